What follows belongs to an exercise in optimizing a design on an open flow for small area; a production flow would make more cautious choices. At most, simulation tests tie the RTL to the original design; equivalence was not proved. Runs are listed by start time; runs that overlapped did not see each other's results, and the first one shown may already differ from the original design. Not every run is shown, and edits may drop behaviour that the tests do not exercise. For runs 3 and 4, only the layout was checked, not whether the RTL still works. Power and IR drop assume default switching activity.

==> flow/design.v <==
module tamagotchi_top (
    input        clk,
    input        reset,        
    input        btn_salud,    
    input        btn_ali,      
    input        btn_reset,    
    input        btn_test,     
    input        ult,          
    input        gyro,         
    output       rs,
    output       rw,
    output       enable,
    output [7:0] data,
    output [6:0] seg_display,
    output       clk_out,
    output       an,
    output       tstled
);
    reg [4:0] div;
    always @(posedge clk) begin
        if (!reset) div <= 5'd0;
        else        div <= div + 5'd1;
    end
    assign clk_out = div[4];
    assign enable  = div[2];
    wire fsm_tick = (div == 5'b01111);
    wire lcd_tick = (div[2:0] == 3'b011);
    wire [3:0] display_out;
    wire [1:0] display_out2;
    tamagotchi_fsm U_tamagotchi (
        .clk(clk),
        .reset(reset),
        .tick(fsm_tick),
        .btn_salud(btn_salud),
        .btn_ali(btn_ali),
        .ult(ult),
        .gyro(gyro),
        .btn_reset(btn_reset),
        .btn_test(btn_test),
        .display_out(display_out),
        .display_out2(display_out2),
        .seg_display(seg_display),
        .an(an),
        .tstled(tstled)
    );
    bucleEspera U_bucleEspera (
        .clk(clk),
        .reset(reset),
        .tick(lcd_tick),
        .select_figures(display_out),
        .sleep(display_out2),
        .rs(rs),
        .rw(rw),
        .data(data)
    );
endmodule
module tamagotchi_fsm (
    input wire btn_salud,
    input wire btn_ali,
    input wire ult,
    input wire gyro,
    input wire btn_reset,
    input wire btn_test,
    input wire clk,
    input wire reset,    
    input wire tick,     
    output wire [3:0] display_out,
    output reg  [1:0] display_out2,
    output wire [6:0] seg_display,
    output wire an,
    output wire tstled
    );
    reg [3:0] nivel_salud, nivel_energia, nivel_hambre, nivel_diversion;
    reg [4:0] timer_salud, timer_energia, timer_hambre, timer_diversion;
    reg [7:0] timer_diversion2, timer_energia2;
    reg energia_tst, diversion_tst;    
    reg test_mode, dead_mode;
    reg d3, d1, d0;                    
    reg [3:0] seg_lvl;                 
    wire d2 = (seg_lvl >= 4'd5);
    assign display_out = {d3, d2, d1, d0};
    assign an = 1'b0;
    assign tstled = ~test_mode;
    reg [3:0] n_s, n_e, n_h, n_d;
    reg [4:0] n_ts, n_te, n_th, n_td;
    reg [7:0] n_td2, n_te2;
    reg n_et, n_dt, n_test, n_dead;
    reg [3:0] n_disp;
    reg [1:0] n_do2;
    reg [3:0] n_seg;
    always @(*) begin
        n_s = nivel_salud; n_e = nivel_energia; n_h = nivel_hambre; n_d = nivel_diversion;
        n_ts = timer_salud; n_te = timer_energia; n_th = timer_hambre; n_td = timer_diversion;
        n_td2 = timer_diversion2; n_te2 = timer_energia2;
        n_et = energia_tst; n_dt = diversion_tst;
        n_test = test_mode; n_dead = dead_mode;
        n_disp = display_out;
        n_do2 = display_out2;
        if (!btn_reset) begin
            n_s = 4'd8; n_e = 4'd8; n_h = 4'd8; n_d = 4'd8;
            n_disp = 4'b1000;
            n_do2 = 2'b00;
            n_test = 1'b0;
            n_dead = 1'b0;
            n_et = 1'b0; n_dt = 1'b0;
            n_td = 0; n_te = 0; n_th = 0; n_ts = 0;
        end
        if (!btn_test) begin
            n_test = 1'b1;
            n_d = 4'd1; n_e = 4'd1; n_s = 4'd1; n_h = 4'd1;
            n_dead = 1'b0;
            n_do2 = 2'b00;
        end
        if (nivel_diversion == 4'd1 && nivel_energia == 4'd1 &&
            nivel_salud == 4'd1 && nivel_hambre == 4'd1 && !test_mode)
            n_dead = 1'b1;
        if (test_mode) begin
            if (!btn_salud && nivel_salud != 4'd1) begin
                n_disp = 4'b0000;
                if (display_out == 4'b0100) n_s = 4'd1;
            end
            if (!btn_salud && nivel_salud == 4'd1) begin
                n_disp = 4'b0000;
                if (display_out == 4'b0000) n_s = 4'd10;
            end
            if (!btn_ali && nivel_hambre != 4'd1) begin
                n_disp = 4'b0010;
                if (display_out == 4'b0110) n_h = 4'd1;
            end
            if (!btn_ali && nivel_hambre == 4'd1) begin
                n_disp = 4'b0110;
                if (display_out == 4'b0010) n_h = 4'd10;
            end
            if (ult && !diversion_tst) begin
                n_disp = 4'b0011;
                if (display_out == 4'b0011 && timer_diversion2 > 2) begin
                    n_d = 4'd10; n_td2 = 0; n_dt = 1'b1;
                end else n_td2 = timer_diversion2 + 1;
            end
            if (ult && diversion_tst) begin
                n_disp = 4'b0111;
                if (display_out == 4'b0111 && timer_diversion2 > 2) begin
                    n_d = 4'd1; n_td2 = 0; n_dt = 1'b0;
                end else n_td2 = timer_diversion2 + 1;
            end
            if (!gyro && !energia_tst) begin
                n_disp = 4'b0001;
                if (display_out == 4'b0001 && timer_energia2 > 2) begin
                    n_e = 4'd10; n_te2 = 0; n_et = 1'b1;
                end else n_te2 = timer_energia2 + 1;
            end
            if (!gyro && energia_tst) begin
                n_disp = 4'b0101;
                if (display_out == 4'b0101 && timer_energia2 > 2) begin
                    n_e = 4'd1; n_te2 = 0; n_et = 1'b0;
                end else n_te2 = timer_energia2 + 1;
            end
        end
        if (!dead_mode && !test_mode) begin
            if (!btn_salud && nivel_salud < 4'd5) begin
                n_disp = 4'b0000;
                if (display_out == 4'b0000) n_s = nivel_salud + 1;
            end
            if (!btn_salud && nivel_salud > 4'd4) begin
                n_disp = 4'b0100;
                if (nivel_salud < 4'd10 && display_out == 4'b0100) n_s = nivel_salud + 1;
            end
            if (!btn_ali && nivel_hambre < 4'd5) begin
                n_disp = 4'b0010;
                if (display_out == 4'b0010) n_h = nivel_hambre + 1;
            end
            if (!btn_ali && nivel_hambre > 4'd4) begin
                n_disp = 4'b0110;
                if (nivel_hambre < 4'd10 && display_out == 4'b0110) n_h = nivel_hambre + 1;
            end
            if (ult && nivel_diversion < 4'd5) begin
                n_disp = 4'b0011;
                if (display_out == 4'b0011 && timer_diversion2 == 6) begin
                    n_d = nivel_diversion + 1; n_td2 = 0;
                end else n_td2 = timer_diversion2 + 1;
            end
            if (ult && nivel_diversion > 4'd4) begin
                n_disp = 4'b0111;
                if (nivel_diversion < 4'd10 && display_out == 4'b0111 && timer_diversion2 == 6) begin
                    n_d = nivel_diversion + 1; n_td2 = 0;
                end else n_td2 = timer_diversion2 + 1;
            end
            if (!gyro && nivel_energia < 4'd5) begin
                n_disp = 4'b0101;
                n_do2 = 2'b01;
                if (display_out2 == 2'b01 && timer_energia2 == 12) begin
                    n_e = nivel_energia + 1; n_te2 = 0;
                end else n_te2 = timer_energia2 + 1;
            end
            if (!gyro && nivel_energia > 4'd4) begin
                n_disp = 4'b0101;
                n_do2 = 2'b01;
                if (nivel_energia < 4'd10 && display_out2 == 2'b01 && timer_energia2 == 12) begin
                    n_e = nivel_energia + 1; n_te2 = 0;
                end else n_te2 = timer_energia2 + 1;
            end
        end
        if (!test_mode) begin
            if (timer_salud == 24 && nivel_salud > 4'd1) begin
                n_s = nivel_salud - 1; n_ts = 0;
            end else n_ts = timer_salud + 1;
            if (nivel_salud == 4'd1) n_ts = 0;
            if (gyro) begin
                if (!dead_mode) begin
                    n_do2 = 2'b00;
                    if (timer_energia == 24 && nivel_energia > 4'd1) begin
                        n_e = nivel_energia - 1; n_te = 0;
                    end else n_te = timer_energia + 1;
                    if (nivel_energia == 4'd1) n_te = 0;
                end
                if (dead_mode) n_do2 = 2'b11;
            end
            if (timer_hambre == 24 && nivel_hambre > 4'd1) begin
                n_h = nivel_hambre - 1; n_th = 0;
            end else n_th = timer_hambre + 1;
            if (nivel_hambre == 4'd1) n_th = 0;
            if (timer_diversion == 24 && nivel_diversion > 4'd1) begin
                n_d = nivel_diversion - 1; n_td = 0;
            end else n_td = timer_diversion + 1;
            if (nivel_diversion == 4'd1) n_td = 0;
        end
        case (display_out[1:0])
            2'b00: n_seg = nivel_salud;
            2'b01: n_seg = nivel_energia;
            2'b10: n_seg = nivel_hambre;
            default: n_seg = nivel_diversion;
        endcase
    end
    always @(posedge clk) begin
        if (!reset) begin
            nivel_salud <= 4'd3;
            nivel_energia <= 4'd4;
            nivel_hambre <= 4'd5;
            nivel_diversion <= 4'd6;
            timer_salud <= 0;
            timer_energia <= 0;
            timer_hambre <= 0;
            timer_diversion <= 0;
            timer_diversion2 <= 0;
            timer_energia2 <= 0;
            d3 <= 1'b1; d1 <= 1'b0; d0 <= 1'b0;
            display_out2 <= 2'b00;
            dead_mode <= 1'b0;
            test_mode <= 1'b0;
            seg_lvl <= 4'd0;
            energia_tst <= 1'b0;
            diversion_tst <= 1'b0;
        end else if (tick) begin
            nivel_salud <= n_s;
            nivel_energia <= n_e;
            nivel_hambre <= n_h;
            nivel_diversion <= n_d;
            timer_salud <= n_ts;
            timer_energia <= n_te;
            timer_hambre <= n_th;
            timer_diversion <= n_td;
            timer_diversion2 <= n_td2;
            timer_energia2 <= n_te2;
            d3 <= n_disp[3]; d1 <= n_disp[1]; d0 <= n_disp[0];
            display_out2 <= n_do2;
            dead_mode <= n_dead;
            test_mode <= n_test;
            seg_lvl <= n_seg;
            energia_tst <= n_et;
            diversion_tst <= n_dt;
        end
    end
    function [6:0] get_seg_display;
        input [3:0] level;
        case (level)
            4'd1:  get_seg_display = 7'b1111001;
            4'd2:  get_seg_display = 7'b0100100;
            4'd3:  get_seg_display = 7'b0110000;
            4'd4:  get_seg_display = 7'b0011001;
            4'd5:  get_seg_display = 7'b0010010;
            4'd6:  get_seg_display = 7'b0000010;
            4'd7:  get_seg_display = 7'b1111000;
            4'd8:  get_seg_display = 7'b0000000;
            4'd9:  get_seg_display = 7'b0010000;
            4'd10: get_seg_display = 7'b0001000;
            default: get_seg_display = 7'b1111111;
        endcase
    endfunction
    assign seg_display = get_seg_display(seg_lvl);
endmodule
module bucleEspera (
    input clk,
    input reset,                  
    input tick,                   
    input [3:0] select_figures,
    input [1:0] sleep,
    output reg rs,
    output rw,
    output reg [7:0] data
);
localparam M_INIT   = 3'd0;   
localparam M_CC0    = 3'd1;   
localparam M_SV     = 3'd2;   
localparam M_CREATE = 3'd3;   
localparam M_CC1    = 3'd4;   
localparam M_SCW    = 3'd5;   
localparam M_WAIT   = 3'd6;   
localparam C_ZERO = 3'd0, C_FELIZ = 3'd1, C_TRISTE = 3'd2, C_NEUTRO = 3'd3,
           C_DORMIDO = 3'd4, C_MUERTO = 3'd5;
localparam L_ZERO = 3'd0, L_SALUD = 3'd1, L_ENERGIA = 3'd2, L_COMIDA = 3'd3,
           L_DIVERSION = 3'd4, L_ZZZ = 3'd5, L_MUERTE = 3'd6;
reg [2:0] mode;
reg [5:0] n;
reg t;
reg change;
reg [2:0] sel1, sel2;
reg [4:0] gatoFeliz [0:63];
reg [4:0] gatoTriste [0:63];
reg [4:0] gatoNeutro [0:63];
reg [4:0] energia [0:63];
reg [4:0] diversion [0:63];
reg [4:0] alimentacion [0:63];
reg [4:0] salud [0:63];
reg [4:0] gatoDormido [0:63];
reg [4:0] zzz [0:63];
reg [4:0] gatoMuerto [0:63];
reg [4:0] muerte [0:63];
initial begin
	$readmemb("GatoFelizF.mem", gatoFeliz);
	$readmemb("GatoTristeF.mem", gatoTriste);
	$readmemb("GatoNeutroF.mem", gatoNeutro);
	$readmemb("ComidaF.mem", alimentacion);
	$readmemb("EnergiaF.mem", energia);
	$readmemb("SaludF.mem", salud);
	$readmemb("DiversionF.mem", diversion);
	$readmemb("GatoDormido.mem", gatoDormido);
	$readmemb("ZZZ.mem", zzz);
	$readmemb("GatoMuerto.mem", gatoMuerto);
	$readmemb("Muerte.mem", muerte);
end
reg [4:0] row1, row2;
always @(*) begin
    case (sel1)
        C_FELIZ:   row1 = gatoFeliz[n];
        C_TRISTE:  row1 = gatoTriste[n];
        C_NEUTRO:  row1 = gatoNeutro[n];
        C_DORMIDO: row1 = gatoDormido[n];
        C_MUERTO:  row1 = gatoMuerto[n];
        default:   row1 = 5'd0;
    endcase
    case (sel2)
        L_SALUD:     row2 = salud[n];
        L_ENERGIA:   row2 = energia[n];
        L_COMIDA:    row2 = alimentacion[n];
        L_DIVERSION: row2 = diversion[n];
        L_ZZZ:       row2 = zzz[n];
        L_MUERTE:    row2 = muerte[n];
        default:     row2 = 5'd0;
    endcase
end
assign rw = 1'b0;
always @(*) begin
    rs = 1'b0;
    data = 8'h00;
    case (mode)
        M_INIT: case (n[1:0])
            2'd1: data = 8'h38;
            2'd2: data = 8'h0C;
            2'd3: data = 8'h01;
            default: data = 8'h00;
        endcase
        M_CC0, M_SV: data = 8'h01;
        M_CREATE: if (!t) data = {2'b01, n[5:3], 3'b000};
                  else begin rs = 1'b1; data = {3'b000, change ? row2 : row1}; end
        M_CC1: data = 8'h0C;
        M_SCW: if (!t) data = {1'b1, n[2], 3'b000, change, n[1:0]};
               else begin rs = 1'b1; data = {5'b00000, n[2:0]}; end
        M_WAIT: if (!t) rs = 1'b1;
                else data = 8'hC4;
        default: ;
    endcase
end
always @(posedge clk) begin
    if (!reset) begin
        mode <= M_INIT;
        n <= 6'd0;
        t <= 1'b0;
        change <= 1'b0;
        sel1 <= C_ZERO;
        sel2 <= L_ZERO;
    end else if (tick) begin
        case (mode)
            M_INIT: begin
                if (n[1:0] == 2'd3) begin
                    mode <= M_CC0; n <= 6'd0;
                end else n <= n + 6'd1;
            end
            M_CC0: begin
                mode <= M_SV;
                if (sleep == 2'b01) begin
                    sel1 <= C_DORMIDO; sel2 <= L_ZZZ;
                end else if (sleep == 2'b11) begin
                    sel1 <= C_MUERTO; sel2 <= L_MUERTE;
                end else begin
                    case (select_figures[3:2])
                        2'b01: sel1 <= C_FELIZ;
                        2'b00: sel1 <= C_TRISTE;
                        2'b10: sel1 <= C_NEUTRO;
                        default: ;
                    endcase
                    if (select_figures[3:2] == 2'b10) sel2 <= L_ZERO;
                    else case (select_figures[1:0])
                        2'b00: sel2 <= L_SALUD;
                        2'b01: sel2 <= L_ENERGIA;
                        2'b10: sel2 <= L_COMIDA;
                        default: sel2 <= L_DIVERSION;
                    endcase
                end
            end
            M_SV: begin
                mode <= M_CREATE; n <= 6'd0; t <= 1'b0;
            end
            M_CREATE: begin
                if (!t) t <= 1'b1;
                else if (n == 6'd62) begin
                    mode <= M_CC1; n <= 6'd0; t <= 1'b0;
                end else begin
                    n <= n + 6'd1;
                    if (n[2:0] == 3'd7) t <= 1'b0;
                end
            end
            M_CC1: begin
                mode <= M_SCW; n <= 6'd0; t <= 1'b0;
            end
            M_SCW: begin
                if (!t) t <= 1'b1;
                else begin
                    t <= 1'b0;
                    if (n[2:0] == 3'd7) begin
                        mode <= M_WAIT; n <= 6'd0; change <= ~change;
                    end else n <= n + 6'd1;
                end
            end
            M_WAIT: begin
                if (!t) begin
                    if (n == 6'd25) begin
                        mode <= M_CC0; n <= 6'd0;
                    end else t <= 1'b1;
                end else begin
                    t <= 1'b0; n <= n + 6'd1;
                end
            end
            default: mode <= M_INIT;
        endcase
    end
end
endmodule
==> flow/ComidaF.mem <==
00000
00000
00000
00000
00000
00000
00000
00000
00000
00000
00000
00000
00000
00000
00000
00000
00000
00000
00011
00100
01000
01000
10000
10000
00000
00000
11100
00010
00010
00001
00001
00001
00000
00000
00000
00000
00000
00000
00000
00000
00001
00001
01111
10000
10000
01001
01001
00110
00000
00000
00000
11111
10000
00000
00000
00000
00001
00010
01100
10000
00000
00000
00000
00000
==> flow/DiversionF.mem <==
00000
00000
00000
00000
00000
00000
00000
00000
00100
00100
00101
01001
10001
11111
10000
10000
00000
11101
00010
00010
00000
10001
00001
00000
00000
10000
01000
01000
00100
10100
10010
00100
00000
00000
00000
00000
00000
00000
00000
00000
10000
01000
00111
00000
00000
00000
00000
00000
00000
00011
11100
00000
00000
00000
00000
00000
10000
00000
00000
00000
00000
00000
00000
00000
==> flow/EnergiaF.mem <==
00000
00000
00000
00000
00000
00000
00000
00000
00000
00000
00000
00001
00010
00010
00010
00010
00000
01110
10001
11111
00000
00011
00110
01100
00000
00000
00000
10000
01000
01000
01000
01000
00000
00000
00000
00000
00000
00000
00000
00000
00010
00010
00010
00010
00010
00010
00001
00000
11111
00110
01100
11000
00000
00000
11111
00000
01000
01000
01000
01000
01000
01000
10000
00000
==> flow/GatoDormido.mem <==
00011
00100
00100
00100
00100
00100
00100
00100
00000
10000
01000
00100
00100
00011
00000
01110
00000
00001
00010
00100
00100
11000
00000
01110
11000
00100
00100
00100
00100
00100
00100
00100
01000
10000
01000
10000
01100
00010
00001
00000
01110
00000
00000
00000
00000
00000
00000
11111
01110
00000
00000
01110
01010
01110
00000
11111
00010
00001
00010
00001
00110
01000
10000
00000
==> flow/GatoFelizF.mem <==
00011
00100
00100
00100
00100
00100
00100
00100
00000
10000
01000
00100
00100
00011
00000
01100
00000
00001
00010
00100
00100
11000
00000
00110
11000
00100
00100
00100
00100
00100
00100
00100
01000
10000
01000
10000
01100
00010
00001
00000
01100
01100
00000
00000
01001
00110
00000
11111
00110
00110
00000
00000
10010
01100
00000
11111
00010
00001
00010
00001
00110
01000
10000
00000
==> flow/GatoMuerto.mem <==
00011
00100
00100
00100
00100
00100
00100
00100
00000
10000
01000
00100
00100
00011
00000
00000
00000
00001
00010
00100
00100
11000
00000
00000
11000
00100
00100
00100
00100
00100
00100
00100
01000
10000
01000
10000
01100
00010
00001
00000
01010
00100
01010
00000
00000
00000
00000
11111
01010
00100
01010
00000
11110
01100
00000
11111
00010
00001
00010
00001
00110
01000
10000
00000
==> flow/GatoNeutroF.mem <==
00011
00100
00100
00100
00100
00100
00100
00100
00000
10000
01000
00100
00100
00011
00000
01100
00000
00001
00010
00100
00100
11000
00000
00110
11000
00100
00100
00100
00100
00100
00100
00100
01000
10000
01000
10000
01100
00010
00001
00000
01100
01100
00000
00000
00111
00000
00000
11111
00110
00110
00000
00000
11100
00000
00000
11111
00010
00001
00010
00001
00110
01000
10000
00000
==> flow/GatoTristeF.mem <==
00011
00100
00100
00100
00100
00100
00100
00100
00000
10000
01000
00100
00100
00011
00000
01100
00000
00001
00010
00100
00100
11000
00000
00110
11000
00100
00100
00100
00100
00100
00100
00100
01000
10000
01000
10000
01100
00010
00001
00000
01100
01100
00000
00011
00100
00100
00000
11111
00110
00110
00000
11000
00100
00100
00000
11111
00010
00001
00010
00001
00110
01000
10000
00000
==> flow/Muerte.mem <==
00000
00000
00000
00000
00000
00000
00000
00000
00000
00000
00000
00001
00010
00010
00010
00010
00000
01110
10001
00100
01110
00100
00100
00000
00000
00000
00000
10000
01000
01000
01000
01000
00000
00000
00000
00000
00000
00000
00000
00000
00010
00010
00010
00010
00010
00010
00010
11111
00000
01010
01110
01110
00000
00000
00000
11111
01000
01000
01000
01000
01000
01000
01000
11111
==> flow/SaludF.mem <==
00000
00000
00000
00000
00000
00000
00000
00000
00000
00111
01000
10000
10000
10000
10000
10000
00000
10001
01010
00100
00000
00000
00000
00000
00000
11100
00010
01001
00101
00001
00001
00001
00000
00000
00000
00000
00000
00000
00000
00000
01000
00100
00010
00001
00000
00000
00000
00000
00000
00000
00000
00000
10001
01010
00100
00000
00010
00100
01000
10000
00000
00000
00000
00000
==> flow/ZZZ.mem <==
00000
00000
00000
00000
00000
00000
00000
00000
00000
00000
11110
00010
00100
01000
10000
11110
00000
00000
00000
00000
00000
00000
00000
00000
00000
00000
11110
00010
00100
01000
10000
11110
11100
00100
01000
10000
11100
00000
00000
00000
00000
00000
00000
00000
00000
00000
00000
00000
11100
00100
01000
10000
11100
00000
00000
00000
00000
00000
00000
00000
00000
00000
00000
00000
==> flow/run.sh <==
#!/bin/bash
# synth_recipe.tcl (not shown) runs the flow's synth.tcl, then flattens the netlist and writes it again
# the make line also repeats each setting of config.mk as NAME=value (left out here)
make -C /OpenROAD-flow-scripts/flow DESIGN_CONFIG=/design/flow/config.mk WORK_HOME=/design/flow/orfs CLKGATE_MAP_FILE= SYNTH_SCRIPT=/design/flow/synth_recipe.tcl finish
==> flow/config.mk <==
export PLATFORM = sky130hd
export DESIGN_NAME = tamagotchi_top
export DESIGN_NICKNAME = tamagotchi_top
export VERILOG_FILES = /design/flow/design.v
export SDC_FILE = /design/flow/constraint.sdc
export NUM_CORES = 4
export LEC_CHECK = 0
export CAP_MARGIN = 20
export CORE_MARGIN = 2
export CORE_UTILIZATION = 40
export SLEW_MARGIN = 20
==> flow/constraint.sdc <==
create_clock -name core_clock -period 10.0 [get_ports {clk}]
set_input_delay 2.0000 -clock core_clock [delete_from_list [all_inputs] [get_ports {clk}]]
set_output_delay 2.0000 -clock core_clock [all_outputs]
set_load 0.01 [all_outputs]
==> qor.tcl, run 1 <==
set qor(total_leakage_power_nw) 3.994
set qor(postSynth.topFlopCell) {dfxtp_1}
set qor(synthesis.instances) 1394
set qor(nFillCells) 2552
set qor(syn_avg_cell_area_um2) 7.362
set qor(switching_share) 0.2577
set qor(wl_um) 35920
set qor(post_synth_instance_area_mm2) 0.01026
set qor(run_status) {finished clean}
set qor(most-common-layout-cells) {nor2_1 (150), dfxtp_1 (144), a21oi_1 (142), nand2_1 (121), o21ai_0 (113)}
set qor(worstSkewPairLatency_ns) 0.44
set qor(detail-route-antenna-nets) 0
set qor(post-cts-setup-buffer-count) 0
set qor(grt_overall_usage) 0.2680
set qor(route.vias.total) 10690
set qor(setup_slack_ns) 4.498
set qor(flow.area_growth_from_synthesis_pct) 9.071
set qor(p_clk_frac) 0.487
set qor(timing.clock.skew_ns) 0.01771
set qor(fmaxAchievable_mhz) 181.8
set qor(synth-seq-cells) 144
set qor(cell_internal_pwr_mw) 0.9332
set qor(grt_setup_unrepaired) {false}
set qor(min_period_over_period) 0.5502
set qor(vert_die_dim_um) 164.2
set qor(holdCritPathClass) {flop to flop}
set qor(cts_buffer_depth) 2
set qor(placement.setup.worst_slack_ns) 4.329
set qor(initial_util) 0.4075
set qor(timing.critical_path.from_type) {flop}
set qor(grt_pass1_wl_um) 57180
set qor(vias_in_the_first_global_route) 10160
set qor(finalWorstPathRequiredPeriod_ns) 5.502
set qor(htreeDepth) 4
set qor(yosysSeqAreaShare) 0.2809
set qor(die_area_mm2) 0.02695
set qor(clk_pin_slew_worst_paths_ns) 0.07
set qor(area.sequential_mm2) 0.002883
set qor(clock_sinks) 144
set qor(synth-edff-count) 0
set qor(power.ir.vdd_worst_mv) 0.07199
set qor(layout-drive-gt1-share) 0.06209
set qor(tightest_slew_margin_relative_to_the_limit) 0.2215
set qor(dieWidth_um) 164.2
set qor(maxCapViolCount) 0
set qor(timing.critical_path.fanout_max) 16
set qor(pwr-share-comb) 0.050
set qor(switchingPower_mw) 0.3239
set qor(power.share.sequential) 0.463
set qor(antenna_found_initial) 0
set qor(post_drt_via_cell_ratio) 6.289
set qor(synth.top_cell.area_share) 0.2809
set qor(drtPass1Iterations) 7
set qor(fraction_of_synthesis_flops_using_an_asynchronous_set_or_reset_pin) 0
set qor(yosysUniqueCellTypes) 92
set qor(post_cts_resized) 0
set qor(row_count) 58
set qor(most_common_cell_after_layout_fill_and_taps_aside) {nor2_1}
set qor(multi_input_comb_area_mm2) 0.006754
set qor(coreArea_mm2) 0.02518
set qor(critical_path_required_ns) 8.00
set qor(tightestPinTransition_ns) 1.167
set qor(io_pins) 29
set qor(drt_iter0_drc) 1286
set qor(nNetsFinal) 1417
set qor(drt_drc_violations_left) 0
set qor(clock_tree_from_tritoncts) {built}
set qor(final-setup-viol-count) 0
set qor(detailed_place_hpwl_um) 25000
set qor(tns_ns) 0
set qor(number_of_hold_slack_violations_in_the_final_timing_report) 0
set qor(cts_made_buffers) 17
set qor(synth-warning-count) 3
set qor(place_congestion) 0.9910
set qor(wire_per_inst_um) 21.14
set qor(largest_net_degree_at_the_start_of_global_routing) 69
set qor(antenna_cells) 0
set qor(holdBufCountCts) 0
set qor(p_per_area_mw_per_mm2) 112.3
set qor(globalRouteOverflowTotal) 0
set qor(yosys-top-cells-area) {dfxtp_1 (28%), a21oi_1 (6.9%), ha_1 (6.5%)}
set qor(cp-end-kind) {output port}
set qor(port-buffer-count) 26
set qor(critPathKind) {flop to output port}
set qor(cell_type_contributing_the_most_total_cell_area_after_synthesis) {dfxtp_1}
set qor(final_max_slew_viol_count) 0
set qor(ctsRootBufferMaster) {clkbuf_16}
set qor(timing.critical_path.arrival_ns) 3.50
-- through the flow --
stage / power, mW / util / cell area [µm²] / hold WS (ns) / instances
6_report: 1.257 / 0.4445 / 11190 / 0.4462 / 1699
5_1_grt: 1.296 / 0.4445 / 11190 / 0.4815 / 1699
4_1_cts: 1.265 / 0.4445 / 11190 / 0.4439 / 1699
3_5_place_dp: 0.6560 / 0.4223 / 10640 / 0.4282 / 1667
3_3_place_gp: 0.6564 / 0.4221 / 10630 / 0.4155 / 1667
2_1_floorplan: 0.6344 / - / 10270 / 0.4021 / 1395
-- routing by layer --
metal | part of all wire | track usage | wire, µm
met1 | 0.44 | 0.3529 | 15720
met2 | 0.46 | 0.4350 | 16660
met3 | 0.064 | 0.04217 | 2281
met4 | 0.035 | 0.1128 | 1256
met5 | 0 | 0 | 0
-- synthesized netlist by cell type (11+ instances only) --
library cell and n:
ha_1 53, a221oi_1 16, o21ai_0 113, o21ai_1 14, o31ai_1 12, and2_1 16, buf_2 16, inv_1 58
o22ai_1 13, and3_1 17, nand3_1 47, nor2_1 150, a21oi_1 142, nand2_1 121, dfxtp_1 144, nor3_1 38
or3_1 16, nand2b_1 11, nor2b_1 23, a211oi_1 23, a31oi_1 25, o211ai_1 25, mux2i_1 17, clkbuf_1 67
-- logic make-up after synthesis --
logic type	synth area share
XOR/XNOR	0.01024
AO/OA/AOI/OAI	0.3194
buffers and inverters	0.06206
multiplexers	0.02865
other	0.0003654
AND/OR/NAND/NOR	0.2337
flip-flops	0.2809
adder cells (fa/ha/maj)	0.06462
-- power groups by stage --
stage / Clock (mW) / Combinational, mW / Sequential, mW
after floorplan: 0 / 0.0414 / 0.593
after global placement: 0 / 0.0617 / 0.595
after detailed placement: 0 / 0.0614 / 0.595
after CTS: 0.622 / 0.0617 / 0.581
after global routing: 0.647 / 0.0679 / 0.582
final: 0.612 / 0.0634 / 0.582
-- critical path: stages (launching register included) --
cell,delay [ns]
dfxtp_1,0.80
nor2b_1,0.35
a221oi_1,0.12
a211oi_1,0.47
a21oi_1,0.14
nand2_1,0.14
o21ai_0,0.10
o31ai_1,0.30
clkdlybuf4s50_1,0.62
-- final timing paths --
check | start | end | slack, ns | cells after the start
setup / recovery | U_bucleEspera.sel2[2]$_SDFFE_PN0P_ | data[3] | 4.50 | 8
hold / removal | div[0]$_SDFF_PN0_ | div[0]$_SDFF_PN0_ | 0.45 | 1
setup reg to reg | div[0]$_SDFF_PN0_ | flop | 4.92 | 16
hold reg to reg | div[0]$_SDFF_PN0_ | div[0]$_SDFF_PN0_ | 0.45 | 1
-- final cells by class --
class                   count  area share
flip-flops and latches    144      0.2575
repair buffers             38     0.03085
clock buffers              20     0.04080
multi-input cells        1091      0.6034
inverters                  64     0.02146
well taps                 330     0.03689
clock inverters            12    0.009054
==> run 2, diff against run 1 <==
==> flow/design.v (replaced) <==
module tamagotchi_top (
    input        clk,
    input        reset,        
    input        btn_salud,    
    input        btn_ali,      
    input        btn_reset,    
    input        btn_test,     
    input        ult,          
    input        gyro,         
    output       rs,
    output       rw,
    output       enable,
    output [7:0] data,
    output [6:0] seg_display,
    output       clk_out,
    output       an,
    output       tstled
);
    reg [4:0] div;
    always @(posedge clk) begin
        if (!reset) div <= 5'd0;
        else        div <= div + 5'd1;
    end
    assign clk_out = div[4];
    assign enable  = div[2];
    wire fsm_tick = (div == 5'b01111);
    wire lcd_tick = (div[2:0] == 3'b011);
    wire [3:0] display_out;
    wire [1:0] display_out2;
    tamagotchi_fsm U_tamagotchi (
        .clk(clk),
        .reset(reset),
        .tick(fsm_tick),
        .btn_salud(btn_salud),
        .btn_ali(btn_ali),
        .ult(ult),
        .gyro(gyro),
        .btn_reset(btn_reset),
        .btn_test(btn_test),
        .display_out(display_out),
        .display_out2(display_out2),
        .seg_display(seg_display),
        .an(an),
        .tstled(tstled)
    );
    bucleEspera U_bucleEspera (
        .clk(clk),
        .reset(reset),
        .tick(lcd_tick),
        .select_figures(display_out),
        .sleep(display_out2),
        .rs(rs),
        .rw(rw),
        .data(data)
    );
endmodule
module tamagotchi_fsm (
    input wire btn_salud,
    input wire btn_ali,
    input wire ult,
    input wire gyro,
    input wire btn_reset,
    input wire btn_test,
    input wire clk,
    input wire reset,    
    input wire tick,     
    output wire [3:0] display_out,
    output reg  [1:0] display_out2,
    output wire [6:0] seg_display,
    output wire an,
    output wire tstled
    );
    reg [3:0] nivel_salud, nivel_energia, nivel_hambre, nivel_diversion;
    reg [4:0] timer_salud, timer_energia, timer_hambre, timer_diversion;
    reg [7:0] timer_diversion2, timer_energia2;
    reg energia_tst, diversion_tst;    
    reg test_mode, dead_mode;
    reg d3, d1, d0;                    
    reg [3:0] seg_lvl;                 
    wire d2 = (seg_lvl >= 4'd5);
    assign display_out = {d3, d2, d1, d0};
    assign an = 1'b0;
    assign tstled = ~test_mode;
    wire R = ~btn_reset;
    wire T = ~btn_test;
    wire S = ~btn_salud;
    wire A = ~btn_ali;
    wire U = ult;
    wire G = ~gyro;             
    wire tm = test_mode;
    wire dm = dead_mode;
    wire nrm = ~dm & ~tm;       
    wire s1 = (nivel_salud == 4'd1);
    wire e1 = (nivel_energia == 4'd1);
    wire h1 = (nivel_hambre == 4'd1);
    wire v1 = (nivel_diversion == 4'd1);
    wire disp0000 = (display_out == 4'b0000);
    wire disp0100 = (display_out == 4'b0100);
    wire disp0010 = (display_out == 4'b0010);
    wire disp0110 = (display_out == 4'b0110);
    wire disp0011 = (display_out == 4'b0011);
    wire disp0111 = (display_out == 4'b0111);
    wire disp0001 = (display_out == 4'b0001);
    wire disp0101 = (display_out == 4'b0101);
    wire tv_ok = (timer_diversion2 > 8'd2);
    wire te_ok = (timer_energia2 > 8'd2);
    wire tv_fire = tm & U & (diversion_tst ? disp0111 : disp0011) & tv_ok;   
    wire te_fire = tm & G & (energia_tst ? disp0101 : disp0001) & te_ok;    
    wire s_inc = nrm & S & (nivel_salud < 4'd5 ? disp0000 : (nivel_salud != 4'd10 & disp0100));
    wire h_inc = nrm & A & (nivel_hambre < 4'd5 ? disp0010 : (nivel_hambre != 4'd10 & disp0110));
    wire v_inc = nrm & U & (timer_diversion2 == 8'd6) &
                 (nivel_diversion < 4'd5 ? disp0011 : (nivel_diversion != 4'd10 & disp0111));
    wire e_inc = nrm & G & (display_out2 == 2'b01) & (timer_energia2 == 8'd12) & (nivel_energia != 4'd10);
    wire s_dec = ~tm & (timer_salud == 5'd24) & ~s1;
    wire h_dec = ~tm & (timer_hambre == 5'd24) & ~h1;
    wire v_dec = ~tm & (timer_diversion == 5'd24) & ~v1;
    wire e_run = ~tm & ~G & ~dm;        
    wire e_dec = e_run & (timer_energia == 5'd24) & ~e1;
    wire act = tm | ~dm;                 
    always @(posedge clk) begin
        if (!reset) begin
            nivel_salud <= 4'd3;
            nivel_energia <= 4'd4;
            nivel_hambre <= 4'd5;
            nivel_diversion <= 4'd6;
            timer_salud <= 0;
            timer_energia <= 0;
            timer_hambre <= 0;
            timer_diversion <= 0;
            timer_diversion2 <= 0;
            timer_energia2 <= 0;
            d3 <= 1'b1; d1 <= 1'b0; d0 <= 1'b0;
            display_out2 <= 2'b00;
            dead_mode <= 1'b0;
            test_mode <= 1'b0;
            seg_lvl <= 4'd0;
            energia_tst <= 1'b0;
            diversion_tst <= 1'b0;
        end else if (tick) begin
            if (tm & S & ~s1 & disp0100)      nivel_salud <= 4'd1;
            else if (tm & S & s1 & disp0000)  nivel_salud <= 4'd10;
            else if (s_dec)                   nivel_salud <= nivel_salud - 4'd1;
            else if (s_inc)                   nivel_salud <= nivel_salud + 4'd1;
            else if (T)                       nivel_salud <= 4'd1;
            else if (R)                       nivel_salud <= 4'd8;
            if (tm & A & ~h1 & disp0110)      nivel_hambre <= 4'd1;
            else if (tm & A & h1 & disp0010)  nivel_hambre <= 4'd10;
            else if (h_dec)                   nivel_hambre <= nivel_hambre - 4'd1;
            else if (h_inc)                   nivel_hambre <= nivel_hambre + 4'd1;
            else if (T)                       nivel_hambre <= 4'd1;
            else if (R)                       nivel_hambre <= 4'd8;
            if (tv_fire)                      nivel_diversion <= diversion_tst ? 4'd1 : 4'd10;
            else if (v_dec)                   nivel_diversion <= nivel_diversion - 4'd1;
            else if (v_inc)                   nivel_diversion <= nivel_diversion + 4'd1;
            else if (T)                       nivel_diversion <= 4'd1;
            else if (R)                       nivel_diversion <= 4'd8;
            if (te_fire)                      nivel_energia <= energia_tst ? 4'd1 : 4'd10;
            else if (e_dec)                   nivel_energia <= nivel_energia - 4'd1;
            else if (e_inc)                   nivel_energia <= nivel_energia + 4'd1;
            else if (T)                       nivel_energia <= 4'd1;
            else if (R)                       nivel_energia <= 4'd8;
            if (~tm)                          timer_salud <= (timer_salud == 5'd24 | s1) ? 5'd0 : timer_salud + 5'd1;
            else if (R)                       timer_salud <= 5'd0;
            if (~tm)                          timer_hambre <= (timer_hambre == 5'd24 | h1) ? 5'd0 : timer_hambre + 5'd1;
            else if (R)                       timer_hambre <= 5'd0;
            if (~tm)                          timer_diversion <= (timer_diversion == 5'd24 | v1) ? 5'd0 : timer_diversion + 5'd1;
            else if (R)                       timer_diversion <= 5'd0;
            if (e_run)                        timer_energia <= (timer_energia == 5'd24 | e1) ? 5'd0 : timer_energia + 5'd1;
            else if (R)                       timer_energia <= 5'd0;
            if (tv_fire | v_inc)              timer_diversion2 <= 8'd0;
            else if (U & act)                 timer_diversion2 <= timer_diversion2 + 8'd1;
            if (te_fire | e_inc)              timer_energia2 <= 8'd0;
            else if (G & act)                 timer_energia2 <= timer_energia2 + 8'd1;
            if (tv_fire)                      diversion_tst <= ~diversion_tst;
            else if (R)                       diversion_tst <= 1'b0;
            if (te_fire)                      energia_tst <= ~energia_tst;
            else if (R)                       energia_tst <= 1'b0;
            if (act & G)                      {d3, d1, d0} <= 3'b001;
            else if (act & U)                 {d3, d1, d0} <= 3'b011;
            else if (act & A)                 {d3, d1, d0} <= 3'b010;
            else if (act & S)                 {d3, d1, d0} <= 3'b000;
            else if (R)                       {d3, d1, d0} <= 3'b100;
            if (~tm & ~G)                     display_out2 <= dm ? 2'b11 : 2'b00;
            else if (nrm & G)                 display_out2 <= 2'b01;
            else if (R | T)                   display_out2 <= 2'b00;
            if (T)                            test_mode <= 1'b1;
            else if (R)                       test_mode <= 1'b0;
            if (s1 & e1 & h1 & v1 & ~tm)      dead_mode <= 1'b1;
            else if (R | T)                   dead_mode <= 1'b0;
            case (display_out[1:0])
                2'b00: seg_lvl <= nivel_salud;
                2'b01: seg_lvl <= nivel_energia;
                2'b10: seg_lvl <= nivel_hambre;
                default: seg_lvl <= nivel_diversion;
            endcase
        end
    end
    localparam [111:0] SEG_TABLE = 112'b1111111111111111111111111111111111100010000010000000000011110000000010001001000110010110000010010011110011111111;
    assign seg_display = SEG_TABLE[seg_lvl * 7 +: 7];
endmodule
module bucleEspera (
    input clk,
    input reset,                  
    input tick,                   
    input [3:0] select_figures,
    input [1:0] sleep,
    output reg rs,
    output rw,
    output reg [7:0] data
);
localparam M_INIT   = 3'd0;   
localparam M_CC0    = 3'd1;   
localparam M_SV     = 3'd2;   
localparam M_CREATE = 3'd3;   
localparam M_CC1    = 3'd4;   
localparam M_SCW    = 3'd5;   
localparam M_WAIT   = 3'd6;   
localparam C_ZERO = 3'd0, C_FELIZ = 3'd1, C_TRISTE = 3'd2, C_NEUTRO = 3'd3,
           C_DORMIDO = 3'd4, C_MUERTO = 3'd5;
localparam L_ZERO = 3'd0, L_SALUD = 3'd1, L_ENERGIA = 3'd2, L_COMIDA = 3'd3,
           L_DIVERSION = 3'd4, L_ZZZ = 3'd5, L_MUERTE = 3'd6;
reg [2:0] mode;
reg [5:0] n;
reg t;
reg change;
reg [2:0] sel1, sel2;
localparam [511:0] ROM_CAT0 = 512'h000000000000000000000000000000000a808040000220010a808040000220010a809040000220010a808840000220010a809040000220010000000000000000;
localparam [511:0] ROM_CAT1 = 512'h00000000000000000000000000000000159585200004200115b981200084a001158390200084200115838820008420011593a020008420010000000000000000;
localparam [511:0] ROM_CAT2 = 512'h0000000000000000000000000000000010b28210fe1818fe10a98110fe9898fe10939310fe9898fe10b3b310fe9898fe10a3a310fe9898fe0000000000000000;
localparam [511:0] ROM_CAT3 = 512'h0000000000000000000000000000000020b585150120040020b9811501a084002090831501208400208883150120840020a09315012084000000000000000000;
localparam [511:0] ROM_CAT4 = 512'h000000000000000000000000000000004090800a012002004080800a012002004090800a012002004088800a012002004090800a012002000000000000000000;
localparam [511:0] ROM_LVL0 = 512'h0000000000000000808080000004080000000000000000000002040000623c0001086700e004000000414000002c080000100800f80202000000000000000000;
localparam [511:0] ROM_LVL1 = 512'h0000000000000000808eff000012f000000000008c008c0000020400400c2000020884001804000000433f00006af00001200400040402000000000000000000;
localparam [511:0] ROM_LVL2 = 512'h0000000000000000808c8000007a0000001300139400940000040400b002270004088400040800000047000000ca000002400200120802000000000000000000;
localparam [511:0] ROM_LVL3 = 512'h0000000000000000ff8e8000f012000000150015a400a400000402000c02280004086400043000003f4d0000f08a0000042001000a0404000000000000000000;
localparam [511:0] ROM_LVL4 = 512'h0000000000000000808080000804000000190019c400c400010401006222f0000818180004c0000040490000080c0000081000000202f8000000000000000000;
wire [4:0] row1 = {ROM_CAT4[{sel1, n}], ROM_CAT3[{sel1, n}], ROM_CAT2[{sel1, n}],
                   ROM_CAT1[{sel1, n}], ROM_CAT0[{sel1, n}]};
wire [4:0] row2 = {ROM_LVL4[{sel2, n}], ROM_LVL3[{sel2, n}], ROM_LVL2[{sel2, n}],
                   ROM_LVL1[{sel2, n}], ROM_LVL0[{sel2, n}]};
assign rw = 1'b0;
always @(*) begin
    rs = 1'b0;
    data = 8'h00;
    case (mode)
        M_INIT: case (n[1:0])
            2'd1: data = 8'h38;
            2'd2: data = 8'h0C;
            2'd3: data = 8'h01;
            default: data = 8'h00;
        endcase
        M_CC0, M_SV: data = 8'h01;
        M_CREATE: if (!t) data = {2'b01, n[5:3], 3'b000};
                  else begin rs = 1'b1; data = {3'b000, change ? row2 : row1}; end
        M_CC1: data = 8'h0C;
        M_SCW: if (!t) data = {1'b1, n[2], 3'b000, change, n[1:0]};
               else begin rs = 1'b1; data = {5'b00000, n[2:0]}; end
        M_WAIT: if (!t) rs = 1'b1;
                else data = 8'hC4;
        default: ;
    endcase
end
always @(posedge clk) begin
    if (!reset) begin
        mode <= M_INIT;
        n <= 6'd0;
        t <= 1'b0;
        change <= 1'b0;
        sel1 <= C_ZERO;
        sel2 <= L_ZERO;
    end else if (tick) begin
        case (mode)
            M_INIT: begin
                if (n[1:0] == 2'd3) begin
                    mode <= M_CC0; n <= 6'd0;
                end else n <= n + 6'd1;
            end
            M_CC0: begin
                mode <= M_SV;
                if (sleep == 2'b01) begin
                    sel1 <= C_DORMIDO; sel2 <= L_ZZZ;
                end else if (sleep == 2'b11) begin
                    sel1 <= C_MUERTO; sel2 <= L_MUERTE;
                end else begin
                    case (select_figures[3:2])
                        2'b01: sel1 <= C_FELIZ;
                        2'b00: sel1 <= C_TRISTE;
                        2'b10: sel1 <= C_NEUTRO;
                        default: ;
                    endcase
                    if (select_figures[3:2] == 2'b10) sel2 <= L_ZERO;
                    else case (select_figures[1:0])
                        2'b00: sel2 <= L_SALUD;
                        2'b01: sel2 <= L_ENERGIA;
                        2'b10: sel2 <= L_COMIDA;
                        default: sel2 <= L_DIVERSION;
                    endcase
                end
            end
            M_SV: begin
                mode <= M_CREATE; n <= 6'd0; t <= 1'b0;
            end
            M_CREATE: begin
                if (!t) t <= 1'b1;
                else if (n == 6'd62) begin
                    mode <= M_CC1; n <= 6'd0; t <= 1'b0;
                end else begin
                    n <= n + 6'd1;
                    if (n[2:0] == 3'd7) t <= 1'b0;
                end
            end
            M_CC1: begin
                mode <= M_SCW; n <= 6'd0; t <= 1'b0;
            end
            M_SCW: begin
                if (!t) t <= 1'b1;
                else begin
                    t <= 1'b0;
                    if (n[2:0] == 3'd7) begin
                        mode <= M_WAIT; n <= 6'd0; change <= ~change;
                    end else n <= n + 6'd1;
                end
            end
            M_WAIT: begin
                if (!t) begin
                    if (n == 6'd25) begin
                        mode <= M_CC0; n <= 6'd0;
                    end else t <= 1'b1;
                end else begin
                    t <= 1'b0; n <= n + 6'd1;
                end
            end
            default: mode <= M_INIT;
        endcase
    end
end
endmodule
removed: flow/ComidaF.mem
removed: flow/DiversionF.mem
removed: flow/EnergiaF.mem
removed: flow/GatoDormido.mem
removed: flow/GatoFelizF.mem
removed: flow/GatoMuerto.mem
removed: flow/GatoNeutroF.mem
removed: flow/GatoTristeF.mem
removed: flow/Muerte.mem
removed: flow/SaludF.mem
removed: flow/ZZZ.mem
==> run 2 against run 1 <==
Effect of this change: die area down 20%; cell count down 17%; flip-flop and latch count shrank 57; worst setup slack worse by 0.90 ns; clock power decreased by 46%; synthesized area shrank 20%; sequential power is about 40% lower; clock skew decreased by 0.0042 ns; largest cell class unchanged; total power fell by 42%; first-iteration DRC count shrank 21%; sequential share of layout area down 5.9 points; combinational power shrank 11%.
==> qor.tcl, run 2 <==
set qor(run_status) {finished clean}
set qor(synth_top_cells_by_count) {nor2_1 (147), o21ai_0 (108), nand2_1 (104)}
set qor(globalRouteOverflowTotal) 0 ;# unchanged
set qor(syn_avg_cell_area_um2) 6.956 ;# -5.5%
set qor(vert_die_dim_um) 147.1 ;# -10%
set qor(timing.critical_path.fanout_max) 20 ;# +4
set qor(p_per_area_mw_per_mm2) 83.49 ;# -26%
set qor(drtPass1Iterations) 6 ;# -1
set qor(clk_pin_slew_worst_paths_ns) 0.07 ;# about the same
set qor(final_max_slew_viol_count) 0 ;# unchanged
set qor(crit_path_top_delay_cell) {nor2b_1}
set qor(number_of_hold_slack_violations_in_the_final_timing_report) 0 ;# unchanged
set qor(grt_pass1_wl_um) 42420 ;# -26%
set qor(drt_drc_violations_left) 0 ;# unchanged
set qor(holdCritPathClass) {flop to flop}
set qor(postSynth.topFlopCell) {dfxtp_1}
set qor(cp-end-kind) {output port}
set qor(largest_net_degree_at_the_start_of_global_routing) 67 ;# -2.9%
set qor(final-setup-viol-count) 0 ;# unchanged
set qor(timing.critical_path.cells) {inv_1 -> ha_1 -> nor2b_1 -> a22oi_1 -> a2111oi_0 -> a311oi_1 -> a2111oi_0 -> a31o_2 -> clkdlybuf4s50_1}
set qor(fmaxAchievable_mhz) 156.1 ;# -14%
set qor(yosysUniqueCellTypes) 79 ;# -14%
set qor(post_synth_instance_area_mm2) 0.008194 ;# -20%
set qor(port-buffer-count) 26 ;# unchanged
set qor(synth-edff-count) 0 ;# unchanged
set qor(kind_of_cell_adding_the_most_delay_to_the_critical_path) {compound AO/OA/AOI/OAI gates}
set qor(antenna_cells) 0 ;# unchanged
set qor(nNetsFinal) 1202 ;# -15%
set qor(most-common-layout-cells) {nor2_1 (147), o21ai_0 (107), nand2_1 (104), a21oi_1 (97), dfxtp_1 (85)}
set qor(top_regs) {U_tamagotchi.timer_diversion2: 8 flops, U_tamagotchi.timer_energia2: 8 flops, U_bucleEspera.n: 6 flops}
set qor(cell_type_contributing_the_most_total_cell_area_after_synthesis) {dfxtp_1}
set qor(most_common_cell_after_layout_fill_and_taps_aside) {nor2_1}
set qor(layout-drive-gt1-share) 0.03944 ;# -0.02265
set qor(nFillCells) 2081 ;# -18%
set qor(cp_num_buf_inv) 2 ;# +1
set qor(synth-seq-cells) 87 ;# -40%
set qor(clock_sinks) 87 ;# -40%
set qor(yosys-top-cells-area) {dfxtp_1 (21%), ha_1 (8.9%), nor2_1 (6.7%)}
set qor(yosysSeqAreaShare) 0.2126 ;# -0.06836
set qor(pwr-share-comb) 0.077 ;# +0.027
set qor(cts_buffer_depth) 2 ;# unchanged
set qor(min_from) {div[0]$_SDFF_PN0_}
set qor(post_cts_resized) 0 ;# unchanged
set qor(ctsRootBufferMaster) {clkbuf_16}
set qor(post-layout-total-power_mw) 0.7340 ;# -42%
set qor(dominant_cell_type_by_count_on_the_critical_path) {a2111oi_0}
set qor(grt_util_met2) 0.3773 ;# -0.05762
set qor(io_pins) 29 ;# unchanged
set qor(flow.area_growth_from_synthesis_pct) 7.299
set qor(synth-warning-count) 3 ;# unchanged
set qor(timing.clock.skew_ns) 0.01348 ;# -0.004227 ns
set qor(row_count) 52 ;# -10%
set qor(dieWidth_um) 147.1 ;# -10%
set qor(p_clk_frac) 0.446 ;# -0.041
set qor(drt_iter0_drc) 1010 ;# -21%
set qor(timing.critical_path.from_type) {flop}
set qor(critical_path_required_ns) 8.00 ;# about the same
set qor(timing.critical_path.arrival_ns) 4.41 ;# +0.91 ns
set qor(wl_um) 26850 ;# -25%
set qor(synth.top_cell.area_share) 0.2126 ;# -0.06836
set qor(cell_internal_pwr_mw) 0.5381 ;# -42%
set qor(grt_setup_unrepaired) {false}
set qor(tns_ns) 0 ;# unchanged
set qor(post-cts-setup-buffer-count) 0 ;# unchanged
set qor(detail-route-antenna-nets) 0 ;# unchanged
set qor(min_period_over_period) 0.6406 ;# +0.09040
set qor(fraction_of_synthesis_flops_using_an_asynchronous_set_or_reset_pin) 0 ;# unchanged
set qor(detailed_place_hpwl_um) 18790 ;# -25%
set qor(power.ir.vdd_worst_mv) 0.06876 ;# -4.5%
set qor(tightestPinTransition_ns) 1.003 ;# -0.1632 ns
set qor(cp-startpoint) {U_bucleEspera.n[0]$_SDFFE_PN0P_}
set qor(route.vias.total) 8732 ;# -18%
set qor(place_congestion) 0.9943 ;# +0.33%
set qor(switching_share) 0.2670 ;# +0.009295
set qor(worstSkewPairLatency_ns) 0.36 ;# -0.08 ns
set qor(vias_in_the_first_global_route) 7984 ;# -21%
set qor(clock_tree_from_tritoncts) {built}
set qor(initial_util) 0.4063 ;# -0.001267
set qor(maxCapViolCount) 0 ;# unchanged
set qor(antenna_found_initial) 0 ;# unchanged
set qor(holdBufCountCts) 0 ;# unchanged
set qor(layer_carrying_the_most_global_route_usage) {met2}
set qor(met3_usage) 0.04006 ;# -0.002110
set qor(synth_most_common_cell) {nor2_1}
set qor(synthesis.instances) 1178 ;# -15%
set qor(grt_overall_usage) 0.2409 ;# -0.02717
set qor(slowest_delay_ns) 0.74 ;# -0.06 ns
set qor(cts_made_buffers) 9 ;# -8
set qor(power.share.sequential) 0.477 ;# +0.014
set qor(worstReg2RegStart) {U_bucleEspera.n[0]$_SDFFE_PN0P_}
set qor(wire_per_inst_um) 19.03 ;# -10%
set qor(coreArea_mm2) 0.02017 ;# -20%
set qor(post_drt_via_cell_ratio) 6.189 ;# -1.6%
set qor(global_route.usage.met1) 0.3153 ;# -0.03759
set qor(htreeDepth) 3 ;# -1
set qor(tightest_slew_margin_relative_to_the_limit) 0.3266 ;# +0.1051
set qor(finalWorstPathRequiredPeriod_ns) 6.406 ;# +0.9040 ns
set qor(critPathKind) {flop to output port}
set qor(switchingPower_mw) 0.1960 ;# -40%
set qor(total_leakage_power_nw) 3.037 ;# -24%
set qor(die_area_mm2) 0.02165 ;# -20%
==> run 2: cell count changes in the layout (fill, tap and decap cells not counted), moves of 9 or more <==
| cell | previous run | this run |
|---|---|---|
| o211ai_1 | 25 | 12 |
| xor2_1 | 3 | 16 |
| nand3_1 | 47 | 32 |
| a21oi_1 | 142 | 97 |
| dfxtp_1 | 144 | 85 |
| a221oi_1 | 16 | 6 |
| nand2_1 | 121 | 104 |
| o21ai_1 | 14 | 5 |
| nand2b_1 | 11 | 24 |
==> run 2: logic make-up (layout without fill, tap and decap cells) <==
group | count (synthesis) | after routing | synth area share
other | 1 | 2 | 0.0004576
multiplexers | 17 | 17 | 0.02107
flip-flops | 87 | 87 | 0.2126
AO/OA/AOI/OAI | 380 | 380 | 0.2994
adder cells (fa/ha/maj) | 58 | 58 | 0.08856
AND/OR/NAND/NOR | 455 | 455 | 0.2718
XOR/XNOR | 33 | 33 | 0.03527
buffers and inverters | 147 | 109 | 0.07085
==> run 2: cell type report <==
| cell class | instances | area [µm²] | share of cell area |
|---|---|---|---|
| Multi-Input combinational cell | 945 | 5876 | 0.6683 |
| Sequential cell | 87 | 1744 | 0.1984 |
| Timing Repair Buffer | 37 | 342.8 | 0.03899 |
| Tap cell | 270 | 337.8 | 0.03842 |
| Clock buffer | 10 | 229.0 | 0.02604 |
| Inverter | 56 | 210.2 | 0.02391 |
| Clock inverter | 6 | 52.55 | 0.005977 |
==> run 2: worst register-to-register path: stages, from the launching register on <==
cell and delay [ns]:
dfxtp_1 0.80, ha_1 0.58, nand2b_1 0.28, nor3_1 0.40, o21bai_1 0.11, a31oi_1 0.61, inv_1 0.15, o21ai_0 0.38
nor2_1 0.11
==> run 2: per-stage QoR <==
step	utilization	std cells	hold slack [ns]	area (µm²)	setup slack (ns)
finish	0.4359	1411	0.4509	8792	3.594
global route	0.4359	1411	0.4834	8792	3.193
CTS	0.4359	1411	0.4548	8792	3.660
detailed placement	0.4220	1395	0.4385	8511	4.063
global placement	0.4220	1395	0.4312	8511	4.161
floorplan	-	1179	0.4175	8198	5.488
==> run 2: power by group through the flow <==
stage,sequential (mW),combinational [mW],clock (mW)
after global routing,0.351,0.0602,0.351
after CTS,0.350,0.0545,0.338
after detailed placement,0.358,0.0545,0
after floorplan,0.357,0.0366,0
after global placement,0.358,0.0548,0
final,0.350,0.0562,0.328
==> run 2: final timing paths <==
kind / cells after the start / slack [ns] / end
worst max-delay path: 9 / 3.59 / data[1]
worst min register to register: 1 / 0.45 / div[0]$_SDFF_PN0_
worst min-delay path: 1 / 0.45 / div[0]$_SDFF_PN0_
worst max register to register: 8 / 6.46 / U_bucleEspera.n[3]$_SDFFE_PN0P_
==> run 2: metal layers <==
layer  share of wire  wire length (µm)  vias to the layer above
met3           0.079              2110                      107
met1            0.43             11590                     4013
met4           0.052              1395                        0
li1                -                 -                     4166
met5               0                 0                        -
met2            0.44             11750                      446
==> run 3, diff against run 2 <==
--- a/flow/design.v
+++ b/flow/design.v
@@ -73,6 +73,16 @@
     reg [3:0] nivel_salud, nivel_energia, nivel_hambre, nivel_diversion;
     reg [4:0] timer_salud, timer_energia, timer_hambre, timer_diversion;
     reg [7:0] timer_diversion2, timer_energia2;
+    function [4:0] step5;
+        input [4:0] t;
+        step5 = {t[3:0], ~(t[4] ^ t[2])};
+    endfunction
+    function [7:0] step8;
+        input [7:0] t;
+        step8 = {t[6:0], ~(t[7] ^ t[5] ^ t[4] ^ t[3]) ^ (t[6:0] == 7'h7f)};
+    endfunction
+    localparam [4:0] T24 = 5'b10100;
+    localparam [7:0] T6 = 8'h3D, T12 = 8'h43;
     reg energia_tst, diversion_tst;    
     reg test_mode, dead_mode;
     reg d3, d1, d0;                    
@@ -102,20 +112,20 @@
     wire disp0111 = (display_out == 4'b0111);
     wire disp0001 = (display_out == 4'b0001);
     wire disp0101 = (display_out == 4'b0101);
-    wire tv_ok = (timer_diversion2 > 8'd2);
-    wire te_ok = (timer_energia2 > 8'd2);
+    wire tv_ok = ~(timer_diversion2[7:2] == 6'd0 && timer_diversion2[1:0] != 2'b10);    
+    wire te_ok = ~(timer_energia2[7:2] == 6'd0 && timer_energia2[1:0] != 2'b10);
     wire tv_fire = tm & U & (diversion_tst ? disp0111 : disp0011) & tv_ok;   
     wire te_fire = tm & G & (energia_tst ? disp0101 : disp0001) & te_ok;    
     wire s_inc = nrm & S & (nivel_salud < 4'd5 ? disp0000 : (nivel_salud != 4'd10 & disp0100));
     wire h_inc = nrm & A & (nivel_hambre < 4'd5 ? disp0010 : (nivel_hambre != 4'd10 & disp0110));
-    wire v_inc = nrm & U & (timer_diversion2 == 8'd6) &
+    wire v_inc = nrm & U & (timer_diversion2 == T6) &
                  (nivel_diversion < 4'd5 ? disp0011 : (nivel_diversion != 4'd10 & disp0111));
-    wire e_inc = nrm & G & (display_out2 == 2'b01) & (timer_energia2 == 8'd12) & (nivel_energia != 4'd10);
-    wire s_dec = ~tm & (timer_salud == 5'd24) & ~s1;
-    wire h_dec = ~tm & (timer_hambre == 5'd24) & ~h1;
-    wire v_dec = ~tm & (timer_diversion == 5'd24) & ~v1;
+    wire e_inc = nrm & G & (display_out2 == 2'b01) & (timer_energia2 == T12) & (nivel_energia != 4'd10);
+    wire s_dec = ~tm & (timer_salud == T24) & ~s1;
+    wire h_dec = ~tm & (timer_hambre == T24) & ~h1;
+    wire v_dec = ~tm & (timer_diversion == T24) & ~v1;
     wire e_run = ~tm & ~G & ~dm;        
-    wire e_dec = e_run & (timer_energia == 5'd24) & ~e1;
+    wire e_dec = e_run & (timer_energia == T24) & ~e1;
     wire act = tm | ~dm;                 
     always @(posedge clk) begin
         if (!reset) begin
@@ -159,18 +169,18 @@
             else if (e_inc)                   nivel_energia <= nivel_energia + 4'd1;
             else if (T)                       nivel_energia <= 4'd1;
             else if (R)                       nivel_energia <= 4'd8;
-            if (~tm)                          timer_salud <= (timer_salud == 5'd24 | s1) ? 5'd0 : timer_salud + 5'd1;
+            if (~tm)                          timer_salud <= (timer_salud == T24 | s1) ? 5'd0 : step5(timer_salud);
             else if (R)                       timer_salud <= 5'd0;
-            if (~tm)                          timer_hambre <= (timer_hambre == 5'd24 | h1) ? 5'd0 : timer_hambre + 5'd1;
+            if (~tm)                          timer_hambre <= (timer_hambre == T24 | h1) ? 5'd0 : step5(timer_hambre);
             else if (R)                       timer_hambre <= 5'd0;
-            if (~tm)                          timer_diversion <= (timer_diversion == 5'd24 | v1) ? 5'd0 : timer_diversion + 5'd1;
+            if (~tm)                          timer_diversion <= (timer_diversion == T24 | v1) ? 5'd0 : step5(timer_diversion);
             else if (R)                       timer_diversion <= 5'd0;
-            if (e_run)                        timer_energia <= (timer_energia == 5'd24 | e1) ? 5'd0 : timer_energia + 5'd1;
+            if (e_run)                        timer_energia <= (timer_energia == T24 | e1) ? 5'd0 : step5(timer_energia);
             else if (R)                       timer_energia <= 5'd0;
             if (tv_fire | v_inc)              timer_diversion2 <= 8'd0;
-            else if (U & act)                 timer_diversion2 <= timer_diversion2 + 8'd1;
+            else if (U & act)                 timer_diversion2 <= step8(timer_diversion2);
             if (te_fire | e_inc)              timer_energia2 <= 8'd0;
-            else if (G & act)                 timer_energia2 <= timer_energia2 + 8'd1;
+            else if (G & act)                 timer_energia2 <= step8(timer_energia2);
             if (tv_fire)                      diversion_tst <= ~diversion_tst;
             else if (R)                       diversion_tst <= 1'b0;
             if (te_fire)                      energia_tst <= ~energia_tst;
@@ -215,29 +225,17 @@
 localparam M_CC1    = 3'd4;   
 localparam M_SCW    = 3'd5;   
 localparam M_WAIT   = 3'd6;   
-localparam C_ZERO = 3'd0, C_FELIZ = 3'd1, C_TRISTE = 3'd2, C_NEUTRO = 3'd3,
+localparam C_ZERO = 3'd2, C_FELIZ = 3'd3, C_TRISTE = 3'd1, C_NEUTRO = 3'd0,
            C_DORMIDO = 3'd4, C_MUERTO = 3'd5;
-localparam L_ZERO = 3'd0, L_SALUD = 3'd1, L_ENERGIA = 3'd2, L_COMIDA = 3'd3,
-           L_DIVERSION = 3'd4, L_ZZZ = 3'd5, L_MUERTE = 3'd6;
+localparam L_ZERO = 3'd0, L_SALUD = 3'd6, L_ENERGIA = 3'd2, L_COMIDA = 3'd5,
+           L_DIVERSION = 3'd4, L_ZZZ = 3'd3, L_MUERTE = 3'd7;
 reg [2:0] mode;
 reg [5:0] n;
 reg t;
 reg change;
 reg [2:0] sel1, sel2;
-localparam [511:0] ROM_CAT0 = 512'h000000000000000000000000000000000a808040000220010a808040000220010a809040000220010a808840000220010a809040000220010000000000000000;
-localparam [511:0] ROM_CAT1 = 512'h00000000000000000000000000000000159585200004200115b981200084a001158390200084200115838820008420011593a020008420010000000000000000;
-localparam [511:0] ROM_CAT2 = 512'h0000000000000000000000000000000010b28210fe1818fe10a98110fe9898fe10939310fe9898fe10b3b310fe9898fe10a3a310fe9898fe0000000000000000;
-localparam [511:0] ROM_CAT3 = 512'h0000000000000000000000000000000020b585150120040020b9811501a084002090831501208400208883150120840020a09315012084000000000000000000;
-localparam [511:0] ROM_CAT4 = 512'h000000000000000000000000000000004090800a012002004080800a012002004090800a012002004088800a012002004090800a012002000000000000000000;
-localparam [511:0] ROM_LVL0 = 512'h0000000000000000808080000004080000000000000000000002040000623c0001086700e004000000414000002c080000100800f80202000000000000000000;
-localparam [511:0] ROM_LVL1 = 512'h0000000000000000808eff000012f000000000008c008c0000020400400c2000020884001804000000433f00006af00001200400040402000000000000000000;
-localparam [511:0] ROM_LVL2 = 512'h0000000000000000808c8000007a0000001300139400940000040400b002270004088400040800000047000000ca000002400200120802000000000000000000;
-localparam [511:0] ROM_LVL3 = 512'h0000000000000000ff8e8000f012000000150015a400a400000402000c02280004086400043000003f4d0000f08a0000042001000a0404000000000000000000;
-localparam [511:0] ROM_LVL4 = 512'h0000000000000000808080000804000000190019c400c400010401006222f0000818180004c0000040490000080c0000081000000202f8000000000000000000;
-wire [4:0] row1 = {ROM_CAT4[{sel1, n}], ROM_CAT3[{sel1, n}], ROM_CAT2[{sel1, n}],
-                   ROM_CAT1[{sel1, n}], ROM_CAT0[{sel1, n}]};
-wire [4:0] row2 = {ROM_LVL4[{sel2, n}], ROM_LVL3[{sel2, n}], ROM_LVL2[{sel2, n}],
-                   ROM_LVL1[{sel2, n}], ROM_LVL0[{sel2, n}]};
+wire [4:0] row;
+glyph_rom U_rom (.s1(sel1), .s2(sel2), .n(n), .ch(change), .q(row));
 assign rw = 1'b0;
 always @(*) begin
     rs = 1'b0;
@@ -251,7 +249,7 @@
         endcase
         M_CC0, M_SV: data = 8'h01;
         M_CREATE: if (!t) data = {2'b01, n[5:3], 3'b000};
-                  else begin rs = 1'b1; data = {3'b000, change ? row2 : row1}; end
+                  else begin rs = 1'b1; data = {3'b000, row}; end
         M_CC1: data = 8'h0C;
         M_SCW: if (!t) data = {1'b1, n[2], 3'b000, change, n[1:0]};
                else begin rs = 1'b1; data = {5'b00000, n[2:0]}; end
@@ -335,3 +333,830 @@
     end
 end
 endmodule
+module glyph_rom(s1, s2, n, ch, q);
+  input [2:0] s1;
+  wire [2:0] s1;
+  input [2:0] s2;
+  wire [2:0] s2;
+  input [5:0] n;
+  wire [5:0] n;
+  input ch;
+  wire ch;
+  output [4:0] q;
+  wire [4:0] q;
+  wire _000_;
+  wire _001_;
+  wire _002_;
+  wire _003_;
+  wire _004_;
+  wire _005_;
+  wire _006_;
+  wire _007_;
+  wire _008_;
+  wire _009_;
+  wire _010_;
+  wire _011_;
+  wire _012_;
+  wire _013_;
+  wire _014_;
+  wire _015_;
+  wire _016_;
+  wire _017_;
+  wire _018_;
+  wire _019_;
+  wire _020_;
+  wire _021_;
+  wire _022_;
+  wire _023_;
+  wire _024_;
+  wire _025_;
+  wire _026_;
+  wire _027_;
+  wire _028_;
+  wire _029_;
+  wire _030_;
+  wire _031_;
+  wire _032_;
+  wire _033_;
+  wire _034_;
+  wire _035_;
+  wire _036_;
+  wire _037_;
+  wire _038_;
+  wire _039_;
+  wire _040_;
+  wire _041_;
+  wire _042_;
+  wire _043_;
+  wire _044_;
+  wire _045_;
+  wire _046_;
+  wire _047_;
+  wire _048_;
+  wire _049_;
+  wire _050_;
+  wire _051_;
+  wire _052_;
+  wire _053_;
+  wire _054_;
+  wire _055_;
+  wire _056_;
+  wire _057_;
+  wire _058_;
+  wire _059_;
+  wire _060_;
+  wire _061_;
+  wire _062_;
+  wire _063_;
+  wire _064_;
+  wire _065_;
+  wire _066_;
+  wire _067_;
+  wire _068_;
+  wire _069_;
+  wire _070_;
+  wire _071_;
+  wire _072_;
+  wire _073_;
+  wire _074_;
+  wire _075_;
+  wire _076_;
+  wire _077_;
+  wire _078_;
+  wire _079_;
+  wire _080_;
+  wire _081_;
+  wire _082_;
+  wire _083_;
+  wire _084_;
+  wire _085_;
+  wire _086_;
+  wire _087_;
+  wire _088_;
+  wire _089_;
+  wire _090_;
+  wire _091_;
+  wire _092_;
+  wire _093_;
+  wire _094_;
+  wire _095_;
+  wire _096_;
+  wire _097_;
+  wire _098_;
+  wire _099_;
+  wire _100_;
+  wire _101_;
+  wire _102_;
+  wire _103_;
+  wire _104_;
+  wire _105_;
+  wire _106_;
+  wire _107_;
+  wire _108_;
+  wire _109_;
+  wire _110_;
+  wire _111_;
+  wire _112_;
+  wire _113_;
+  wire _114_;
+  wire _115_;
+  wire _116_;
+  wire _117_;
+  wire _118_;
+  wire _119_;
+  wire _120_;
+  wire _121_;
+  wire _122_;
+  wire _123_;
+  wire _124_;
+  wire _125_;
+  wire _126_;
+  wire _127_;
+  wire _128_;
+  wire _129_;
+  wire _130_;
+  wire _131_;
+  wire _132_;
+  wire _133_;
+  wire _134_;
+  wire _135_;
+  wire _136_;
+  wire _137_;
+  wire _138_;
+  wire _139_;
+  wire _140_;
+  wire _141_;
+  wire _142_;
+  wire _143_;
+  wire _144_;
+  wire _145_;
+  wire _146_;
+  wire _147_;
+  wire _148_;
+  wire _149_;
+  wire _150_;
+  wire _151_;
+  wire _152_;
+  wire _153_;
+  wire _154_;
+  wire _155_;
+  wire _156_;
+  wire _157_;
+  wire _158_;
+  wire _159_;
+  wire _160_;
+  wire _161_;
+  wire _162_;
+  wire _163_;
+  wire _164_;
+  wire _165_;
+  wire _166_;
+  wire _167_;
+  wire _168_;
+  wire _169_;
+  wire _170_;
+  wire _171_;
+  wire _172_;
+  wire _173_;
+  wire _174_;
+  wire _175_;
+  wire _176_;
+  wire _177_;
+  wire _178_;
+  wire _179_;
+  wire _180_;
+  wire _181_;
+  wire _182_;
+  wire _183_;
+  wire _184_;
+  wire _185_;
+  wire _186_;
+  wire _187_;
+  wire _188_;
+  wire _189_;
+  wire _190_;
+  wire _191_;
+  wire _192_;
+  wire _193_;
+  wire _194_;
+  wire _195_;
+  wire _196_;
+  wire _197_;
+  wire _198_;
+  wire _199_;
+  wire _200_;
+  wire _201_;
+  wire _202_;
+  wire _203_;
+  wire _204_;
+  wire _205_;
+  wire _206_;
+  wire _207_;
+  wire _208_;
+  wire _209_;
+  wire _210_;
+  wire _211_;
+  wire _212_;
+  wire _213_;
+  wire _214_;
+  wire _215_;
+  wire _216_;
+  wire _217_;
+  wire _218_;
+  wire _219_;
+  wire _220_;
+  wire _221_;
+  wire _222_;
+  wire _223_;
+  wire _224_;
+  wire _225_;
+  wire _226_;
+  wire _227_;
+  wire _228_;
+  wire _229_;
+  wire _230_;
+  wire _231_;
+  wire _232_;
+  wire _233_;
+  wire _234_;
+  wire _235_;
+  wire _236_;
+  wire _237_;
+  wire _238_;
+  wire _239_;
+  wire _240_;
+  wire _241_;
+  wire _242_;
+  wire _243_;
+  wire _244_;
+  wire _245_;
+  wire _246_;
+  wire _247_;
+  wire _248_;
+  wire _249_;
+  wire _250_;
+  wire _251_;
+  wire _252_;
+  wire _253_;
+  wire _254_;
+  wire _255_;
+  wire _256_;
+  wire _257_;
+  wire _258_;
+  wire _259_;
+  wire _260_;
+  wire _261_;
+  wire _262_;
+  wire _263_;
+  wire _264_;
+  wire _265_;
+  wire _266_;
+  wire _267_;
+  wire _268_;
+  wire _269_;
+  wire _270_;
+  wire _271_;
+  wire _272_;
+  wire _273_;
+  wire _274_;
+  wire _275_;
+  wire _276_;
+  wire _277_;
+  wire _278_;
+  wire _279_;
+  wire _280_;
+  wire _281_;
+  wire _282_;
+  wire _283_;
+  wire _284_;
+  wire _285_;
+  wire _286_;
+  wire _287_;
+  wire _288_;
+  wire _289_;
+  wire _290_;
+  wire _291_;
+  wire _292_;
+  wire _293_;
+  wire _294_;
+  wire _295_;
+  wire _296_;
+  wire _297_;
+  wire _298_;
+  wire _299_;
+  wire _300_;
+  wire _301_;
+  wire _302_;
+  wire _303_;
+  wire _304_;
+  wire _305_;
+  wire _306_;
+  wire _307_;
+  wire _308_;
+  wire _309_;
+  wire _310_;
+  wire _311_;
+  wire _312_;
+  wire _313_;
+  wire _314_;
+  wire _315_;
+  wire _316_;
+  wire _317_;
+  wire _318_;
+  wire _319_;
+  wire _320_;
+  wire _321_;
+  wire _322_;
+  wire _323_;
+  wire _324_;
+  wire _325_;
+  wire _326_;
+  wire _327_;
+  wire _328_;
+  wire _329_;
+  wire _330_;
+  wire _331_;
+  wire _332_;
+  wire _333_;
+  wire _334_;
+  wire _335_;
+  wire _336_;
+  wire _337_;
+  wire _338_;
+  wire _339_;
+  wire _340_;
+  wire _341_;
+  wire _342_;
+  wire _343_;
+  wire _344_;
+  wire _345_;
+  wire _346_;
+  wire _347_;
+  wire _348_;
+  wire _349_;
+  wire _350_;
+  wire _351_;
+  wire _352_;
+  wire _353_;
+  wire _354_;
+  wire _355_;
+  wire _356_;
+  wire _357_;
+  wire _358_;
+  wire _359_;
+  wire _360_;
+  wire _361_;
+  wire _362_;
+  wire _363_;
+  wire _364_;
+  wire _365_;
+  wire _366_;
+  wire _367_;
+  wire _368_;
+  wire _369_;
+  wire _370_;
+  wire _371_;
+  wire _372_;
+  wire _373_;
+  wire _374_;
+  wire _375_;
+  wire _376_;
+  wire _377_;
+  wire _378_;
+  wire _379_;
+  wire _380_;
+  wire _381_;
+  wire _382_;
+  wire _383_;
+  wire _384_;
+  wire _385_;
+  wire _386_;
+  wire _387_;
+  wire _388_;
+  wire _389_;
+  wire _390_;
+  wire _391_;
+  wire _392_;
+  wire _393_;
+  wire _394_;
+  wire _395_;
+  wire _396_;
+  wire _397_;
+  wire _398_;
+  wire _399_;
+  wire _400_;
+  wire _401_;
+  wire _402_;
+  wire _403_;
+  wire _404_;
+  assign _090_ = 4'h8 >> { n[0], n[1] };
+  assign _100_ = 4'h8 >> { _090_, n[2] };
+  assign _111_ = 4'h1 >> n[4:3];
+  assign _122_ = 4'h8 >> n[4:3];
+  assign _133_ = 4'h1 >> { _122_, _111_ };
+  assign _144_ = 4'h8 >> { _133_, n[5] };
+  assign _155_ = 4'h8 >> { _144_, _100_ };
+  assign _166_ = 4'h2 >> { _155_, s2[0] };
+  assign _176_ = 4'h4 >> n[4:3];
+  assign _187_ = 4'h8 >> { n[5], n[2] };
+  assign _198_ = 4'h4 >> { n[0], n[1] };
+  assign _209_ = 4'h8 >> { _198_, n[5] };
+  assign _220_ = 4'h1 >> { n[0], n[1] };
+  assign _231_ = 4'h8 >> { _220_, n[2] };
+  assign _241_ = 4'h1 >> { _231_, _209_ };
+  assign _252_ = 4'h1 >> { _241_, _187_ };
+  assign _263_ = 4'h4 >> { n[5], n[2] };
+  assign _274_ = 4'h8 >> { _263_, n[1] };
+  assign _285_ = 4'h1 >> { n[5], n[2] };
+  assign _296_ = 4'h8 >> { _285_, _198_ };
+  assign _306_ = 4'h1 >> { _296_, _274_ };
+  assign _317_ = 4'h4 >> { _306_, _252_ };
+  assign _328_ = 4'h2 >> { _317_, _176_ };
+  assign _339_ = 4'h2 >> { _328_, _166_ };
+  assign _348_ = 4'h2 >> n[4:3];
+  assign _349_ = 4'h4 >> { _348_, _285_ };
+  assign _350_ = 4'h2 >> { _349_, _339_ };
+  assign _351_ = 4'h4 >> { n[5], n[0] };
+  assign _352_ = 4'h1 >> { _351_, n[4] };
+  assign _353_ = 4'h4 >> { n[4], n[0] };
+  assign _354_ = 4'h2 >> { _353_, n[1] };
+  assign _355_ = 4'h4 >> { _354_, _352_ };
+  assign _356_ = 4'h2 >> { _355_, s2[0] };
+  assign _357_ = 4'h1 >> { _356_, _350_ };
+  assign _358_ = 4'h2 >> n[3:2];
+  assign _359_ = 4'h8 >> { _358_, _355_ };
+  assign _360_ = 4'h2 >> { _359_, _357_ };
+  assign _361_ = 4'h4 >> n[3:2];
+  assign _362_ = 4'h2 >> { n[0], n[1] };
+  assign _363_ = 4'h8 >> { _362_, _361_ };
+  assign _364_ = 4'h8 >> { _363_, n[4] };
+  assign _365_ = 4'h2 >> { n[1], n[2] };
+  assign _366_ = 4'h2 >> { _187_, _176_ };
+  assign _367_ = 4'h8 >> { _348_, _209_ };
+  assign _368_ = 4'h1 >> { _367_, _366_ };
+  assign _369_ = 4'h2 >> { _368_, _365_ };
+  assign _370_ = 4'h1 >> { _369_, _364_ };
+  assign _371_ = 4'h4 >> { _370_, _360_ };
+  assign _372_ = 4'h4 >> { _366_, _090_ };
+  assign _373_ = 4'h4 >> { _372_, _306_ };
+  assign _374_ = 4'h2 >> { n[5], n[2] };
+  assign _375_ = 4'h8 >> { _374_, _348_ };
+  assign _376_ = 4'h8 >> { _375_, _198_ };
+  assign _377_ = 4'h1 >> { _376_, s2[0] };
+  assign _378_ = 4'h4 >> { _377_, _373_ };
+  assign _379_ = 4'h1 >> { n[4], n[0] };
+  assign _380_ = 4'h2 >> { n[5], n[1] };
+  assign _381_ = 4'h8 >> { _380_, _361_ };
+  assign _382_ = 4'h4 >> { _381_, _379_ };
+  assign _383_ = 4'h4 >> { _361_, n[1] };
+  assign _384_ = 4'h4 >> n[5:4];
+  assign _385_ = 4'h8 >> { _384_, n[0] };
+  assign _386_ = 4'h8 >> { _385_, _383_ };
+  assign _387_ = 4'h1 >> { _386_, _382_ };
+  assign _388_ = 4'h8 >> { _387_, _378_ };
+  assign _389_ = 4'h8 >> { ch, s2[2] };
+  assign _390_ = 4'h4 >> { _389_, s2[1] };
+  assign _391_ = 4'h4 >> { _390_, _388_ };
+  assign _392_ = 4'h4 >> { _391_, _371_ };
+  assign _393_ = 4'h2 >> s2[2:1];
+  assign _394_ = 4'h8 >> { _393_, ch };
+  assign _395_ = 4'h2 >> { _365_, n[4] };
+  assign _396_ = 4'h1 >> { _395_, s2[0] };
+  assign _397_ = 4'h2 >> { _396_, _394_ };
+  assign _398_ = 4'h1 >> { _374_, _351_ };
+  assign _399_ = 4'h1 >> { _398_, n[3] };
+  assign _400_ = 4'h4 >> { _399_, s2[0] };
+  assign _401_ = 4'h1 >> { n[5], n[3] };
+  assign _402_ = 4'h8 >> { n[5], n[3] };
+  assign _403_ = 4'h1 >> { _402_, _401_ };
+  assign _404_ = 4'h8 >> { _220_, n[5] };
+  assign _000_ = 4'h1 >> { _404_, _252_ };
+  assign _001_ = 4'h2 >> { _000_, _403_ };
+  assign _002_ = 4'h1 >> { _001_, _400_ };
+  assign _003_ = 4'h4 >> { _403_, n[2] };
+  assign _004_ = 4'h2 >> { _003_, _002_ };
+  assign _005_ = 4'h2 >> { _004_, _351_ };
+  assign _006_ = 4'h8 >> { _380_, s2[0] };
+  assign _007_ = 4'h8 >> { _006_, _363_ };
+  assign _008_ = 4'h8 >> { _374_, n[3] };
+  assign _009_ = 4'h8 >> { _008_, n[0] };
+  assign _010_ = 4'h2 >> { s2[0], n[0] };
+  assign _011_ = 4'h8 >> { _010_, _401_ };
+  assign _012_ = 4'h1 >> { _011_, _009_ };
+  assign _013_ = 4'h4 >> { _012_, _007_ };
+  assign _014_ = 4'h4 >> { _013_, _005_ };
+  assign _015_ = 4'h2 >> { _014_, _397_ };
+  assign _016_ = 4'h4 >> { _209_, s1[1] };
+  assign _017_ = 4'h4 >> { s1[0], n[0] };
+  assign _018_ = 4'h2 >> s1[1:0];
+  assign _019_ = 4'h1 >> { _018_, n[2] };
+  assign _020_ = 4'h1 >> { _019_, _017_ };
+  assign _021_ = 4'h4 >> { _020_, _016_ };
+  assign _022_ = 4'h4 >> { _021_, _380_ };
+  assign _023_ = 4'h2 >> { _022_, _176_ };
+  assign _024_ = 4'h1 >> { _023_, s1[2] };
+  assign _025_ = 4'h4 >> { _111_, n[2] };
+  assign _026_ = 4'h2 >> { _025_, n[5] };
+  assign _027_ = 4'h1 >> { _026_, n[0] };
+  assign _028_ = 4'h8 >> { _348_, _100_ };
+  assign _029_ = 4'h1 >> { n[4], n[2] };
+  assign _030_ = 4'h2 >> { _029_, n[3] };
+  assign _031_ = 4'h2 >> { _030_, _220_ };
+  assign _032_ = 4'h8 >> { _176_, _090_ };
+  assign _033_ = 4'h8 >> { n[4], n[2] };
+  assign _034_ = 4'h8 >> { _033_, _198_ };
+  assign _035_ = 4'h1 >> { _034_, _032_ };
+  assign _036_ = 4'h4 >> { _035_, _031_ };
+  assign _037_ = 4'h4 >> { _036_, _028_ };
+  assign _038_ = 4'h4 >> { _037_, _027_ };
+  assign _039_ = 4'h1 >> { _374_, _263_ };
+  assign _040_ = 4'h8 >> { s1[0], n[1] };
+  assign _041_ = 4'h4 >> { _040_, _039_ };
+  assign _042_ = 4'h2 >> { _041_, _038_ };
+  assign _043_ = 4'h8 >> { _041_, n[0] };
+  assign _044_ = 4'h2 >> { _043_, s1[2] };
+  assign _045_ = 4'h4 >> { _044_, _042_ };
+  assign _046_ = 4'h1 >> { _045_, _024_ };
+  assign _047_ = 4'h8 >> { _220_, s1[1] };
+  assign _048_ = 4'h1 >> { _047_, s1[2] };
+  assign _049_ = 4'h4 >> { _048_, _383_ };
+  assign _050_ = 4'h1 >> { _049_, _122_ };
+  assign _051_ = 4'h2 >> { _050_, _038_ };
+  assign _052_ = 4'h4 >> { _380_, n[2] };
+  assign _053_ = 4'h8 >> { _052_, _348_ };
+  assign _054_ = 4'h8 >> { _383_, n[4] };
+  assign _055_ = 4'h8 >> { n[0], n[2] };
+  assign _056_ = 4'h4 >> { _055_, _122_ };
+  assign _057_ = 4'h1 >> { _056_, n[5] };
+  assign _058_ = 4'h4 >> { _057_, _054_ };
+  assign _059_ = 4'h4 >> { _058_, _053_ };
+  assign _060_ = 4'h2 >> { s1[2], s1[0] };
+  assign _061_ = 4'h2 >> { _060_, s1[1] };
+  assign _062_ = 4'h1 >> { _061_, ch };
+  assign _063_ = 4'h4 >> { _062_, _059_ };
+  assign _064_ = 4'h4 >> { _063_, _051_ };
+  assign _065_ = 4'h4 >> { _064_, _046_ };
+  assign _066_ = 4'h2 >> { _285_, _122_ };
+  assign _067_ = 4'h2 >> { _066_, _339_ };
+  assign _068_ = 4'h8 >> { _389_, s2[1] };
+  assign _069_ = 4'h8 >> { _285_, _090_ };
+  assign _070_ = 4'h2 >> { _069_, _133_ };
+  assign _071_ = 4'h8 >> { _404_, _361_ };
+  assign _072_ = 4'h1 >> { _071_, _052_ };
+  assign _073_ = 4'h2 >> { _072_, _070_ };
+  assign _074_ = 4'h2 >> n[5:4];
+  assign _075_ = 4'h8 >> { _074_, n[0] };
+  assign _076_ = 4'h8 >> { _353_, n[1] };
+  assign _077_ = 4'h8 >> { _076_, n[5] };
+  assign _078_ = 4'h1 >> { _077_, _075_ };
+  assign _079_ = 4'h2 >> { _078_, _361_ };
+  assign _080_ = 4'h8 >> { _198_, _176_ };
+  assign _081_ = 4'h8 >> { _080_, _187_ };
+  assign _082_ = 4'h1 >> { _081_, s2[0] };
+  assign _083_ = 4'h4 >> { _082_, _079_ };
+  assign _084_ = 4'h4 >> { _083_, _073_ };
+  assign _085_ = 4'h2 >> { _084_, _068_ };
+  assign _086_ = 4'h4 >> { _085_, _067_ };
+  assign _087_ = 4'h4 >> { _402_, n[1] };
+  assign _088_ = 4'h1 >> { _008_, _274_ };
+  assign _089_ = 4'h4 >> { _088_, _087_ };
+  assign _091_ = 4'h4 >> { _394_, s2[0] };
+  assign _092_ = 4'h8 >> { _091_, n[4] };
+  assign _093_ = 4'h4 >> { _092_, _089_ };
+  assign _094_ = 4'h1 >> { _093_, _086_ };
+  assign _095_ = 4'h4 >> { _094_, _065_ };
+  assign _096_ = 4'h4 >> { _095_, _015_ };
+  assign q[3] = 4'hb >> { _096_, _392_ };
+  assign _097_ = 4'h4 >> { _187_, n[0] };
+  assign _098_ = 4'h8 >> { _198_, s1[2] };
+  assign _099_ = 4'h4 >> { _098_, _187_ };
+  assign _101_ = 4'h1 >> { _099_, _097_ };
+  assign _102_ = 4'h1 >> { _101_, s1[0] };
+  assign _103_ = 4'h1 >> { _187_, _090_ };
+  assign _104_ = 4'h2 >> { _103_, _045_ };
+  assign _105_ = 4'h4 >> { _220_, s1[0] };
+  assign _106_ = 4'h1 >> { _105_, _252_ };
+  assign _107_ = 4'h4 >> { _106_, _104_ };
+  assign _108_ = 4'h1 >> { _107_, _102_ };
+  assign _109_ = 4'h8 >> { _209_, s1[0] };
+  assign _110_ = 4'h1 >> { _055_, _220_ };
+  assign _112_ = 4'h1 >> { s1[1], n[0] };
+  assign _113_ = 4'h2 >> { _112_, _365_ };
+  assign _114_ = 4'h1 >> { _113_, _110_ };
+  assign _115_ = 4'h1 >> { _114_, _109_ };
+  assign _116_ = 4'h1 >> { _115_, s1[2] };
+  assign _117_ = 4'h2 >> { _116_, _070_ };
+  assign _118_ = 4'h4 >> { _117_, _108_ };
+  assign _119_ = 4'h1 >> { _220_, n[5] };
+  assign _120_ = 4'h1 >> { _119_, _231_ };
+  assign _121_ = 4'h4 >> { _120_, _144_ };
+  assign _123_ = 4'h2 >> { _121_, _062_ };
+  assign _124_ = 4'h4 >> { _123_, _118_ };
+  assign _125_ = 4'h1 >> { _001_, _100_ };
+  assign _126_ = 4'h1 >> { _125_, n[3] };
+  assign _127_ = 4'h1 >> { n[0], n[2] };
+  assign _128_ = 4'h4 >> { _127_, _403_ };
+  assign _129_ = 4'h8 >> { _348_, _198_ };
+  assign _130_ = 4'h1 >> { _404_, _385_ };
+  assign _131_ = 4'h4 >> { _130_, _129_ };
+  assign _132_ = 4'h4 >> { _131_, _128_ };
+  assign _134_ = 4'h4 >> { _132_, _126_ };
+  assign _135_ = 4'h8 >> { _134_, _366_ };
+  assign _136_ = 4'h2 >> { _135_, _166_ };
+  assign _137_ = 4'h8 >> { _252_, _122_ };
+  assign _138_ = 4'h8 >> { n[1], n[2] };
+  assign _139_ = 4'h8 >> { _138_, _351_ };
+  assign _140_ = 4'h1 >> { _139_, _069_ };
+  assign _141_ = 4'h2 >> { _140_, _176_ };
+  assign _142_ = 4'h8 >> { _383_, n[0] };
+  assign _143_ = 4'h1 >> { _142_, s2[0] };
+  assign _145_ = 4'h4 >> { _143_, _141_ };
+  assign _146_ = 4'h4 >> { _145_, _137_ };
+  assign _147_ = 4'h2 >> { _146_, _068_ };
+  assign _148_ = 4'h4 >> { _147_, _136_ };
+  assign _149_ = 4'h1 >> { _011_, _006_ };
+  assign _150_ = 4'h1 >> { _149_, _013_ };
+  assign _151_ = 4'h2 >> { _150_, _002_ };
+  assign _152_ = 4'h2 >> { _151_, _397_ };
+  assign _153_ = 4'h1 >> { _032_, _363_ };
+  assign _154_ = 4'h1 >> n[5:4];
+  assign _156_ = 4'h1 >> { _154_, _033_ };
+  assign _157_ = 4'h4 >> { _156_, _153_ };
+  assign _158_ = 4'h1 >> { _033_, _029_ };
+  assign _159_ = 4'h2 >> { n[5], n[3] };
+  assign _160_ = 4'h1 >> { _159_, _158_ };
+  assign _161_ = 4'h1 >> { _160_, _166_ };
+  assign _162_ = 4'h1 >> { _161_, _157_ };
+  assign _163_ = 4'h4 >> { _090_, n[4] };
+  assign _164_ = 4'h1 >> { _158_, _076_ };
+  assign _165_ = 4'h4 >> { _164_, _163_ };
+  assign _167_ = 4'h2 >> { _165_, _378_ };
+  assign _168_ = 4'h2 >> { _167_, _390_ };
+  assign _169_ = 4'h4 >> { _168_, _162_ };
+  assign _170_ = 4'h1 >> { _169_, _152_ };
+  assign _171_ = 4'h4 >> { _170_, _148_ };
+  assign q[2] = 4'hb >> { _171_, _124_ };
+  assign _172_ = 4'h8 >> { _384_, _363_ };
+  assign _173_ = 4'h8 >> { _052_, _372_ };
+  assign _174_ = 4'h8 >> { _361_, _090_ };
+  assign _175_ = 4'h8 >> { _174_, _074_ };
+  assign _177_ = 4'h1 >> { _175_, _173_ };
+  assign _178_ = 4'h8 >> { _177_, _166_ };
+  assign _179_ = 4'h4 >> { _178_, _357_ };
+  assign _180_ = 4'h1 >> { _179_, _358_ };
+  assign _181_ = 4'h1 >> { _180_, _137_ };
+  assign _182_ = 4'h4 >> { _375_, n[1] };
+  assign _183_ = 4'h1 >> { _182_, s2[0] };
+  assign _184_ = 4'h1 >> { _380_, _209_ };
+  assign _185_ = 4'h1 >> { _184_, n[3] };
+  assign _186_ = 4'h8 >> { _374_, _362_ };
+  assign _188_ = 4'h1 >> { _186_, _185_ };
+  assign _189_ = 4'h2 >> { _188_, n[4] };
+  assign _190_ = 4'h2 >> { _189_, _183_ };
+  assign _191_ = 4'h1 >> { _190_, _379_ };
+  assign _192_ = 4'h4 >> { _191_, _181_ };
+  assign _193_ = 4'h1 >> { _192_, _172_ };
+  assign _194_ = 4'h2 >> { _193_, _390_ };
+  assign _195_ = 4'h8 >> { _112_, _358_ };
+  assign _196_ = 4'h2 >> { _021_, _348_ };
+  assign _197_ = 4'h1 >> { _196_, _195_ };
+  assign _199_ = 4'h4 >> { _197_, _134_ };
+  assign _200_ = 4'h1 >> { _199_, _045_ };
+  assign _201_ = 4'h2 >> { _198_, n[5] };
+  assign _202_ = 4'h2 >> { _201_, s1[2] };
+  assign _203_ = 4'h2 >> { _202_, n[4] };
+  assign _204_ = 4'h8 >> { s1[0], n[4] };
+  assign _205_ = 4'h2 >> { _204_, _056_ };
+  assign _206_ = 4'h1 >> { _403_, s1[2] };
+  assign _207_ = 4'h1 >> { _206_, _128_ };
+  assign _208_ = 4'h4 >> { _207_, _205_ };
+  assign _210_ = 4'h4 >> { _208_, _203_ };
+  assign _211_ = 4'h8 >> { _111_, n[1] };
+  assign _212_ = 4'h4 >> { _074_, n[1] };
+  assign _213_ = 4'h1 >> { _212_, _211_ };
+  assign _214_ = 4'h8 >> { _213_, _062_ };
+  assign _215_ = 4'h4 >> { _214_, _210_ };
+  assign _216_ = 4'h4 >> { _215_, _200_ };
+  assign _217_ = 4'h1 >> { _164_, _156_ };
+  assign _218_ = 4'h1 >> { _075_, _384_ };
+  assign _219_ = 4'h4 >> { _263_, n[1] };
+  assign _221_ = 4'h2 >> { _219_, _218_ };
+  assign _222_ = 4'h1 >> { _221_, _138_ };
+  assign _223_ = 4'h1 >> { _222_, _217_ };
+  assign _224_ = 4'h8 >> { _091_, _133_ };
+  assign _225_ = 4'h4 >> { _224_, _223_ };
+  assign _226_ = 4'h2 >> { _072_, _353_ };
+  assign _227_ = 4'h8 >> { _129_, _285_ };
+  assign _228_ = 4'h1 >> { _227_, _172_ };
+  assign _229_ = 4'h8 >> { _228_, _082_ };
+  assign _230_ = 4'h4 >> { _229_, _226_ };
+  assign _232_ = 4'h2 >> { _230_, _068_ };
+  assign _233_ = 4'h1 >> { _232_, _225_ };
+  assign _234_ = 4'h1 >> { _233_, _350_ };
+  assign _235_ = 4'h8 >> { _006_, _394_ };
+  assign _236_ = 4'h8 >> { _235_, _188_ };
+  assign _237_ = 4'h1 >> { _236_, _234_ };
+  assign _238_ = 4'h4 >> { _237_, _216_ };
+  assign q[1] = 4'hb >> { _238_, _194_ };
+  assign _239_ = 4'h8 >> { _119_, _066_ };
+  assign _240_ = 4'h1 >> { _071_, _367_ };
+  assign _242_ = 4'h4 >> { _240_, _239_ };
+  assign _243_ = 4'h4 >> { _242_, _173_ };
+  assign _244_ = 4'h4 >> { _243_, _360_ };
+  assign _245_ = 4'h1 >> { _138_, _198_ };
+  assign _246_ = 4'h2 >> { _245_, _366_ };
+  assign _247_ = 4'h1 >> { _172_, _053_ };
+  assign _248_ = 4'h4 >> { _247_, _246_ };
+  assign _249_ = 4'h8 >> { _248_, _183_ };
+  assign _250_ = 4'h2 >> { _249_, _390_ };
+  assign _251_ = 4'h4 >> { _250_, _244_ };
+  assign _253_ = 4'h4 >> { _156_, n[3] };
+  assign _254_ = 4'h4 >> { _253_, _134_ };
+  assign _255_ = 4'h2 >> { _156_, _134_ };
+  assign _256_ = 4'h1 >> { _018_, _231_ };
+  assign _257_ = 4'h4 >> { _018_, _090_ };
+  assign _258_ = 4'h1 >> { _257_, s1[2] };
+  assign _259_ = 4'h4 >> { _258_, _256_ };
+  assign _260_ = 4'h1 >> { _122_, _100_ };
+  assign _261_ = 4'h4 >> { _260_, _259_ };
+  assign _262_ = 4'h8 >> { _261_, _402_ };
+  assign _264_ = 4'h1 >> { _380_, _353_ };
+  assign _265_ = 4'h8 >> { _264_, _062_ };
+  assign _266_ = 4'h4 >> { _265_, _003_ };
+  assign _267_ = 4'h4 >> { _266_, _262_ };
+  assign _268_ = 4'h4 >> { _267_, _255_ };
+  assign _269_ = 4'h4 >> { _268_, _254_ };
+  assign _270_ = 4'h2 >> { n[0], n[3] };
+  assign _271_ = 4'h2 >> { _270_, _052_ };
+  assign _272_ = 4'h1 >> { _271_, _139_ };
+  assign _273_ = 4'h1 >> { _231_, n[1] };
+  assign _275_ = 4'h8 >> { _273_, _399_ };
+  assign _276_ = 4'h2 >> { _275_, _272_ };
+  assign _277_ = 4'h2 >> { _276_, _224_ };
+  assign _278_ = 4'h1 >> { _174_, _008_ };
+  assign _279_ = 4'h8 >> { _263_, _090_ };
+  assign _280_ = 4'h1 >> { _279_, _404_ };
+  assign _281_ = 4'h1 >> { _280_, n[3] };
+  assign _282_ = 4'h8 >> { _281_, _033_ };
+  assign _283_ = 4'h8 >> { _218_, _174_ };
+  assign _284_ = 4'h1 >> { _375_, s2[0] };
+  assign _286_ = 4'h4 >> { _284_, _283_ };
+  assign _287_ = 4'h4 >> { _286_, _282_ };
+  assign _288_ = 4'h1 >> { _287_, _178_ };
+  assign _289_ = 4'h1 >> { _288_, _278_ };
+  assign _290_ = 4'h8 >> { _296_, _133_ };
+  assign _291_ = 4'h8 >> { _288_, _278_ };
+  assign _292_ = 4'h1 >> { _291_, _290_ };
+  assign _293_ = 4'h4 >> { _292_, _289_ };
+  assign _294_ = 4'h2 >> { _052_, _166_ };
+  assign _295_ = 4'h2 >> { _294_, _068_ };
+  assign _297_ = 4'h4 >> { _295_, _293_ };
+  assign _298_ = 4'h1 >> { _297_, _277_ };
+  assign _299_ = 4'h4 >> { _298_, _269_ };
+  assign q[0] = 4'hb >> { _299_, _251_ };
+  assign _300_ = 4'h1 >> { _008_, s2[1] };
+  assign _301_ = 4'h1 >> { _300_, _287_ };
+  assign _302_ = 4'h2 >> { _285_, s2[1] };
+  assign _303_ = 4'h1 >> { _186_, _372_ };
+  assign _304_ = 4'h1 >> { _303_, _089_ };
+  assign _305_ = 4'h8 >> { _074_, _198_ };
+  assign _307_ = 4'h1 >> { _305_, _071_ };
+  assign _308_ = 4'h4 >> { _307_, _304_ };
+  assign _309_ = 4'h1 >> { _308_, _302_ };
+  assign _310_ = 4'h1 >> { _309_, _301_ };
+  assign _311_ = 4'h8 >> { _231_, _144_ };
+  assign _312_ = 4'h4 >> { _279_, _111_ };
+  assign _313_ = 4'h1 >> { _138_, _362_ };
+  assign _314_ = 4'h2 >> { _313_, _074_ };
+  assign _315_ = 4'h1 >> { _314_, _312_ };
+  assign _316_ = 4'h4 >> { _315_, _311_ };
+  assign _318_ = 4'h2 >> { _316_, _310_ };
+  assign _319_ = 4'h2 >> { _318_, _178_ };
+  assign _320_ = 4'h4 >> { _310_, _178_ };
+  assign _321_ = 4'h2 >> { _320_, _389_ };
+  assign _322_ = 4'h4 >> { _321_, _319_ };
+  assign _323_ = 4'h8 >> { _201_, _176_ };
+  assign _324_ = 4'h2 >> { _119_, n[3] };
+  assign _325_ = 4'h8 >> { _324_, _089_ };
+  assign _326_ = 4'h1 >> { _325_, _323_ };
+  assign _327_ = 4'h8 >> { s1[2], s1[0] };
+  assign _329_ = 4'h8 >> { _327_, _365_ };
+  assign _330_ = 4'h2 >> { _329_, _261_ };
+  assign _331_ = 4'h1 >> { _330_, _326_ };
+  assign _332_ = 4'h8 >> { _003_, _385_ };
+  assign _333_ = 4'h8 >> { _080_, _374_ };
+  assign _334_ = 4'h1 >> { _333_, _227_ };
+  assign _335_ = 4'h4 >> { _334_, _332_ };
+  assign _336_ = 4'h4 >> { _335_, _331_ };
+  assign _337_ = 4'h2 >> { _336_, _062_ };
+  assign _338_ = 4'h8 >> { _187_, n[3] };
+  assign _340_ = 4'h2 >> { _338_, _272_ };
+  assign _341_ = 4'h1 >> { _340_, s2[0] };
+  assign _342_ = 4'h1 >> { _270_, _008_ };
+  assign _343_ = 4'h2 >> { _342_, _006_ };
+  assign _344_ = 4'h1 >> { _343_, _281_ };
+  assign _345_ = 4'h4 >> { _344_, _341_ };
+  assign _346_ = 4'h2 >> { _345_, _397_ };
+  assign _347_ = 4'h1 >> { _346_, _337_ };
+  assign q[4] = 4'hb >> { _347_, _322_ };
+endmodule
==> flow/flow/run.sh (new file) <==
#!/bin/bash
# Layout: the standard ORFS flow, with the port buffers made of buf_1
# cells, a clock tree of clkbuf_8 cells without dummy loads, and power
# recovery (downsizing of non-critical cells) after CTS.
set -euo pipefail
bash standard.sh \
  "BUFFER_PORTS_ARGS=-buffer_cell sky130_fd_sc_hd__buf_1" \
  "CTS_ARGS=-sink_clustering_enable -repair_clock_nets -buf_list sky130_fd_sc_hd__clkbuf_8 -root_buf sky130_fd_sc_hd__clkbuf_8 -sink_clustering_size 20 -sink_clustering_max_diameter 60 -dont_use_dummy_load" \
  RECOVER_POWER=100 \
  finish > flow.log 2>&1
==> flow/standard.sh (new file) <==
#!/bin/bash
# synth_recipe.tcl (not shown) runs the flow's synth.tcl, then flattens the netlist and writes it again
# the make line also repeats each setting of config.mk as NAME=value (left out here)
make -C /OpenROAD-flow-scripts/flow DESIGN_CONFIG=/design/flow/config.mk WORK_HOME=/design/flow/orfs CLKGATE_MAP_FILE= SYNTH_SCRIPT=/design/flow/synth_recipe.tcl "${@:-finish}"
removed: flow/run.sh
==> run 3 against run 2 <==
Effect of this change: clock power fell by about 40%; the layout now fails its checks (capacitance limit, slew limit); cell count fell by 14%; largest power group unchanged; design area fell by 13%; register-to-register slack barely moved.
==> qor.tcl, run 3 <==
set qor(cell_type_contributing_the_most_total_cell_area_after_synthesis) {dfxtp_1}
set qor(route.vias.total) 7890 ;# -9.6%
set qor(wl_um) 24810 ;# -7.6%
set qor(met3_usage) 0.05678 ;# +0.01672
set qor(cts_made_buffers) 9 ;# unchanged
set qor(grt_setup_unrepaired) {false}
set qor(yosysSeqAreaShare) 0.2366 ;# +0.02402
set qor(p_per_area_mw_per_mm2) 78.47 ;# -6.0%
set qor(cp-end-kind) {output port}
set qor(die_area_mm2) 0.01951 ;# -9.9%
set qor(synth-warning-count) 3 ;# unchanged
set qor(coreArea_mm2) 0.01802 ;# -11%
set qor(post-cts-setup-buffer-count) 0 ;# unchanged
set qor(antenna_cells) 0 ;# unchanged
set qor(holdCritPathClass) {flop to flop}
set qor(io_pins) 29 ;# unchanged
set qor(final_max_slew_viol_count) 68 ;# +68
set qor(timing.critical_path.cells) {clkbuf_1 -> ha_1 -> nor2b_1 -> o21ai_0 -> o22a_1 -> a211oi_1 -> a21oi_1 -> a2111oi_0 -> o21ai_1 -> buf_1}
set qor(fraction_of_synthesis_flops_using_an_asynchronous_set_or_reset_pin) 0 ;# unchanged
set qor(placedInstanceArea_mm2) 0.007556 ;# -11%
set qor(clock_tree_from_tritoncts) {built}
set qor(htreeDepth) 3 ;# unchanged
set qor(cell_internal_pwr_mw) 0.4438 ;# -18%
set qor(synth-seq-cells) 87 ;# unchanged
set qor(synth-edff-count) 0 ;# unchanged
set qor(row_count) 49 ;# -5.8%
set qor(post_drt_via_cell_ratio) 6.494 ;# +4.9%
set qor(tightestPinTransition_ns) 3.154 ;# +2.151 ns
set qor(largest_net_degree_at_the_start_of_global_routing) 68 ;# +1.5%
set qor(post_cts_resized) 0 ;# unchanged
set qor(timing.rr.end) {U_tamagotchi.timer_energia2[5]$_SDFFE_PN0P_}
set qor(vias_in_the_first_global_route) 6907 ;# -13%
set qor(worstReg2RegStart) {div[0]$_SDFF_PN0_}
set qor(critical_path_required_ns) 8.00 ;# about the same
set qor(grt_util_met2) 0.3529 ;# -0.02440
set qor(finalWorstPathRequiredPeriod_ns) 6.128 ;# -0.2783 ns
set qor(power.ir.vdd_worst_mv) 0.06427 ;# -6.5%
set qor(pwr-share-comb) 0.089 ;# +0.012
set qor(yosysUniqueCellTypes) 89 ;# +13%
set qor(min_from) {div[0]$_SDFF_PN0_}
set qor(total_leakage_power_nw) 2.574 ;# -15%
set qor(clock_sinks) 87 ;# unchanged
set qor(synth.top_cell.area_share) 0.2366 ;# +0.02402
set qor(clk_pin_slew_worst_paths_ns) 0.10 ;# +0.03 ns
set qor(syn_avg_cell_area_um2) 7.304 ;# +5.0%
set qor(grt_overall_usage) 0.2471 ;# +0.006285
set qor(post_synth_instance_area_mm2) 0.007362 ;# -10%
set qor(drtPass1Iterations) 7 ;# +1
set qor(nFillCells) 1901 ;# -8.6%
set qor(timing.reg2reg.setup_slack_ns) 6.47 ;# about the same
set qor(flow.area_growth_from_synthesis_pct) 3.926
set qor(initial_util) 0.4084 ;# +0.002175
set qor(wire_per_inst_um) 20.42 ;# +7.3%
set qor(fmaxAchievable_mhz) 163.2 ;# +4.5%
set qor(detail-route-antenna-nets) 0 ;# unchanged
set qor(drt_iter0_drc) 1081 ;# +7.0%
set qor(globalRouteOverflowTotal) 0 ;# unchanged
set qor(min_period_over_period) 0.6128 ;# -0.02783
set qor(crit_path_top_delay_cell) {clkbuf_1}
set qor(synthesis.instances) 1008 ;# -14%
set qor(grt_pass1_wl_um) 38640 ;# -8.9%
set qor(timing.critical_path.fanout_max) 21 ;# +5.0%
set qor(p_clk_frac) 0.327 ;# -0.119
set qor(holdBufCountCts) 0 ;# unchanged
set qor(ctsRootBufferMaster) {clkbuf_8}
set qor(synth_most_common_cell) {nor2_1}
set qor(power.share.sequential) 0.584 ;# +0.107
set qor(slowest_delay_ns) 0.86 ;# +0.12 ns
set qor(final-setup-viol-count) 0 ;# unchanged
set qor(drt_drc_violations_left) 0 ;# unchanged
set qor(dieWidth_um) 139.7 ;# -5.1%
set qor(switching_share) 0.2608 ;# -0.006161
set qor(worst_hold_path.endpoint) {div[0]$_SDFF_PN0_}
set qor(vert_die_dim_um) 139.7 ;# -5.1%
set qor(yosys-top-cells-area) {dfxtp_1 (24%), ha_1 (7.5%), nor2_1 (6.6%)}
set qor(layout_violations) {capacitance limit, slew limit}
set qor(layer_carrying_the_most_global_route_usage) {met1}
set qor(timing.clock.skew_ns) 0.03191 ;# +0.01843 ns
set qor(tns_ns) 0 ;# unchanged
set qor(critPathKind) {flop to output port}
set qor(finalInstanceArea_mm2) 0.007651 ;# -13%
set qor(layout-drive-gt1-share) 0.03448 ;# -0.004956
set qor(rr_worst_depth) 9 ;# +1
set qor(most-common-layout-cells) {nor2_1 (130), nand2_1 (94), dfxtp_1 (87), o21ai_0 (65), a21oi_1 (58)}
set qor(cp-startpoint) {U_bucleEspera.n[0]$_SDFFE_PN0P_}
set qor(run_status) {finished with violations}
set qor(number_of_hold_slack_violations_in_the_final_timing_report) 0 ;# unchanged
set qor(timing.critical_path.from_type) {flop}
set qor(nNetsFinal) 1040 ;# -13%
set qor(top_regs) {U_tamagotchi.timer_diversion2: 8 flops, U_tamagotchi.timer_energia2: 8 flops, U_bucleEspera.n: 6 flops}
set qor(synth_top_cells_by_count) {nor2_1 (130), nand2_1 (94), dfxtp_1 (87)}
set qor(cts_buffer_depth) 2 ;# unchanged
set qor(detailed_place_hpwl_um) 17690 ;# -5.9%
set qor(switchingPower_mw) 0.1566 ;# -20%
set qor(place_congestion) 1.039 ;# +4.5%
set qor(tightest_slew_margin_relative_to_the_limit) -1.103 ;# -1.429
set qor(maxCapViolCount) 1 ;# +1
set qor(worstSkewPairLatency_ns) 0.38 ;# +0.02 ns
set qor(number_of_cells_traversed_by_the_worst_hold_path) 1 ;# unchanged
set qor(port-buffer-count) 26 ;# unchanged
set qor(timing.critical_path.arrival_ns) 4.13 ;# -0.28 ns
set qor(global_route.usage.met1) 0.3554 ;# +0.04016
set qor(antenna_found_initial) 0 ;# unchanged
set qor(most_common_cell_after_layout_fill_and_taps_aside) {nor2_1}
set qor(postSynth.topFlopCell) {dfxtp_1}
-- run 3: cell count changes after synthesis, sizes merged, moves of 8 or more --
cell	delta
a21oi	-39
a22oi	+39
a311oi	-9
buf	-12
clkbuf	-10
ha	-14
nand2	-11
nand2b	-14
nor2	-17
nor3	-8
o21a	+9
o21ai	-37
xor2	-12
-- run 3: how the worst max path moves through the flow --
| stage | cells after the start | end | slack, ns |
|---|---|---|---|
| final | 10 | data[0] | 3.87 |
| after global routing | 10 | data[0] | 3.75 |
| after CTS | 10 | data[0] | 4.56 |
| after detailed placement | 10 | data[0] | 4.96 |
| after global placement | 10 | data[0] | 4.94 |
| after floorplan | 10 | data[0] | 5.36 |
-- run 3: final cells by class --
| cell class | count | area [µm²] | share of cell area |
|---|---|---|---|
| Timing Repair Buffer | 37 | 168.9 | 0.02208 |
| Multi-Input combinational cell | 803 | 5142 | 0.6721 |
| Tap cell | 229 | 286.5 | 0.03745 |
| Clock buffer | 9 | 123.9 | 0.01619 |
| Sequential cell | 87 | 1742 | 0.2276 |
| Inverter | 50 | 187.7 | 0.02453 |
-- run 3: power groups by stage --
stage,sequential (mW),combinational (mW),clock [mW]
after floorplan,0.358,0.0347,0
after detailed placement,0.359,0.0517,0
after global placement,0.359,0.0528,0
final,0.351,0.0533,0.196
after CTS,0.351,0.0521,0.204
after global routing,0.351,0.0567,0.219
-- run 3: stage by stage --
stage,power [mW],std cells,setup slack [ns],util,hold WS (ns)
floorplan,0.3931,1009,5.356,-,0.4179
global placement,0.4115,1206,4.940,0.4192,0.4261
detailed placement,0.4105,1206,4.965,0.4192,0.4347
CTS,0.6068,1215,4.559,0.4261,0.4552
global route,0.6266,1215,3.753,0.4245,0.4881
finish,0.6003,1215,3.872,0.4245,0.4501
-- run 3: critical path: cells and delay by family (launching register included) --
kind / cells / cell delay (ns)
adders and majority gates: 1 / 0.71
DFF: 1 / 0.33
and+or+nand+nor: 1 / 0.20
buffers and inverters: 2 / 1.01
AOI/OAI and AO/OA: 6 / 1.51
-- run 3: routing by layer --
layer  routed length (µm)  vias to the layer above
met5                    0                        -
met4                 1024                        0
met3                 2089                       84
met2                10380                      399
met1                11320                     3729
li1                     -                     3678
-- run 3: kinds of logic after synthesis --
logic type	Yosys count	share of synthesized area
DFF	87	0.2366
and+or+nand+nor	375	0.2441
AOI/OAI and AO/OA	343	0.3217
adders and majority gates	44	0.07478
buffers and inverters	119	0.06305
xor gates and xnor gates	18	0.02141
muxes	21	0.03790
other	1	0.0005094
==> run 4, diff against run 3 <==
==> flow/flow/run.sh (replaced) <==
#!/bin/bash
# Layout: the standard ORFS flow, with the port buffers made of buf_1
# cells, a clock tree of clkbuf_8 cells without dummy loads, and power
# recovery (downsizing of non-critical cells) after CTS.
set -euo pipefail
bash standard.sh \
  "BUFFER_PORTS_ARGS=-buffer_cell sky130_fd_sc_hd__buf_1" \
  "CTS_ARGS=-sink_clustering_enable -repair_clock_nets -buf_list sky130_fd_sc_hd__clkbuf_8 -root_buf sky130_fd_sc_hd__clkbuf_8 -sink_clustering_size 14 -sink_clustering_max_diameter 50 -dont_use_dummy_load" \
  RECOVER_POWER=100 \
  finish > flow.log 2>&1
--- a/flow/config.mk
+++ b/flow/config.mk
@@ -7,5 +7,5 @@
 export LEC_CHECK = 0
 export CAP_MARGIN = 20
 export CORE_MARGIN = 2
-export CORE_UTILIZATION = 40
+export CORE_UTILIZATION = 65
 export SLEW_MARGIN = 20
==> run 4 against run 3 <==
Effect of this change: still fails the layout checks on capacitance limit, slew limit; first-iteration DRC count grew 34%; via count grew 3.9%; core utilization grew 26 points; combinational power shrank 1%; design area shrank 1.7%; clock power is essentially flat; synthesized cell count is the same; sequential share of layout area grew 0.38 points; register-to-register slack lost 0.02 ns; total power shrank 0.38%; critical path type unchanged; largest cell class unchanged; highest routed layer unchanged.
==> qor.tcl, run 4 <==
set qor(nFillCells) 885 ;# -53%
set qor(wire_per_inst_um) 21.31 ;# +4.3%
set qor(timing.critical_path.fanout_max) 21 ;# unchanged
set qor(route.vias.total) 8200 ;# +3.9%
set qor(holdBufCountCts) 0 ;# unchanged
set qor(grt_pass1_wl_um) 38160 ;# -1.2%
set qor(post_layout_nonfiller_instances) 1124 ;# -7.5%
set qor(drt_iter0_drc) 1451 ;# +34%
set qor(htreeDepth) 3 ;# unchanged
set qor(route.layer.met1.wl_um) 9667 ;# -15%
set qor(clock_sinks) 87 ;# unchanged
set qor(timing.rr.end) {U_tamagotchi.timer_energia2[6]$_SDFFE_PN0P_}
set qor(yosys-top-cells-area) {dfxtp_1 (24%), ha_1 (7.5%), nor2_1 (6.6%)}
set qor(detail-route-antenna-nets) 0 ;# unchanged
set qor(drt_drc_violations_left) 0 ;# unchanged
set qor(worstSkewPairLatency_ns) 0.37 ;# about the same
set qor(syn_avg_cell_area_um2) 7.304 ;# unchanged
set qor(postSynth.topFlopCell) {dfxtp_1}
set qor(fraction_of_synthesis_flops_using_an_asynchronous_set_or_reset_pin) 0 ;# unchanged
set qor(synth-seq-cells) 87 ;# unchanged
set qor(fmaxAchievable_mhz) 168.9 ;# +3.5%
set qor(wl_um) 23950 ;# -3.5%
set qor(grt_overall_usage) 0.3772 ;# +0.1301
set qor(place_congestion) 1.136 ;# +9.3%
set qor(layout_violations) {capacitance limit, slew limit}
set qor(timing.critical_path.from_type) {flop}
set qor(cts_buffer_depth) 2 ;# unchanged
set qor(dieWidth_um) 110.4 ;# -21%
set qor(tns_ns) 0 ;# unchanged
set qor(post_cts_resized) 0 ;# unchanged
set qor(maxCapViolCount) 1 ;# unchanged
set qor(coreArea_mm2) 0.01094 ;# -39%
set qor(timing.reg2reg.setup_slack_ns) 6.45 ;# -0.02 ns
set qor(nNetsFinal) 1038 ;# -0.19%
set qor(synthesis.instances) 1008 ;# unchanged
set qor(most-common-layout-cells) {nor2_1 (130), nand2_1 (94), dfxtp_1 (87), o21ai_0 (65), a21oi_1 (58)}
set qor(end_of_the_critical_path) {data[0]}
set qor(yosysUniqueCellTypes) 89 ;# unchanged
set qor(synth.top_cell.area_share) 0.2366 ;# unchanged
set qor(most_common_cell_after_layout_fill_and_taps_aside) {nor2_1}
set qor(crit_path_top_delay_cell) {clkbuf_1}
set qor(post-cts-setup-buffer-count) 0 ;# unchanged
set qor(tightestPinTransition_ns) 2.824 ;# -0.3303 ns
set qor(clock_tree_from_tritoncts) {built}
set qor(cts_made_buffers) 9 ;# unchanged
set qor(cp-startpoint) {U_bucleEspera.n[0]$_SDFFE_PN0P_}
set qor(die_area_mm2) 0.01219 ;# -37%
set qor(drtPass1Iterations) 6 ;# -1
set qor(row_count) 38 ;# -22%
set qor(initial_util) 0.6732 ;# +0.2648
set qor(power.ir.vdd_worst_mv) 0.1104 ;# +72%
set qor(antenna_found_initial) 0 ;# unchanged
set qor(largest_net_degree_at_the_start_of_global_routing) 65 ;# -4.4%
set qor(p_per_area_mw_per_mm2) 79.48 ;# +1.3%
set qor(tightest_slew_margin_relative_to_the_limit) -0.8824 ;# +0.2202
set qor(number_of_hold_slack_violations_in_the_final_timing_report) 0 ;# unchanged
set qor(timing.critical_path.cells) {clkbuf_1 -> ha_1 -> nor2b_1 -> o21ai_0 -> o22a_1 -> a211oi_1 -> a21oi_1 -> a2111oi_0 -> o21ai_1 -> buf_1}
set qor(routed_length_on_met3_um) 3257 ;# +56%
set qor(critPathKind) {flop to output port}
set qor(post_drt_via_cell_ratio) 7.295 ;# +12%
set qor(io_pins) 29 ;# unchanged
set qor(slowest_delay_ns) 0.79 ;# -0.07 ns
set qor(run_status) {finished with violations}
set qor(cp-end-kind) {output port}
set qor(holdCritPathClass) {flop to flop}
set qor(final_max_slew_viol_count) 65 ;# -4.4%
set qor(synth-edff-count) 0 ;# unchanged
set qor(final-setup-viol-count) 0 ;# unchanged
set qor(post_synth_instance_area_mm2) 0.007362 ;# unchanged
set qor(layout-drive-gt1-share) 0.03252 ;# -0.001962
set qor(total_leakage_power_nw) 2.570 ;# -0.19%
set qor(flow.area_growth_from_synthesis_pct) 2.209
set qor(clk_pin_slew_worst_paths_ns) 0.08 ;# -0.02 ns
set qor(placed_cells) 1115 ;# -7.5%
set qor(timing.clock.skew_ns) 0.02237 ;# -0.009537 ns
set qor(globalRouteOverflowTotal) 0 ;# unchanged
set qor(min_period_over_period) 0.5920 ;# -0.02077
set qor(yosysSeqAreaShare) 0.2366 ;# unchanged
set qor(port-buffer-count) 26 ;# unchanged
set qor(timing.critical_path.arrival_ns) 3.92 ;# -0.21 ns
set qor(detailed_place_hpwl_um) 16890 ;# -4.5%
set qor(finalWorstPathRequiredPeriod_ns) 5.920 ;# -0.2077 ns
set qor(synth_top_cells_by_count) {nor2_1 (130), nand2_1 (94), dfxtp_1 (87)}
set qor(rr_worst_depth) 9 ;# unchanged
set qor(worstReg2RegStart) {div[0]$_SDFF_PN0_}
set qor(ctsRootBufferMaster) {clkbuf_8}
set qor(critical_path_required_ns) 8.00 ;# about the same
set qor(maxUsedRoutingLayer) {met4}
set qor(antenna_cells) 0 ;# unchanged
set qor(grt_setup_unrepaired) {false}
set qor(top_regs) {U_tamagotchi.timer_diversion2: 8 flops, U_tamagotchi.timer_energia2: 8 flops, U_bucleEspera.n: 6 flops}
set qor(vias_in_the_first_global_route) 7474 ;# +8.2%
set qor(synth-warning-count) 3 ;# unchanged
set qor(synth_most_common_cell) {nor2_1}
set qor(cell_type_contributing_the_most_total_cell_area_after_synthesis) {dfxtp_1}
set qor(detailroute.wirelength.met2_um) 10090 ;# -2.8%
set qor(vert_die_dim_um) 110.4 ;# -21%
-- run 4: worst max-delay path, delay by kind of cell (launching register included) --
kind                     cells  cell delay [ns]
AND/OR/NAND/NOR              1             0.20
buffers and inverters        2             0.93
adder cells (fa/ha/maj)      1             0.71
flip-flops                   1             0.33
AO/OA/AOI/OAI                6             1.37
-- run 4: layer usage --
metal | vias up | track usage
li1 | 3675 | -
met1 | 3754 | 0.5216
met2 | 640 | 0.5554
met3 | 131 | 0.1070
met4 | 0 | 0.1483
met5 | - | 0
-- run 4: worst min-delay path by stage --
stage          cells past startpoint                 to  slack, ns               from
2_1_floorplan                      1  div[0]$_SDFF_PN0_       0.42  div[0]$_SDFF_PN0_
3_3_place_gp                       1  div[0]$_SDFF_PN0_       0.43  div[0]$_SDFF_PN0_
3_5_place_dp                       1  div[0]$_SDFF_PN0_       0.44  div[0]$_SDFF_PN0_
4_1_cts                            1  div[0]$_SDFF_PN0_       0.46  div[0]$_SDFF_PN0_
5_1_grt                            1  div[0]$_SDFF_PN0_       0.48  div[0]$_SDFF_PN0_
6_report                           1  div[0]$_SDFF_PN0_       0.45  div[0]$_SDFF_PN0_
-- run 4: cell families (layout without fill, tap and decap cells) --
family | after synthesis | in the layout | share of synthesized area
and+or+nand+nor | 375 | 375 | 0.2441
AOI/OAI and AO/OA | 343 | 343 | 0.3217
buffers and inverters | 119 | 94 | 0.06305
DFF | 87 | 87 | 0.2366
adders and majority gates | 44 | 44 | 0.07478
muxes | 21 | 21 | 0.03790
xor gates and xnor gates | 18 | 18 | 0.02141
other | 1 | 2 | 0.0005094
-- run 4: where the power goes --
group | switching [mW] | internal (mW)
registers | 0.00201 | 0.348
clock network | 0.114 | 0.0807
logic | 0.0380 | 0.0146
total | 0.154 | 0.444
-- run 4: final cells by class --
| cell class | count | area, µm² | area share |
|---|---|---|---|
| Clock buffer | 9 | 123.9 | 0.01646 |
| Inverter | 50 | 187.7 | 0.02494 |
| Multi-Input combinational cell | 803 | 5142 | 0.6834 |
| Sequential cell | 87 | 1742 | 0.2315 |
| Tap cell | 140 | 175.2 | 0.02328 |
| Timing Repair Buffer | 35 | 153.9 | 0.02045 |
-- run 4: metrics by stage --
step                      total power [mW]  setup slack, ns  instance area (µm²)  utilization  hold WS (ns)
after floorplan                     0.3931            5.356                 7366            -        0.4179
after global placement              0.4076            4.963                 7430       0.6794        0.4273
after detailed placement            0.4080            4.857                 7430       0.6794        0.4450
after CTS                           0.5949            4.468                 7553       0.6907        0.4600
after global routing                0.6132            3.900                 7525       0.6881        0.4816
final                               0.5980            4.080                 7525       0.6881        0.4523
==> run 5, diff against run 4 <==
--- a/flow/design.v
+++ b/flow/design.v
@@ -71,6 +71,28 @@
     output wire tstled
     );
     reg [3:0] nivel_salud, nivel_energia, nivel_hambre, nivel_diversion;
+    localparam [3:0] LV1 = 4'd12;
+    localparam [3:0] LV2 = 4'd8;
+    localparam [3:0] LV3 = 4'd0;
+    localparam [3:0] LV4 = 4'd1;
+    localparam [3:0] LV5 = 4'd2;
+    localparam [3:0] LV6 = 4'd5;
+    localparam [3:0] LV7 = 4'd10;
+    localparam [3:0] LV8 = 4'd4;
+    localparam [3:0] LV9 = 4'd9;
+    localparam [3:0] LV10 = 4'd3;
+    localparam [3:0] LVX = 4'd6;    
+    localparam [15:0] LT5_TABLE = 16'h1103;    
+    localparam [15:0] GE5_TABLE = 16'h063c;    
+    localparam [15:0] SEG0_TABLE = 16'hf8c2;    
+    localparam [15:0] SEG1_TABLE = 16'he8e4;    
+    localparam [15:0] SEG2_TABLE = 16'he9c0;    
+    localparam [15:0] SEG3_TABLE = 16'hfcca;    
+    localparam [15:0] SEG4_TABLE = 16'hfec7;    
+    localparam [15:0] SEG5_TABLE = 16'hfdc1;    
+    localparam [15:0] SEG6_TABLE = 16'hfcc0;    
+    function [3:0] lvl_inc; input [3:0] t; lvl_inc = {t[2:0], ~(t[3] ^ t[0])}; endfunction
+    function [3:0] lvl_dec; input [3:0] t; lvl_dec = {~(t[0] ^ t[1]), t[3:1]}; endfunction
     reg [4:0] timer_salud, timer_energia, timer_hambre, timer_diversion;
     reg [7:0] timer_diversion2, timer_energia2;
     function [4:0] step5;
@@ -87,7 +109,7 @@
     reg test_mode, dead_mode;
     reg d3, d1, d0;                    
     reg [3:0] seg_lvl;                 
-    wire d2 = (seg_lvl >= 4'd5);
+    wire d2 = GE5_TABLE[seg_lvl];
     assign display_out = {d3, d2, d1, d0};
     assign an = 1'b0;
     assign tstled = ~test_mode;
@@ -100,10 +122,10 @@
     wire tm = test_mode;
     wire dm = dead_mode;
     wire nrm = ~dm & ~tm;       
-    wire s1 = (nivel_salud == 4'd1);
-    wire e1 = (nivel_energia == 4'd1);
-    wire h1 = (nivel_hambre == 4'd1);
-    wire v1 = (nivel_diversion == 4'd1);
+    wire s1 = (nivel_salud == LV1);
+    wire e1 = (nivel_energia == LV1);
+    wire h1 = (nivel_hambre == LV1);
+    wire v1 = (nivel_diversion == LV1);
     wire disp0000 = (display_out == 4'b0000);
     wire disp0100 = (display_out == 4'b0100);
     wire disp0010 = (display_out == 4'b0010);
@@ -116,11 +138,11 @@
     wire te_ok = ~(timer_energia2[7:2] == 6'd0 && timer_energia2[1:0] != 2'b10);
     wire tv_fire = tm & U & (diversion_tst ? disp0111 : disp0011) & tv_ok;   
     wire te_fire = tm & G & (energia_tst ? disp0101 : disp0001) & te_ok;    
-    wire s_inc = nrm & S & (nivel_salud < 4'd5 ? disp0000 : (nivel_salud != 4'd10 & disp0100));
-    wire h_inc = nrm & A & (nivel_hambre < 4'd5 ? disp0010 : (nivel_hambre != 4'd10 & disp0110));
+    wire s_inc = nrm & S & (LT5_TABLE[nivel_salud] ? disp0000 : (nivel_salud != LV10 & disp0100));
+    wire h_inc = nrm & A & (LT5_TABLE[nivel_hambre] ? disp0010 : (nivel_hambre != LV10 & disp0110));
     wire v_inc = nrm & U & (timer_diversion2 == T6) &
-                 (nivel_diversion < 4'd5 ? disp0011 : (nivel_diversion != 4'd10 & disp0111));
-    wire e_inc = nrm & G & (display_out2 == 2'b01) & (timer_energia2 == T12) & (nivel_energia != 4'd10);
+                 (LT5_TABLE[nivel_diversion] ? disp0011 : (nivel_diversion != LV10 & disp0111));
+    wire e_inc = nrm & G & (display_out2 == 2'b01) & (timer_energia2 == T12) & (nivel_energia != LV10);
     wire s_dec = ~tm & (timer_salud == T24) & ~s1;
     wire h_dec = ~tm & (timer_hambre == T24) & ~h1;
     wire v_dec = ~tm & (timer_diversion == T24) & ~v1;
@@ -129,10 +151,10 @@
     wire act = tm | ~dm;                 
     always @(posedge clk) begin
         if (!reset) begin
-            nivel_salud <= 4'd3;
-            nivel_energia <= 4'd4;
-            nivel_hambre <= 4'd5;
-            nivel_diversion <= 4'd6;
+            nivel_salud <= LV3;
+            nivel_energia <= LV4;
+            nivel_hambre <= LV5;
+            nivel_diversion <= LV6;
             timer_salud <= 0;
             timer_energia <= 0;
             timer_hambre <= 0;
@@ -143,32 +165,32 @@
             display_out2 <= 2'b00;
             dead_mode <= 1'b0;
             test_mode <= 1'b0;
-            seg_lvl <= 4'd0;
+            seg_lvl <= LVX;
             energia_tst <= 1'b0;
             diversion_tst <= 1'b0;
         end else if (tick) begin
-            if (tm & S & ~s1 & disp0100)      nivel_salud <= 4'd1;
-            else if (tm & S & s1 & disp0000)  nivel_salud <= 4'd10;
-            else if (s_dec)                   nivel_salud <= nivel_salud - 4'd1;
-            else if (s_inc)                   nivel_salud <= nivel_salud + 4'd1;
-            else if (T)                       nivel_salud <= 4'd1;
-            else if (R)                       nivel_salud <= 4'd8;
-            if (tm & A & ~h1 & disp0110)      nivel_hambre <= 4'd1;
-            else if (tm & A & h1 & disp0010)  nivel_hambre <= 4'd10;
-            else if (h_dec)                   nivel_hambre <= nivel_hambre - 4'd1;
-            else if (h_inc)                   nivel_hambre <= nivel_hambre + 4'd1;
-            else if (T)                       nivel_hambre <= 4'd1;
-            else if (R)                       nivel_hambre <= 4'd8;
-            if (tv_fire)                      nivel_diversion <= diversion_tst ? 4'd1 : 4'd10;
-            else if (v_dec)                   nivel_diversion <= nivel_diversion - 4'd1;
-            else if (v_inc)                   nivel_diversion <= nivel_diversion + 4'd1;
-            else if (T)                       nivel_diversion <= 4'd1;
-            else if (R)                       nivel_diversion <= 4'd8;
-            if (te_fire)                      nivel_energia <= energia_tst ? 4'd1 : 4'd10;
-            else if (e_dec)                   nivel_energia <= nivel_energia - 4'd1;
-            else if (e_inc)                   nivel_energia <= nivel_energia + 4'd1;
-            else if (T)                       nivel_energia <= 4'd1;
-            else if (R)                       nivel_energia <= 4'd8;
+            if (tm & S & ~s1 & disp0100)      nivel_salud <= LV1;
+            else if (tm & S & s1 & disp0000)  nivel_salud <= LV10;
+            else if (s_dec)                   nivel_salud <= lvl_dec(nivel_salud);
+            else if (s_inc)                   nivel_salud <= lvl_inc(nivel_salud);
+            else if (T)                       nivel_salud <= LV1;
+            else if (R)                       nivel_salud <= LV8;
+            if (tm & A & ~h1 & disp0110)      nivel_hambre <= LV1;
+            else if (tm & A & h1 & disp0010)  nivel_hambre <= LV10;
+            else if (h_dec)                   nivel_hambre <= lvl_dec(nivel_hambre);
+            else if (h_inc)                   nivel_hambre <= lvl_inc(nivel_hambre);
+            else if (T)                       nivel_hambre <= LV1;
+            else if (R)                       nivel_hambre <= LV8;
+            if (tv_fire)                      nivel_diversion <= diversion_tst ? LV1 : LV10;
+            else if (v_dec)                   nivel_diversion <= lvl_dec(nivel_diversion);
+            else if (v_inc)                   nivel_diversion <= lvl_inc(nivel_diversion);
+            else if (T)                       nivel_diversion <= LV1;
+            else if (R)                       nivel_diversion <= LV8;
+            if (te_fire)                      nivel_energia <= energia_tst ? LV1 : LV10;
+            else if (e_dec)                   nivel_energia <= lvl_dec(nivel_energia);
+            else if (e_inc)                   nivel_energia <= lvl_inc(nivel_energia);
+            else if (T)                       nivel_energia <= LV1;
+            else if (R)                       nivel_energia <= LV8;
             if (~tm)                          timer_salud <= (timer_salud == T24 | s1) ? 5'd0 : step5(timer_salud);
             else if (R)                       timer_salud <= 5'd0;
             if (~tm)                          timer_hambre <= (timer_hambre == T24 | h1) ? 5'd0 : step5(timer_hambre);
@@ -205,8 +227,8 @@
             endcase
         end
     end
-    localparam [111:0] SEG_TABLE = 112'b1111111111111111111111111111111111100010000010000000000011110000000010001001000110010110000010010011110011111111;
-    assign seg_display = SEG_TABLE[seg_lvl * 7 +: 7];
+    assign seg_display = {SEG6_TABLE[seg_lvl], SEG5_TABLE[seg_lvl], SEG4_TABLE[seg_lvl], SEG3_TABLE[seg_lvl],
+                          SEG2_TABLE[seg_lvl], SEG1_TABLE[seg_lvl], SEG0_TABLE[seg_lvl]};
 endmodule
 module bucleEspera (
     input clk,
==> flow/flow/run.sh (replaced) <==
#!/bin/bash
# Layout: the standard ORFS flow, with the port buffers made of buf_1
# cells and a clock tree of clkbuf_8 cells without dummy loads.
# ORFS writes each step's full log under orfs/logs/; make's own output
# goes to flow.log.
set -euo pipefail
bash standard.sh \
  "BUFFER_PORTS_ARGS=-buffer_cell sky130_fd_sc_hd__buf_1" \
  "CTS_ARGS=-sink_clustering_enable -repair_clock_nets -buf_list sky130_fd_sc_hd__clkbuf_8 -root_buf sky130_fd_sc_hd__clkbuf_8 -sink_clustering_size 20 -sink_clustering_max_diameter 60 -dont_use_dummy_load" \
  finish > flow.log 2>&1
--- a/flow/config.mk
+++ b/flow/config.mk
@@ -7,5 +7,5 @@
 export LEC_CHECK = 0
 export CAP_MARGIN = 20
 export CORE_MARGIN = 2
-export CORE_UTILIZATION = 65
+export CORE_UTILIZATION = 40
 export SLEW_MARGIN = 20
==> run 5 against run 4 <==
Effect of this change: the run now finishes clean; global-route usage is 13 points lower; via count decreased by 10%; critical path depth rose by 1; critical path type unchanged; critical endpoint unchanged.
==> qor.tcl, run 5 <==
set qor(largest_net_degree_at_the_start_of_global_routing) 58 ;# -11%
set qor(switchingPower_mw) 0.1485 ;# -3.8%
set qor(tns_ns) 0 ;# unchanged
set qor(cp-end-kind) {output port}
set qor(final-setup-viol-count) 0 ;# unchanged
set qor(drt_iter0_drc) 1024 ;# -29%
set qor(holdCritPathClass) {flop to flop}
set qor(yosysUniqueCellTypes) 82 ;# -7.9%
set qor(cell_type_contributing_the_most_total_cell_area_after_synthesis) {dfxtp_1}
set qor(grt_setup_unrepaired) {false}
set qor(switching_share) 0.2522 ;# -0.005943
set qor(most_common_cell_after_layout_fill_and_taps_aside) {nor2_1}
set qor(top_regs) {U_tamagotchi.timer_diversion2: 8 flops, U_tamagotchi.timer_energia2: 8 flops, U_bucleEspera.n: 6 flops}
set qor(grt_pass1_wl_um) 36020 ;# -5.6%
set qor(port-buffer-count) 26 ;# unchanged
set qor(p_per_area_mw_per_mm2) 79.91 ;# +0.55%
set qor(number_of_hold_slack_violations_in_the_final_timing_report) 0 ;# unchanged
set qor(drt_drc_violations_left) 0 ;# unchanged
set qor(clock_tree_from_tritoncts) {built}
set qor(antenna_found_initial) 0 ;# unchanged
set qor(drtPass1Iterations) 8 ;# +2
set qor(dieWidth_um) 136.7 ;# +24%
set qor(timing.critical_path.from_type) {flop}
set qor(synth_top_cells_by_count) {nor2_1 (127), dfxtp_1 (87), nand2_1 (86)}
set qor(synth-warning-count) 3 ;# unchanged
set qor(most-common-layout-cells) {nor2_1 (127), dfxtp_1 (87), nand2_1 (86), a21oi_1 (63), o21ai_0 (59)}
set qor(place_congestion) 0.9958 ;# -12%
set qor(fraction_of_synthesis_flops_using_an_asynchronous_set_or_reset_pin) 0 ;# unchanged
set qor(post-cts-setup-buffer-count) 0 ;# unchanged
set qor(worstSkewPairLatency_ns) 0.37 ;# about the same
set qor(post_cts_resized) 0 ;# unchanged
set qor(post_synth_instance_area_mm2) 0.007041 ;# -4.4%
set qor(synth-edff-count) 0 ;# unchanged
set qor(synth.top_cell.area_share) 0.2474 ;# +0.01080
set qor(timing.critical_path.fanout_max) 35 ;# +67%
set qor(p_clk_frac) 0.330 ;# +0.004
set qor(cts_made_buffers) 9 ;# unchanged
set qor(die_area_mm2) 0.01868 ;# +53%
set qor(finalInstanceArea_mm2) 0.007370 ;# -2.1%
set qor(syn_avg_cell_area_um2) 7.342 ;# +0.52%
set qor(yosys-top-cells-area) {dfxtp_1 (25%), ha_1 (7.5%), nor2_1 (6.8%)}
set qor(clock_sinks) 87 ;# unchanged
set qor(cts_buffer_depth) 2 ;# unchanged
set qor(power.share.sequential) 0.592 ;# +0.006
set qor(nFillCells) 1770 ;# +100%
set qor(tightest_slew_margin_relative_to_the_limit) 0.4912 ;# +1.374
set qor(coreArea_mm2) 0.01724 ;# +58%
set qor(pwr-share-comb) 0.078 ;# -0.010
set qor(grt_util_met2) 0.3694 ;# -0.1860
set qor(power.ir.vdd_worst_mv) 0.1219 ;# +10%
set qor(critical_path_required_ns) 8.00 ;# about the same
set qor(postSynth.topFlopCell) {dfxtp_1}
set qor(maxCapViolCount) 0 ;# -1
set qor(detail-route-antenna-nets) 0 ;# unchanged
set qor(critPathKind) {flop to output port}
set qor(synth-seq-cells) 87 ;# unchanged
set qor(flow.area_growth_from_synthesis_pct) 4.674
set qor(synthesis.instances) 959 ;# -4.9%
set qor(io_pins) 29 ;# unchanged
set qor(post_drt_via_cell_ratio) 6.296 ;# -14%
set qor(total_leakage_power_nw) 2.573 ;# +0.14%
set qor(wire_per_inst_um) 19.29 ;# -9.5%
set qor(finalWorstPathRequiredPeriod_ns) 5.740 ;# -0.1796 ns
set qor(fmaxAchievable_mhz) 174.2 ;# +3.1%
set qor(antenna_cells) 0 ;# unchanged
set qor(nNetsFinal) 995 ;# -4.1%
set qor(holdBufCountCts) 0 ;# unchanged
set qor(final_max_slew_viol_count) 0 ;# -100%
set qor(global_route.usage.met1) 0.3358 ;# -0.1857
set qor(ctsRootBufferMaster) {clkbuf_8}
set qor(htreeDepth) 3 ;# unchanged
set qor(synth_most_common_cell) {nor2_1}
set qor(run_status) {finished clean}
set qor(clk_pin_slew_worst_paths_ns) 0.07 ;# about the same
set qor(vias_in_the_first_global_route) 6755 ;# -9.6%
set qor(layout-drive-gt1-share) 0.04666 ;# +0.01414
set qor(detailed_place_hpwl_um) 15770 ;# -6.6%
set qor(vert_die_dim_um) 136.7 ;# +24%
set qor(globalRouteOverflowTotal) 0 ;# unchanged
set qor(timing.clock.skew_ns) 0.02615 ;# +0.003772 ns
set qor(timing.critical_path.arrival_ns) 3.74 ;# -0.18 ns
set qor(wl_um) 22530 ;# -5.9%
set qor(row_count) 48 ;# +26%
set qor(layer_carrying_the_most_global_route_usage) {met2}
set qor(tightestPinTransition_ns) 0.7573 ;# -2.066 ns
set qor(placedInstanceArea_mm2) 0.007241 ;# -2.5%
set qor(grt_overall_usage) 0.2430 ;# -0.1342
set qor(initial_util) 0.4085 ;# -0.2648
set qor(met3_usage) 0.04593 ;# -0.06110
set qor(min_period_over_period) 0.5740 ;# -0.01796
set qor(cell_internal_pwr_mw) 0.4404 ;# -0.74%
set qor(yosysSeqAreaShare) 0.2474 ;# +0.01080
set qor(route.vias.total) 7354 ;# -10%
-- run 5: metal layers --
| metal | vias to the layer above | part of all wire |
|---|---|---|
| met5 | - | 0 |
| met4 | 0 | 0.037 |
| met3 | 70 | 0.075 |
| met2 | 342 | 0.44 |
| met1 | 3457 | 0.45 |
| li1 | 3485 | - |
-- run 5: critical path, stage by stage (launching register included) --
cell      delay (ns)
dfxtp_1         0.31
buf_4           0.36
clkinv_1        0.45
ha_1            0.45
a22o_1          0.26
a22oi_1         0.24
a32oi_1         0.17
o41a_1          0.17
o211ai_1        0.21
a21oi_1         0.09
or4_1           0.51
buf_1           0.14
-- run 5: cell families (layout without fill, tap and decap cells) --
group,Yosys count,after routing,synth area share
compound gates,310,310,0.3009
xor+xnor,19,19,0.02364
fa+ha+maj,42,42,0.07464
buf+inv,105,88,0.05847
flops,87,87,0.2474
mux,19,19,0.03430
other cells,1,2,0.0005326
simple gates,376,376,0.2602
-- run 5: metrics by stage --
| step | instances | utilization | hold slack, ns | setup slack [ns] | power, mW |
|---|---|---|---|---|---|
| after floorplan | 960 | - | 0.4179 | 5.317 | 0.3868 |
| after global placement | 1159 | 0.4201 | 0.4372 | 4.801 | 0.4017 |
| after detailed placement | 1159 | 0.4201 | 0.4479 | 4.763 | 0.4009 |
| after CTS | 1168 | 0.4273 | 0.4614 | 4.347 | 0.5965 |
| after global routing | 1168 | 0.4276 | 0.4962 | 4.084 | 0.6132 |
| final | 1168 | 0.4276 | 0.4560 | 4.260 | 0.5889 |
-- run 5: layout make-up --
class | instances | area, µm² | area share
Timing Repair Buffer | 34 | 158.9 | 0.02156
Clock buffer | 9 | 123.9 | 0.01681
Inverter | 45 | 168.9 | 0.02292
Sequential cell | 87 | 1742 | 0.2363
Multi-Input combinational cell | 768 | 4895 | 0.6642
Tap cell | 225 | 281.5 | 0.03820
-- run 5: power by group through the flow --
stage	registers, mW	logic, mW	clock network (mW)
6_report	0.349	0.0461	0.194
5_1_grt	0.349	0.0496	0.215
4_1_cts	0.348	0.0445	0.203
3_5_place_dp	0.357	0.0443	0
3_3_place_gp	0.357	0.0452	0
2_1_floorplan	0.357	0.0296	0
-- run 5: final timing paths --
path,depth (start not counted),slack (ns),start,endpoint
worst min-delay path,1,0.46,div[0]$_SDFF_PN0_,div[0]$_SDFF_PN0_
worst max register to register,9,6.82,U_tamagotchi.seg_lvl[0]$_SDFFE_PN0P_,U_tamagotchi.nivel_diversion[0]$_SDFFE_PN1P_
worst max-delay path,11,4.26,U_bucleEspera.n[2]$_SDFFE_PN0P_,data[0]
worst min register to register,1,0.46,div[0]$_SDFF_PN0_,div[0]$_SDFF_PN0_
==> run 6, diff against run 5 <==
--- a/flow/design.v
+++ b/flow/design.v
@@ -23,14 +23,13 @@
     end
     assign clk_out = div[4];
     assign enable  = div[2];
-    wire fsm_tick = (div == 5'b01111);
     wire lcd_tick = (div[2:0] == 3'b011);
     wire [3:0] display_out;
     wire [1:0] display_out2;
     tamagotchi_fsm U_tamagotchi (
         .clk(clk),
         .reset(reset),
-        .tick(fsm_tick),
+        .div(div),
         .btn_salud(btn_salud),
         .btn_ali(btn_ali),
         .ult(ult),
@@ -63,14 +62,13 @@
     input wire btn_test,
     input wire clk,
     input wire reset,    
-    input wire tick,     
+    input wire [4:0] div,    
     output wire [3:0] display_out,
     output reg  [1:0] display_out2,
     output wire [6:0] seg_display,
     output wire an,
     output wire tstled
     );
-    reg [3:0] nivel_salud, nivel_energia, nivel_hambre, nivel_diversion;
     localparam [3:0] LV1 = 4'd12;
     localparam [3:0] LV2 = 4'd8;
     localparam [3:0] LV3 = 4'd0;
@@ -93,8 +91,6 @@
     localparam [15:0] SEG6_TABLE = 16'hfcc0;    
     function [3:0] lvl_inc; input [3:0] t; lvl_inc = {t[2:0], ~(t[3] ^ t[0])}; endfunction
     function [3:0] lvl_dec; input [3:0] t; lvl_dec = {~(t[0] ^ t[1]), t[3:1]}; endfunction
-    reg [4:0] timer_salud, timer_energia, timer_hambre, timer_diversion;
-    reg [7:0] timer_diversion2, timer_energia2;
     function [4:0] step5;
         input [4:0] t;
         step5 = {t[3:0], ~(t[4] ^ t[2])};
@@ -105,10 +101,14 @@
     endfunction
     localparam [4:0] T24 = 5'b10100;
     localparam [7:0] T6 = 8'h3D, T12 = 8'h43;
+    reg [3:0] lvl0, lvl1, lvl2, lvl3;
+    reg [4:0] tmr0, tmr1, tmr2, tmr3;
+    reg [7:0] timer_diversion2, timer_energia2;
     reg energia_tst, diversion_tst;    
     reg test_mode, dead_mode;
     reg d3, d1, d0;                    
     reg [3:0] seg_lvl;                 
+    reg S_l, A_l, U_l, G_l, R_l, T_l, tm_l, dm_l, d2_l;
     wire d2 = GE5_TABLE[seg_lvl];
     assign display_out = {d3, d2, d1, d0};
     assign an = 1'b0;
@@ -119,46 +119,93 @@
     wire A = ~btn_ali;
     wire U = ult;
     wire G = ~gyro;             
-    wire tm = test_mode;
-    wire dm = dead_mode;
-    wire nrm = ~dm & ~tm;       
-    wire s1 = (nivel_salud == LV1);
-    wire e1 = (nivel_energia == LV1);
-    wire h1 = (nivel_hambre == LV1);
-    wire v1 = (nivel_diversion == LV1);
-    wire disp0000 = (display_out == 4'b0000);
-    wire disp0100 = (display_out == 4'b0100);
-    wire disp0010 = (display_out == 4'b0010);
-    wire disp0110 = (display_out == 4'b0110);
-    wire disp0011 = (display_out == 4'b0011);
-    wire disp0111 = (display_out == 4'b0111);
-    wire disp0001 = (display_out == 4'b0001);
-    wire disp0101 = (display_out == 4'b0101);
+    wire tick  = (div == 5'd15);                  
+    wire lane0 = (div == 5'd16);                  
+    wire lane1 = (div == 5'd17);                  
+    wire lane2 = (div == 5'd18);                  
+    wire proc  = tick | lane0 | lane1 | lane2;
+    wire c_tm = tick ? test_mode : tm_l;
+    wire c_dm = tick ? dead_mode : dm_l;
+    wire c_R  = tick ? R : R_l;
+    wire c_T  = tick ? T : T_l;
+    wire c_d2 = tick ? d2 : d2_l;
+    wire [3:0] c_disp = {d3, c_d2, d1, d0};
+    wire c_nrm = ~c_dm & ~c_tm;
+    wire [3:0] L = lvl0;
+    wire [4:0] M = tmr0;
+    wire L1  = (L == LV1);
+    wire lt5 = LT5_TABLE[L];
+    wire n10 = (L != LV10);
+    wire tmr_end = (M == T24);
     wire tv_ok = ~(timer_diversion2[7:2] == 6'd0 && timer_diversion2[1:0] != 2'b10);    
     wire te_ok = ~(timer_energia2[7:2] == 6'd0 && timer_energia2[1:0] != 2'b10);
-    wire tv_fire = tm & U & (diversion_tst ? disp0111 : disp0011) & tv_ok;   
-    wire te_fire = tm & G & (energia_tst ? disp0101 : disp0001) & te_ok;    
-    wire s_inc = nrm & S & (LT5_TABLE[nivel_salud] ? disp0000 : (nivel_salud != LV10 & disp0100));
-    wire h_inc = nrm & A & (LT5_TABLE[nivel_hambre] ? disp0010 : (nivel_hambre != LV10 & disp0110));
-    wire v_inc = nrm & U & (timer_diversion2 == T6) &
-                 (LT5_TABLE[nivel_diversion] ? disp0011 : (nivel_diversion != LV10 & disp0111));
-    wire e_inc = nrm & G & (display_out2 == 2'b01) & (timer_energia2 == T12) & (nivel_energia != LV10);
-    wire s_dec = ~tm & (timer_salud == T24) & ~s1;
-    wire h_dec = ~tm & (timer_hambre == T24) & ~h1;
-    wire v_dec = ~tm & (timer_diversion == T24) & ~v1;
-    wire e_run = ~tm & ~G & ~dm;        
-    wire e_dec = e_run & (timer_energia == T24) & ~e1;
-    wire act = tm | ~dm;                 
+    wire tv_fire = c_tm & U_l & (diversion_tst ? c_disp == 4'b0111 : c_disp == 4'b0011) & tv_ok;
+    wire te_fire = c_tm & G & (energia_tst ? c_disp == 4'b0101 : c_disp == 4'b0001) & te_ok;
+    reg set1, set10, inc, dec, run;
+    always @(*) begin
+        set1 = 1'b0; set10 = 1'b0; inc = 1'b0;
+        dec = ~c_tm & tmr_end & ~L1;
+        run = ~c_tm;
+        case (div[1:0])
+            2'd0: begin      
+                set1  = c_tm & S_l & ~L1 & (c_disp == 4'b0100);
+                set10 = c_tm & S_l & L1 & (c_disp == 4'b0000);
+                inc = c_nrm & S_l & (lt5 ? c_disp == 4'b0000 : n10 & c_disp == 4'b0100);
+            end
+            2'd1: begin      
+                set1  = c_tm & A_l & ~L1 & (c_disp == 4'b0110);
+                set10 = c_tm & A_l & L1 & (c_disp == 4'b0010);
+                inc = c_nrm & A_l & (lt5 ? c_disp == 4'b0010 : n10 & c_disp == 4'b0110);
+            end
+            2'd2: begin      
+                set1  = tv_fire & diversion_tst;
+                set10 = tv_fire & ~diversion_tst;
+                inc = c_nrm & U_l & (timer_diversion2 == T6) &
+                      (lt5 ? c_disp == 4'b0011 : n10 & c_disp == 4'b0111);
+            end
+            default: begin   
+                set1  = te_fire & energia_tst;
+                set10 = te_fire & ~energia_tst;
+                inc = c_nrm & G & (display_out2 == 2'b01) & (timer_energia2 == T12) & n10;
+                run = ~c_tm & ~G & ~c_dm;
+                dec = run & tmr_end & ~L1;
+            end
+        endcase
+    end
+    reg [3:0] L_next;
+    reg [4:0] M_next;
+    always @(*) begin
+        if (set1)        L_next = LV1;
+        else if (set10)  L_next = LV10;
+        else if (dec)    L_next = lvl_dec(L);
+        else if (inc)    L_next = lvl_inc(L);
+        else if (c_T)    L_next = LV1;
+        else if (c_R)    L_next = LV8;
+        else             L_next = L;
+        if (run)         M_next = (tmr_end | L1) ? 5'd0 : step5(M);
+        else if (c_R)    M_next = 5'd0;
+        else             M_next = M;
+    end
+    wire all1 = (lvl0 == LV1) & (lvl1 == LV1) & (lvl2 == LV1) & (lvl3 == LV1);
+    always @(posedge clk) begin
+        if (!reset) begin
+            lvl0 <= LV3; lvl1 <= LV5; lvl2 <= LV6; lvl3 <= LV4;
+            tmr0 <= 5'd0; tmr1 <= 5'd0; tmr2 <= 5'd0; tmr3 <= 5'd0;
+        end else begin
+            lvl0 <= lvl1; lvl1 <= lvl2; lvl2 <= lvl3;
+            tmr0 <= tmr1; tmr1 <= tmr2; tmr2 <= tmr3;
+            lvl3 <= proc ? L_next : lvl0;
+            tmr3 <= proc ? M_next : tmr0;
+        end
+    end
+    always @(posedge clk) begin
+        if (tick) begin
+            S_l <= S; A_l <= A; U_l <= U; G_l <= G; R_l <= R; T_l <= T;
+            tm_l <= test_mode; dm_l <= dead_mode; d2_l <= d2;
+        end
+    end
     always @(posedge clk) begin
         if (!reset) begin
-            nivel_salud <= LV3;
-            nivel_energia <= LV4;
-            nivel_hambre <= LV5;
-            nivel_diversion <= LV6;
-            timer_salud <= 0;
-            timer_energia <= 0;
-            timer_hambre <= 0;
-            timer_diversion <= 0;
             timer_diversion2 <= 0;
             timer_energia2 <= 0;
             d3 <= 1'b1; d1 <= 1'b0; d0 <= 1'b0;
@@ -168,63 +215,37 @@
             seg_lvl <= LVX;
             energia_tst <= 1'b0;
             diversion_tst <= 1'b0;
-        end else if (tick) begin
-            if (tm & S & ~s1 & disp0100)      nivel_salud <= LV1;
-            else if (tm & S & s1 & disp0000)  nivel_salud <= LV10;
-            else if (s_dec)                   nivel_salud <= lvl_dec(nivel_salud);
-            else if (s_inc)                   nivel_salud <= lvl_inc(nivel_salud);
-            else if (T)                       nivel_salud <= LV1;
-            else if (R)                       nivel_salud <= LV8;
-            if (tm & A & ~h1 & disp0110)      nivel_hambre <= LV1;
-            else if (tm & A & h1 & disp0010)  nivel_hambre <= LV10;
-            else if (h_dec)                   nivel_hambre <= lvl_dec(nivel_hambre);
-            else if (h_inc)                   nivel_hambre <= lvl_inc(nivel_hambre);
-            else if (T)                       nivel_hambre <= LV1;
-            else if (R)                       nivel_hambre <= LV8;
-            if (tv_fire)                      nivel_diversion <= diversion_tst ? LV1 : LV10;
-            else if (v_dec)                   nivel_diversion <= lvl_dec(nivel_diversion);
-            else if (v_inc)                   nivel_diversion <= lvl_inc(nivel_diversion);
-            else if (T)                       nivel_diversion <= LV1;
-            else if (R)                       nivel_diversion <= LV8;
-            if (te_fire)                      nivel_energia <= energia_tst ? LV1 : LV10;
-            else if (e_dec)                   nivel_energia <= lvl_dec(nivel_energia);
-            else if (e_inc)                   nivel_energia <= lvl_inc(nivel_energia);
-            else if (T)                       nivel_energia <= LV1;
-            else if (R)                       nivel_energia <= LV8;
-            if (~tm)                          timer_salud <= (timer_salud == T24 | s1) ? 5'd0 : step5(timer_salud);
-            else if (R)                       timer_salud <= 5'd0;
-            if (~tm)                          timer_hambre <= (timer_hambre == T24 | h1) ? 5'd0 : step5(timer_hambre);
-            else if (R)                       timer_hambre <= 5'd0;
-            if (~tm)                          timer_diversion <= (timer_diversion == T24 | v1) ? 5'd0 : step5(timer_diversion);
-            else if (R)                       timer_diversion <= 5'd0;
-            if (e_run)                        timer_energia <= (timer_energia == T24 | e1) ? 5'd0 : step5(timer_energia);
-            else if (R)                       timer_energia <= 5'd0;
-            if (tv_fire | v_inc)              timer_diversion2 <= 8'd0;
-            else if (U & act)                 timer_diversion2 <= step8(timer_diversion2);
-            if (te_fire | e_inc)              timer_energia2 <= 8'd0;
-            else if (G & act)                 timer_energia2 <= step8(timer_energia2);
-            if (tv_fire)                      diversion_tst <= ~diversion_tst;
-            else if (R)                       diversion_tst <= 1'b0;
-            if (te_fire)                      energia_tst <= ~energia_tst;
-            else if (R)                       energia_tst <= 1'b0;
-            if (act & G)                      {d3, d1, d0} <= 3'b001;
-            else if (act & U)                 {d3, d1, d0} <= 3'b011;
-            else if (act & A)                 {d3, d1, d0} <= 3'b010;
-            else if (act & S)                 {d3, d1, d0} <= 3'b000;
-            else if (R)                       {d3, d1, d0} <= 3'b100;
-            if (~tm & ~G)                     display_out2 <= dm ? 2'b11 : 2'b00;
-            else if (nrm & G)                 display_out2 <= 2'b01;
-            else if (R | T)                   display_out2 <= 2'b00;
-            if (T)                            test_mode <= 1'b1;
-            else if (R)                       test_mode <= 1'b0;
-            if (s1 & e1 & h1 & v1 & ~tm)      dead_mode <= 1'b1;
-            else if (R | T)                   dead_mode <= 1'b0;
-            case (display_out[1:0])
-                2'b00: seg_lvl <= nivel_salud;
-                2'b01: seg_lvl <= nivel_energia;
-                2'b10: seg_lvl <= nivel_hambre;
-                default: seg_lvl <= nivel_diversion;
-            endcase
+        end else begin
+            if (tick) begin
+                if (T)                            test_mode <= 1'b1;
+                else if (R)                       test_mode <= 1'b0;
+                if (all1 & ~test_mode)            dead_mode <= 1'b1;
+                else if (R | T)                   dead_mode <= 1'b0;
+                if (~test_mode & ~G)              display_out2 <= dead_mode ? 2'b11 : 2'b00;
+                else if (~dead_mode & ~test_mode & G) display_out2 <= 2'b01;
+                else if (R | T)                   display_out2 <= 2'b00;
+                case (display_out[1:0])
+                    2'b00: seg_lvl <= lvl1;
+                    2'b01: seg_lvl <= lvl0;
+                    2'b10: seg_lvl <= lvl2;
+                    default: seg_lvl <= lvl3;
+                endcase
+                if (te_fire | inc)  timer_energia2 <= 8'd0;
+                else if (G & (test_mode | ~dead_mode))        timer_energia2 <= step8(timer_energia2);
+                if (te_fire)                      energia_tst <= ~energia_tst;
+                else if (R)                       energia_tst <= 1'b0;
+            end
+            if (lane2) begin
+                if (tv_fire | inc)  timer_diversion2 <= 8'd0;
+                else if (U_l & (tm_l | ~dm_l))    timer_diversion2 <= step8(timer_diversion2);
+                if (tv_fire)                      diversion_tst <= ~diversion_tst;
+                else if (R_l)                     diversion_tst <= 1'b0;
+                if ((tm_l | ~dm_l) & G_l)         {d3, d1, d0} <= 3'b001;
+                else if ((tm_l | ~dm_l) & U_l)    {d3, d1, d0} <= 3'b011;
+                else if ((tm_l | ~dm_l) & A_l)    {d3, d1, d0} <= 3'b010;
+                else if ((tm_l | ~dm_l) & S_l)    {d3, d1, d0} <= 3'b000;
+                else if (R_l)                     {d3, d1, d0} <= 3'b100;
+            end
         end
     end
     assign seg_display = {SEG6_TABLE[seg_lvl], SEG5_TABLE[seg_lvl], SEG4_TABLE[seg_lvl], SEG3_TABLE[seg_lvl],
--- a/flow/config.mk
+++ b/flow/config.mk
@@ -5,6 +5,7 @@
 export SDC_FILE = /design/flow/constraint.sdc
 export NUM_CORES = 4
 export LEC_CHECK = 0
+export ABC_AREA = 1
 export CAP_MARGIN = 20
 export CORE_MARGIN = 2
 export CORE_UTILIZATION = 40
==> run 6 against run 5 <==
Effect of this change: still clean on timing, DRC and antenna; total power is 10% higher; count of clock-buffer cells in the layout unchanged; sequential share of layout area increased by 4.3 points; register-to-register slack lost 0.24 ns; first-iteration DRC count down 15%; routed wire length decreased by 0.99%; die area is 5.4% lower; clock skew rose by 0.013 ns; design area is 4.8% lower; flip-flop and latch count increased by 9; non-clock buffer count decreased by 5; critical path type unchanged; critical endpoint is now data[2].
==> qor.tcl, run 6 <==
set qor(drt_iter0_drc) 873 ;# -15%
set qor(drt_drc_violations_left) 0 ;# unchanged
set qor(grt_overall_usage) 0.2544 ;# +0.01143
set qor(drtPass1Iterations) 6 ;# -2
set qor(antenna_cells) 0 ;# unchanged
set qor(setup_slack_ns) 4.331 ;# +0.07139 ns
set qor(critical_path_required_ns) 8.00 ;# about the same
set qor(post_synth_instance_area_mm2) 0.006648 ;# -5.6%
set qor(yosysSeqAreaShare) 0.2951 ;# +0.04775
set qor(row_count) 47 ;# -2.1%
set qor(post_drt_via_cell_ratio) 5.602 ;# -11%
set qor(globalRouteOverflowTotal) 0 ;# unchanged
set qor(cp-end-kind) {output port}
set qor(finalWorstPathRequiredPeriod_ns) 5.669 ;# -0.07139 ns
set qor(final_max_slew_viol_count) 0 ;# unchanged
set qor(holdBufCountCts) 0 ;# unchanged
set qor(critPathKind) {flop to output port}
set qor(flow.area_growth_from_synthesis_pct) 5.571
set qor(die_area_mm2) 0.01767 ;# -5.4%
set qor(io_pins) 29 ;# unchanged
set qor(postSynth.topFlopCell) {dfxtp_1}
set qor(yosysUniqueCellTypes) 54 ;# -34%
set qor(layout-drive-gt1-share) 0.05172 ;# +0.005065
set qor(top_regs) {U_tamagotchi.timer_diversion2: 8 flops, U_tamagotchi.timer_energia2: 8 flops, U_bucleEspera.n: 6 flops}
set qor(cts_buffer_depth) 2 ;# unchanged
set qor(syn_avg_cell_area_um2) 6.448 ;# -12%
set qor(synth-edff-count) 4 ;# +4
set qor(p_per_area_mw_per_mm2) 92.62 ;# +16%
set qor(synth_top_family_by_area) {simple AND/OR/NAND/NOR gates}
set qor(timing.critical_path.arrival_ns) 3.67 ;# -0.07 ns
set qor(placedInstanceArea_mm2) 0.006894 ;# -4.8%
set qor(clock_sinks) 96 ;# +10%
set qor(synth_compound_gate_area_share) 0.2087 ;# -0.09214
set qor(most_common_cell_after_layout_fill_and_taps_aside) {nand2_1}
set qor(synth_most_common_cell) {nand2_1}
set qor(route.vias.total) 7081 ;# -3.7%
set qor(min_period_over_period) 0.5669 ;# -0.007139
set qor(clk_pin_slew_worst_paths_ns) 0.10 ;# +0.03 ns
set qor(fraction_of_synthesis_flops_using_an_asynchronous_set_or_reset_pin) 0 ;# unchanged
set qor(tightestPinTransition_ns) 0.9611 ;# +0.2038 ns
set qor(post_cts_resized) 0 ;# unchanged
set qor(synth-warning-count) 3 ;# unchanged
set qor(vias_in_the_first_global_route) 6456 ;# -4.4%
set qor(wire_per_inst_um) 17.65 ;# -8.5%
set qor(nNetsFinal) 1093 ;# +9.8%
set qor(placement.setup.worst_slack_ns) 4.819 ;# +0.05604 ns
set qor(vert_die_dim_um) 132.9 ;# -2.7%
set qor(initial_util) 0.4052 ;# -0.003294
set qor(yosys-top-cells-area) {dfxtp_1 (28%), nand2_1 (13%), inv_1 (7.7%)}
set qor(power.ir.vdd_worst_mv) 0.09975 ;# -18%
set qor(final-setup-viol-count) 0 ;# unchanged
set qor(htreeDepth) 3 ;# unchanged
set qor(tns_ns) 0 ;# unchanged
set qor(cell_type_contributing_the_most_total_cell_area_after_synthesis) {dfxtp_1}
set qor(post_layout_nonfiller_instances) 1264 ;# +8.2%
set qor(yosys.area_share.simple) 0.3027 ;# +0.04248
set qor(wl_um) 22310 ;# -0.99%
set qor(dieWidth_um) 132.9 ;# -2.7%
set qor(synth_top_cells_by_count) {nand2_1 (238), inv_1 (137), nor2_1 (109)}
set qor(number_of_hold_slack_violations_in_the_final_timing_report) 0 ;# unchanged
set qor(antenna_found_initial) 0 ;# unchanged
set qor(post-layout-total-power_mw) 0.6500 ;# +10%
set qor(timing.critical_path.fanout_max) 14 ;# -60%
set qor(detailed_place_hpwl_um) 16980 ;# +7.7%
set qor(cts_made_buffers) 9 ;# unchanged
set qor(coreArea_mm2) 0.01641 ;# -4.8%
set qor(holdCritPathClass) {flop to flop}
set qor(port-buffer-count) 26 ;# unchanged
set qor(finalInstanceArea_mm2) 0.007018 ;# -4.8%
set qor(timing.critical_path.from_type) {flop}
set qor(synthesis.instances) 1031 ;# +7.5%
set qor(tightest_slew_margin_relative_to_the_limit) 0.3593 ;# -0.1320
set qor(place_congestion) 1.021 ;# +2.6%
set qor(synth-seq-cells) 96 ;# +10%
set qor(detail-route-antenna-nets) 0 ;# unchanged
set qor(fmaxAchievable_mhz) 176.4 ;# +1.3%
set qor(grt_pass1_wl_um) 35290 ;# -2.0%
set qor(most-common-layout-cells) {nand2_1 (238), inv_1 (137), nor2_1 (109), dfxtp_1 (92), o21ai_0 (92)}
set qor(placed_cells) 1255 ;# +8.3%
set qor(maxCapViolCount) 0 ;# unchanged
set qor(clock_tree_from_tritoncts) {built}
set qor(largest_net_degree_at_the_start_of_global_routing) 57 ;# -1.7%
set qor(post-cts-setup-buffer-count) 0 ;# unchanged
set qor(ctsRootBufferMaster) {clkbuf_8}
set qor(worstSkewPairLatency_ns) 0.39 ;# +0.02 ns
set qor(run_status) {finished clean}
set qor(timing.clock.skew_ns) 0.03958 ;# +0.01344 ns
set qor(synth.top_cell.area_share) 0.2771 ;# +0.02968
set qor(post_synth_fa_ha_maj_area_fraction) 0.07340 ;# -0.001235
set qor(synth_mux_area_frac) 0 ;# -0.03430
set qor(post_synth_xor_area_fraction) 0.009223 ;# -0.01441
set qor(grt_setup_unrepaired) {false}
set qor(total_leakage_power_nw) 3.120 ;# +21%
-- run 6: worst paths after layout --
path,start,endpoint,slack (ns),cells after the start
max,U_bucleEspera.n[4]$_SDFFE_PN0P_,data[2],4.33,15
min,U_tamagotchi.tmr3[4]$_SDFF_PN0_,U_tamagotchi.tmr2[4]$_SDFF_PN0_,0.40,2
max reg2reg,div[0]$_SDFF_PN0_,U_tamagotchi.timer_diversion2[5]$_SDFFE_PN0P_,6.58,15
min reg2reg,U_tamagotchi.tmr3[4]$_SDFF_PN0_,U_tamagotchi.tmr2[4]$_SDFF_PN0_,0.40,2
-- run 6: where the power goes --
group / total, mW / internal (mW) / switching, mW
logic: 0.0474 / 0.0144 / 0.0330
registers: 0.395 / 0.389 / 0.00648
clock network: 0.207 / 0.0810 / 0.126
-- run 6: logic make-up (layout without fill, tap and decap cells) --
kind of cell               after synthesis  count (layout)
adders and majority gates               39              39
AOI/OAI and AO/OA                      244             244
xor gates and xnor gates                 7               7
and+or+nand+nor                        465             465
DFF                                     96              96
other                                    1               2
buffers and inverters                  179             191
-- run 6: metrics by stage --
stage                     hold WS (ns)  utilization
after floorplan                 0.3905            -
after global placement          0.3918       0.4202
after detailed placement        0.3988       0.4202
after CTS                       0.3904       0.4277
after global routing            0.4155       0.4277
final                           0.3968       0.4277
-- run 6: area by class of cell --
type	count	area (µm²)
Tap cell	220	275.3
Sequential cell	96	1962
Timing Repair Buffer	29	121.4
Clock buffer	9	123.9
Fill cell	1827	9389
Inverter	153	579.3
Multi-Input combinational cell	757	3956
-- run 6: routing by layer --
metal | track usage | part of all wire | routed length [µm]
met2 | 0.3952 | 0.44 | 9811
met5 | 0 | 0 | 0
met1 | 0.3367 | 0.43 | 9696
met3 | 0.03946 | 0.071 | 1584
met4 | 0.1440 | 0.054 | 1214
-- run 6: critical path, cell delays in order (launching register included) --
cell and delay [ns]:
dfxtp_1 0.70, clkinv_1 0.60, ha_1 0.51, inv_1 0.13
o21ai_0 0.15, inv_1 0.11, nand4_1 0.11, nand2_1 0.21
o21ai_0 0.15, nand2_1 0.09, nand2_1 0.11, nand3_1 0.12
nand2_1 0.06, nand2_1 0.06, nand2_1 0.04, buf_1 0.14
==> run 7, diff against run 6 <==
==> flow/flow/run.sh (replaced) <==
#!/bin/bash
# Layout: the standard ORFS flow, with three changes:
#  1. after the standard synthesis, the combinational logic between the
#     registers is re-optimised and re-mapped with Yosys/ABC (&deepsyn, then
#     amap); the registers (names and cells) are left exactly as the standard
#     synthesis made them, and the new netlist is used only if Yosys proves
#     it equivalent to the standard one (otherwise the standard one is kept);
#  2. the port buffers are buf_1 cells;
#  3. the clock tree is built of clkbuf_8 cells, without dummy loads.
# Each tool writes its full output to a log here: synth.log, remap.log,
# equiv.log, flow.log, and ORFS's per-step logs under orfs/logs/.
set -euo pipefail
W=$(pwd)
YOSYS=$FLOW_HOME/../tools/install/yosys/bin/yosys
LIB=$FLOW_HOME/platforms/sky130hd/lib/sky130_fd_sc_hd__tt_025C_1v80.lib
R=$W/orfs/results/sky130hd/tamagotchi_top/base

bash standard.sh synth > synth.log 2>&1
cp $R/1_2_yosys.v $W/std_netlist.v

printf 'strash\n&get -n\n&deepsyn -T 90\n&put\ndch -f\namap\n' > $W/remap.abc
DU="-dont_use *probe* -dont_use *lpflow* -dont_use *clkbuf* -dont_use *dly* -dont_use *buf_* -dont_use *sdf* -dont_use *edf* -dont_use *df* -dont_use *dl*"
if $YOSYS -l remap.log -p "read_liberty -ignore_miss_func -ignore_miss_dir $LIB; \
    blackbox sky130_fd_sc_hd__dfxtp_1 sky130_fd_sc_hd__dfxtp_2 sky130_fd_sc_hd__dfxtp_4 sky130_fd_sc_hd__edfxtp_1 sky130_fd_sc_hd__conb_1; \
    read_verilog $W/std_netlist.v; hierarchy -top $FLOW_TOP; flatten; opt -purge; \
    abc -liberty $LIB $DU -script $W/remap.abc; opt_clean -purge; \
    hilomap -hicell sky130_fd_sc_hd__conb_1 HI -locell sky130_fd_sc_hd__conb_1 LO; \
    splitnets; opt_clean -purge; \
    write_verilog -noattr -noexpr -nohex -nodec $W/remap_netlist.v" > /dev/null 2>&1 \
  && $YOSYS -l equiv.log -p "read_liberty -ignore_miss_func -ignore_miss_dir $LIB; \
    read_verilog $W/std_netlist.v; rename $FLOW_TOP gold; read_verilog $W/remap_netlist.v; rename $FLOW_TOP gate; \
    flatten gold gate; techmap; opt_clean; async2sync; equiv_make gold gate eq; hierarchy -top eq; \
    equiv_simple -seq 2; equiv_induct -seq 2; equiv_status -assert" > /dev/null 2>&1 \
  && ! grep -q "assign" $W/remap_netlist.v
then
  echo "remapped netlist used" > remap_result.txt
  cp $W/remap_netlist.v $R/1_2_yosys.v
  rm -f $R/1_synth.odb $R/1_synth.sdc
else
  echo "standard netlist kept" > remap_result.txt
fi

bash standard.sh \
  "BUFFER_PORTS_ARGS=-buffer_cell sky130_fd_sc_hd__buf_1" \
  "CTS_ARGS=-sink_clustering_enable -repair_clock_nets -buf_list sky130_fd_sc_hd__clkbuf_8 -root_buf sky130_fd_sc_hd__clkbuf_8 -sink_clustering_size 20 -sink_clustering_max_diameter 60 -dont_use_dummy_load" \
  finish > flow.log 2>&1
==> run 7 against run 6 <==
Effect of this change: routed wire length unchanged; critical path depth unchanged; fmax did not move; critical endpoint unchanged; highest routed layer unchanged.
==> qor.tcl, run 7 <==
set qor(placedInstanceArea_mm2) 0.006894 ;# unchanged
set qor(row_count) 47 ;# unchanged
set qor(post_drt_via_cell_ratio) 5.602 ;# unchanged
set qor(ctsRootBufferMaster) {clkbuf_8}
set qor(number_of_cells_traversed_by_the_worst_hold_path) 2 ;# unchanged
set qor(flow.area_growth_from_synthesis_pct) 5.571 ;# unchanged
set qor(power.ir.vdd_worst_mv) 0.09975 ;# unchanged
set qor(crit_path_top_delay_cell) {dfxtp_1}
set qor(slowest_delay_ns) 0.70 ;# about the same
set qor(number_of_hold_slack_violations_in_the_final_timing_report) 0 ;# unchanged
set qor(final_max_slew_viol_count) 0 ;# unchanged
set qor(rr_worst_depth) 15 ;# unchanged
set qor(kind_of_cell_adding_the_most_delay_to_the_critical_path) {buffers and inverters}
set qor(grt_overall_usage) 0.2544 ;# unchanged
set qor(timing.critical_path.arrival_ns) 3.67 ;# about the same
set qor(dieWidth_um) 132.9 ;# unchanged
set qor(drtPass1Iterations) 6 ;# unchanged
set qor(critPathKind) {flop to output port}
set qor(global_route.usage.met1) 0.3367 ;# unchanged
set qor(route.vias.total) 7081 ;# unchanged
set qor(final-setup-viol-count) 0 ;# unchanged
set qor(total_leakage_power_nw) 3.120 ;# unchanged
set qor(holdCritPathClass) {flop to flop}
set qor(yosysUniqueCellTypes) 54 ;# unchanged
set qor(post-cts-setup-buffer-count) 0 ;# unchanged
set qor(tightest_slew_margin_relative_to_the_limit) 0.3593 ;# unchanged
set qor(cts_made_buffers) 9 ;# unchanged
set qor(timing.critical_path.fanout_max) 14 ;# unchanged
set qor(synthesis.instances) 1031 ;# unchanged
set qor(port-buffer-count) 26 ;# unchanged
set qor(cell_internal_pwr_mw) 0.4841 ;# unchanged
set qor(timing.critical_path.cells) {clkinv_1 -> ha_1 -> inv_1 -> o21ai_0 -> inv_1 -> nand4_1 -> nand2_1 -> o21ai_0 -> nand2_1 -> nand2_1 -> nand3_1 -> nand2_1 -> nand2_1 -> nand2_1 -> buf_1}
set qor(timing.rr.end) {U_tamagotchi.timer_diversion2[5]$_SDFFE_PN0P_}
set qor(min_period_over_period) 0.5669 ;# unchanged
set qor(synth-edff-count) 4 ;# unchanged
set qor(synth-warning-count) 3 ;# unchanged
set qor(grt_pass1_wl_um) 35290 ;# unchanged
set qor(synth_most_common_cell) {nand2_1}
set qor(clk_pin_slew_worst_paths_ns) 0.10 ;# about the same
set qor(initial_util) 0.4052 ;# unchanged
set qor(vias_in_the_first_global_route) 6456 ;# unchanged
set qor(finalInstanceArea_mm2) 0.007018 ;# unchanged
set qor(synth_top_cells_by_count) {nand2_1 (238), inv_1 (137), nor2_1 (109)}
set qor(postSynth.topFlopCell) {dfxtp_1}
set qor(cell_type_contributing_the_most_total_cell_area_after_synthesis) {dfxtp_1}
set qor(globalRouteOverflowTotal) 0 ;# unchanged
set qor(critical_path_required_ns) 8.00 ;# about the same
set qor(pwr-share-comb) 0.073 ;# about the same
set qor(dominant_cell_type_by_count_on_the_critical_path) {nand2_1}
set qor(fraction_of_synthesis_flops_using_an_asynchronous_set_or_reset_pin) 0 ;# unchanged
set qor(worstReg2RegStart) {div[0]$_SDFF_PN0_}
set qor(wire_per_inst_um) 17.65 ;# unchanged
set qor(nNetsFinal) 1093 ;# unchanged
set qor(p_per_area_mw_per_mm2) 92.62 ;# unchanged
set qor(place_congestion) 1.021 ;# unchanged
set qor(timing.reg2reg.setup_slack_ns) 6.58 ;# about the same
set qor(power.share.sequential) 0.608 ;# about the same
set qor(htreeDepth) 3 ;# unchanged
set qor(switchingPower_mw) 0.1659 ;# unchanged
set qor(layout-drive-gt1-share) 0.05172 ;# unchanged
set qor(met3_usage) 0.03946 ;# unchanged
set qor(synth.top_cell.area_share) 0.2771 ;# unchanged
set qor(layer_carrying_the_most_global_route_usage) {met2}
set qor(holdBufCountCts) 0 ;# unchanged
set qor(timing.clock.skew_ns) 0.03958 ;# unchanged
set qor(drt_drc_violations_left) 0 ;# unchanged
set qor(detailed_place_hpwl_um) 16980 ;# unchanged
set qor(worst_hold_path.endpoint) {U_tamagotchi.tmr2[4]$_SDFF_PN0_}
set qor(yosysSeqAreaShare) 0.2951 ;# unchanged
set qor(cts_buffer_depth) 2 ;# unchanged
set qor(finalWorstPathRequiredPeriod_ns) 5.669 ;# unchanged
set qor(syn_avg_cell_area_um2) 6.448 ;# unchanged
set qor(most_common_cell_after_layout_fill_and_taps_aside) {nand2_1}
set qor(area.sequential_mm2) 0.001962 ;# unchanged
set qor(vert_die_dim_um) 132.9 ;# unchanged
set qor(nFillCells) 1827 ;# unchanged
set qor(drt_iter0_drc) 873 ;# unchanged
set qor(run_status) {finished clean}
set qor(post_synth_instance_area_mm2) 0.006648 ;# unchanged
set qor(most-common-layout-cells) {nand2_1 (238), inv_1 (137), nor2_1 (109), dfxtp_1 (92), o21ai_0 (92)}
set qor(yosys-top-cells-area) {dfxtp_1 (28%), nand2_1 (13%), inv_1 (7.7%)}
set qor(tightestPinTransition_ns) 0.9611 ;# unchanged
set qor(detail-route-antenna-nets) 0 ;# unchanged
set qor(post_cts_resized) 0 ;# unchanged
set qor(antenna_cells) 0 ;# unchanged
set qor(switching_share) 0.2552 ;# unchanged
set qor(wl_um) 22310 ;# unchanged
set qor(multi_input_comb_area_mm2) 0.003956 ;# unchanged
set qor(min_from) {U_tamagotchi.tmr3[4]$_SDFF_PN0_}
set qor(die_area_mm2) 0.01767 ;# unchanged
set qor(worstSkewPairLatency_ns) 0.39 ;# about the same
set qor(grt_util_met2) 0.3952 ;# unchanged
set qor(timing.critical_path.from_type) {flop}
set qor(coreArea_mm2) 0.01641 ;# unchanged
set qor(antenna_found_initial) 0 ;# unchanged
set qor(io_pins) 29 ;# unchanged
set qor(maxCapViolCount) 0 ;# unchanged
set qor(fmaxAchievable_mhz) 176.4 ;# unchanged
set qor(largest_net_degree_at_the_start_of_global_routing) 57 ;# unchanged
set qor(clock_tree_from_tritoncts) {built}
set qor(grt_setup_unrepaired) {false}
set qor(cp-end-kind) {output port}
set qor(tns_ns) 0 ;# unchanged
set qor(p_clk_frac) 0.319 ;# about the same
set qor(top_regs) {U_tamagotchi.timer_diversion2: 8 flops, U_tamagotchi.timer_energia2: 8 flops, U_bucleEspera.n: 6 flops}
set qor(synth-seq-cells) 96 ;# unchanged
set qor(cp_num_buf_inv) 4 ;# unchanged
set qor(post-layout-total-power_mw) 0.6500 ;# unchanged
set qor(clock_sinks) 96 ;# unchanged
## run 7: per-layer routing
layer / share of wire / vias to the layer above
met2: 0.44 / 326
met3: 0.071 / 86
met1: 0.43 / 3244
li1: - / 3425
met4: 0.054 / 0
met5: 0 / -
## run 7: cell families after synthesis
family | Yosys count | synth area share
flip-flops | 96 | 0.2951
AO/OA/AOI/OAI | 244 | 0.2087
adder cells (fa/ha/maj) | 39 | 0.07341
other | 1 | 0.0005641
XOR/XNOR | 7 | 0.009223
AND/OR/NAND/NOR | 465 | 0.3027
buffers and inverters | 179 | 0.1103
## run 7: worst max-delay path by stage
stage | start | end | slack (ns) | cells after the start
after floorplan | U_bucleEspera.n[0]$_SDFFE_PN0P_ | data[1] | 5.73 | 18
final | U_bucleEspera.n[4]$_SDFFE_PN0P_ | data[2] | 4.33 | 15
after detailed placement | U_bucleEspera.n[4]$_SDFFE_PN0P_ | data[3] | 4.82 | 13
after CTS | U_bucleEspera.n[4]$_SDFFE_PN0P_ | data[3] | 4.43 | 13
after global routing | U_bucleEspera.n[4]$_SDFFE_PN0P_ | data[1] | 4.13 | 17
after global placement | U_bucleEspera.n[4]$_SDFFE_PN0P_ | data[3] | 4.62 | 13
## run 7: power by group through the flow
| stage | Clock (mW) | Combinational, mW | Sequential [mW] |
|---|---|---|---|
| after floorplan | 0 | 0.0341 | 0.401 |
| after global placement | 0 | 0.0471 | 0.404 |
| after detailed placement | 0 | 0.0463 | 0.404 |
| after CTS | 0.215 | 0.0466 | 0.395 |
| after global routing | 0.229 | 0.0528 | 0.396 |
| final | 0.207 | 0.0474 | 0.395 |
## run 7: final cells by class
cell class	instances	share of cell area
Sequential cell	96	0.2796
Tap cell	220	0.03922
Clock buffer	9	0.01765
Multi-Input combinational cell	757	0.5637
Inverter	153	0.08255
Timing Repair Buffer	29	0.01729
## run 7: worst min-delay path: stages (launching register included)
cell,delay [ns]
dfxtp_1,0.30
nand2_1,0.05
inv_1,0.03
## run 7: per-stage QoR
step / hold WS (ns) / util / worst slack, ns / std cells
floorplan: 0.3905 / - / 5.733 / 1032
global placement: 0.3918 / 0.4202 / 4.621 / 1255
detailed placement: 0.3988 / 0.4202 / 4.819 / 1255
CTS: 0.3904 / 0.4277 / 4.427 / 1264
global route: 0.4155 / 0.4277 / 4.129 / 1264
finish: 0.3968 / 0.4277 / 4.331 / 1264
==> run 8, diff against run 7 <==
--- a/flow/flow/run.sh
+++ b/flow/flow/run.sh
@@ -24,8 +24,8 @@
     blackbox sky130_fd_sc_hd__dfxtp_1 sky130_fd_sc_hd__dfxtp_2 sky130_fd_sc_hd__dfxtp_4 sky130_fd_sc_hd__edfxtp_1 sky130_fd_sc_hd__conb_1; \
     read_verilog $W/std_netlist.v; hierarchy -top $FLOW_TOP; flatten; opt -purge; \
     abc -liberty $LIB $DU -script $W/remap.abc; opt_clean -purge; \
-    hilomap -hicell sky130_fd_sc_hd__conb_1 HI -locell sky130_fd_sc_hd__conb_1 LO; \
-    splitnets; opt_clean -purge; \
+    hilomap -singleton -hicell sky130_fd_sc_hd__conb_1 HI -locell sky130_fd_sc_hd__conb_1 LO; \
+    insbuf -buf sky130_fd_sc_hd__buf_1 A X; splitnets; opt_clean -purge; \
     write_verilog -noattr -noexpr -nohex -nodec $W/remap_netlist.v" > /dev/null 2>&1 \
   && $YOSYS -l equiv.log -p "read_liberty -ignore_miss_func -ignore_miss_dir $LIB; \
     read_verilog $W/std_netlist.v; rename $FLOW_TOP gold; read_verilog $W/remap_netlist.v; rename $FLOW_TOP gate; \
==> run 8 against run 7 <==
Effect of this change: still clean on timing, DRC and antenna; die area fell by 18%; clock skew rose by 0.011 ns; global-route usage rose by 3.3 points; synthesized area fell by 18%; via count fell by 13%; sequential share of layout area rose by 5.2 points; largest power group unchanged.
==> qor.tcl, run 8 <==
set qor(synth-warning-count) 3 ;# unchanged
set qor(clock_sinks) 96 ;# unchanged
set qor(top_regs) {U_tamagotchi.timer_diversion2: 8 flops, U_tamagotchi.timer_energia2: 8 flops, U_bucleEspera.n: 6 flops}
set qor(critical_path_required_ns) 8.00 ;# about the same
set qor(drt_iter0_drc) 556 ;# -36%
set qor(initial_util) 0.4098 ;# +0.004599
set qor(antenna_found_initial) 0 ;# unchanged
set qor(vert_die_dim_um) 120.5 ;# -9.4%
set qor(placedInstanceArea_mm2) 0.005787 ;# -16%
set qor(worstSkewPairLatency_ns) 0.38 ;# about the same
set qor(p_per_area_mw_per_mm2) 113.3 ;# +22%
set qor(post-layout-total-power_mw) 0.6696 ;# +3.0%
set qor(p_clk_frac) 0.296 ;# -0.023
set qor(clk_pin_slew_worst_paths_ns) 0.08 ;# -0.02 ns
set qor(switching_share) 0.2684 ;# +0.01318
set qor(holdCritPathClass) {flop to flop}
set qor(pwr-share-comb) 0.108 ;# +0.035
set qor(drt_drc_violations_left) 0 ;# unchanged
set qor(cts_made_buffers) 9 ;# unchanged
set qor(post_synth_instance_area_mm2) 0.005426 ;# -18%
set qor(final-setup-viol-count) 0 ;# unchanged
set qor(cts_buffer_depth) 2 ;# unchanged
set qor(post_drt_via_cell_ratio) 6.121 ;# +9.3%
set qor(nNetsFinal) 841 ;# -23%
set qor(most_common_cell_after_layout_fill_and_taps_aside) {nor2_1}
set qor(port-buffer-count) 26 ;# unchanged
set qor(htreeDepth) 3 ;# unchanged
set qor(switchingPower_mw) 0.1797 ;# +8.3%
set qor(largest_net_degree_at_the_start_of_global_routing) 36 ;# -37%
set qor(timing.reg2reg.setup_slack_ns) 5.84 ;# -0.74 ns
set qor(post-cts-setup-buffer-count) 0 ;# unchanged
set qor(min_period_over_period) 0.6618 ;# +0.09492
set qor(wl_um) 20640 ;# -7.5%
set qor(synthesis.instances) 791 ;# -23%
set qor(flow.area_growth_from_synthesis_pct) 8.923
set qor(grt_overall_usage) 0.2877 ;# +0.03333
set qor(holdBufCountCts) 0 ;# unchanged
set qor(clock_tree_from_tritoncts) {built}
set qor(grt_pass1_wl_um) 32140 ;# -8.9%
set qor(tightestPinTransition_ns) 0.9131 ;# -0.04805 ns
set qor(row_count) 42 ;# -11%
set qor(final_util) 0.4463 ;# +0.01859
set qor(die_area_mm2) 0.01451 ;# -18%
set qor(tightest_slew_margin_relative_to_the_limit) 0.3849 ;# +0.02560
set qor(drtPass1Iterations) 11 ;# +5
set qor(route.vias.total) 6164 ;# -13%
set qor(run_status) {finished clean}
set qor(ctsRootBufferMaster) {clkbuf_8}
set qor(area.sequential_mm2) 0.001962 ;# unchanged
set qor(power.share.sequential) 0.596 ;# -0.012
set qor(hold_slack_ns) 0.4328 ;# +0.03601 ns
set qor(met3_usage) 0.05330 ;# +0.01384
set qor(timing.critical_path.from_type) {flop}
set qor(nFillCells) 1400 ;# -23%
set qor(timing.clock.skew_ns) 0.05093 ;# +0.01134 ns
set qor(grt_setup_unrepaired) {false}
set qor(post_cts_resized) 0 ;# unchanged
set qor(dieWidth_um) 120.5 ;# -9.4%
set qor(tns_ns) 0 ;# unchanged
set qor(cell_internal_pwr_mw) 0.4899 ;# +1.2%
set qor(power.ir.vdd_worst_mv) 0.09322 ;# -6.5%
set qor(timing.critical_path.arrival_ns) 4.62 ;# +0.95 ns
set qor(timing.critical_path.fanout_max) 19 ;# +5
set qor(final_max_slew_viol_count) 0 ;# unchanged
set qor(most-common-layout-cells) {nor2_1 (182), clkinv_1 (116), dfxtp_1 (92), nand2_1 (59), o21ai_0 (57)}
set qor(globalRouteOverflowTotal) 0 ;# unchanged
set qor(coreArea_mm2) 0.01324 ;# -19%
set qor(layout-drive-gt1-share) 0.01805 ;# -0.03367
set qor(place_congestion) 1.021 ;# about the same
set qor(number_of_hold_slack_violations_in_the_final_timing_report) 0 ;# unchanged
set qor(maxCapViolCount) 0 ;# unchanged
set qor(multi_input_comb_area_mm2) 0.003034 ;# -23%
set qor(fmaxAchievable_mhz) 151.1 ;# -14%
set qor(detail-route-antenna-nets) 0 ;# unchanged
set qor(cp-end-kind) {output port}
set qor(finalWorstPathRequiredPeriod_ns) 6.618 ;# +0.9492 ns
set qor(vias_in_the_first_global_route) 5782 ;# -10%
set qor(layer_carrying_the_most_global_route_usage) {met2}
set qor(critPathKind) {flop to output port}
set qor(total_leakage_power_nw) 1.933 ;# -38%
set qor(wire_per_inst_um) 20.50 ;# +16%
set qor(syn_avg_cell_area_um2) 6.860 ;# +6.4%
set qor(grt_util_met2) 0.4739 ;# +0.07865
set qor(finalInstanceArea_mm2) 0.005911 ;# -16%
set qor(detailed_place_hpwl_um) 16070 ;# -5.4%
set qor(global_route.usage.met1) 0.3552 ;# +0.01851
set qor(antenna_cells) 0 ;# unchanged
set qor(io_pins) 29 ;# unchanged
## run 8: worst paths after layout
path,start,to,cells past startpoint
max reg2reg,U_tamagotchi.seg_lvl[2]$_SDFFE_PN1P_,U_tamagotchi.lvl3[2]$_SDFF_PN0_,18
min reg2reg,U_tamagotchi.tmr3[1]$_SDFF_PN0_,U_tamagotchi.tmr2[1]$_SDFF_PN0_,1
min,U_tamagotchi.tmr3[1]$_SDFF_PN0_,U_tamagotchi.tmr2[1]$_SDFF_PN0_,1
max,U_bucleEspera.n[0]$_SDFFE_PN0P_,data[1],14
## run 8: routing by layer
layer,routed length [µm],vias up,part of all wire
met1,8525,2884,0.41
met4,1158,0,0.056
li1,-,2884,-
met2,9575,314,0.46
met3,1383,82,0.067
met5,0,-,0
## run 8: area by class of cell
class,instances,share of cell area
multi-input cells,579,0.5133
inverters,116,0.07367
clock buffers,9,0.02096
repair buffers,31,0.02286
well taps,176,0.03726
flip-flops and latches,96,0.3319
## run 8: through the flow
stage	std cells	setup WS (ns)
after floorplan	792	5.295
after global placement	998	3.773
after detailed placement	998	4.052
after CTS	1007	3.604
after global routing	1007	3.045
final	1007	3.382
## run 8: critical path: stages (launching register included)
cell      delay (ns)
dfxtp_1         0.78
clkinv_1        0.62
nor2_1          0.35
clkinv_1        0.27
nor2_1          0.35
clkinv_1        0.16
nor2_1          0.37
clkinv_1        0.16
nor2_1          0.29
nor4_1          0.11
nor3_1          0.13
o21ai_0         0.11
a31oi_1         0.24
a31o_1          0.14
buf_1           0.15
## run 8: power groups by stage
stage               Clock, mW  Combinational [mW]  Sequential [mW]
floorplan                   0              0.0444            0.405
global placement            0              0.0706            0.408
detailed placement          0              0.0682            0.408
CTS                     0.209              0.0685            0.399
global route            0.221              0.0767            0.400
finish                  0.198              0.0720            0.399
==> run 9, diff against run 8 <==
==> flow/flow/run.sh (replaced) <==
#!/bin/bash
# Layout: the standard ORFS flow, with three changes:
#  1. after the standard synthesis, the combinational logic between the
#     registers is re-optimised and re-mapped with Yosys/ABC (&deepsyn with
#     a few seeds, then amap; the smallest result is kept). The registers
#     (names and cells) are left exactly as the standard synthesis made
#     them, and a new netlist is used only if Yosys proves it equivalent to
#     the standard one (otherwise the standard one is kept);
#  2. the port buffers are buf_1 cells;
#  3. the clock tree is built of clkbuf_8 cells, without dummy loads.
# Each tool writes its full output to a log here: synth.log, remap_<seed>.log,
# equiv_<seed>.log, flow.log, and ORFS's per-step logs under orfs/logs/.
set -euo pipefail
W=$(pwd)
YOSYS=$FLOW_HOME/../tools/install/yosys/bin/yosys
LIB=$FLOW_HOME/platforms/sky130hd/lib/sky130_fd_sc_hd__tt_025C_1v80.lib
R=$W/orfs/results/sky130hd/tamagotchi_top/base

bash standard.sh synth > synth.log 2>&1
cp $R/1_2_yosys.v $W/std_netlist.v

DU="-dont_use *probe* -dont_use *lpflow* -dont_use *clkbuf* -dont_use *dly* -dont_use *buf_* -dont_use *sdf* -dont_use *edf* -dont_use *df* -dont_use *dl*"
remap() {   # remap SEED: writes remap_SEED.v and remap_SEED.area if it is proven equivalent
  local S=$1
  printf 'strash\n&get -n\n&deepsyn -T 120 -S %s\n&put\ndch -f\namap\n' $S > $W/remap_$S.abc
  $YOSYS -l remap_$S.log -p "read_liberty -ignore_miss_func -ignore_miss_dir $LIB; \
    blackbox sky130_fd_sc_hd__dfxtp_1 sky130_fd_sc_hd__dfxtp_2 sky130_fd_sc_hd__dfxtp_4 sky130_fd_sc_hd__edfxtp_1 sky130_fd_sc_hd__conb_1; \
    read_verilog $W/std_netlist.v; hierarchy -top $FLOW_TOP; flatten; opt -purge; \
    abc -liberty $LIB $DU -script $W/remap_$S.abc; opt_clean -purge; \
    hilomap -singleton -hicell sky130_fd_sc_hd__conb_1 HI -locell sky130_fd_sc_hd__conb_1 LO; \
    insbuf -buf sky130_fd_sc_hd__buf_1 A X; splitnets; opt_clean -purge; \
    write_verilog -noattr -noexpr -nohex -nodec $W/remap_$S.v; \
    tee -o $W/remap_$S.stat stat -liberty $LIB" > /dev/null 2>&1 || return 0
  grep -q "assign" $W/remap_$S.v && return 0
  $YOSYS -l equiv_$S.log -p "read_liberty -ignore_miss_func -ignore_miss_dir $LIB; \
    read_verilog $W/std_netlist.v; rename $FLOW_TOP gold; read_verilog $W/remap_$S.v; rename $FLOW_TOP gate; \
    flatten gold gate; techmap; opt_clean; async2sync; equiv_make gold gate eq; hierarchy -top eq; \
    equiv_simple -seq 2; equiv_induct -seq 2; equiv_status -assert" > /dev/null 2>&1 || return 0
  grep "Chip area" $W/remap_$S.stat | awk '{print $NF}' > $W/remap_$S.area
}
for S in 1 2 3 4; do remap $S & done
wait

BEST=""; BESTA=""
for S in 1 2 3 4; do
  if [[ -s $W/remap_$S.area ]]; then
    A=$(cat $W/remap_$S.area)
    if [[ -z "$BEST" ]] || awk "BEGIN{exit !($A < $BESTA)}"; then BEST=$S; BESTA=$A; fi
  fi
done
if [[ -n "$BEST" ]]; then
  echo "remapped netlist used: seed $BEST, area $BESTA" > remap_result.txt
  cp $W/remap_$BEST.v $R/1_2_yosys.v
  rm -f $R/1_synth.odb $R/1_synth.sdc
else
  echo "standard netlist kept" > remap_result.txt
fi

bash standard.sh \
  "BUFFER_PORTS_ARGS=-buffer_cell sky130_fd_sc_hd__buf_1" \
  "CTS_ARGS=-sink_clustering_enable -repair_clock_nets -buf_list sky130_fd_sc_hd__clkbuf_8 -root_buf sky130_fd_sc_hd__clkbuf_8 -sink_clustering_size 20 -sink_clustering_max_diameter 60 -dont_use_dummy_load" \
  finish > flow.log 2>&1
==> run 9 against run 8 <==
Effect of this change: still clean; total power shrank 5.2%; design area down 0.99%; synthesized cell count shrank 0.88%; synthesized area is 0.71% lower; register-to-register slack got worse by 0.34 ns; largest cell class unchanged; largest power group unchanged.
==> qor.tcl, run 9 <==
set qor(run_status) {finished clean}
set qor(timing.clock.skew_ns) 0.02558 ;# -0.02535 ns
set qor(final_max_slew_viol_count) 0 ;# unchanged
set qor(crit_path_top_delay_cell) {dfxtp_1}
set qor(antenna_cells) 0 ;# unchanged
set qor(fmaxAchievable_mhz) 146.3 ;# -3.2%
set qor(dieWidth_um) 120.1 ;# -0.35%
set qor(p_per_area_mw_per_mm2) 108.5 ;# -4.2%
set qor(layout-drive-gt1-share) 0.01460 ;# -0.003452
set qor(slowest_delay_ns) 0.71 ;# -0.07 ns
set qor(timing.critical_path.arrival_ns) 4.84 ;# +0.22 ns
set qor(min_period_over_period) 0.6836 ;# +0.02183
set qor(top_regs) {U_tamagotchi.timer_diversion2: 8 flops, U_tamagotchi.timer_energia2: 8 flops, U_bucleEspera.n: 6 flops}
set qor(cts_buffer_depth) 2 ;# unchanged
set qor(syn_avg_cell_area_um2) 6.872 ;# +0.17%
set qor(grt_overall_usage) 0.2963 ;# +0.008549
set qor(total_leakage_power_nw) 1.903 ;# -1.6%
set qor(post_layout_nonfiller_instances) 998 ;# -0.89%
set qor(synthesis.instances) 784 ;# -0.88%
set qor(clock_tree_from_tritoncts) {built}
set qor(detailed_place_hpwl_um) 16150 ;# +0.52%
set qor(post_cts_resized) 0 ;# unchanged
set qor(initial_util) 0.4085 ;# -0.001308
set qor(timing.critical_path.cells) {clkinv_1 -> nor2_1 -> nand3_1 -> o21ai_0 -> clkinv_1 -> nor2_1 -> nor2_1 -> a221oi_1 -> or3_1 -> a31oi_1 -> or4_1 -> buf_1}
set qor(most_common_cell_after_layout_fill_and_taps_aside) {nor2_1}
set qor(placed_cells) 989 ;# -0.90%
set qor(dominant_cell_type_by_count_on_the_critical_path) {nor2_1}
set qor(final-setup-viol-count) 0 ;# unchanged
set qor(largest_net_degree_at_the_start_of_global_routing) 32 ;# -11%
set qor(globalRouteOverflowTotal) 0 ;# unchanged
set qor(power.ir.vdd_worst_mv) 0.09157 ;# -1.8%
set qor(htreeDepth) 3 ;# unchanged
set qor(io_pins) 29 ;# unchanged
set qor(kind_of_cell_adding_the_most_delay_to_the_critical_path) {simple AND/OR/NAND/NOR gates}
set qor(row_count) 42 ;# unchanged
set qor(tns_ns) 0 ;# unchanged
set qor(post-cts-setup-buffer-count) 0 ;# unchanged
set qor(die_area_mm2) 0.01441 ;# -0.70%
set qor(post_drt_via_cell_ratio) 6.206 ;# +1.4%
set qor(clock_sinks) 96 ;# unchanged
set qor(vias_in_the_first_global_route) 5835 ;# +0.92%
set qor(cts_made_buffers) 9 ;# unchanged
set qor(timing.critical_path.fanout_max) 20 ;# +1
set qor(finalWorstPathRequiredPeriod_ns) 6.836 ;# +0.2183 ns
set qor(route.vias.total) 6194 ;# +0.49%
set qor(holdBufCountCts) 0 ;# unchanged
set qor(flow.area_growth_from_synthesis_pct) 8.616
set qor(place_congestion) 1.032 ;# +1.0%
set qor(maxCapViolCount) 0 ;# unchanged
set qor(cp-end-kind) {output port}
set qor(synth-warning-count) 3 ;# unchanged
set qor(worstSkewPairLatency_ns) 0.37 ;# about the same
set qor(drtPass1Iterations) 5 ;# -6
set qor(ctsRootBufferMaster) {clkbuf_8}
set qor(drt_iter0_drc) 653 ;# +17%
set qor(wire_per_inst_um) 21.12 ;# +3.0%
set qor(timing.critical_path.from_type) {flop}
set qor(holdCritPathClass) {flop to flop}
set qor(grt_pass1_wl_um) 32450 ;# +0.96%
set qor(antenna_found_initial) 0 ;# unchanged
set qor(clk_pin_slew_worst_paths_ns) 0.09 ;# about the same
set qor(wl_um) 21080 ;# +2.1%
set qor(timing.reg2reg.setup_slack_ns) 5.50 ;# -0.34 ns
set qor(tightest_slew_margin_relative_to_the_limit) 0.3392 ;# -0.04562
set qor(critical_path_required_ns) 8.00 ;# about the same
set qor(nNetsFinal) 832 ;# -1.1%
set qor(drt_drc_violations_left) 0 ;# unchanged
set qor(coreArea_mm2) 0.01319 ;# -0.40%
set qor(grt_setup_unrepaired) {false}
set qor(number_of_hold_slack_violations_in_the_final_timing_report) 0 ;# unchanged
set qor(critPathKind) {flop to output port}
set qor(cp_num_buf_inv) 3 ;# -2
set qor(detail-route-antenna-nets) 0 ;# unchanged
set qor(vert_die_dim_um) 120.1 ;# -0.35%
set qor(tightestPinTransition_ns) 0.9787 ;# +0.06565 ns
set qor(port-buffer-count) 26 ;# unchanged
set qor(most-common-layout-cells) {nor2_1 (172), clkinv_1 (123), dfxtp_1 (92), nand2_1 (61), o21ai_0 (52)}
set qor(post_synth_instance_area_mm2) 0.005388 ;# -0.71%
run 9: metal layers:
layer	routed length, µm	GRT usage
met1	8244	0.3497
met2	10010	0.5007
met3	1481	0.05371
met4	1347	0.1750
met5	0	0
run 9: worst paths after layout:
kind / end / cells past startpoint / from
max: data[0] / 12 / U_bucleEspera.n[3]$_SDFFE_PN0P_
min: U_tamagotchi.tmr1[4]$_SDFF_PN0_ / 1 / U_tamagotchi.tmr2[4]$_SDFF_PN0_
max reg2reg: U_bucleEspera.n[4]$_SDFFE_PN0P_ / 9 / U_bucleEspera.n[3]$_SDFFE_PN0P_
min reg2reg: U_tamagotchi.tmr1[4]$_SDFF_PN0_ / 1 / U_tamagotchi.tmr2[4]$_SDFF_PN0_
run 9: cell type report:
class / instances / area [µm²]
Sequential cell: 96 / 1962
Inverter: 123 / 461.7
Tap cell: 176 / 220.2
Multi-Input combinational cell: 565 / 2964
Fill cell: 1384 / 7338
Timing Repair Buffer: 29 / 120.1
Clock buffer: 9 / 123.9
run 9: report_power, final:
group	total [mW]	switching (mW)	internal (mW)
sequential	0.394	0.00522	0.389
clock	0.200	0.119	0.0809
combinational	0.0406	0.0297	0.0109
run 9: stage by stage:
stage | power (mW) | setup WS (ns) | util | hold WS [ns] | cell area (µm²)
after floorplan | 0.4275 | 4.880 | - | 0.4118 | 5391
after global placement | 0.4432 | 3.681 | 0.4343 | 0.4147 | 5728
after detailed placement | 0.4427 | 3.781 | 0.4343 | 0.4212 | 5728
after CTS | 0.6401 | 3.372 | 0.4437 | 0.4350 | 5852
after global routing | 0.6611 | 2.978 | 0.4437 | 0.4425 | 5852
final | 0.6351 | 3.164 | 0.4437 | 0.4297 | 5852
==> run 10, diff against run 9 <==
--- a/flow/design.v
+++ b/flow/design.v
@@ -276,7 +276,7 @@
 reg [5:0] n;
 reg t;
 reg change;
-reg [2:0] sel1, sel2;
+reg [2:0] sel1, sel2;    
 wire [4:0] row;
 glyph_rom U_rom (.s1(sel1), .s2(sel2), .n(n), .ch(change), .q(row));
 assign rw = 1'b0;
@@ -308,7 +308,6 @@
         t <= 1'b0;
         change <= 1'b0;
         sel1 <= C_ZERO;
-        sel2 <= L_ZERO;
     end else if (tick) begin
         case (mode)
             M_INIT: begin
--- a/flow/config.mk
+++ b/flow/config.mk
@@ -8,5 +8,5 @@
 export ABC_AREA = 1
 export CAP_MARGIN = 20
 export CORE_MARGIN = 2
-export CORE_UTILIZATION = 40
+export CORE_UTILIZATION = 55
 export SLEW_MARGIN = 20
==> run 10 against run 9 <==
Effect of this change: worst setup slack lost 0.73 ns; combinational power shrank about 20%; sequential power is essentially flat; design area shrank 0.43%.
==> qor.tcl, run 10 <==
set qor(end_of_the_critical_path) {data[2]}
set qor(number_of_hold_slack_violations_in_the_final_timing_report) 0 ;# unchanged
set qor(antenna_cells) 0 ;# unchanged
set qor(post-cts-setup-buffer-count) 0 ;# unchanged
set qor(htreeDepth) 3 ;# unchanged
set qor(detail-route-antenna-nets) 0 ;# unchanged
set qor(timing.critical_path.fanout_max) 13 ;# -35%
set qor(vert_die_dim_um) 103.1 ;# -14%
set qor(worstReg2RegStart) {U_bucleEspera.n[0]$_SDFFE_PN0P_}
set qor(post_drt_via_cell_ratio) 6.746 ;# +8.7%
set qor(wire_per_inst_um) 20.96 ;# -0.77%
set qor(most-common-layout-cells) {nor2_1 (166), clkinv_1 (112), dfxtp_1 (89), nand2_1 (57), o21ai_0 (50)}
set qor(cp-startpoint) {U_bucleEspera.n[0]$_SDFFE_PN0P_}
set qor(power.ir.vdd_worst_mv) 0.1382 ;# +51%
set qor(antenna_found_initial) 0 ;# unchanged
set qor(detailed_place_hpwl_um) 15070 ;# -6.7%
set qor(io_pins) 29 ;# unchanged
set qor(cts_made_buffers) 9 ;# unchanged
set qor(drt_iter0_drc) 803 ;# +23%
set qor(p_per_area_mw_per_mm2) 107.2 ;# -1.3%
set qor(tns_ns) 0 ;# unchanged
set qor(initial_util) 0.5606 ;# +0.1522
set qor(post_synth_instance_area_mm2) 0.005404 ;# +0.30%
set qor(finalInstanceArea_mm2) 0.005827 ;# -0.43%
set qor(nFillCells) 900 ;# -35%
set qor(critical_path_required_ns) 8.00 ;# about the same
set qor(place_congestion) 1.102 ;# +6.8%
set qor(cp-end-kind) {output port}
set qor(area.sequential_mm2) 0.001992 ;# +1.5%
set qor(grt_setup_unrepaired) {false}
set qor(largest_net_degree_at_the_start_of_global_routing) 42 ;# +31%
set qor(row_count) 36 ;# -14%
set qor(timing.clock.skew_ns) 0.03283 ;# +0.007249 ns
set qor(min_period_over_period) 0.7567 ;# +0.07306
set qor(placedInstanceArea_mm2) 0.005703 ;# -0.44%
set qor(placed_cells) 941 ;# -4.9%
set qor(port-buffer-count) 26 ;# unchanged
set qor(cts_buffer_depth) 2 ;# unchanged
set qor(maxCapViolCount) 0 ;# unchanged
set qor(min_from) {U_tamagotchi.tmr2[1]$_SDFF_PN0_}
set qor(multi_input_comb_area_mm2) 0.002997 ;# +1.1%
set qor(timing.critical_path.arrival_ns) 5.57 ;# +0.73 ns
set qor(total_leakage_power_nw) 1.838 ;# -3.4%
set qor(critPathKind) {flop to output port}
set qor(clk_pin_slew_worst_paths_ns) 0.08 ;# about the same
set qor(dieWidth_um) 103.1 ;# -14%
set qor(final_max_slew_viol_count) 0 ;# unchanged
set qor(holdCritPathClass) {flop to flop}
set qor(nNetsFinal) 827 ;# -0.60%
set qor(holdBufCountCts) 0 ;# unchanged
set qor(syn_avg_cell_area_um2) 6.946 ;# +1.1%
set qor(post-layout-total-power_mw) 0.6244 ;# -1.7%
set qor(final_util) 0.6045 ;# +0.1608
set qor(flow.area_growth_from_synthesis_pct) 7.826
set qor(post_cts_resized) 0 ;# unchanged
set qor(tightestPinTransition_ns) 0.9120 ;# -0.06674 ns
set qor(top_regs) {U_tamagotchi.timer_diversion2: 8 flops, U_tamagotchi.timer_energia2: 8 flops, U_bucleEspera.n: 6 flops}
set qor(grt_overall_usage) 0.3826 ;# +0.08633
set qor(route.vias.total) 6409 ;# +3.5%
set qor(ctsRootBufferMaster) {clkbuf_8}
set qor(drtPass1Iterations) 8 ;# +3
set qor(run_status) {finished clean}
set qor(setup_slack_ns) 2.433 ;# -0.7307 ns
set qor(synth-warning-count) 3 ;# unchanged
set qor(finalWorstPathRequiredPeriod_ns) 7.567 ;# +0.7306 ns
set qor(layout-drive-gt1-share) 0.01714 ;# +0.002537
set qor(coreArea_mm2) 0.009639 ;# -27%
set qor(vias_in_the_first_global_route) 5857 ;# +0.38%
set qor(globalRouteOverflowTotal) 0 ;# unchanged
set qor(drt_drc_violations_left) 0 ;# unchanged
set qor(hold_slack_ns) 0.4364 ;# +0.006729 ns
set qor(final-setup-viol-count) 0 ;# unchanged
set qor(wl_um) 19910 ;# -5.5%
set qor(fmaxAchievable_mhz) 132.2 ;# -9.7%
set qor(most_common_cell_after_layout_fill_and_taps_aside) {nor2_1}
set qor(post_layout_nonfiller_instances) 950 ;# -4.8%
set qor(die_area_mm2) 0.01063 ;# -26%
set qor(tightest_slew_margin_relative_to_the_limit) 0.3856 ;# +0.04635
set qor(timing.critical_path.from_type) {flop}
set qor(grt_pass1_wl_um) 30500 ;# -6.0%
set qor(timing.rr.end) {U_bucleEspera.t$_SDFFE_PN0P_}
set qor(clock_sinks) 96 ;# unchanged
set qor(rr_worst_depth) 13 ;# +4
set qor(timing.reg2reg.setup_slack_ns) 5.35 ;# -0.15 ns
set qor(synthesis.instances) 778 ;# -0.77%
set qor(clock_tree_from_tritoncts) {built}
set qor(placement.setup.worst_slack_ns) 3.187 ;# -0.5943 ns
set qor(worstSkewPairLatency_ns) 0.38 ;# about the same
## run 10: critical path, stage by stage (launching register included)
cell	delay, ns
dfxtp_1	0.73
clkinv_1	0.56
nor2_1	0.51
clkinv_1	0.40
nor2_1	0.41
clkinv_1	0.35
nor2_1	0.18
nor3_1	0.10
a221oi_1	0.57
o21ai_0	0.19
a221oi_1	0.33
a211oi_1	0.18
a2111oi_0	0.41
o21bai_1	0.12
buf_1	0.14
## run 10: worst min path at each step
| stage | to | slack, ns | cells after the start |
|---|---|---|---|
| 2_1_floorplan | div[0]$_SDFF_PN0_ | 0.40 | 1 |
| 3_3_place_gp | div[0]$_SDFF_PN0_ | 0.41 | 1 |
| 3_5_place_dp | U_tamagotchi.tmr0[3]$_SDFF_PN0_ | 0.42 | 1 |
| 4_1_cts | U_tamagotchi.tmr0[3]$_SDFF_PN0_ | 0.44 | 1 |
| 5_1_grt | U_tamagotchi.tmr2[0]$_SDFF_PN0_ | 0.46 | 1 |
| 6_report | U_tamagotchi.tmr1[1]$_SDFF_PN0_ | 0.44 | 1 |
## run 10: layer usage
metal  part of all wire  vias to the layer above  GRT usage
met1               0.36                     2882     0.4507
met5                  0                        -          0
met4              0.072                        0     0.2551
met2               0.46                      517     0.6269
li1                   -                     2864          -
met3               0.11                      146    0.08068
## run 10: power by group
part	leakage, nW	internal [mW]	switching [mW]
clock	0.0647	0.0807	0.116
sequential	0.785	0.390	0.00460
combinational	0.989	0.00861	0.0239
total	1.84	0.480	0.145
## run 10: area by class of cell
| type | instances | share of cell area |
|---|---|---|
| inverter | 112 | 0.07215 |
| sequential | 96 | 0.3419 |
| timing repair buffer | 30 | 0.02190 |
| multi-input combinational | 570 | 0.5143 |
| tap | 133 | 0.02856 |
| clock buffer | 9 | 0.02126 |
==> run 11, diff against run 10 <==
--- a/flow/design.v
+++ b/flow/design.v
@@ -276,7 +276,7 @@
 reg [5:0] n;
 reg t;
 reg change;
-reg [2:0] sel1, sel2;    
+reg [2:0] sel1, sel2;
 wire [4:0] row;
 glyph_rom U_rom (.s1(sel1), .s2(sel2), .n(n), .ch(change), .q(row));
 assign rw = 1'b0;
@@ -308,6 +308,7 @@
         t <= 1'b0;
         change <= 1'b0;
         sel1 <= C_ZERO;
+        sel2 <= L_ZERO;
     end else if (tick) begin
         case (mode)
             M_INIT: begin
--- a/flow/flow/run.sh
+++ b/flow/flow/run.sh
@@ -58,5 +58,5 @@
 
 bash standard.sh \
   "BUFFER_PORTS_ARGS=-buffer_cell sky130_fd_sc_hd__buf_1" \
-  "CTS_ARGS=-sink_clustering_enable -repair_clock_nets -buf_list sky130_fd_sc_hd__clkbuf_8 -root_buf sky130_fd_sc_hd__clkbuf_8 -sink_clustering_size 20 -sink_clustering_max_diameter 60 -dont_use_dummy_load" \
+  "CTS_ARGS=-sink_clustering_enable -repair_clock_nets -buf_list sky130_fd_sc_hd__clkbuf_8 -root_buf sky130_fd_sc_hd__clkbuf_8 -sink_clustering_size 32 -sink_clustering_max_diameter 100 -dont_use_dummy_load" \
   finish > flow.log 2>&1
--- a/flow/config.mk
+++ b/flow/config.mk
@@ -8,5 +8,5 @@
 export ABC_AREA = 1
 export CAP_MARGIN = 20
 export CORE_MARGIN = 2
-export CORE_UTILIZATION = 55
+export CORE_UTILIZATION = 40
 export SLEW_MARGIN = 20
==> run 11 against run 10 <==
Effect of this change: combinational power increased by 25%; sequential power hardly changed; sequential share of layout area fell by 0.66 points; global-route usage decreased by 8.6 points; critical path depth fell by 2; routed wire length rose by 5.9%; total power grew 1.7%; fmax grew 11%; critical endpoint is now data[0].
==> qor.tcl, run 11 <==
set qor(run_status) {finished clean}
set qor(timing.critical_path.fanout_max) 20 ;# +7
set qor(clock_tree_from_tritoncts) {built}
set qor(power.ir.vdd_worst_mv) 0.09157 ;# -34%
set qor(cts_made_buffers) 9 ;# unchanged
set qor(drtPass1Iterations) 5 ;# -3
set qor(row_count) 42 ;# +17%
set qor(setup_slack_ns) 3.164 ;# +0.7307 ns
set qor(antenna_cells) 0 ;# unchanged
set qor(vert_die_dim_um) 120.1 ;# +16%
set qor(drt_iter0_drc) 653 ;# -19%
set qor(dominant_cell_type_by_count_on_the_critical_path) {nor2_1}
set qor(number_of_hold_slack_violations_in_the_final_timing_report) 0 ;# unchanged
set qor(grt_pass1_wl_um) 32450 ;# +6.4%
set qor(maxCapViolCount) 0 ;# unchanged
set qor(critical_path_required_ns) 8.00 ;# about the same
set qor(slowest_delay_ns) 0.71 ;# -0.02 ns
set qor(most_common_cell_after_layout_fill_and_taps_aside) {nor2_1}
set qor(final_util) 0.4437 ;# -0.1608
set qor(placement.setup.worst_slack_ns) 3.781 ;# +0.5943 ns
set qor(wire_per_inst_um) 21.12 ;# +0.78%
set qor(globalRouteOverflowTotal) 0 ;# unchanged
set qor(timing.critical_path.from_type) {flop}
set qor(port-buffer-count) 26 ;# unchanged
set qor(fmaxAchievable_mhz) 146.3 ;# +11%
set qor(coreArea_mm2) 0.01319 ;# +37%
set qor(flow.area_growth_from_synthesis_pct) 8.616
set qor(layout-drive-gt1-share) 0.01460 ;# -0.002537
set qor(timing.critical_path.cells) {clkinv_1 -> nor2_1 -> nand3_1 -> o21ai_0 -> clkinv_1 -> nor2_1 -> nor2_1 -> a221oi_1 -> or3_1 -> a31oi_1 -> or4_1 -> buf_1}
set qor(placed_cells) 989 ;# +5.1%
set qor(route.vias.total) 6194 ;# -3.4%
set qor(cp-end-kind) {output port}
set qor(drt_drc_violations_left) 0 ;# unchanged
set qor(grt_setup_unrepaired) {false}
set qor(finalInstanceArea_mm2) 0.005852 ;# +0.43%
set qor(detailed_place_hpwl_um) 16150 ;# +7.2%
set qor(grt_overall_usage) 0.2963 ;# -0.08633
set qor(holdCritPathClass) {flop to flop}
set qor(ctsRootBufferMaster) {clkbuf_8}
set qor(post_drt_via_cell_ratio) 6.206 ;# -8.0%
set qor(top_regs) {U_tamagotchi.timer_diversion2: 8 flops, U_tamagotchi.timer_energia2: 8 flops, U_bucleEspera.n: 6 flops}
set qor(p_per_area_mw_per_mm2) 108.5 ;# +1.3%
set qor(cts_buffer_depth) 2 ;# unchanged
set qor(final-setup-viol-count) 0 ;# unchanged
set qor(die_area_mm2) 0.01441 ;# +36%
set qor(post-layout-total-power_mw) 0.6351 ;# +1.7%
set qor(hold_slack_ns) 0.4297 ;# -0.006729 ns
set qor(synth-warning-count) 3 ;# unchanged
set qor(clock_sinks) 96 ;# unchanged
set qor(detail-route-antenna-nets) 0 ;# unchanged
set qor(vias_in_the_first_global_route) 5835 ;# -0.38%
set qor(crit_path_top_delay_cell) {dfxtp_1}
set qor(timing.critical_path.arrival_ns) 4.84 ;# -0.73 ns
set qor(place_congestion) 1.032 ;# -6.4%
set qor(finalWorstPathRequiredPeriod_ns) 6.836 ;# -0.7306 ns
set qor(wl_um) 21080 ;# +5.9%
set qor(syn_avg_cell_area_um2) 6.872 ;# -1.1%
set qor(dieWidth_um) 120.1 ;# +16%
set qor(largest_net_degree_at_the_start_of_global_routing) 32 ;# -24%
set qor(placedInstanceArea_mm2) 0.005728 ;# +0.44%
set qor(post-cts-setup-buffer-count) 0 ;# unchanged
set qor(clk_pin_slew_worst_paths_ns) 0.09 ;# about the same
set qor(critPathKind) {flop to output port}
set qor(initial_util) 0.4085 ;# -0.1522
set qor(final_max_slew_viol_count) 0 ;# unchanged
set qor(post_cts_resized) 0 ;# unchanged
set qor(tightest_slew_margin_relative_to_the_limit) 0.3392 ;# -0.04635
set qor(antenna_found_initial) 0 ;# unchanged
set qor(htreeDepth) 3 ;# unchanged
set qor(timing.clock.skew_ns) 0.02558 ;# -0.007249 ns
set qor(post_layout_nonfiller_instances) 998 ;# +5.1%
set qor(synthesis.instances) 784 ;# +0.77%
set qor(cp_num_buf_inv) 3 ;# -1
set qor(post_synth_instance_area_mm2) 0.005388 ;# -0.30%
set qor(holdBufCountCts) 0 ;# unchanged
set qor(most-common-layout-cells) {nor2_1 (172), clkinv_1 (123), dfxtp_1 (92), nand2_1 (61), o21ai_0 (52)}
set qor(total_leakage_power_nw) 1.903 ;# +3.5%
set qor(tightestPinTransition_ns) 0.9787 ;# +0.06674 ns
set qor(tns_ns) 0 ;# unchanged
set qor(kind_of_cell_adding_the_most_delay_to_the_critical_path) {simple AND/OR/NAND/NOR gates}
set qor(nNetsFinal) 832 ;# +0.60%
set qor(min_period_over_period) 0.6836 ;# -0.07306
set qor(io_pins) 29 ;# unchanged
set qor(worstSkewPairLatency_ns) 0.37 ;# about the same
==> run 11: cell count changes in the layout (fill, tap and decap cells not counted), sizes merged, moves of 6 or more <==
| cell | before | now |
|---|---|---|
| o22ai | 48 | 36 |
| clkinv | 112 | 123 |
| nor3 | 42 | 34 |
| nor2 | 166 | 172 |
| nor4 | 9 | 15 |
==> run 11: worst paths after layout <==
check	from	endpoint	slack, ns	cells after the start
worst min register to register	U_tamagotchi.tmr2[4]$_SDFF_PN0_	U_tamagotchi.tmr1[4]$_SDFF_PN0_	0.43	1
worst max register to register	U_bucleEspera.n[3]$_SDFFE_PN0P_	U_bucleEspera.n[4]$_SDFFE_PN0P_	5.50	9
worst max-delay path	U_bucleEspera.n[3]$_SDFFE_PN0P_	data[0]	3.16	12
worst min-delay path	U_tamagotchi.tmr2[4]$_SDFF_PN0_	U_tamagotchi.tmr1[4]$_SDFF_PN0_	0.43	1
==> run 11: power breakdown <==
part	leakage [nW]	switching (mW)	total, mW	internal [mW]
Combinational	1.06	0.0297	0.0406	0.0109
Sequential	0.781	0.00522	0.394	0.389
Clock	0.0647	0.119	0.200	0.0809
Total	1.90	0.154	0.635	0.481
==> run 11: cell type report <==
type / count / area [µm²]
clock buffers: 9 / 123.9
multi-input cells: 565 / 2964
flip-flops and latches: 96 / 1962
repair buffers: 29 / 120.1
fillers: 1384 / 7338
well taps: 176 / 220.2
inverters: 123 / 461.7
==> run 11: routing by layer <==
metal | up-vias | GRT usage | share of wire
li1 | 2858 | - | -
met1 | 2900 | 0.3497 | 0.39
met2 | 343 | 0.5007 | 0.47
met3 | 93 | 0.05371 | 0.070
met4 | 0 | 0.1750 | 0.064
met5 | - | 0 | 0
==> run 12, diff against run 11 <==
--- a/flow/design.v
+++ b/flow/design.v
@@ -103,8 +103,9 @@
     localparam [7:0] T6 = 8'h3D, T12 = 8'h43;
     reg [3:0] lvl0, lvl1, lvl2, lvl3;
     reg [4:0] tmr0, tmr1, tmr2, tmr3;
-    reg [7:0] timer_diversion2, timer_energia2;
-    reg energia_tst, diversion_tst;    
+    reg [8:0] sens0, sens1;
+    wire [7:0] H = sens0[7:0];
+    wire X = sens0[8];
     reg test_mode, dead_mode;
     reg d3, d1, d0;                    
     reg [3:0] seg_lvl;                 
@@ -137,10 +138,9 @@
     wire lt5 = LT5_TABLE[L];
     wire n10 = (L != LV10);
     wire tmr_end = (M == T24);
-    wire tv_ok = ~(timer_diversion2[7:2] == 6'd0 && timer_diversion2[1:0] != 2'b10);    
-    wire te_ok = ~(timer_energia2[7:2] == 6'd0 && timer_energia2[1:0] != 2'b10);
-    wire tv_fire = c_tm & U_l & (diversion_tst ? c_disp == 4'b0111 : c_disp == 4'b0011) & tv_ok;
-    wire te_fire = c_tm & G & (energia_tst ? c_disp == 4'b0101 : c_disp == 4'b0001) & te_ok;
+    wire h_ok = ~(H[7:2] == 6'd0 && H[1:0] != 2'b10);    
+    wire tv_fire = c_tm & U_l & (X ? c_disp == 4'b0111 : c_disp == 4'b0011) & h_ok;
+    wire te_fire = c_tm & G & (X ? c_disp == 4'b0101 : c_disp == 4'b0001) & h_ok;
     reg set1, set10, inc, dec, run;
     always @(*) begin
         set1 = 1'b0; set10 = 1'b0; inc = 1'b0;
@@ -158,15 +158,15 @@
                 inc = c_nrm & A_l & (lt5 ? c_disp == 4'b0010 : n10 & c_disp == 4'b0110);
             end
             2'd2: begin      
-                set1  = tv_fire & diversion_tst;
-                set10 = tv_fire & ~diversion_tst;
-                inc = c_nrm & U_l & (timer_diversion2 == T6) &
+                set1  = tv_fire & X;
+                set10 = tv_fire & ~X;
+                inc = c_nrm & U_l & (H == T6) &
                       (lt5 ? c_disp == 4'b0011 : n10 & c_disp == 4'b0111);
             end
             default: begin   
-                set1  = te_fire & energia_tst;
-                set10 = te_fire & ~energia_tst;
-                inc = c_nrm & G & (display_out2 == 2'b01) & (timer_energia2 == T12) & n10;
+                set1  = te_fire & X;
+                set10 = te_fire & ~X;
+                inc = c_nrm & G & (display_out2 == 2'b01) & (H == T12) & n10;
                 run = ~c_tm & ~G & ~c_dm;
                 dec = run & tmr_end & ~L1;
             end
@@ -186,6 +186,18 @@
         else if (c_R)    M_next = 5'd0;
         else             M_next = M;
     end
+    wire s_fire = tick ? te_fire : tv_fire;
+    wire s_adv  = tick ? G & (test_mode | ~dead_mode) : U_l & (tm_l | ~dm_l);
+    wire [7:0] H_next = (s_fire | inc) ? 8'd0 : s_adv ? step8(H) : H;
+    wire X_next = s_fire ? ~X : c_R ? 1'b0 : X;
+    always @(posedge clk) begin
+        if (!reset) begin
+            sens0 <= 9'd0; sens1 <= 9'd0;
+        end else begin
+            sens0 <= sens1;
+            sens1 <= (tick | lane2) ? {X_next, H_next} : sens0;
+        end
+    end
     wire all1 = (lvl0 == LV1) & (lvl1 == LV1) & (lvl2 == LV1) & (lvl3 == LV1);
     always @(posedge clk) begin
         if (!reset) begin
@@ -206,15 +218,11 @@
     end
     always @(posedge clk) begin
         if (!reset) begin
-            timer_diversion2 <= 0;
-            timer_energia2 <= 0;
             d3 <= 1'b1; d1 <= 1'b0; d0 <= 1'b0;
             display_out2 <= 2'b00;
             dead_mode <= 1'b0;
             test_mode <= 1'b0;
             seg_lvl <= LVX;
-            energia_tst <= 1'b0;
-            diversion_tst <= 1'b0;
         end else begin
             if (tick) begin
                 if (T)                            test_mode <= 1'b1;
@@ -230,16 +238,8 @@
                     2'b10: seg_lvl <= lvl2;
                     default: seg_lvl <= lvl3;
                 endcase
-                if (te_fire | inc)  timer_energia2 <= 8'd0;
-                else if (G & (test_mode | ~dead_mode))        timer_energia2 <= step8(timer_energia2);
-                if (te_fire)                      energia_tst <= ~energia_tst;
-                else if (R)                       energia_tst <= 1'b0;
             end
             if (lane2) begin
-                if (tv_fire | inc)  timer_diversion2 <= 8'd0;
-                else if (U_l & (tm_l | ~dm_l))    timer_diversion2 <= step8(timer_diversion2);
-                if (tv_fire)                      diversion_tst <= ~diversion_tst;
-                else if (R_l)                     diversion_tst <= 1'b0;
                 if ((tm_l | ~dm_l) & G_l)         {d3, d1, d0} <= 3'b001;
                 else if ((tm_l | ~dm_l) & U_l)    {d3, d1, d0} <= 3'b011;
                 else if ((tm_l | ~dm_l) & A_l)    {d3, d1, d0} <= 3'b010;
--- a/flow/flow/run.sh
+++ b/flow/flow/run.sh
@@ -58,5 +58,5 @@
 
 bash standard.sh \
   "BUFFER_PORTS_ARGS=-buffer_cell sky130_fd_sc_hd__buf_1" \
-  "CTS_ARGS=-sink_clustering_enable -repair_clock_nets -buf_list sky130_fd_sc_hd__clkbuf_8 -root_buf sky130_fd_sc_hd__clkbuf_8 -sink_clustering_size 32 -sink_clustering_max_diameter 100 -dont_use_dummy_load" \
+  "CTS_ARGS=-sink_clustering_enable -repair_clock_nets -buf_list sky130_fd_sc_hd__clkbuf_8 -root_buf sky130_fd_sc_hd__clkbuf_8 -sink_clustering_size 20 -sink_clustering_max_diameter 60 -dont_use_dummy_load" \
   finish > flow.log 2>&1
==> run 12 against run 11 <==
Effect of this change: still clean; routed wire length is 2.2% lower; total power is 0.94% higher; synthesized area down 2.9%; count of clock-buffer cells in the layout unchanged; critical path type unchanged; critical endpoint is now data[2]; highest routed layer unchanged.
==> qor.tcl, run 12 <==
set qor(clk_pin_slew_worst_paths_ns) 0.07 ;# -0.02 ns
set qor(placed_cells) 940 ;# -5.0%
set qor(timing.reg2reg.setup_slack_ns) 5.62 ;# +0.12 ns
set qor(worst_hold_path.endpoint) {U_tamagotchi.tmr2[4]$_SDFF_PN0_}
set qor(port-buffer-count) 26 ;# unchanged
set qor(top_regs) {U_tamagotchi.sens0: 9 flops, U_tamagotchi.sens1: 9 flops, U_bucleEspera.n: 6 flops}
set qor(finalWorstPathRequiredPeriod_ns) 6.938 ;# +0.1022 ns
set qor(grt_setup_unrepaired) {false}
set qor(cts_made_buffers) 9 ;# unchanged
set qor(wire_per_inst_um) 21.73 ;# +2.9%
set qor(largest_net_degree_at_the_start_of_global_routing) 48 ;# +50%
set qor(row_count) 41 ;# -2.4%
set qor(most_common_cell_after_layout_fill_and_taps_aside) {nor2_1}
set qor(timing.critical_path.from_type) {flop}
set qor(worstReg2RegStart) {div[1]$_SDFF_PN0_}
set qor(antenna_cells) 0 ;# unchanged
set qor(maxCapViolCount) 0 ;# unchanged
set qor(rr_worst_depth) 17 ;# +8
set qor(tightest_slew_margin_relative_to_the_limit) 0.3762 ;# +0.03699
set qor(vias_in_the_first_global_route) 5714 ;# -2.1%
set qor(layout-drive-gt1-share) 0.01673 ;# +0.002132
set qor(timing.critical_path.fanout_max) 12 ;# -40%
set qor(clock_tree_from_tritoncts) {built}
set qor(post_layout_nonfiller_instances) 949 ;# -4.9%
set qor(grt_overall_usage) 0.2955 ;# -0.0007985
set qor(drtPass1Iterations) 6 ;# +1
set qor(total_leakage_power_nw) 1.815 ;# -4.6%
set qor(post_cts_resized) 0 ;# unchanged
set qor(synthesis.instances) 738 ;# -5.9%
set qor(fmaxAchievable_mhz) 144.1 ;# -1.5%
set qor(holdBufCountCts) 0 ;# unchanged
set qor(worstSkewPairLatency_ns) 0.38 ;# about the same
set qor(post_drt_via_cell_ratio) 6.233 ;# +0.43%
set qor(dieWidth_um) 118.4 ;# -1.4%
set qor(ctsRootBufferMaster) {clkbuf_8}
set qor(detail-route-antenna-nets) 0 ;# unchanged
set qor(htreeDepth) 3 ;# unchanged
set qor(vert_die_dim_um) 118.4 ;# -1.4%
set qor(area.sequential_mm2) 0.001962 ;# unchanged
set qor(post-layout-total-power_mw) 0.6411 ;# +0.94%
set qor(min_period_over_period) 0.6938 ;# +0.01022
set qor(flow.area_growth_from_synthesis_pct) 8.921
set qor(tightestPinTransition_ns) 0.9121 ;# -0.06665 ns
set qor(drt_drc_violations_left) 0 ;# unchanged
set qor(timing.critical_path.arrival_ns) 4.94 ;# +0.10 ns
set qor(die_area_mm2) 0.01401 ;# -2.8%
set qor(most-common-layout-cells) {nor2_1 (156), clkinv_1 (107), dfxtp_1 (92), nand2_1 (54), o21ai_0 (52)}
set qor(final-setup-viol-count) 0 ;# unchanged
set qor(final_max_slew_viol_count) 0 ;# unchanged
set qor(syn_avg_cell_area_um2) 7.088 ;# +3.1%
set qor(slowest_delay_ns) 0.66 ;# -0.05 ns
set qor(nFillCells) 1346 ;# -2.7%
set qor(timing.critical_path.cells) {clkinv_1 -> nor2_1 -> clkinv_1 -> nor2_1 -> a2111oi_0 -> a221oi_1 -> a31oi_1 -> a31oi_1 -> or4_1 -> o311ai_0 -> a31oi_1 -> or3_1 -> buf_1}
set qor(detailed_place_hpwl_um) 15360 ;# -4.9%
set qor(synth-warning-count) 3 ;# unchanged
set qor(place_congestion) 1.098 ;# +6.4%
set qor(p_per_area_mw_per_mm2) 112.5 ;# +3.7%
set qor(timing.rr.end) {U_bucleEspera.n[5]$_SDFFE_PN0P_}
set qor(cp-end-kind) {output port}
set qor(globalRouteOverflowTotal) 0 ;# unchanged
set qor(post_synth_instance_area_mm2) 0.005231 ;# -2.9%
set qor(power.ir.vdd_worst_mv) 0.1178 ;# +29%
set qor(cp-startpoint) {U_bucleEspera.n[1]$_SDFFE_PN0P_}
set qor(critical_path_required_ns) 8.00 ;# about the same
set qor(initial_util) 0.4129 ;# +0.004395
set qor(number_of_hold_slack_violations_in_the_final_timing_report) 0 ;# unchanged
set qor(wl_um) 20630 ;# -2.2%
set qor(tns_ns) 0 ;# unchanged
set qor(critPathKind) {flop to output port}
set qor(run_status) {finished clean}
set qor(holdCritPathClass) {flop to flop}
set qor(io_pins) 29 ;# unchanged
set qor(clock_sinks) 96 ;# unchanged
set qor(coreArea_mm2) 0.01267 ;# -3.9%
set qor(crit_path_top_delay_cell) {nor2_1}
set qor(grt_pass1_wl_um) 32000 ;# -1.4%
set qor(cts_buffer_depth) 2 ;# unchanged
set qor(nNetsFinal) 787 ;# -5.4%
set qor(dominant_cell_type_by_count_on_the_critical_path) {a31oi_1}
set qor(drt_iter0_drc) 593 ;# -9.2%
set qor(timing.clock.skew_ns) 0.02074 ;# -0.004838 ns
set qor(number_of_cells_traversed_by_the_worst_hold_path) 1 ;# unchanged
set qor(multi_input_comb_area_mm2) 0.002868 ;# -3.3%
set qor(min_from) {U_tamagotchi.tmr3[4]$_SDFF_PN0_}
set qor(antenna_found_initial) 0 ;# unchanged
set qor(post-cts-setup-buffer-count) 0 ;# unchanged
set qor(route.vias.total) 5915 ;# -4.5%
-- run 12: changes by cell type in the layout (fill, tap and decap cells not counted), moves of 3 or more --
cell,delta
a21oi_1,-9
a221oi_1,+3
a31oi_1,+5
and3_1,+3
clkinv_1,-16
nand2_1,-7
nand3_1,-5
nand4_1,-4
nor2_1,-16
nor2b_1,+13
nor3_1,-11
nor3b_1,+3
o211ai_1,-4
o21a_1,+6
-- run 12: per-layer routing --
layer,GRT usage,vias to the layer above,part of all wire
met5,0,-,0
met4,0.2093,0,0.078
met3,0.06322,120,0.084
met2,0.4884,380,0.46
met1,0.3379,2712,0.38
li1,-,2703,-
-- run 12: how the worst max path moves through the flow --
stage	end	slack, ns	cells after the start
floorplan	data[2]	4.97	13
global placement	data[1]	3.63	14
detailed placement	data[2]	3.83	13
CTS	data[2]	3.44	13
global route	data[2]	2.87	13
finish	data[2]	3.06	13
-- run 12: cell type report --
| cell class | count | area share |
|---|---|---|
| Multi-Input combinational cell | 535 | 0.5033 |
| Sequential cell | 96 | 0.3443 |
| Inverter | 107 | 0.07049 |
| Tap cell | 172 | 0.03777 |
| Timing Repair Buffer | 30 | 0.02240 |
| Clock buffer | 9 | 0.02174 |
-- run 12: critical path, delay by kind of cell, from the launching register on --
kind | cells | cell delay [ns]
buffers and inverters | 3 | 1.02
AOI/OAI and AO/OA | 6 | 1.55
and+or+nand+nor | 4 | 1.54
DFF | 1 | 0.47
-- run 12: report_power, final --
group	switching [mW]	total, mW	internal (mW)
Sequential	0.00548	0.395	0.389
Combinational	0.0320	0.0436	0.0116
Clock	0.122	0.203	0.0809
Total	0.159	0.641	0.482
-- run 12: through the flow --
step                      hold WS (ns)  area [µm²]  setup slack [ns]    util
after floorplan                 0.4100        5235             4.968       -
after global placement          0.4142        5574             3.627  0.4399
after detailed placement        0.4217        5574             3.827  0.4399
after CTS                       0.4452        5698             3.437  0.4497
after global routing            0.4499        5698             2.868  0.4497
final                           0.4409        5698             3.062  0.4497
==> run 13, diff against run 12 <==
--- a/flow/flow/run.sh
+++ b/flow/flow/run.sh
@@ -2,7 +2,7 @@
 # Layout: the standard ORFS flow, with three changes:
 #  1. after the standard synthesis, the combinational logic between the
 #     registers is re-optimised and re-mapped with Yosys/ABC (&deepsyn with
-#     a few seeds, then amap; the smallest result is kept). The registers
+#     eight seeds, then amap; the smallest result is kept). The registers
 #     (names and cells) are left exactly as the standard synthesis made
 #     them, and a new netlist is used only if Yosys proves it equivalent to
 #     the standard one (otherwise the standard one is kept);
@@ -40,9 +40,11 @@
 }
 for S in 1 2 3 4; do remap $S & done
 wait
+for S in 5 6 7 8; do remap $S & done
+wait
 
 BEST=""; BESTA=""
-for S in 1 2 3 4; do
+for S in 1 2 3 4 5 6 7 8; do
   if [[ -s $W/remap_$S.area ]]; then
     A=$(cat $W/remap_$S.area)
     if [[ -z "$BEST" ]] || awk "BEGIN{exit !($A < $BESTA)}"; then BEST=$S; BESTA=$A; fi
==> run 13 against run 12 <==
Effect of this change: still clean on timing, DRC and antenna; non-clock buffer count unchanged; critical path depth unchanged; synthesized cell count did not move; critical endpoint unchanged.
==> qor.tcl, run 13 <==
set qor(post_layout_nonfiller_instances) 949 ;# unchanged
set qor(rr_worst_depth) 17 ;# unchanged
set qor(maxUsedRoutingLayer) {met4}
set qor(cts_made_buffers) 9 ;# unchanged
set qor(critical_path_required_ns) 8.00 ;# about the same
set qor(tns_ns) 0 ;# unchanged
set qor(number_of_hold_slack_violations_in_the_final_timing_report) 0 ;# unchanged
set qor(dieWidth_um) 118.4 ;# unchanged
set qor(io_pins) 29 ;# unchanged
set qor(synth-warning-count) 3 ;# unchanged
set qor(htreeDepth) 3 ;# unchanged
set qor(finalWorstPathRequiredPeriod_ns) 6.938 ;# unchanged
set qor(clock_sinks) 96 ;# unchanged
set qor(vias_in_the_first_global_route) 5714 ;# unchanged
set qor(timing.critical_path.arrival_ns) 4.94 ;# about the same
set qor(most_common_cell_after_layout_fill_and_taps_aside) {nor2_1}
set qor(grt_pass1_wl_um) 32000 ;# unchanged
set qor(grt_setup_unrepaired) {false}
set qor(timing.critical_path.cells) {clkinv_1 -> nor2_1 -> clkinv_1 -> nor2_1 -> a2111oi_0 -> a221oi_1 -> a31oi_1 -> a31oi_1 -> or4_1 -> o311ai_0 -> a31oi_1 -> or3_1 -> buf_1}
set qor(total_leakage_power_nw) 1.815 ;# unchanged
set qor(place_congestion) 1.098 ;# unchanged
set qor(kind_of_cell_adding_the_most_delay_to_the_critical_path) {compound AO/OA/AOI/OAI gates}
set qor(timing.clock.skew_ns) 0.02074 ;# unchanged
set qor(holdBufCountCts) 0 ;# unchanged
set qor(final-setup-viol-count) 0 ;# unchanged
set qor(routed_length_on_met3_um) 1736 ;# unchanged
set qor(placed_cells) 940 ;# unchanged
set qor(maxCapViolCount) 0 ;# unchanged
set qor(detailroute.wirelength.met2_um) 9454 ;# unchanged
set qor(post_cts_resized) 0 ;# unchanged
set qor(timing.rr.end) {U_bucleEspera.n[5]$_SDFFE_PN0P_}
set qor(run_status) {finished clean}
set qor(vert_die_dim_um) 118.4 ;# unchanged
set qor(clock_tree_from_tritoncts) {built}
set qor(path_depth) 13 ;# unchanged
set qor(cp-startpoint) {U_bucleEspera.n[1]$_SDFFE_PN0P_}
set qor(worstReg2RegStart) {div[1]$_SDFF_PN0_}
set qor(synthesis.instances) 738 ;# unchanged
set qor(port-buffer-count) 26 ;# unchanged
set qor(row_count) 41 ;# unchanged
set qor(post_synth_instance_area_mm2) 0.005231 ;# unchanged
set qor(largest_net_degree_at_the_start_of_global_routing) 48 ;# unchanged
set qor(placement.setup.worst_slack_ns) 3.827 ;# unchanged
set qor(timing.reg2reg.setup_slack_ns) 5.62 ;# about the same
set qor(tightestPinTransition_ns) 0.9121 ;# unchanged
set qor(timing.critical_path.fanout_max) 12 ;# unchanged
set qor(drtPass1Iterations) 6 ;# unchanged
set qor(power.ir.vdd_worst_mv) 0.1178 ;# unchanged
set qor(slowest_delay_ns) 0.66 ;# about the same
set qor(coreArea_mm2) 0.01267 ;# unchanged
set qor(critPathKind) {flop to output port}
set qor(min_period_over_period) 0.6938 ;# unchanged
set qor(crit_path_top_delay_cell) {nor2_1}
set qor(die_area_mm2) 0.01401 ;# unchanged
set qor(drt_drc_violations_left) 0 ;# unchanged
set qor(cp-end-kind) {output port}
set qor(grt_overall_usage) 0.2955 ;# unchanged
set qor(clk_pin_slew_worst_paths_ns) 0.07 ;# about the same
set qor(most-common-layout-cells) {nor2_1 (156), clkinv_1 (107), dfxtp_1 (92), nand2_1 (54), o21ai_0 (52)}
set qor(top_regs) {U_tamagotchi.sens0: 9 flops, U_tamagotchi.sens1: 9 flops, U_bucleEspera.n: 6 flops}
set qor(fmaxAchievable_mhz) 144.1 ;# unchanged
set qor(cp_num_buf_inv) 3 ;# unchanged
set qor(cts_buffer_depth) 2 ;# unchanged
set qor(min_from) {U_tamagotchi.tmr3[4]$_SDFF_PN0_}
set qor(layout-drive-gt1-share) 0.01673 ;# unchanged
set qor(drt_iter0_drc) 593 ;# unchanged
set qor(post-layout-total-power_mw) 0.6411 ;# unchanged
set qor(nNetsFinal) 787 ;# unchanged
set qor(flow.area_growth_from_synthesis_pct) 8.921 ;# unchanged
set qor(worst_hold_path.endpoint) {U_tamagotchi.tmr2[4]$_SDFF_PN0_}
set qor(antenna_found_initial) 0 ;# unchanged
set qor(final_max_slew_viol_count) 0 ;# unchanged
set qor(detailed_place_hpwl_um) 15360 ;# unchanged
set qor(globalRouteOverflowTotal) 0 ;# unchanged
set qor(wire_per_inst_um) 21.73 ;# unchanged
set qor(p_per_area_mw_per_mm2) 112.5 ;# unchanged
set qor(wl_um) 20630 ;# unchanged
set qor(number_of_cells_traversed_by_the_worst_hold_path) 1 ;# unchanged
set qor(post-cts-setup-buffer-count) 0 ;# unchanged
set qor(detail-route-antenna-nets) 0 ;# unchanged
set qor(initial_util) 0.4129 ;# unchanged
set qor(dominant_cell_type_by_count_on_the_critical_path) {a31oi_1}
set qor(route.layer.met1.wl_um) 7824 ;# unchanged
set qor(timing.critical_path.from_type) {flop}
set qor(setup_slack_ns) 3.062 ;# unchanged
set qor(syn_avg_cell_area_um2) 7.088 ;# unchanged
set qor(antenna_cells) 0 ;# unchanged
set qor(tightest_slew_margin_relative_to_the_limit) 0.3762 ;# unchanged
set qor(worstSkewPairLatency_ns) 0.38 ;# about the same
set qor(route.vias.total) 5915 ;# unchanged
set qor(post_drt_via_cell_ratio) 6.233 ;# unchanged
set qor(holdCritPathClass) {flop to flop}
set qor(ctsRootBufferMaster) {clkbuf_8}
## run 13: cell counts in the layout (fill, tap and decap cells not counted)
No cell type changed its count.
## run 13: metrics by stage
stage	cell area, µm²	utilization	hold slack (ns)
5_1_grt	5698	0.4497	0.4499
2_1_floorplan	5235	-	0.4100
3_3_place_gp	5574	0.4399	0.4142
4_1_cts	5698	0.4497	0.4452
3_5_place_dp	5574	0.4399	0.4217
6_report	5698	0.4497	0.4409
## run 13: where the power goes
part | internal (mW) | total, mW | switching (mW)
logic | 0.0116 | 0.0436 | 0.0320
registers | 0.389 | 0.395 | 0.00548
clock network | 0.0809 | 0.203 | 0.122
total | 0.482 | 0.641 | 0.159
## run 13: final cells by class
cell class              instances  area [µm²]
fillers                      1346        6973
multi-input cells             535        2868
flip-flops and latches         96        1962
inverters                     107       401.6
well taps                     172       215.2
repair buffers                 30       127.6
clock buffers                   9       123.9
## run 13: routing by layer
layer / global-route usage / up-vias
li1: - / 2703
met1: 0.3379 / 2712
met2: 0.4884 / 380
met3: 0.06322 / 120
met4: 0.2093 / 0
met5: 0 / -
## run 13: worst register-to-register path, stage by stage, from the launching register on
cell and delay [ns]:
dfxtp_1 0.35, clkinv_1 0.17, nor2_1 0.30, clkinv_1 0.17
nor2_1 0.38, o21ai_0 0.21, nor2_1 0.19, nand2_1 0.10
nor2_1 0.23, clkinv_1 0.16, nor2_1 0.28, clkinv_1 0.22
a221oi_1 0.46, a31oi_1 0.16, o21ai_0 0.47, a21oi_1 0.14
clkinv_1 0.16, a211oi_1 0.08
## run 13: worst max-delay path by stage
stage,endpoint
2_1_floorplan,data[2]
3_3_place_gp,data[1]
3_5_place_dp,data[2]
4_1_cts,data[2]
5_1_grt,data[2]
6_report,data[2]
==> run 14, diff against run 13 <==
--- a/flow/flow/run.sh
+++ b/flow/flow/run.sh
@@ -2,12 +2,12 @@
 # Layout: the standard ORFS flow, with three changes:
 #  1. after the standard synthesis, the combinational logic between the
 #     registers is re-optimised and re-mapped with Yosys/ABC (&deepsyn with
-#     eight seeds, then amap; the smallest result is kept). The registers
+#     a few seeds, then amap; the smallest result is kept). The registers
 #     (names and cells) are left exactly as the standard synthesis made
 #     them, and a new netlist is used only if Yosys proves it equivalent to
 #     the standard one (otherwise the standard one is kept);
 #  2. the port buffers are buf_1 cells;
-#  3. the clock tree is built of clkbuf_8 cells, without dummy loads.
+#  3. the clock tree is built of clkbuf_4 cells (a clkbuf_8 root), without dummy loads.
 # Each tool writes its full output to a log here: synth.log, remap_<seed>.log,
 # equiv_<seed>.log, flow.log, and ORFS's per-step logs under orfs/logs/.
 set -euo pipefail
@@ -40,11 +40,9 @@
 }
 for S in 1 2 3 4; do remap $S & done
 wait
-for S in 5 6 7 8; do remap $S & done
-wait
 
 BEST=""; BESTA=""
-for S in 1 2 3 4 5 6 7 8; do
+for S in 1 2 3 4; do
   if [[ -s $W/remap_$S.area ]]; then
     A=$(cat $W/remap_$S.area)
     if [[ -z "$BEST" ]] || awk "BEGIN{exit !($A < $BESTA)}"; then BEST=$S; BESTA=$A; fi
@@ -60,5 +58,5 @@
 
 bash standard.sh \
   "BUFFER_PORTS_ARGS=-buffer_cell sky130_fd_sc_hd__buf_1" \
-  "CTS_ARGS=-sink_clustering_enable -repair_clock_nets -buf_list sky130_fd_sc_hd__clkbuf_8 -root_buf sky130_fd_sc_hd__clkbuf_8 -sink_clustering_size 20 -sink_clustering_max_diameter 60 -dont_use_dummy_load" \
+  "CTS_ARGS=-sink_clustering_enable -repair_clock_nets -buf_list sky130_fd_sc_hd__clkbuf_4 -root_buf sky130_fd_sc_hd__clkbuf_8 -sink_clustering_size 10 -sink_clustering_max_diameter 40 -dont_use_dummy_load" \
   finish > flow.log 2>&1
==> run 14 against run 13 <==
Effect of this change: synthesized cell count did not move; routed wire length unchanged; global-route usage did not move; register-to-register slack about the same; first-iteration DRC count unchanged; critical path depth unchanged; clock power hardly changed; clock skew stayed put; flip-flop and latch count stayed put; core utilization did not move; die area did not move; largest cell class unchanged.
==> qor.tcl, run 14 <==
set qor(run_status) {finished clean}
set qor(largest_net_degree_at_the_start_of_global_routing) 48 ;# unchanged
set qor(switchingPower_mw) 0.1593 ;# unchanged
set qor(vert_die_dim_um) 118.4 ;# unchanged
set qor(cell_internal_pwr_mw) 0.4818 ;# unchanged
set qor(dieWidth_um) 118.4 ;# unchanged
set qor(drtPass1Iterations) 6 ;# unchanged
set qor(final_max_slew_viol_count) 0 ;# unchanged
set qor(post_drt_via_cell_ratio) 6.233 ;# unchanged
set qor(post_synth_instance_area_mm2) 0.005231 ;# unchanged
set qor(synthesis.instances) 738 ;# unchanged
set qor(min_period_over_period) 0.6938 ;# unchanged
set qor(detailed_place_hpwl_um) 15360 ;# unchanged
set qor(timing.critical_path.cells) {clkinv_1 -> nor2_1 -> clkinv_1 -> nor2_1 -> a2111oi_0 -> a221oi_1 -> a31oi_1 -> a31oi_1 -> or4_1 -> o311ai_0 -> a31oi_1 -> or3_1 -> buf_1}
set qor(flow.area_growth_from_synthesis_pct) 8.921 ;# unchanged
set qor(timing.critical_path.fanout_max) 12 ;# unchanged
set qor(post_cts_resized) 0 ;# unchanged
set qor(power.ir.vdd_worst_mv) 0.1178 ;# unchanged
set qor(wire_per_inst_um) 21.73 ;# unchanged
set qor(vias_in_the_first_global_route) 5714 ;# unchanged
set qor(ctsRootBufferMaster) {clkbuf_8}
set qor(worstSkewPairLatency_ns) 0.38 ;# about the same
set qor(most-common-layout-cells) {nor2_1 (156), clkinv_1 (107), dfxtp_1 (92), nand2_1 (54), o21ai_0 (52)}
set qor(die_area_mm2) 0.01401 ;# unchanged
set qor(p_per_area_mw_per_mm2) 112.5 ;# unchanged
set qor(drt_drc_violations_left) 0 ;# unchanged
set qor(pwr-share-comb) 0.068 ;# about the same
set qor(coreArea_mm2) 0.01267 ;# unchanged
set qor(wl_um) 20630 ;# unchanged
set qor(rr_worst_depth) 17 ;# unchanged
set qor(most_common_cell_after_layout_fill_and_taps_aside) {nor2_1}
set qor(synth-warning-count) 3 ;# unchanged
set qor(timing.critical_path.from_type) {flop}
set qor(antenna_found_initial) 0 ;# unchanged
set qor(power.share.sequential) 0.616 ;# about the same
set qor(port-buffer-count) 26 ;# unchanged
set qor(clock_sinks) 96 ;# unchanged
set qor(layout-drive-gt1-share) 0.01673 ;# unchanged
set qor(htreeDepth) 3 ;# unchanged
set qor(holdBufCountCts) 0 ;# unchanged
set qor(clock_tree_from_tritoncts) {built}
set qor(route.vias.total) 5915 ;# unchanged
set qor(post-layout-total-power_mw) 0.6411 ;# unchanged
set qor(number_of_hold_slack_violations_in_the_final_timing_report) 0 ;# unchanged
set qor(place_congestion) 1.098 ;# unchanged
set qor(switching_share) 0.2485 ;# unchanged
set qor(row_count) 41 ;# unchanged
set qor(cts_buffer_depth) 2 ;# unchanged
set qor(clk_pin_slew_worst_paths_ns) 0.07 ;# about the same
set qor(fmaxAchievable_mhz) 144.1 ;# unchanged
set qor(slowest_delay_ns) 0.66 ;# about the same
set qor(globalRouteOverflowTotal) 0 ;# unchanged
set qor(cts_made_buffers) 9 ;# unchanged
set qor(nFillCells) 1346 ;# unchanged
set qor(syn_avg_cell_area_um2) 7.088 ;# unchanged
set qor(tightestPinTransition_ns) 0.9121 ;# unchanged
set qor(grt_setup_unrepaired) {false}
set qor(p_clk_frac) 0.316 ;# about the same
set qor(critPathKind) {flop to output port}
set qor(holdCritPathClass) {flop to flop}
set qor(total_leakage_power_nw) 1.815 ;# unchanged
set qor(initial_util) 0.4129 ;# unchanged
set qor(io_pins) 29 ;# unchanged
set qor(tns_ns) 0 ;# unchanged
set qor(nNetsFinal) 787 ;# unchanged
set qor(final-setup-viol-count) 0 ;# unchanged
set qor(critical_path_required_ns) 8.00 ;# about the same
set qor(cp-end-kind) {output port}
set qor(dominant_cell_type_by_count_on_the_critical_path) {a31oi_1}
set qor(antenna_cells) 0 ;# unchanged
set qor(detail-route-antenna-nets) 0 ;# unchanged
set qor(post-cts-setup-buffer-count) 0 ;# unchanged
set qor(top_regs) {U_tamagotchi.sens0: 9 flops, U_tamagotchi.sens1: 9 flops, U_bucleEspera.n: 6 flops}
set qor(grt_overall_usage) 0.2955 ;# unchanged
set qor(number_of_cells_traversed_by_the_worst_hold_path) 1 ;# unchanged
set qor(grt_pass1_wl_um) 32000 ;# unchanged
set qor(maxCapViolCount) 0 ;# unchanged
set qor(tightest_slew_margin_relative_to_the_limit) 0.3762 ;# unchanged
set qor(finalWorstPathRequiredPeriod_ns) 6.938 ;# unchanged
set qor(crit_path_top_delay_cell) {nor2_1}
set qor(timing.critical_path.arrival_ns) 4.94 ;# about the same
set qor(drt_iter0_drc) 593 ;# unchanged
set qor(timing.clock.skew_ns) 0.02074 ;# unchanged
-- run 14: power by group through the flow --
stage | Combinational, mW | Clock, mW | Sequential [mW]
global route | 0.0472 | 0.221 | 0.395
finish | 0.0436 | 0.203 | 0.395
detailed placement | 0.0417 | 0 | 0.403
floorplan | 0.0260 | 0 | 0.402
global placement | 0.0424 | 0 | 0.403
CTS | 0.0421 | 0.208 | 0.395
-- run 14: worst max-delay path: cells and delay by family (launching register included) --
family	cells	cell delay (ns)
buf+inv	3	1.02
simple gates	4	1.54
compound gates	6	1.55
flops	1	0.47
-- run 14: routing by layer --
metal,wire length (µm),part of all wire,vias up,track usage
met3,1736,0.084,120,0.06322
met1,7824,0.38,2712,0.3379
met2,9454,0.46,380,0.4884
li1,-,-,2703,-
met5,0,0,-,0
met4,1609,0.078,0,0.2093
-- run 14: stage by stage --
step | hold slack (ns) | instances | worst slack (ns) | instance area (µm²) | utilization
3_3_place_gp | 0.4142 | 940 | 3.627 | 5574 | 0.4399
2_1_floorplan | 0.4100 | 739 | 4.968 | 5235 | -
6_report | 0.4409 | 949 | 3.062 | 5698 | 0.4497
4_1_cts | 0.4452 | 949 | 3.437 | 5698 | 0.4497
3_5_place_dp | 0.4217 | 940 | 3.827 | 5574 | 0.4399
5_1_grt | 0.4499 | 949 | 2.868 | 5698 | 0.4497
-- run 14: worst paths after layout --
check | start | end | slack [ns]
setup reg to reg | div[1]$_SDFF_PN0_ | U_bucleEspera.n[5]$_SDFFE_PN0P_ | 5.62
hold reg to reg | U_tamagotchi.tmr3[4]$_SDFF_PN0_ | U_tamagotchi.tmr2[4]$_SDFF_PN0_ | 0.44
setup / recovery | U_bucleEspera.n[1]$_SDFFE_PN0P_ | data[2] | 3.06
hold / removal | U_tamagotchi.tmr3[4]$_SDFF_PN0_ | U_tamagotchi.tmr2[4]$_SDFF_PN0_ | 0.44
-- run 14: cell type report --
cell class | count | area (µm²) | share of cell area
inverters | 107 | 401.6 | 0.07049
flip-flops and latches | 96 | 1962 | 0.3443
repair buffers | 30 | 127.6 | 0.02240
well taps | 172 | 215.2 | 0.03777
multi-input cells | 535 | 2868 | 0.5033
clock buffers | 9 | 123.9 | 0.02174
==> run 15, diff against run 14 <==
--- a/flow/design.v
+++ b/flow/design.v
@@ -125,11 +125,11 @@
     wire lane1 = (div == 5'd17);                  
     wire lane2 = (div == 5'd18);                  
     wire proc  = tick | lane0 | lane1 | lane2;
-    wire c_tm = tick ? test_mode : tm_l;
-    wire c_dm = tick ? dead_mode : dm_l;
+    wire c_tm = tm_l;
+    wire c_dm = dm_l;
     wire c_R  = tick ? R : R_l;
     wire c_T  = tick ? T : T_l;
-    wire c_d2 = tick ? d2 : d2_l;
+    wire c_d2 = d2_l;
     wire [3:0] c_disp = {d3, c_d2, d1, d0};
     wire c_nrm = ~c_dm & ~c_tm;
     wire [3:0] L = lvl0;
@@ -213,6 +213,8 @@
     always @(posedge clk) begin
         if (tick) begin
             S_l <= S; A_l <= A; U_l <= U; G_l <= G; R_l <= R; T_l <= T;
+        end
+        if (!(tick | lane0 | lane1)) begin
             tm_l <= test_mode; dm_l <= dead_mode; d2_l <= d2;
         end
     end
@@ -274,7 +276,7 @@
            L_DIVERSION = 3'd4, L_ZZZ = 3'd3, L_MUERTE = 3'd7;
 reg [2:0] mode;
 reg [5:0] n;
-reg t;
+reg t;       
 reg change;
 reg [2:0] sel1, sel2;
 wire [4:0] row;
@@ -305,7 +307,6 @@
     if (!reset) begin
         mode <= M_INIT;
         n <= 6'd0;
-        t <= 1'b0;
         change <= 1'b0;
         sel1 <= C_ZERO;
         sel2 <= L_ZERO;
--- a/flow/flow/run.sh
+++ b/flow/flow/run.sh
@@ -2,12 +2,12 @@
 # Layout: the standard ORFS flow, with three changes:
 #  1. after the standard synthesis, the combinational logic between the
 #     registers is re-optimised and re-mapped with Yosys/ABC (&deepsyn with
-#     a few seeds, then amap; the smallest result is kept). The registers
+#     eight seeds, then amap; the smallest result is kept). The registers
 #     (names and cells) are left exactly as the standard synthesis made
 #     them, and a new netlist is used only if Yosys proves it equivalent to
 #     the standard one (otherwise the standard one is kept);
 #  2. the port buffers are buf_1 cells;
-#  3. the clock tree is built of clkbuf_4 cells (a clkbuf_8 root), without dummy loads.
+#  3. the clock tree is built of clkbuf_8 cells, without dummy loads.
 # Each tool writes its full output to a log here: synth.log, remap_<seed>.log,
 # equiv_<seed>.log, flow.log, and ORFS's per-step logs under orfs/logs/.
 set -euo pipefail
@@ -40,9 +40,11 @@
 }
 for S in 1 2 3 4; do remap $S & done
 wait
+for S in 5 6 7 8; do remap $S & done
+wait
 
 BEST=""; BESTA=""
-for S in 1 2 3 4; do
+for S in 1 2 3 4 5 6 7 8; do
   if [[ -s $W/remap_$S.area ]]; then
     A=$(cat $W/remap_$S.area)
     if [[ -z "$BEST" ]] || awk "BEGIN{exit !($A < $BESTA)}"; then BEST=$S; BESTA=$A; fi
@@ -58,5 +60,5 @@
 
 bash standard.sh \
   "BUFFER_PORTS_ARGS=-buffer_cell sky130_fd_sc_hd__buf_1" \
-  "CTS_ARGS=-sink_clustering_enable -repair_clock_nets -buf_list sky130_fd_sc_hd__clkbuf_4 -root_buf sky130_fd_sc_hd__clkbuf_8 -sink_clustering_size 10 -sink_clustering_max_diameter 40 -dont_use_dummy_load" \
+  "CTS_ARGS=-sink_clustering_enable -repair_clock_nets -buf_list sky130_fd_sc_hd__clkbuf_8 -root_buf sky130_fd_sc_hd__clkbuf_8 -sink_clustering_size 20 -sink_clustering_max_diameter 60 -dont_use_dummy_load" \
   finish > flow.log 2>&1
==> run 15 against run 14 <==
Effect of this change: still clean; non-clock buffer count is 7 higher; flip-flop and latch count stayed put; combinational power decreased by 22%; synthesized cell count rose by 0.14%; register-to-register slack better by 0.40 ns; cell count grew 0.84%; first-iteration DRC count grew 0.67%; total power down 2.2%; core utilization grew 0.41 points; clock skew increased by 0.011 ns; fmax decreased by 1.8%; worst setup slack worse by 0.13 ns; largest cell class unchanged.
==> qor.tcl, run 15 <==
set qor(synthesis.instances) 739 ;# +0.14%
set qor(final_max_slew_viol_count) 0 ;# unchanged
set qor(cp-end-kind) {output port}
set qor(number_of_hold_slack_violations_in_the_final_timing_report) 0 ;# unchanged
set qor(place_congestion) 1.041 ;# -5.2%
set qor(antenna_cells) 0 ;# unchanged
set qor(post-cts-setup-buffer-count) 0 ;# unchanged
set qor(critical_path_required_ns) 8.00 ;# about the same
set qor(drt_drc_violations_left) 0 ;# unchanged
set qor(tns_ns) 0 ;# unchanged
set qor(most-common-layout-cells) {nor2_1 (166), clkinv_1 (103), dfxtp_1 (88), o21ai_0 (57), nand2_1 (42)}
set qor(grt_setup_unrepaired) {false}
set qor(critPathKind) {flop to output port}
set qor(timing.reg2reg.setup_slack_ns) 6.02 ;# +0.40 ns
set qor(io_pins) 29 ;# unchanged
set qor(power.ir.vdd_worst_mv) 0.09577 ;# -19%
set qor(clock_tree_from_tritoncts) {built}
set qor(die_area_mm2) 0.01413 ;# +0.86%
set qor(globalRouteOverflowTotal) 0 ;# unchanged
set qor(synth-warning-count) 3 ;# unchanged
set qor(timing.critical_path.from_type) {flop}
set qor(drtPass1Iterations) 5 ;# -1
set qor(holdCritPathClass) {flop to flop}
set qor(min_period_over_period) 0.7069 ;# +0.01304
set qor(cts_made_buffers) 9 ;# unchanged
set qor(grt_pass1_wl_um) 31980 ;# about the same
set qor(timing.critical_path.fanout_max) 18 ;# +6
set qor(coreArea_mm2) 0.01277 ;# +0.81%
set qor(met3_usage) 0.04741 ;# -0.01581
set qor(tightestPinTransition_ns) 1.045 ;# +0.1331 ns
set qor(vert_die_dim_um) 118.9 ;# +0.43%
set qor(global_route.usage.met1) 0.3491 ;# +0.01114
set qor(port-buffer-count) 26 ;# unchanged
set qor(vias_in_the_first_global_route) 5718 ;# +0.070%
set qor(ctsRootBufferMaster) {clkbuf_8}
set qor(total_leakage_power_nw) 1.856 ;# +2.3%
set qor(grt_util_met2) 0.4838 ;# -0.004603
set qor(run_status) {finished clean}
set qor(detail-route-antenna-nets) 0 ;# unchanged
set qor(detailed_place_hpwl_um) 15190 ;# -1.1%
set qor(post_synth_instance_area_mm2) 0.005278 ;# +0.88%
set qor(worstSkewPairLatency_ns) 0.36 ;# -0.02 ns
set qor(dominant_cell_type_by_count_on_the_critical_path) {nor2_1}
set qor(post_drt_via_cell_ratio) 6.250 ;# +0.27%
set qor(tightest_slew_margin_relative_to_the_limit) 0.2852 ;# -0.09106
set qor(initial_util) 0.4132 ;# about the same
set qor(kind_of_cell_adding_the_most_delay_to_the_critical_path) {simple AND/OR/NAND/NOR gates}
set qor(final-setup-viol-count) 0 ;# unchanged
set qor(largest_net_degree_at_the_start_of_global_routing) 53 ;# +10%
set qor(cp-startpoint) {U_bucleEspera.n[0]$_SDFFE_PN0P_}
set qor(finalWorstPathRequiredPeriod_ns) 7.069 ;# +0.1304 ns
set qor(drt_iter0_drc) 597 ;# +0.67%
set qor(most_common_cell_after_layout_fill_and_taps_aside) {nor2_1}
set qor(holdBufCountCts) 0 ;# unchanged
set qor(layer_carrying_the_most_global_route_usage) {met2}
set qor(timing.critical_path.cells) {clkinv_1 -> nor2_1 -> clkinv_1 -> nor2_1 -> nor2_1 -> nor2_1 -> nor4_1 -> a221oi_1 -> clkinv_1 -> a221oi_1 -> nor2_1 -> a311oi_1 -> nor4_1 -> o21ai_0 -> buf_1}
set qor(timing.clock.skew_ns) 0.03134 ;# +0.01060 ns
set qor(cp_num_buf_inv) 4 ;# +1
set qor(slowest_delay_ns) 0.63 ;# -0.03 ns
set qor(crit_path_top_delay_cell) {clkinv_1}
set qor(worstReg2RegStart) {U_bucleEspera.n[2]$_SDFFE_PN0P_}
set qor(wl_um) 20460 ;# -0.79%
set qor(grt_overall_usage) 0.2922 ;# -0.003332
set qor(nNetsFinal) 795 ;# +1.0%
set qor(flow.area_growth_from_synthesis_pct) 9.839
set qor(maxCapViolCount) 0 ;# unchanged
set qor(hold_slack_ns) 0.4233 ;# -0.01755 ns
set qor(antenna_found_initial) 0 ;# unchanged
set qor(p_per_area_mw_per_mm2) 108.1 ;# -3.9%
set qor(syn_avg_cell_area_um2) 7.141 ;# +0.75%
set qor(wire_per_inst_um) 21.38 ;# -1.6%
set qor(dieWidth_um) 118.9 ;# +0.43%
set qor(layout-drive-gt1-share) 0.02548 ;# +0.008747
set qor(timing.critical_path.arrival_ns) 5.07 ;# +0.13 ns
set qor(cts_buffer_depth) 2 ;# unchanged
set qor(route.vias.total) 5981 ;# +1.1%
set qor(fmaxAchievable_mhz) 141.5 ;# -1.8%
set qor(clock_sinks) 96 ;# unchanged
set qor(htreeDepth) 3 ;# unchanged
set qor(top_regs) {U_tamagotchi.sens0: 9 flops, U_tamagotchi.sens1: 9 flops, U_bucleEspera.n: 6 flops}
set qor(min_from) {U_tamagotchi.tmr1[1]$_SDFF_PN0_}
set qor(post_cts_resized) 0 ;# unchanged
set qor(clk_pin_slew_worst_paths_ns) 0.07 ;# about the same
set qor(row_count) 41 ;# unchanged
[run 15: report_power, final]
part           switching (mW)  leakage, nW  internal, mW
Sequential            0.00480        0.794         0.391
Clock                   0.116       0.0647        0.0809
Combinational          0.0242        0.997       0.00986
Total                   0.145         1.86         0.482
[run 15: cell type report]
class	instances	area (µm²)
Fill cell	1298	6977
Multi-Input combinational cell	540	2889
Sequential cell	96	2002
Inverter	103	386.6
Tap cell	172	215.2
Timing Repair Buffer	37	180.2
Clock buffer	9	123.9
[run 15: worst paths after layout]
kind,end,cells past startpoint
setup / recovery,data[2],15
hold reg to reg,U_tamagotchi.tmr0[1]$_SDFF_PN0_,1
setup reg to reg,U_bucleEspera.n[2]$_SDFFE_PN0P_,10
hold / removal,U_tamagotchi.tmr0[1]$_SDFF_PN0_,1
[run 15: routing by layer]
metal / wire [µm] / vias to the layer above
met5: 0 / -
met4: 1467 / 0
met3: 1503 / 102
met2: 9572 / 350
met1: 7920 / 2785
li1: - / 2744
[run 15: through the flow]
stage	std cells	util	total power, mW	area [µm²]	setup WS, ns
after CTS	957	0.4538	0.6312	5797	3.213
after global placement	948	0.4441	0.4378	5673	3.506
after detailed placement	948	0.4441	0.4376	5673	3.620
after global routing	957	0.4538	0.6535	5797	2.667
after floorplan	740	-	0.4247	5281	4.793
final	957	0.4538	0.6268	5797	2.931
==> run 16, diff against run 15 <==
--- a/flow/design.v
+++ b/flow/design.v
@@ -125,11 +125,11 @@
     wire lane1 = (div == 5'd17);                  
     wire lane2 = (div == 5'd18);                  
     wire proc  = tick | lane0 | lane1 | lane2;
-    wire c_tm = tm_l;
-    wire c_dm = dm_l;
+    wire c_tm = tick ? test_mode : tm_l;
+    wire c_dm = tick ? dead_mode : dm_l;
     wire c_R  = tick ? R : R_l;
     wire c_T  = tick ? T : T_l;
-    wire c_d2 = d2_l;
+    wire c_d2 = tick ? d2 : d2_l;
     wire [3:0] c_disp = {d3, c_d2, d1, d0};
     wire c_nrm = ~c_dm & ~c_tm;
     wire [3:0] L = lvl0;
@@ -213,8 +213,6 @@
     always @(posedge clk) begin
         if (tick) begin
             S_l <= S; A_l <= A; U_l <= U; G_l <= G; R_l <= R; T_l <= T;
-        end
-        if (!(tick | lane0 | lane1)) begin
             tm_l <= test_mode; dm_l <= dead_mode; d2_l <= d2;
         end
     end
@@ -276,7 +274,7 @@
            L_DIVERSION = 3'd4, L_ZZZ = 3'd3, L_MUERTE = 3'd7;
 reg [2:0] mode;
 reg [5:0] n;
-reg t;       
+reg t;
 reg change;
 reg [2:0] sel1, sel2;
 wire [4:0] row;
@@ -307,6 +305,7 @@
     if (!reset) begin
         mode <= M_INIT;
         n <= 6'd0;
+        t <= 1'b0;
         change <= 1'b0;
         sel1 <= C_ZERO;
         sel2 <= L_ZERO;
--- a/flow/flow/run.sh
+++ b/flow/flow/run.sh
@@ -2,7 +2,8 @@
 # Layout: the standard ORFS flow, with three changes:
 #  1. after the standard synthesis, the combinational logic between the
 #     registers is re-optimised and re-mapped with Yosys/ABC (&deepsyn with
-#     eight seeds, then amap; the smallest result is kept). The registers
+#     eight seeds, then amap, and a second pass from the best of those;
+#     the smallest result is kept). The registers
 #     (names and cells) are left exactly as the standard synthesis made
 #     them, and a new netlist is used only if Yosys proves it equivalent to
 #     the standard one (otherwise the standard one is kept);
@@ -20,12 +21,12 @@
 cp $R/1_2_yosys.v $W/std_netlist.v
 
 DU="-dont_use *probe* -dont_use *lpflow* -dont_use *clkbuf* -dont_use *dly* -dont_use *buf_* -dont_use *sdf* -dont_use *edf* -dont_use *df* -dont_use *dl*"
-remap() {   # remap SEED: writes remap_SEED.v and remap_SEED.area if it is proven equivalent
-  local S=$1
-  printf 'strash\n&get -n\n&deepsyn -T 120 -S %s\n&put\ndch -f\namap\n' $S > $W/remap_$S.abc
+remap() {   # remap SEED INPUT: writes remap_SEED.v and remap_SEED.area if it is proven equivalent
+  local S=$1 IN=$2
+  printf 'strash\n&get -n\n&deepsyn -T 150 -S %s\n&put\ndch -f\namap\n' $S > $W/remap_$S.abc
   $YOSYS -l remap_$S.log -p "read_liberty -ignore_miss_func -ignore_miss_dir $LIB; \
     blackbox sky130_fd_sc_hd__dfxtp_1 sky130_fd_sc_hd__dfxtp_2 sky130_fd_sc_hd__dfxtp_4 sky130_fd_sc_hd__edfxtp_1 sky130_fd_sc_hd__conb_1; \
-    read_verilog $W/std_netlist.v; hierarchy -top $FLOW_TOP; flatten; opt -purge; \
+    read_verilog $IN; hierarchy -top $FLOW_TOP; flatten; opt -purge; \
     abc -liberty $LIB $DU -script $W/remap_$S.abc; opt_clean -purge; \
     hilomap -singleton -hicell sky130_fd_sc_hd__conb_1 HI -locell sky130_fd_sc_hd__conb_1 LO; \
     insbuf -buf sky130_fd_sc_hd__buf_1 A X; splitnets; opt_clean -purge; \
@@ -38,18 +39,26 @@
     equiv_simple -seq 2; equiv_induct -seq 2; equiv_status -assert" > /dev/null 2>&1 || return 0
   grep "Chip area" $W/remap_$S.stat | awk '{print $NF}' > $W/remap_$S.area
 }
-for S in 1 2 3 4; do remap $S & done
+pick() {   # pick SEEDS...: sets BEST/BESTA to the smallest proven result so far
+  for S in "$@"; do
+    if [[ -s $W/remap_$S.area ]]; then
+      A=$(cat $W/remap_$S.area)
+      if [[ -z "$BEST" ]] || awk "BEGIN{exit !($A < $BESTA)}"; then BEST=$S; BESTA=$A; fi
+    fi
+  done
+}
+BEST=""; BESTA=""
+for S in 1 2 3 4; do remap $S $W/std_netlist.v & done
 wait
-for S in 5 6 7 8; do remap $S & done
+for S in 5 6 7 8; do remap $S $W/std_netlist.v & done
 wait
-
-BEST=""; BESTA=""
-for S in 1 2 3 4 5 6 7 8; do
-  if [[ -s $W/remap_$S.area ]]; then
-    A=$(cat $W/remap_$S.area)
-    if [[ -z "$BEST" ]] || awk "BEGIN{exit !($A < $BESTA)}"; then BEST=$S; BESTA=$A; fi
-  fi
-done
+pick 1 2 3 4 5 6 7 8
+if [[ -n "$BEST" ]]; then
+  cp $W/remap_$BEST.v $W/round1_best.v
+  for S in 11 12 13 14; do remap $S $W/round1_best.v & done
+  wait
+  pick 11 12 13 14
+fi
 if [[ -n "$BEST" ]]; then
   echo "remapped netlist used: seed $BEST, area $BESTA" > remap_result.txt
   cp $W/remap_$BEST.v $R/1_2_yosys.v
==> run 16 against run 15 <==
Effect of this change: critical path type unchanged; via count decreased by 2.4%; core utilization down 0.36 points; global-route usage barely moved; still clean; largest cell class unchanged; die area decreased by 1.1%.
==> qor.tcl, run 16 <==
set qor(cp-end-kind) {output port}
set qor(grt_setup_unrepaired) {false}
set qor(ctsRootBufferMaster) {clkbuf_8}
set qor(top_regs) {U_tamagotchi.sens0: 9 flops, U_tamagotchi.sens1: 9 flops, U_bucleEspera.n: 6 flops}
set qor(row_count) 41 ;# unchanged
set qor(clk_pin_slew_worst_paths_ns) 0.10 ;# +0.03 ns
set qor(clock_sinks) 96 ;# unchanged
set qor(synthesis.instances) 739 ;# unchanged
set qor(route.vias.total) 5836 ;# -2.4%
set qor(rr_worst_depth) 18 ;# +8
set qor(nNetsFinal) 790 ;# -0.63%
set qor(globalRouteOverflowTotal) 0 ;# unchanged
set qor(largest_net_degree_at_the_start_of_global_routing) 48 ;# -9.4%
set qor(drtPass1Iterations) 5 ;# unchanged
set qor(drt_drc_violations_left) 0 ;# unchanged
set qor(number_of_cells_traversed_by_the_worst_hold_path) 1 ;# unchanged
set qor(antenna_found_initial) 0 ;# unchanged
set qor(final_max_slew_viol_count) 0 ;# unchanged
set qor(final-setup-viol-count) 0 ;# unchanged
set qor(holdBufCountCts) 0 ;# unchanged
set qor(total_leakage_power_nw) 1.845 ;# -0.60%
set qor(cts_buffer_depth) 2 ;# unchanged
set qor(synth-warning-count) 3 ;# unchanged
set qor(htreeDepth) 3 ;# unchanged
set qor(min_from) {U_tamagotchi.sens1[5]$_SDFF_PN0_}
set qor(detailed_place_hpwl_um) 15340 ;# +1.0%
set qor(wl_um) 20430 ;# -0.16%
set qor(tightest_slew_margin_relative_to_the_limit) 0.2127 ;# -0.07246
set qor(detail-route-antenna-nets) 0 ;# unchanged
set qor(critical_path_required_ns) 8.00 ;# about the same
set qor(maxCapViolCount) 0 ;# unchanged
set qor(min_period_over_period) 0.6553 ;# -0.05160
set qor(clock_tree_from_tritoncts) {built}
set qor(grt_overall_usage) 0.2923 ;# about the same
set qor(vert_die_dim_um) 118.2 ;# -0.55%
set qor(layout-drive-gt1-share) 0.02051 ;# -0.004965
set qor(area.sequential_mm2) 0.001962 ;# -2.0%
set qor(port-buffer-count) 26 ;# unchanged
set qor(most-common-layout-cells) {nor2_1 (147), clkinv_1 (101), dfxtp_1 (92), nand2_1 (60), o21ai_0 (58)}
set qor(antenna_cells) 0 ;# unchanged
set qor(power.ir.vdd_worst_mv) 0.1071 ;# +12%
set qor(post-cts-setup-buffer-count) 0 ;# unchanged
set qor(place_congestion) 1.008 ;# -3.1%
set qor(die_area_mm2) 0.01397 ;# -1.1%
set qor(io_pins) 29 ;# unchanged
set qor(holdCritPathClass) {flop to flop}
set qor(tightestPinTransition_ns) 1.151 ;# +0.1059 ns
set qor(tns_ns) 0 ;# unchanged
set qor(post_cts_resized) 0 ;# unchanged
set qor(fmaxAchievable_mhz) 152.6 ;# +7.9%
set qor(vias_in_the_first_global_route) 5691 ;# -0.47%
set qor(most_common_cell_after_layout_fill_and_taps_aside) {nor2_1}
set qor(timing.critical_path.fanout_max) 13 ;# -5
set qor(dieWidth_um) 118.2 ;# -0.55%
set qor(timing.critical_path.from_type) {flop}
set qor(cts_made_buffers) 9 ;# unchanged
set qor(wire_per_inst_um) 21.46 ;# +0.36%
set qor(post_drt_via_cell_ratio) 6.130 ;# -1.9%
set qor(post_synth_instance_area_mm2) 0.005218 ;# -1.1%
set qor(timing.clock.skew_ns) 0.02694 ;# -0.004404 ns
set qor(timing.critical_path.arrival_ns) 4.55 ;# -0.52 ns
set qor(worstSkewPairLatency_ns) 0.37 ;# about the same
set qor(worstReg2RegStart) {U_bucleEspera.mode[2]$_SDFFE_PN0P_}
set qor(multi_input_comb_area_mm2) 0.002882 ;# -0.26%
set qor(p_per_area_mw_per_mm2) 110.7 ;# +2.4%
set qor(coreArea_mm2) 0.01267 ;# -0.80%
set qor(flow.area_growth_from_synthesis_pct) 9.329
set qor(grt_pass1_wl_um) 31590 ;# -1.2%
set qor(run_status) {finished clean}
set qor(number_of_hold_slack_violations_in_the_final_timing_report) 0 ;# unchanged
set qor(finalWorstPathRequiredPeriod_ns) 6.553 ;# -0.5160 ns
set qor(critPathKind) {flop to output port}
set qor(cp-startpoint) {U_bucleEspera.n[3]$_SDFFE_PN0P_}
set qor(final_util) 0.4502 ;# -0.003632
set qor(nFillCells) 1345 ;# +3.6%
set qor(syn_avg_cell_area_um2) 7.060 ;# -1.1%
set qor(drt_iter0_drc) 463 ;# -22%
set qor(initial_util) 0.4118 ;# -0.001394
[run 16: final cells by class]
| cell class | instances | share of cell area |
|---|---|---|
| Timing Repair Buffer | 32 | 0.02501 |
| Sequential cell | 96 | 0.3439 |
| Multi-Input combinational cell | 542 | 0.5052 |
| Tap cell | 172 | 0.03773 |
| Inverter | 101 | 0.06646 |
| Clock buffer | 9 | 0.02172 |
[run 16: final timing paths]
| path | endpoint | slack (ns) |
|---|---|---|
| worst min-delay path | U_tamagotchi.sens0[5]$_SDFF_PN0_ | 0.43 |
| worst max register to register | U_bucleEspera.mode[0]$_SDFFE_PN0P_ | 5.24 |
| worst max-delay path | data[2] | 3.45 |
| worst min register to register | U_tamagotchi.sens0[5]$_SDFF_PN0_ | 0.43 |
[run 16: power by group]
group          total (mW)  switching, mW  internal (mW)
clock               0.194          0.113         0.0808
combinational      0.0414         0.0299         0.0115
sequential          0.396        0.00614          0.389
[run 16: worst max-delay path, stage by stage (launching register included)]
cell       delay [ns]
dfxtp_1          0.75
clkinv_1         0.57
nor2_1           0.52
nand2_1          0.20
nand3_1          0.10
nand4_1          0.16
nor2_1           0.12
a211oi_1         0.08
a21oi_1          0.27
a2111oi_0        0.10
or4_1            0.43
o311a_1          0.14
o41ai_1          0.40
o2111ai_1        0.17
buf_1            0.16
[run 16: through the flow]
stage	cells	instance area (µm²)	total power, mW	setup slack [ns]	hold slack [ns]
2_1_floorplan	740	5221	0.4285	5.170	0.4126
3_3_place_gp	943	5580	0.4445	3.792	0.4145
3_5_place_dp	943	5580	0.4444	4.006	0.4231
4_1_cts	952	5704	0.6371	3.574	0.4323
5_1_grt	952	5704	0.6557	3.306	0.4490
6_report	952	5704	0.6313	3.447	0.4295
[run 16: routing by layer]
layer	vias to the layer above	share of wire	track usage	routed length, µm
li1	2708	-	-	-
met1	2734	0.38	0.3315	7818
met2	316	0.49	0.5025	9980
met3	78	0.069	0.05261	1408
met4	0	0.060	0.1898	1223
met5	-	0	0	0

[separate check: timing with driven ports]
In the flow no input, the clock included, has a driving cell. The finished layouts below were timed again as built, in two steps. Step 1, drivers: a clkbuf_16 drives clk and a buf_2 each remaining input, both assumed. Step 2 adds t to the input delays and takes it off the output delays; t is the mean of the earliest and latest rising clock arrival at the registers after step 1. Input paths then give back, and output paths get back, about the clock's delay inside the block. Three values: no drivers, after step 1, after step 2; two values: the first two.
| run | shift t [ns] | setup slack, ns | worst hold slack (ns) | clock arrival spread, ns | pins driven straight from the clock port |
|---|---|---|---|---|---|
| run 1 | 0.476 | 4.498 / 4.450 / 4.151 | 0.446 / 0.446 / 0.446 | 0.018 / 0.017 | 1 |
| run 2 | 0.393 | 3.594 / 3.550 / 3.943 | 0.451 / 0.451 / 0.451 | 0.014 / 0.014 | 1 |
| run 3 | 0.406 | 3.872 / 3.832 / 4.239 | 0.450 / 0.450 / 0.450 | 0.034 / 0.033 | 1 |
| run 4 | 0.395 | 4.080 / 4.044 / 4.068 | 0.452 / 0.452 / 0.452 | 0.023 / 0.022 | 1 |
| run 5 | 0.394 | 4.260 / 4.224 / 4.619 | 0.456 / 0.456 / 0.456 | 0.026 / 0.027 | 1 |
| run 6 | 0.410 | 4.331 / 4.292 / 4.702 | 0.397 / 0.397 / 0.397 | 0.040 / 0.040 | 1 |
| run 7 | 0.410 | 4.331 / 4.292 / 4.702 | 0.397 / 0.397 / 0.397 | 0.040 / 0.040 | 1 |
| run 8 | 0.398 | 3.382 / 3.341 / 3.740 | 0.433 / 0.433 / 0.433 | 0.051 / 0.051 | 1 |
| run 9 | 0.393 | 3.164 / 3.127 / 3.519 | 0.430 / 0.430 / 0.430 | 0.027 / 0.027 | 1 |
| run 10 | 0.403 | 2.433 / 2.397 / 2.800 | 0.436 / 0.436 / 0.436 | 0.032 / 0.033 | 1 |
| run 11 | 0.393 | 3.164 / 3.127 / 3.519 | 0.430 / 0.430 / 0.430 | 0.027 / 0.027 | 1 |
| run 12 | 0.403 | 3.062 / 3.025 / 3.428 | 0.441 / 0.441 / 0.441 | 0.022 / 0.021 | 1 |
| run 13 | 0.403 | 3.062 / 3.025 / 3.428 | 0.441 / 0.441 / 0.441 | 0.022 / 0.021 | 1 |
| run 14 | 0.403 | 3.062 / 3.025 / 3.428 | 0.441 / 0.441 / 0.441 | 0.022 / 0.021 | 1 |
| run 15 | 0.381 | 2.931 / 2.899 / 3.280 | 0.423 / 0.423 / 0.423 | 0.031 / 0.032 | 1 |
| run 16 | 0.388 | 3.447 / 3.411 / 3.799 | 0.430 / 0.430 / 0.430 | 0.027 / 0.027 | 1 |
For run 1, which loses most, drivers alone change the setup slack by -0.048 ns; drivers and shift together by -0.347 ns.
